Source: an optimization exercise on an open RTL-to-GDS flow (aim: small area and a short achievable clock period). Production flows keep margins and buffers that such runs may drop. Where RTL was checked, it was by simulation tests only, not by an equivalence proof against the original. The runs stand in the order in which they began. Some may have run side by side, so a run need not build on the results above it, and the first need not be the original design. Not every run is shown, and edits may drop behaviour that the tests do not exercise. The RTL of runs 2 and 3 was laid out without a check of its function. The clock cells of runs 10 to 14 come from the design's own scripts or RTL, not from TritonCTS. The clock port is modelled as an ideal driver, which makes a skipped or thinned clock tree look cheaper than it is; a real chip needs a root buffer or a tree. Power is estimated from default activity; no workload was simulated.

==> design.v <==
`timescale 1ns/1ps
module exec_top (clk, rs1_d, rs2i_d, imm_d, op_a, op_l, op_s, sel_r, bra_c, pc_v, off_v, b_rs1_pc,
                 res_d_op, res_bra, res_brt_dma);
    input clk;
    input [31:0] rs1_d, rs2i_d, imm_d, pc_v, off_v;
    input [3:0] op_a, op_s;
    input [2:0] op_l;
    input [1:0] sel_r;
    input [2:0] bra_c;
    input b_rs1_pc;
    output reg [31:0] res_d_op, res_brt_dma;
    output reg res_bra;
    reg [31:0] q_rs1_d, q_rs2i_d, q_imm_d, q_pc_v, q_off_v;
    reg [3:0] q_op_a, q_op_s;
    reg [2:0] q_op_l, q_bra_c;
    reg [1:0] q_sel_r;
    reg q_b_rs1_pc;
    wire [31:0] w_res_d_op, w_res_brt_dma;
    wire w_res_bra;
    always @(posedge clk) begin
        q_rs1_d <= rs1_d; q_rs2i_d <= rs2i_d; q_imm_d <= imm_d; q_pc_v <= pc_v; q_off_v <= off_v;
        q_op_a <= op_a; q_op_s <= op_s; q_op_l <= op_l; q_bra_c <= bra_c; q_sel_r <= sel_r;
        q_b_rs1_pc <= b_rs1_pc;
        res_d_op <= w_res_d_op;
        res_brt_dma <= w_res_brt_dma;
        res_bra <= w_res_bra;
    end
    exec u_exec (.rs1_d(q_rs1_d), .rs2i_d(q_rs2i_d), .imm_d(q_imm_d), .op_a(q_op_a), .op_l(q_op_l),
                 .op_s(q_op_s), .sel_r(q_sel_r), .bra_c(q_bra_c), .res_d_op(w_res_d_op),
                 .res_bra(w_res_bra), .pc_v(q_pc_v), .off_v(q_off_v), .b_rs1_pc(q_b_rs1_pc),
                 .res_brt_dma(w_res_brt_dma));
endmodule

`timescale 1ns/1ps
module exec (rs1_d, rs2i_d, imm_d, op_a, op_l, op_s, sel_r, bra_c, res_d_op, res_bra, pc_v, off_v,  b_rs1_pc, res_brt_dma);
    input [31:0] rs1_d, rs2i_d, imm_d, pc_v, off_v;      
    input [3:0] op_a, op_s;      
    input [2:0] op_l;      
    input [1:0] sel_r;      
    input [2:0] bra_c;      
    input b_rs1_pc;      
    output [31:0] res_d_op, res_brt_dma;      
    output res_bra;      
    reg [31:0] res_d_op, res_brt_dma;
    reg res_bra;
    reg [32:0] res_d_op_a_33;      
    reg [31:0] res_d_op_a_32;      
    reg [31:0] res_d_op_l_32;      
    reg [31:0] res_d_op_s_32;      
    always @(*)
    begin
        casex (op_a)      
        4 'b0000 : 
            begin
            res_d_op_a_33 =  rs1_d +  rs2i_d;      
            res_d_op_a_32 =  res_d_op_a_33 [31:0];      
            end
        4 'b1000 : 
            begin
            res_d_op_a_33 =  rs1_d -  rs2i_d;      
            res_d_op_a_32 =  res_d_op_a_33 [31:0];      
            end
        4 'bx010 :
            begin 
            res_d_op_a_33 = rs1_d - rs2i_d;      
            res_d_op_a_32 = {{31{1'b0}}, res_d_op_a_33[32]};      
            end
        4 'bx011:
            begin 
            res_d_op_a_33 =  rs1_d - rs2i_d;      
            res_d_op_a_32 = {{31{1'b0}}, !res_d_op_a_33[32]};      
            end
        default: 
            begin
            res_d_op_a_33 =  rs1_d +  rs2i_d;      
            res_d_op_a_32 = res_d_op_a_33 [31:0];      
            end
        endcase
        casex (op_l)      
        3 'b 100: res_d_op_l_32 = rs1_d ^ rs2i_d;      
        3 'b 110: res_d_op_l_32 = rs1_d | rs2i_d;      
        3 'b 111: res_d_op_l_32 = rs1_d & rs2i_d;      
        default: res_d_op_l_32 = rs1_d ^ rs2i_d;      
        endcase
        casex (op_s)      
        4 'b0001: res_d_op_s_32 = rs1_d << rs2i_d [4:0];      
        4 'b0101: res_d_op_s_32 = rs1_d >> rs2i_d [4:0];      
        4 'b1101: res_d_op_s_32 = rs1_d >>> rs2i_d [4:0];      
        default: res_d_op_s_32 = rs1_d << rs2i_d [4:0];      
        endcase
        casex (bra_c)      
        3 'b000 : res_bra = !(|res_d_op_a_33);
        3 'b001 : res_bra = |res_d_op_a_33;
        3 'b100 : res_bra = res_d_op_a_33[32];
        3 'b101 : res_bra = !res_d_op_a_33[32];
        3 'b110 : res_bra = !res_d_op_a_33[32];
        3 'b111 : res_bra = res_d_op_a_33[32];
        default: res_bra = 1 'b0;
        endcase
        casex (sel_r)
        2 'b00 : res_d_op = res_d_op_a_32;
        2 'b01 : res_d_op = res_d_op_l_32;
        2 'b10 : res_d_op = res_d_op_s_32;
        default: res_d_op = rs2i_d;
        endcase
        casex (b_rs1_pc)
        1 'b0 : res_brt_dma =  rs1_d + off_v;
        1 'b1 : res_brt_dma = pc_v + off_v;
        endcase
    end 
endmodule
==> run.sh <==
#!/bin/bash
# synth_recipe.tcl (not shown) runs the flow's synth.tcl, then flattens the netlist and writes it again
# the make line also repeats each setting of config.mk as NAME=value (left out here)
make -C /OpenROAD-flow-scripts/flow DESIGN_CONFIG=/design/flow/config.mk WORK_HOME=/design/flow/orfs CLKGATE_MAP_FILE= SYNTH_SCRIPT=/design/flow/synth_recipe.tcl finish
==> config.mk <==
export PLATFORM = sky130hd
export DESIGN_NAME = exec_top
export DESIGN_NICKNAME = exec_top
export VERILOG_FILES = /design/flow/design.v
export SDC_FILE = /design/flow/constraint.sdc
export NUM_CORES = 4
export LEC_CHECK = 0
export CAP_MARGIN = 20
export CORE_MARGIN = 2
export CORE_UTILIZATION = 40
export SLEW_MARGIN = 20
==> constraint.sdc <==
create_clock -name core_clock -period 5.5 [get_ports {clk}]
set_input_delay 1.1000 -clock core_clock [delete_from_list [all_inputs] [get_ports {clk}]]
set_output_delay 1.1000 -clock core_clock [all_outputs]
set_load 0.01 [all_outputs]
==> results of run 1 <==
==> how the worst max path moves through the flow <==
stage                           start  cells past startpoint  slack, ns  endpoint
after floorplan           q_rs2i_d[2]                     19       1.21   res_bra
after global placement     q_rs1_d[1]                     15       0.92   res_bra
after detailed placement   q_rs1_d[1]                     15       0.92   res_bra
after CTS                  q_rs1_d[1]                     15       0.89   res_bra
after global routing       q_rs1_d[7]                     15       0.41   res_bra
final                     q_rs1_d[13]                     15       0.77   res_bra
==> sequential cells by signal (all words and copies together) (netlist names) <==
register     count
q_off_v         32
q_pc_v          32
q_rs1_d         32
q_rs2i_d        32
res_brt_dma     32
res_d_op        32
q_op_a           4
q_bra_c          3
q_op_l           3
q_op_s           3
q_sel_r          2
q_b_rs1_pc       1
res_bra          1
==> per-layer routing <==
layer | track usage [%] | part of all wire, % | vias to the layer above
li1 | - | - | 7367
met1 | 36.7 | 43 | 7251
met2 | 45.4 | 45 | 581
met3 | 3.27 | 5.8 | 123
met4 | 13.4 | 5.5 | 0
met5 | 0 | 0 | -
==> synthesized netlist by cell type (13+ instances only) <==
library cell,n
mux4_2,24
dfxtp_1,209
o21a_1,14
xor2_1,22
inv_1,99
ha_1,133
nor4_1,18
a31oi_1,18
a21o_1,31
mux2i_1,79
o21ai_0,189
nor3_1,36
nand2b_1,20
a221oi_1,13
and3_1,16
clkbuf_1,98
a21oi_1,175
nand2_1,177
a211oi_1,25
nor2_1,202
nor2b_1,15
nand3_1,22
xnor2_1,53
or3_1,18
o211ai_1,26
o22ai_1,34
==> cell type report <==
type	instances	area, sq um
Tap cell	518	648
Sequential cell	209	4190
Multi-Input combinational cell	1537	10500
Inverter	106	398
Clock inverter	7	95.1
Clock buffer	34	699
Fill cell	3943	19800
Timing Repair Buffer	232	2270
==> per-stage QoR <==
step                      cells  total power, mW  hold slack, ns  setup slack, ns  instance area, sq um
after floorplan            1980             2.85           0.432             1.21                 15600
after global placement     2601             3.52           0.446            0.920                 18000
after detailed placement   2601             3.52           0.465            0.921                 18000
after CTS                  2642             5.14           0.482            0.886                 18800
after global routing       2643             5.37           0.494            0.407                 18800
final                      2643             5.11           0.475            0.773                 18800
==> power by group <==
| part | leakage (nW) | switching (mW) | internal, mW |
|---|---|---|---|
| clock | 0.387 | 0.617 | 0.972 |
| combinational | 5.78 | 0.984 | 0.768 |
| sequential | 1.76 | 0.0928 | 1.68 |
==> kinds of logic after synthesis <==
group,after synthesis
AO/OA/AOI/OAI,649
multiplexers,105
buffers and inverters,234
AND/OR/NAND/NOR,572
flip-flops,209
adder cells (fa/ha/maj),136
XOR/XNOR,75
==> worst max-delay path, delay by kind of cell (launching register included) <==
family | cells | cell delay [ns]
DFF | 1 | 0.49
buffers and inverters | 2 | 0.56
AOI/OAI and AO/OA | 6 | 1.53
and+or+nand+nor | 5 | 1.24
adders and majority gates | 1 | 0.60
muxes | 1 | 0.21
==> run summary, run 1 <==
Worst-Skew Late Latency 0.54 ns; setup TNS 0 ns; vias in the first global route 14.6k; Hold EP res_brt_dma[0]; mux contribution to synthesized area 8.67%; Final Core Density 48.7%; final HPWL from detailed placement 45,300 microns; clock sink total 209; Mapped Cells 1,980; Clock Pin Slew Worst Setup and Hold Paths 0.06 ns; nets@finish 2,424; Hold Path Class reg2reg; Pwr Density 272 mW/mm^2; RR Endpoint res_bra; top cells by area, synth dfxtp_1 27%, ha_1 11%, o21ai_0 6.1%, a21oi_1 5.6%, mux2i_1 5.1%; Synth Area in Adders 11.0%; root buf cell clkbuf_16; share of post-route cells with drive strength above 1 6.07%; Initial Util 40.5%; first-pass GRT wire length 88,000 microns; Final min period 4.73 ns; Synth async-reset ratio 0%; # DRC 0; crit share post-route 85.9%; sequential area share after synthesis 26.8%; CTS tree done; TritonCTS Buffers 24; initial antenna violation count 0; most frequent cells in the layout 209 x clkdlybuf4s50_1, 204 x dfxtp_1, 202 x nor2_1; number of synthesized flops with an enable pin 0; Post CTS Setup Buffer Count 0; hold buffer count at CTS 0; crit-path max cell delay 0.60 ns; Yosys top cell area share 26.8%; critical path type reg2reg; cell area after synthesis 0.0156 sq mm; input/output buffers 209; Via Count 15.3k; remaining antenna violation count 0; Iter 0 DRT Violations 1,315; Avg Inst Size Synth 7.89 sq um; Die ar. 0.0406 sq mm; Synth Area in XOR/XNOR 4.21%; WP data arrival 5.16 ns; syn nets 2,294; routed length per instance 22.0 microns; Layout area overhead 20.3%; Netlist cell types 94; reg2reg path depth 15; worst vdd ir 225 uV; Worst EP required 5.93 ns; Crit-path slowest cell ha_1; H-tree Lvls 1; CTS resizes 0; Via-to-Cell Ratio 5.80; area leader, netlist dfxtp_1; Ant. Diodes 0; Hold Crit Depth 1; Max-Cap Viols 0; Relative slew margins 32.5%; count of final hold-check violations 0; FP Rows 72; GRT overflow 0; routability cong. 0.959; Die X 202 microns; Clock Path Buffers 3; largest family of logic cells by synthesized area compound AO/OA/AOI/OAI gates; Synth Area in Compound Gates 26.4%; RSZ-0062 raised after global routing false; r2r setup slk 0.77 ns; drt pass-1 iters 6; Top cell by count, worst path o31ai_1; # setup viols final 0; Post-Route WL 58,100 microns; FF-to-FF Start q_rs1_d[13]; Critical Path Start Type flop; leakage 7.93 nW; Synth warnings 2; pin count of the biggest net entering global routing 101; IO Pins 243; skew final 0.00976 ns; CP Max Fanout 14; final slew viol count 0; simple-gate area share of the yosys netlist 16.8%; outcome timing/DRC/antenna clean; Main synth FF type dfxtp_1; highest clock rate 212 MHz; total track usage 27.9%; CP cell instances inv_1, ha_1, clkinv_1, a21oi_1, o31ai_1, a21o_1, or3_1, a2111oi_1, o31ai_1, nor4_1, nand4_1, nor4_2, o2111ai_1, mux2i_1, nand2_1; Yosys reg bits 209; Critical Path End Type flop; commonest non-fill, non-tap cell in the layout clkdlybuf4s50_1; worst-margin pin slew 1.01 ns; core footprint 0.0386 sq mm; Die Y 202 microns; worst hold start q_off_v[0]
==> inputs of run 2 (changes only) <==
==> design.v (replaced) <==
`timescale 1ns/1ps
module exec_top (clk, rs1_d, rs2i_d, imm_d, op_a, op_l, op_s, sel_r, bra_c, pc_v, off_v, b_rs1_pc,
                 res_d_op, res_bra, res_brt_dma);
    input clk;
    input [31:0] rs1_d, rs2i_d, imm_d, pc_v, off_v;
    input [3:0] op_a, op_s;
    input [2:0] op_l;
    input [1:0] sel_r;
    input [2:0] bra_c;
    input b_rs1_pc;
    output reg [31:0] res_d_op, res_brt_dma;
    output reg res_bra;
    reg [31:0] q_rs1_d, q_rs2i_d, q_imm_d, q_pc_v, q_off_v;
    reg [3:0] q_op_a, q_op_s;
    reg [2:0] q_op_l, q_bra_c;
    reg [1:0] q_sel_r;
    reg q_b_rs1_pc;
    wire [31:0] w_res_d_op, w_res_brt_dma;
    wire w_res_bra;
    always @(posedge clk) begin
        q_rs1_d <= rs1_d; q_rs2i_d <= rs2i_d; q_imm_d <= imm_d; q_pc_v <= pc_v; q_off_v <= off_v;
        q_op_a <= op_a; q_op_s <= op_s; q_op_l <= op_l; q_bra_c <= bra_c; q_sel_r <= sel_r;
        q_b_rs1_pc <= b_rs1_pc;
        res_d_op <= w_res_d_op;
        res_brt_dma <= w_res_brt_dma;
        res_bra <= w_res_bra;
    end
    exec u_exec (.rs1_d(q_rs1_d), .rs2i_d(q_rs2i_d), .imm_d(q_imm_d), .op_a(q_op_a), .op_l(q_op_l),
                 .op_s(q_op_s), .sel_r(q_sel_r), .bra_c(q_bra_c), .res_d_op(w_res_d_op),
                 .res_bra(w_res_bra), .pc_v(q_pc_v), .off_v(q_off_v), .b_rs1_pc(q_b_rs1_pc),
                 .res_brt_dma(w_res_brt_dma));
endmodule

`timescale 1ns/1ps
module exec (rs1_d, rs2i_d, imm_d, op_a, op_l, op_s, sel_r, bra_c, res_d_op, res_bra, pc_v, off_v,  b_rs1_pc, res_brt_dma);
    input [31:0] rs1_d, rs2i_d, imm_d, pc_v, off_v;
    input [3:0] op_a, op_s;
    input [2:0] op_l;
    input [1:0] sel_r;
    input [2:0] bra_c;
    input b_rs1_pc;
    output [31:0] res_d_op, res_brt_dma;
    output res_bra;
    wire [31:0] a = rs1_d;
    wire [31:0] b = rs2i_d;
    wire sub = (op_a == 4'b1000) | (op_a[2:1] == 2'b01);
    wire slt = (op_a[2:1] == 2'b01);
    wire [31:0] sum;
    wire cout;
    exec_add32a u_add (.a(a), .b(b ^ {32{sub}}), .cin(sub), .s(sum), .cout(cout));
    wire r32 = cout ^ sub;
    wire [31:0] res_l = (op_l == 3'b110) ? (a | b) :
                        (op_l == 3'b111) ? (a & b) : (a ^ b);
    wire shr = (op_s[2:0] == 3'b101);
    wire [31:0] a_rev;
    genvar i;
    generate for (i = 0; i < 32; i = i + 1) begin : g_rev
        assign a_rev[i] = a[31 - i];
    end endgenerate
    wire [31:0] sh_out = (shr ? a : a_rev) >> b[4:0];
    wire [31:0] sh_out_rev;
    generate for (i = 0; i < 32; i = i + 1) begin : g_rev2
        assign sh_out_rev[i] = sh_out[31 - i];
    end endgenerate
    wire en_a = (sel_r == 2'b00) & ~slt;
    wire en_t = (sel_r == 2'b00) & slt;
    wire en_l = (sel_r == 2'b01);
    wire en_r = (sel_r == 2'b10) & shr;
    wire en_f = (sel_r == 2'b10) & ~shr;
    wire en_b = (sel_r == 2'b11);
    assign res_d_op = ({32{en_a}} & sum) | ({32{en_l}} & res_l) | ({32{en_r}} & sh_out) |
                      ({32{en_f}} & sh_out_rev) | ({32{en_b}} & b) |
                      {31'b0, en_t & (r32 ^ op_a[0])};
    wire zero = sub ? (a == b) : ((a | b) == 32'b0);
    assign res_bra = (bra_c[2:1] == 2'b00) ? (zero ^ bra_c[0]) :
                     bra_c[2] ? (r32 ^ bra_c[1] ^ bra_c[0]) : 1'b0;
    wire bco;
    exec_add32b u_badd (.a(b_rs1_pc ? pc_v : rs1_d), .b(off_v), .cin(1'b0), .s(res_brt_dma), .cout(bco));
endmodule
module exec_add32a (a, b, cin, s, cout);
    input [31:0] a, b;
    input cin;
    output [31:0] s;
    output cout;
    wire [31:0] p = a ^ b;
    wire [31:0] g = a & b;
    wire g0c = g[0] | (p[0] & cin);
    wire G0_1 = g[1] | (p[1] & g0c);
    wire P0_1 = p[1] & p[0];
    wire G0_3 = g[3] | (p[3] & g[2]);
    wire P0_3 = p[3] & p[2];
    wire G0_5 = g[5] | (p[5] & g[4]);
    wire P0_5 = p[5] & p[4];
    wire G0_7 = g[7] | (p[7] & g[6]);
    wire P0_7 = p[7] & p[6];
    wire G0_9 = g[9] | (p[9] & g[8]);
    wire P0_9 = p[9] & p[8];
    wire G0_11 = g[11] | (p[11] & g[10]);
    wire P0_11 = p[11] & p[10];
    wire G0_13 = g[13] | (p[13] & g[12]);
    wire P0_13 = p[13] & p[12];
    wire G0_15 = g[15] | (p[15] & g[14]);
    wire P0_15 = p[15] & p[14];
    wire G0_17 = g[17] | (p[17] & g[16]);
    wire P0_17 = p[17] & p[16];
    wire G0_19 = g[19] | (p[19] & g[18]);
    wire P0_19 = p[19] & p[18];
    wire G0_21 = g[21] | (p[21] & g[20]);
    wire P0_21 = p[21] & p[20];
    wire G0_23 = g[23] | (p[23] & g[22]);
    wire P0_23 = p[23] & p[22];
    wire G0_25 = g[25] | (p[25] & g[24]);
    wire P0_25 = p[25] & p[24];
    wire G0_27 = g[27] | (p[27] & g[26]);
    wire P0_27 = p[27] & p[26];
    wire G0_29 = g[29] | (p[29] & g[28]);
    wire P0_29 = p[29] & p[28];
    wire G0_31 = g[31] | (p[31] & g[30]);
    wire P0_31 = p[31] & p[30];
    wire G1_2 = g[2] | (p[2] & G0_1);
    wire P1_2 = p[2] & P0_1;
    wire G1_3 = G0_3 | (P0_3 & G0_1);
    wire P1_3 = P0_3 & P0_1;
    wire G1_6 = g[6] | (p[6] & G0_5);
    wire P1_6 = p[6] & P0_5;
    wire G1_7 = G0_7 | (P0_7 & G0_5);
    wire P1_7 = P0_7 & P0_5;
    wire G1_10 = g[10] | (p[10] & G0_9);
    wire P1_10 = p[10] & P0_9;
    wire G1_11 = G0_11 | (P0_11 & G0_9);
    wire P1_11 = P0_11 & P0_9;
    wire G1_14 = g[14] | (p[14] & G0_13);
    wire P1_14 = p[14] & P0_13;
    wire G1_15 = G0_15 | (P0_15 & G0_13);
    wire P1_15 = P0_15 & P0_13;
    wire G1_18 = g[18] | (p[18] & G0_17);
    wire P1_18 = p[18] & P0_17;
    wire G1_19 = G0_19 | (P0_19 & G0_17);
    wire P1_19 = P0_19 & P0_17;
    wire G1_22 = g[22] | (p[22] & G0_21);
    wire P1_22 = p[22] & P0_21;
    wire G1_23 = G0_23 | (P0_23 & G0_21);
    wire P1_23 = P0_23 & P0_21;
    wire G1_26 = g[26] | (p[26] & G0_25);
    wire P1_26 = p[26] & P0_25;
    wire G1_27 = G0_27 | (P0_27 & G0_25);
    wire P1_27 = P0_27 & P0_25;
    wire G1_30 = g[30] | (p[30] & G0_29);
    wire P1_30 = p[30] & P0_29;
    wire G1_31 = G0_31 | (P0_31 & G0_29);
    wire P1_31 = P0_31 & P0_29;
    wire G2_4 = g[4] | (p[4] & G1_3);
    wire P2_4 = p[4] & P1_3;
    wire G2_5 = G0_5 | (P0_5 & G1_3);
    wire P2_5 = P0_5 & P1_3;
    wire G2_6 = G1_6 | (P1_6 & G1_3);
    wire P2_6 = P1_6 & P1_3;
    wire G2_7 = G1_7 | (P1_7 & G1_3);
    wire P2_7 = P1_7 & P1_3;
    wire G2_12 = g[12] | (p[12] & G1_11);
    wire P2_12 = p[12] & P1_11;
    wire G2_13 = G0_13 | (P0_13 & G1_11);
    wire P2_13 = P0_13 & P1_11;
    wire G2_14 = G1_14 | (P1_14 & G1_11);
    wire P2_14 = P1_14 & P1_11;
    wire G2_15 = G1_15 | (P1_15 & G1_11);
    wire P2_15 = P1_15 & P1_11;
    wire G2_20 = g[20] | (p[20] & G1_19);
    wire P2_20 = p[20] & P1_19;
    wire G2_21 = G0_21 | (P0_21 & G1_19);
    wire P2_21 = P0_21 & P1_19;
    wire G2_22 = G1_22 | (P1_22 & G1_19);
    wire P2_22 = P1_22 & P1_19;
    wire G2_23 = G1_23 | (P1_23 & G1_19);
    wire P2_23 = P1_23 & P1_19;
    wire G2_28 = g[28] | (p[28] & G1_27);
    wire P2_28 = p[28] & P1_27;
    wire G2_29 = G0_29 | (P0_29 & G1_27);
    wire P2_29 = P0_29 & P1_27;
    wire G2_30 = G1_30 | (P1_30 & G1_27);
    wire P2_30 = P1_30 & P1_27;
    wire G2_31 = G1_31 | (P1_31 & G1_27);
    wire P2_31 = P1_31 & P1_27;
    wire G3_8 = g[8] | (p[8] & G2_7);
    wire P3_8 = p[8] & P2_7;
    wire G3_9 = G0_9 | (P0_9 & G2_7);
    wire P3_9 = P0_9 & P2_7;
    wire G3_10 = G1_10 | (P1_10 & G2_7);
    wire P3_10 = P1_10 & P2_7;
    wire G3_11 = G1_11 | (P1_11 & G2_7);
    wire P3_11 = P1_11 & P2_7;
    wire G3_12 = G2_12 | (P2_12 & G2_7);
    wire P3_12 = P2_12 & P2_7;
    wire G3_13 = G2_13 | (P2_13 & G2_7);
    wire P3_13 = P2_13 & P2_7;
    wire G3_14 = G2_14 | (P2_14 & G2_7);
    wire P3_14 = P2_14 & P2_7;
    wire G3_15 = G2_15 | (P2_15 & G2_7);
    wire P3_15 = P2_15 & P2_7;
    wire G3_24 = g[24] | (p[24] & G2_23);
    wire P3_24 = p[24] & P2_23;
    wire G3_25 = G0_25 | (P0_25 & G2_23);
    wire P3_25 = P0_25 & P2_23;
    wire G3_26 = G1_26 | (P1_26 & G2_23);
    wire P3_26 = P1_26 & P2_23;
    wire G3_27 = G1_27 | (P1_27 & G2_23);
    wire P3_27 = P1_27 & P2_23;
    wire G3_28 = G2_28 | (P2_28 & G2_23);
    wire P3_28 = P2_28 & P2_23;
    wire G3_29 = G2_29 | (P2_29 & G2_23);
    wire P3_29 = P2_29 & P2_23;
    wire G3_30 = G2_30 | (P2_30 & G2_23);
    wire P3_30 = P2_30 & P2_23;
    wire G3_31 = G2_31 | (P2_31 & G2_23);
    wire P3_31 = P2_31 & P2_23;
    wire G4_16 = g[16] | (p[16] & G3_15);
    wire P4_16 = p[16] & P3_15;
    wire G4_17 = G0_17 | (P0_17 & G3_15);
    wire P4_17 = P0_17 & P3_15;
    wire G4_18 = G1_18 | (P1_18 & G3_15);
    wire P4_18 = P1_18 & P3_15;
    wire G4_19 = G1_19 | (P1_19 & G3_15);
    wire P4_19 = P1_19 & P3_15;
    wire G4_20 = G2_20 | (P2_20 & G3_15);
    wire P4_20 = P2_20 & P3_15;
    wire G4_21 = G2_21 | (P2_21 & G3_15);
    wire P4_21 = P2_21 & P3_15;
    wire G4_22 = G2_22 | (P2_22 & G3_15);
    wire P4_22 = P2_22 & P3_15;
    wire G4_23 = G2_23 | (P2_23 & G3_15);
    wire P4_23 = P2_23 & P3_15;
    wire G4_24 = G3_24 | (P3_24 & G3_15);
    wire P4_24 = P3_24 & P3_15;
    wire G4_25 = G3_25 | (P3_25 & G3_15);
    wire P4_25 = P3_25 & P3_15;
    wire G4_26 = G3_26 | (P3_26 & G3_15);
    wire P4_26 = P3_26 & P3_15;
    wire G4_27 = G3_27 | (P3_27 & G3_15);
    wire P4_27 = P3_27 & P3_15;
    wire G4_28 = G3_28 | (P3_28 & G3_15);
    wire P4_28 = P3_28 & P3_15;
    wire G4_29 = G3_29 | (P3_29 & G3_15);
    wire P4_29 = P3_29 & P3_15;
    wire G4_30 = G3_30 | (P3_30 & G3_15);
    wire P4_30 = P3_30 & P3_15;
    wire G4_31 = G3_31 | (P3_31 & G3_15);
    wire P4_31 = P3_31 & P3_15;
    assign s[0] = p[0] ^ cin;
    assign s[1] = p[1] ^ g0c;
    assign s[2] = p[2] ^ G0_1;
    assign s[3] = p[3] ^ G1_2;
    assign s[4] = p[4] ^ G1_3;
    assign s[5] = p[5] ^ G2_4;
    assign s[6] = p[6] ^ G2_5;
    assign s[7] = p[7] ^ G2_6;
    assign s[8] = p[8] ^ G2_7;
    assign s[9] = p[9] ^ G3_8;
    assign s[10] = p[10] ^ G3_9;
    assign s[11] = p[11] ^ G3_10;
    assign s[12] = p[12] ^ G3_11;
    assign s[13] = p[13] ^ G3_12;
    assign s[14] = p[14] ^ G3_13;
    assign s[15] = p[15] ^ G3_14;
    assign s[16] = p[16] ^ G3_15;
    assign s[17] = p[17] ^ G4_16;
    assign s[18] = p[18] ^ G4_17;
    assign s[19] = p[19] ^ G4_18;
    assign s[20] = p[20] ^ G4_19;
    assign s[21] = p[21] ^ G4_20;
    assign s[22] = p[22] ^ G4_21;
    assign s[23] = p[23] ^ G4_22;
    assign s[24] = p[24] ^ G4_23;
    assign s[25] = p[25] ^ G4_24;
    assign s[26] = p[26] ^ G4_25;
    assign s[27] = p[27] ^ G4_26;
    assign s[28] = p[28] ^ G4_27;
    assign s[29] = p[29] ^ G4_28;
    assign s[30] = p[30] ^ G4_29;
    assign s[31] = p[31] ^ G4_30;
    assign cout = G4_31;
endmodule
module exec_add32b (a, b, cin, s, cout);
    input [31:0] a, b;
    input cin;
    output [31:0] s;
    output cout;
    wire [31:0] p = a ^ b;
    wire [31:0] g = a & b;
    wire g0c = g[0] | (p[0] & cin);
    wire G0_1 = g[1] | (p[1] & g0c);
    wire P0_1 = p[1] & p[0];
    wire G0_3 = g[3] | (p[3] & g[2]);
    wire P0_3 = p[3] & p[2];
    wire G0_5 = g[5] | (p[5] & g[4]);
    wire P0_5 = p[5] & p[4];
    wire G0_7 = g[7] | (p[7] & g[6]);
    wire P0_7 = p[7] & p[6];
    wire G0_9 = g[9] | (p[9] & g[8]);
    wire P0_9 = p[9] & p[8];
    wire G0_11 = g[11] | (p[11] & g[10]);
    wire P0_11 = p[11] & p[10];
    wire G0_13 = g[13] | (p[13] & g[12]);
    wire P0_13 = p[13] & p[12];
    wire G0_15 = g[15] | (p[15] & g[14]);
    wire P0_15 = p[15] & p[14];
    wire G0_17 = g[17] | (p[17] & g[16]);
    wire P0_17 = p[17] & p[16];
    wire G0_19 = g[19] | (p[19] & g[18]);
    wire P0_19 = p[19] & p[18];
    wire G0_21 = g[21] | (p[21] & g[20]);
    wire P0_21 = p[21] & p[20];
    wire G0_23 = g[23] | (p[23] & g[22]);
    wire P0_23 = p[23] & p[22];
    wire G0_25 = g[25] | (p[25] & g[24]);
    wire P0_25 = p[25] & p[24];
    wire G0_27 = g[27] | (p[27] & g[26]);
    wire P0_27 = p[27] & p[26];
    wire G0_29 = g[29] | (p[29] & g[28]);
    wire P0_29 = p[29] & p[28];
    wire G0_31 = g[31] | (p[31] & g[30]);
    wire P0_31 = p[31] & p[30];
    wire G1_2 = g[2] | (p[2] & G0_1);
    wire P1_2 = p[2] & P0_1;
    wire G1_3 = G0_3 | (P0_3 & G0_1);
    wire P1_3 = P0_3 & P0_1;
    wire G1_6 = g[6] | (p[6] & G0_5);
    wire P1_6 = p[6] & P0_5;
    wire G1_7 = G0_7 | (P0_7 & G0_5);
    wire P1_7 = P0_7 & P0_5;
    wire G1_10 = g[10] | (p[10] & G0_9);
    wire P1_10 = p[10] & P0_9;
    wire G1_11 = G0_11 | (P0_11 & G0_9);
    wire P1_11 = P0_11 & P0_9;
    wire G1_14 = g[14] | (p[14] & G0_13);
    wire P1_14 = p[14] & P0_13;
    wire G1_15 = G0_15 | (P0_15 & G0_13);
    wire P1_15 = P0_15 & P0_13;
    wire G1_18 = g[18] | (p[18] & G0_17);
    wire P1_18 = p[18] & P0_17;
    wire G1_19 = G0_19 | (P0_19 & G0_17);
    wire P1_19 = P0_19 & P0_17;
    wire G1_22 = g[22] | (p[22] & G0_21);
    wire P1_22 = p[22] & P0_21;
    wire G1_23 = G0_23 | (P0_23 & G0_21);
    wire P1_23 = P0_23 & P0_21;
    wire G1_26 = g[26] | (p[26] & G0_25);
    wire P1_26 = p[26] & P0_25;
    wire G1_27 = G0_27 | (P0_27 & G0_25);
    wire P1_27 = P0_27 & P0_25;
    wire G1_30 = g[30] | (p[30] & G0_29);
    wire P1_30 = p[30] & P0_29;
    wire G1_31 = G0_31 | (P0_31 & G0_29);
    wire P1_31 = P0_31 & P0_29;
    wire G2_4 = g[4] | (p[4] & G1_3);
    wire P2_4 = p[4] & P1_3;
    wire G2_5 = G0_5 | (P0_5 & G1_3);
    wire P2_5 = P0_5 & P1_3;
    wire G2_6 = G1_6 | (P1_6 & G1_3);
    wire P2_6 = P1_6 & P1_3;
    wire G2_7 = G1_7 | (P1_7 & G1_3);
    wire P2_7 = P1_7 & P1_3;
    wire G2_12 = g[12] | (p[12] & G1_11);
    wire P2_12 = p[12] & P1_11;
    wire G2_13 = G0_13 | (P0_13 & G1_11);
    wire P2_13 = P0_13 & P1_11;
    wire G2_14 = G1_14 | (P1_14 & G1_11);
    wire P2_14 = P1_14 & P1_11;
    wire G2_15 = G1_15 | (P1_15 & G1_11);
    wire P2_15 = P1_15 & P1_11;
    wire G2_20 = g[20] | (p[20] & G1_19);
    wire P2_20 = p[20] & P1_19;
    wire G2_21 = G0_21 | (P0_21 & G1_19);
    wire P2_21 = P0_21 & P1_19;
    wire G2_22 = G1_22 | (P1_22 & G1_19);
    wire P2_22 = P1_22 & P1_19;
    wire G2_23 = G1_23 | (P1_23 & G1_19);
    wire P2_23 = P1_23 & P1_19;
    wire G2_28 = g[28] | (p[28] & G1_27);
    wire P2_28 = p[28] & P1_27;
    wire G2_29 = G0_29 | (P0_29 & G1_27);
    wire P2_29 = P0_29 & P1_27;
    wire G2_30 = G1_30 | (P1_30 & G1_27);
    wire P2_30 = P1_30 & P1_27;
    wire G2_31 = G1_31 | (P1_31 & G1_27);
    wire P2_31 = P1_31 & P1_27;
    wire G3_8 = g[8] | (p[8] & G2_7);
    wire P3_8 = p[8] & P2_7;
    wire G3_9 = G0_9 | (P0_9 & G2_7);
    wire P3_9 = P0_9 & P2_7;
    wire G3_10 = G1_10 | (P1_10 & G2_7);
    wire P3_10 = P1_10 & P2_7;
    wire G3_11 = G1_11 | (P1_11 & G2_7);
    wire P3_11 = P1_11 & P2_7;
    wire G3_12 = G2_12 | (P2_12 & G2_7);
    wire P3_12 = P2_12 & P2_7;
    wire G3_13 = G2_13 | (P2_13 & G2_7);
    wire P3_13 = P2_13 & P2_7;
    wire G3_14 = G2_14 | (P2_14 & G2_7);
    wire P3_14 = P2_14 & P2_7;
    wire G3_15 = G2_15 | (P2_15 & G2_7);
    wire P3_15 = P2_15 & P2_7;
    wire G3_24 = g[24] | (p[24] & G2_23);
    wire P3_24 = p[24] & P2_23;
    wire G3_25 = G0_25 | (P0_25 & G2_23);
    wire P3_25 = P0_25 & P2_23;
    wire G3_26 = G1_26 | (P1_26 & G2_23);
    wire P3_26 = P1_26 & P2_23;
    wire G3_27 = G1_27 | (P1_27 & G2_23);
    wire P3_27 = P1_27 & P2_23;
    wire G3_28 = G2_28 | (P2_28 & G2_23);
    wire P3_28 = P2_28 & P2_23;
    wire G3_29 = G2_29 | (P2_29 & G2_23);
    wire P3_29 = P2_29 & P2_23;
    wire G3_30 = G2_30 | (P2_30 & G2_23);
    wire P3_30 = P2_30 & P2_23;
    wire G3_31 = G2_31 | (P2_31 & G2_23);
    wire P3_31 = P2_31 & P2_23;
    wire G4_16 = g[16] | (p[16] & G3_15);
    wire P4_16 = p[16] & P3_15;
    wire G4_17 = G0_17 | (P0_17 & G3_15);
    wire P4_17 = P0_17 & P3_15;
    wire G4_18 = G1_18 | (P1_18 & G3_15);
    wire P4_18 = P1_18 & P3_15;
    wire G4_19 = G1_19 | (P1_19 & G3_15);
    wire P4_19 = P1_19 & P3_15;
    wire G4_20 = G2_20 | (P2_20 & G3_15);
    wire P4_20 = P2_20 & P3_15;
    wire G4_21 = G2_21 | (P2_21 & G3_15);
    wire P4_21 = P2_21 & P3_15;
    wire G4_22 = G2_22 | (P2_22 & G3_15);
    wire P4_22 = P2_22 & P3_15;
    wire G4_23 = G2_23 | (P2_23 & G3_15);
    wire P4_23 = P2_23 & P3_15;
    wire G4_24 = G3_24 | (P3_24 & G3_15);
    wire P4_24 = P3_24 & P3_15;
    wire G4_25 = G3_25 | (P3_25 & G3_15);
    wire P4_25 = P3_25 & P3_15;
    wire G4_26 = G3_26 | (P3_26 & G3_15);
    wire P4_26 = P3_26 & P3_15;
    wire G4_27 = G3_27 | (P3_27 & G3_15);
    wire P4_27 = P3_27 & P3_15;
    wire G4_28 = G3_28 | (P3_28 & G3_15);
    wire P4_28 = P3_28 & P3_15;
    wire G4_29 = G3_29 | (P3_29 & G3_15);
    wire P4_29 = P3_29 & P3_15;
    wire G4_30 = G3_30 | (P3_30 & G3_15);
    wire P4_30 = P3_30 & P3_15;
    wire G4_31 = G3_31 | (P3_31 & G3_15);
    wire P4_31 = P3_31 & P3_15;
    assign s[0] = p[0] ^ cin;
    assign s[1] = p[1] ^ g0c;
    assign s[2] = p[2] ^ G0_1;
    assign s[3] = p[3] ^ G1_2;
    assign s[4] = p[4] ^ G1_3;
    assign s[5] = p[5] ^ G2_4;
    assign s[6] = p[6] ^ G2_5;
    assign s[7] = p[7] ^ G2_6;
    assign s[8] = p[8] ^ G2_7;
    assign s[9] = p[9] ^ G3_8;
    assign s[10] = p[10] ^ G3_9;
    assign s[11] = p[11] ^ G3_10;
    assign s[12] = p[12] ^ G3_11;
    assign s[13] = p[13] ^ G3_12;
    assign s[14] = p[14] ^ G3_13;
    assign s[15] = p[15] ^ G3_14;
    assign s[16] = p[16] ^ G3_15;
    assign s[17] = p[17] ^ G4_16;
    assign s[18] = p[18] ^ G4_17;
    assign s[19] = p[19] ^ G4_18;
    assign s[20] = p[20] ^ G4_19;
    assign s[21] = p[21] ^ G4_20;
    assign s[22] = p[22] ^ G4_21;
    assign s[23] = p[23] ^ G4_22;
    assign s[24] = p[24] ^ G4_23;
    assign s[25] = p[25] ^ G4_24;
    assign s[26] = p[26] ^ G4_25;
    assign s[27] = p[27] ^ G4_26;
    assign s[28] = p[28] ^ G4_27;
    assign s[29] = p[29] ^ G4_28;
    assign s[30] = p[30] ^ G4_29;
    assign s[31] = p[31] ^ G4_30;
    assign cout = G4_31;
endmodule
--- a/config.mk
+++ b/config.mk
@@ -9,3 +9,3 @@
 export CORE_MARGIN = 2
-export CORE_UTILIZATION = 40
+export CORE_UTILIZATION = 45
 export SLEW_MARGIN = 20
==> run summary, run 2 <==
outcome timing/DRC/antenna clean; Hold Path Class reg2reg; Fill cells 2,447 (-38%); CTS tree done; most frequent cells in the layout 209 x clkdlybuf4s50_1, 206 x dfxtp_1, 136 x nand2_1; share of post-route cells with drive strength above 1 6.25% (+0.18 points); Die X 169 microns (-16%); RSZ-0062 raised after global routing false; Die Y 169 microns (-16%); syn nets 1,684 (-27%); Yosys top cell area share 34.1% (+7.4 points); highest clock rate 230 MHz (+8.8%); number of synthesized flops with an enable pin 0 (unchanged); area of the multi-input gates 0.00745 sq mm (-29%); Worst-Skew Late Latency 0.53 ns (about the same); worst vdd ir 375 uV (+67%); Final min period 4.34 ns (-0.383 ns); FP Rows 60 (-17%); hold buffer count at CTS 0 (unchanged); Avg Inst Size Synth 8.93 sq um (+13%); Layout area overhead 25.1%; clock sink total 209 (unchanged); # setup viols final 0 (unchanged); worst-margin pin slew 1.11 ns (+0.101 ns); top cells by area, synth dfxtp_1 34%, ha_1 13%, a21oi_1 4.9%, mux4_2 4.6%, mux2i_1 4.2%; CP cell instances nor2b_1, o21bai_4, xnor2_1, ha_1, a21oi_1, o21ai_0, a211oi_1, o22ai_1, a21oi_2, nor2_1, a211oi_1, mux2_2, nand3_1; routed length per instance 22.1 microns (+0.71%); area leader, netlist dfxtp_1; Netlist cell types 73 (-22%); CP top delay family compound AO/OA/AOI/OAI gates; Critical Path End Type flop; WP data arrival 4.81 ns (-0.35 ns); commonest non-fill, non-tap cell in the layout clkdlybuf4s50_1; # DRC 0 (unchanged); crit share post-route 79.0% (-7.0 points); Reg area 0.00419 sq mm (about the same); remaining antenna violation count 0 (unchanged); CTS resizes 0 (unchanged); setup TNS 0 ns (unchanged); post-placement setup slack 1.34 ns (+0.416 ns); GRT overflow 0 (unchanged); Post CTS Setup Buffer Count 0 (unchanged); Crit-path slowest cell a211oi_1; Pwr Density 299 mW/mm^2 (+10%); drt pass-1 iters 6 (unchanged); count leader, synth dfxtp_1; Yosys reg bits 209 (unchanged); crit-path max cell delay 0.67 ns (+0.07 ns); Main synth FF type dfxtp_1; Worst EP required 5.97 ns (+0.04 ns); H-tree Lvls 1 (unchanged); worst hold margin 0.463 ns (-0.0118 ns); core footprint 0.0269 sq mm (-30%); Top cell by count, worst path a211oi_1; Initial Util 45.6% (+5.1 points); Synth async-reset ratio 0% (unchanged); total track usage 29.1% (+1.2 points); skew final 0.0248 ns (+0.0151 ns); input/output buffers 209 (unchanged); pin count of the biggest net entering global routing 65 (-36%); initial antenna violation count 1 (+1); Clock Path Buffers 3 (unchanged); count of final hold-check violations 0 (unchanged); Worst Path Buf+Inv 0 (-2); Ant. Diodes 0 (unchanged); TritonCTS Buffers 23 (-4.2%); root buf cell clkbuf_16; nets@finish 1,865 (-23%); vias in the first global route 10.6k (-27%); CP Max Fanout 19 (+5); Total Power 4.59 mW (-10%); critical path type reg2reg; Max-Cap Viols 0 (unchanged); IO Pins 243 (unchanged); final HPWL from detailed placement 32,800 microns (-27%); top cells by instance count after synthesis 209 x dfxtp_1, 137 x nand2_1, 124 x ha_1; Critical Path Start Type flop; final worst slack 1.16 ns (+0.383 ns); Via Count 11.0k (-28%); Via-to-Cell Ratio 5.75 (-0.86%); final std cells w/o fill 1,908 (-28%); Clock Pin Slew Worst Setup and Hold Paths 0.06 ns (about the same); Mapped Cells 1,372 (-31%); Synth warnings 1 (-1); Post-Route WL 42,200 microns (-27%); Relative slew margins 25.8% (-6.7 points); cell area after synthesis 0.0123 sq mm (-22%); total placed cells including tap cells 1,868 (-28%); final slew viol count 0 (unchanged); Iter 0 DRT Violations 916 (-30%); leakage 6.62 nW (-16%); sequential area share after synthesis 34.1% (+7.4 points); first-pass GRT wire length 62,700 microns (-29%); routability cong. 0.960 (+0.10%); Die ar. 0.0286 sq mm (-30%)
run 2: report_power, final:
group	total [mW]	internal, mW	switching (mW)
Combinational	1.35	0.650	0.699
Sequential	1.78	1.67	0.110
Clock	1.46	0.843	0.613
run 2: cell type report:
class / instances / share of cell area, %
clock buffer: 30 / 4.06
clock inverter: 9 / 0.539
inverter: 88 / 2.15
multi-input combinational: 1006 / 48.6
sequential: 209 / 27.3
tap: 341 / 2.78
timing repair buffer: 225 / 14.6
run 2: metal layers:
layer / up-vias / routed length [microns] / global-route usage [%]
li1: 5253 / - / -
met1: 5188 / 18200 / 38.6
met2: 453 / 19100 / 47.8
met3: 72 / 3340 / 5.26
met4: 0 / 1570 / 10.1
met5: - / 0 / 0
run 2: cells by family after synthesis:
family	synth area share, %
compound gates	17.9
xor+xnor	5.15
fa+ha+maj	14.3
buf+inv	5.20
flops	34.1
mux	9.99
simple gates	13.4
run 2: path summary, 6_finish.rpt:
kind / to / slack, ns / cells past startpoint / start
worst max-delay path: res_bra / 1.16 / 13 / q_op_a[3]
worst min-delay path: res_brt_dma[0] / 0.46 / 1 / q_off_v[0]
worst max register to register: res_bra / 1.16 / 13 / q_op_a[3]
worst min register to register: res_brt_dma[0] / 0.46 / 1 / q_off_v[0]
run 2: metrics by stage:
step / utilization, % / instance area (sq um)
2_1_floorplan: - / 12300
5_1_grt: 57.0 / 15300
3_3_place_gp: 54.3 / 14600
4_1_cts: 56.9 / 15300
3_5_place_dp: 54.3 / 14600
6_report: 57.0 / 15300
==> inputs of run 3 (changes only) <==
--- a/design.v
+++ b/design.v
@@ -47,8 +47,10 @@
     wire slt = (op_a[2:1] == 2'b01);
-    wire [31:0] sum;
-    wire cout;
-    exec_add32a u_add (.a(a), .b(b ^ {32{sub}}), .cin(sub), .s(sum), .cout(cout));
-    wire r32 = cout ^ sub;
+    wire [31:0] x = a ^ b;
+    wire [32:0] ca, cs;
+    exec_pfx_a u_ca (.g(a & b), .t(a | b), .cin(1'b0), .c(ca));
+    exec_pfx_a u_cs (.g(a & ~b), .t(a | ~b), .cin(1'b1), .c(cs));
+    wire [31:0] sum = sub ? ~(x ^ cs[31:0]) : (x ^ ca[31:0]);
+    wire r32 = sub ? ~cs[32] : ca[32];
     wire [31:0] res_l = (op_l == 3'b110) ? (a | b) :
-                        (op_l == 3'b111) ? (a & b) : (a ^ b);
+                        (op_l == 3'b111) ? (a & b) : x;
     wire shr = (op_s[2:0] == 3'b101);
@@ -73,3 +75,3 @@
                       {31'b0, en_t & (r32 ^ op_a[0])};
-    wire zero = sub ? (a == b) : ((a | b) == 32'b0);
+    wire zero = sub ? ~|x : ~|(a | b);
     assign res_bra = (bra_c[2:1] == 2'b00) ? (zero ^ bra_c[0]) :
@@ -79,76 +81,73 @@
 endmodule
-module exec_add32a (a, b, cin, s, cout);
-    input [31:0] a, b;
+module exec_pfx_a (g, t, cin, c);
+    input [31:0] g, t;
     input cin;
-    output [31:0] s;
-    output cout;
-    wire [31:0] p = a ^ b;
-    wire [31:0] g = a & b;
-    wire g0c = g[0] | (p[0] & cin);
-    wire G0_1 = g[1] | (p[1] & g0c);
-    wire P0_1 = p[1] & p[0];
-    wire G0_3 = g[3] | (p[3] & g[2]);
-    wire P0_3 = p[3] & p[2];
-    wire G0_5 = g[5] | (p[5] & g[4]);
-    wire P0_5 = p[5] & p[4];
-    wire G0_7 = g[7] | (p[7] & g[6]);
-    wire P0_7 = p[7] & p[6];
-    wire G0_9 = g[9] | (p[9] & g[8]);
-    wire P0_9 = p[9] & p[8];
-    wire G0_11 = g[11] | (p[11] & g[10]);
-    wire P0_11 = p[11] & p[10];
-    wire G0_13 = g[13] | (p[13] & g[12]);
-    wire P0_13 = p[13] & p[12];
-    wire G0_15 = g[15] | (p[15] & g[14]);
-    wire P0_15 = p[15] & p[14];
-    wire G0_17 = g[17] | (p[17] & g[16]);
-    wire P0_17 = p[17] & p[16];
-    wire G0_19 = g[19] | (p[19] & g[18]);
-    wire P0_19 = p[19] & p[18];
-    wire G0_21 = g[21] | (p[21] & g[20]);
-    wire P0_21 = p[21] & p[20];
-    wire G0_23 = g[23] | (p[23] & g[22]);
-    wire P0_23 = p[23] & p[22];
-    wire G0_25 = g[25] | (p[25] & g[24]);
-    wire P0_25 = p[25] & p[24];
-    wire G0_27 = g[27] | (p[27] & g[26]);
-    wire P0_27 = p[27] & p[26];
-    wire G0_29 = g[29] | (p[29] & g[28]);
-    wire P0_29 = p[29] & p[28];
-    wire G0_31 = g[31] | (p[31] & g[30]);
-    wire P0_31 = p[31] & p[30];
-    wire G1_2 = g[2] | (p[2] & G0_1);
-    wire P1_2 = p[2] & P0_1;
+    output [32:0] c;
+    wire g0c = g[0] | (t[0] & cin);
+    wire G0_1 = g[1] | (t[1] & g0c);
+    wire P0_1 = t[1] & t[0];
+    wire G0_3 = g[3] | (t[3] & g[2]);
+    wire P0_3 = t[3] & t[2];
+    wire G0_5 = g[5] | (t[5] & g[4]);
+    wire P0_5 = t[5] & t[4];
+    wire G0_7 = g[7] | (t[7] & g[6]);
+    wire P0_7 = t[7] & t[6];
+    wire G0_9 = g[9] | (t[9] & g[8]);
+    wire P0_9 = t[9] & t[8];
+    wire G0_11 = g[11] | (t[11] & g[10]);
+    wire P0_11 = t[11] & t[10];
+    wire G0_13 = g[13] | (t[13] & g[12]);
+    wire P0_13 = t[13] & t[12];
+    wire G0_15 = g[15] | (t[15] & g[14]);
+    wire P0_15 = t[15] & t[14];
+    wire G0_17 = g[17] | (t[17] & g[16]);
+    wire P0_17 = t[17] & t[16];
+    wire G0_19 = g[19] | (t[19] & g[18]);
+    wire P0_19 = t[19] & t[18];
+    wire G0_21 = g[21] | (t[21] & g[20]);
+    wire P0_21 = t[21] & t[20];
+    wire G0_23 = g[23] | (t[23] & g[22]);
+    wire P0_23 = t[23] & t[22];
+    wire G0_25 = g[25] | (t[25] & g[24]);
+    wire P0_25 = t[25] & t[24];
+    wire G0_27 = g[27] | (t[27] & g[26]);
+    wire P0_27 = t[27] & t[26];
+    wire G0_29 = g[29] | (t[29] & g[28]);
+    wire P0_29 = t[29] & t[28];
+    wire G0_31 = g[31] | (t[31] & g[30]);
+    wire P0_31 = t[31] & t[30];
+    wire G1_2 = g[2] | (t[2] & G0_1);
+    wire P1_2 = t[2] & P0_1;
     wire G1_3 = G0_3 | (P0_3 & G0_1);
     wire P1_3 = P0_3 & P0_1;
-    wire G1_6 = g[6] | (p[6] & G0_5);
-    wire P1_6 = p[6] & P0_5;
+    wire G1_6 = g[6] | (t[6] & G0_5);
+    wire P1_6 = t[6] & P0_5;
     wire G1_7 = G0_7 | (P0_7 & G0_5);
     wire P1_7 = P0_7 & P0_5;
-    wire G1_10 = g[10] | (p[10] & G0_9);
-    wire P1_10 = p[10] & P0_9;
+    wire G1_10 = g[10] | (t[10] & G0_9);
+    wire P1_10 = t[10] & P0_9;
     wire G1_11 = G0_11 | (P0_11 & G0_9);
     wire P1_11 = P0_11 & P0_9;
-    wire G1_14 = g[14] | (p[14] & G0_13);
-    wire P1_14 = p[14] & P0_13;
+    wire G1_14 = g[14] | (t[14] & G0_13);
+    wire P1_14 = t[14] & P0_13;
     wire G1_15 = G0_15 | (P0_15 & G0_13);
     wire P1_15 = P0_15 & P0_13;
-    wire G1_18 = g[18] | (p[18] & G0_17);
-    wire P1_18 = p[18] & P0_17;
+    wire G1_18 = g[18] | (t[18] & G0_17);
+    wire P1_18 = t[18] & P0_17;
     wire G1_19 = G0_19 | (P0_19 & G0_17);
     wire P1_19 = P0_19 & P0_17;
-    wire G1_22 = g[22] | (p[22] & G0_21);
-    wire P1_22 = p[22] & P0_21;
+    wire G1_22 = g[22] | (t[22] & G0_21);
+    wire P1_22 = t[22] & P0_21;
     wire G1_23 = G0_23 | (P0_23 & G0_21);
     wire P1_23 = P0_23 & P0_21;
-    wire G1_26 = g[26] | (p[26] & G0_25);
-    wire P1_26 = p[26] & P0_25;
+    wire G1_26 = g[26] | (t[26] & G0_25);
+    wire P1_26 = t[26] & P0_25;
     wire G1_27 = G0_27 | (P0_27 & G0_25);
     wire P1_27 = P0_27 & P0_25;
-    wire G1_30 = g[30] | (p[30] & G0_29);
-    wire P1_30 = p[30] & P0_29;
+    wire G1_30 = g[30] | (t[30] & G0_29);
+    wire P1_30 = t[30] & P0_29;
     wire G1_31 = G0_31 | (P0_31 & G0_29);
     wire P1_31 = P0_31 & P0_29;
-    wire G2_4 = g[4] | (p[4] & G1_3);
-    wire P2_4 = p[4] & P1_3;
+    wire G2_4 = g[4] | (t[4] & G1_3);
+    wire P2_4 = t[4] & P1_3;
     wire G2_5 = G0_5 | (P0_5 & G1_3);
@@ -159,4 +158,4 @@
     wire P2_7 = P1_7 & P1_3;
-    wire G2_12 = g[12] | (p[12] & G1_11);
-    wire P2_12 = p[12] & P1_11;
+    wire G2_12 = g[12] | (t[12] & G1_11);
+    wire P2_12 = t[12] & P1_11;
     wire G2_13 = G0_13 | (P0_13 & G1_11);
@@ -167,4 +166,4 @@
     wire P2_15 = P1_15 & P1_11;
-    wire G2_20 = g[20] | (p[20] & G1_19);
-    wire P2_20 = p[20] & P1_19;
+    wire G2_20 = g[20] | (t[20] & G1_19);
+    wire P2_20 = t[20] & P1_19;
     wire G2_21 = G0_21 | (P0_21 & G1_19);
@@ -175,4 +174,4 @@
     wire P2_23 = P1_23 & P1_19;
-    wire G2_28 = g[28] | (p[28] & G1_27);
-    wire P2_28 = p[28] & P1_27;
+    wire G2_28 = g[28] | (t[28] & G1_27);
+    wire P2_28 = t[28] & P1_27;
     wire G2_29 = G0_29 | (P0_29 & G1_27);
@@ -183,4 +182,4 @@
     wire P2_31 = P1_31 & P1_27;
-    wire G3_8 = g[8] | (p[8] & G2_7);
-    wire P3_8 = p[8] & P2_7;
+    wire G3_8 = g[8] | (t[8] & G2_7);
+    wire P3_8 = t[8] & P2_7;
     wire G3_9 = G0_9 | (P0_9 & G2_7);
@@ -199,4 +198,4 @@
     wire P3_15 = P2_15 & P2_7;
-    wire G3_24 = g[24] | (p[24] & G2_23);
-    wire P3_24 = p[24] & P2_23;
+    wire G3_24 = g[24] | (t[24] & G2_23);
+    wire P3_24 = t[24] & P2_23;
     wire G3_25 = G0_25 | (P0_25 & G2_23);
@@ -215,4 +214,4 @@
     wire P3_31 = P2_31 & P2_23;
-    wire G4_16 = g[16] | (p[16] & G3_15);
-    wire P4_16 = p[16] & P3_15;
+    wire G4_16 = g[16] | (t[16] & G3_15);
+    wire P4_16 = t[16] & P3_15;
     wire G4_17 = G0_17 | (P0_17 & G3_15);
@@ -247,35 +246,35 @@
     wire P4_31 = P3_31 & P3_15;
-    assign s[0] = p[0] ^ cin;
-    assign s[1] = p[1] ^ g0c;
-    assign s[2] = p[2] ^ G0_1;
-    assign s[3] = p[3] ^ G1_2;
-    assign s[4] = p[4] ^ G1_3;
-    assign s[5] = p[5] ^ G2_4;
-    assign s[6] = p[6] ^ G2_5;
-    assign s[7] = p[7] ^ G2_6;
-    assign s[8] = p[8] ^ G2_7;
-    assign s[9] = p[9] ^ G3_8;
-    assign s[10] = p[10] ^ G3_9;
-    assign s[11] = p[11] ^ G3_10;
-    assign s[12] = p[12] ^ G3_11;
-    assign s[13] = p[13] ^ G3_12;
-    assign s[14] = p[14] ^ G3_13;
-    assign s[15] = p[15] ^ G3_14;
-    assign s[16] = p[16] ^ G3_15;
-    assign s[17] = p[17] ^ G4_16;
-    assign s[18] = p[18] ^ G4_17;
-    assign s[19] = p[19] ^ G4_18;
-    assign s[20] = p[20] ^ G4_19;
-    assign s[21] = p[21] ^ G4_20;
-    assign s[22] = p[22] ^ G4_21;
-    assign s[23] = p[23] ^ G4_22;
-    assign s[24] = p[24] ^ G4_23;
-    assign s[25] = p[25] ^ G4_24;
-    assign s[26] = p[26] ^ G4_25;
-    assign s[27] = p[27] ^ G4_26;
-    assign s[28] = p[28] ^ G4_27;
-    assign s[29] = p[29] ^ G4_28;
-    assign s[30] = p[30] ^ G4_29;
-    assign s[31] = p[31] ^ G4_30;
-    assign cout = G4_31;
+    assign c[0] = cin;
+    assign c[1] = g0c;
+    assign c[2] = G0_1;
+    assign c[3] = G1_2;
+    assign c[4] = G1_3;
+    assign c[5] = G2_4;
+    assign c[6] = G2_5;
+    assign c[7] = G2_6;
+    assign c[8] = G2_7;
+    assign c[9] = G3_8;
+    assign c[10] = G3_9;
+    assign c[11] = G3_10;
+    assign c[12] = G3_11;
+    assign c[13] = G3_12;
+    assign c[14] = G3_13;
+    assign c[15] = G3_14;
+    assign c[16] = G3_15;
+    assign c[17] = G4_16;
+    assign c[18] = G4_17;
+    assign c[19] = G4_18;
+    assign c[20] = G4_19;
+    assign c[21] = G4_20;
+    assign c[22] = G4_21;
+    assign c[23] = G4_22;
+    assign c[24] = G4_23;
+    assign c[25] = G4_24;
+    assign c[26] = G4_25;
+    assign c[27] = G4_26;
+    assign c[28] = G4_27;
+    assign c[29] = G4_28;
+    assign c[30] = G4_29;
+    assign c[31] = G4_30;
+    assign c[32] = G4_31;
 endmodule
==> flow/run.sh (new file) <==
#!/bin/bash
# Standard ORFS layout, with two changes to how it is made:
#  - synthesis leaves adders to ABC (no full/half-adder cell extraction),
#  - ports are buffered with the plain sky130 buffer instead of a delay cell.
set -euo pipefail
bash standard.sh ADDER_MAP_FILE= "BUFFER_PORTS_ARGS=-buffer_cell sky130_fd_sc_hd__buf_1" finish > flow_make.log 2>&1
==> standard.sh (new file) <==
#!/bin/bash
# synth_recipe.tcl (not shown) runs the flow's synth.tcl, then flattens the netlist and writes it again
# the make line also repeats each setting of config.mk as NAME=value (left out here)
make -C /OpenROAD-flow-scripts/flow DESIGN_CONFIG=/design/flow/config.mk WORK_HOME=/design/flow/orfs CLKGATE_MAP_FILE= SYNTH_SCRIPT=/design/flow/synth_recipe.tcl "${@:-finish}"
removed: run.sh
==> run summary, run 3 <==
top cells by instance count after synthesis 209 x dfxtp_1, 141 x nor2_1, 128 x a21oi_1; final HPWL from detailed placement 28,600 microns (-13%); GRT overflow 0 (unchanged); # setup viols final 0 (unchanged); nets@finish 1,757 (-5.8%); outcome timing/DRC/antenna clean; Final Core Density 52.2% (-4.9 points); total track usage 26.0% (-3.1 points); FP Rows 59 (-1.7%); Post CTS Setup Buffer Count 0 (unchanged); vias in the first global route 10.5k (-0.97%); Total Power 4.27 mW (-7.0%); Post-Route WL 38,000 microns (-10%); count leader, synth dfxtp_1; Yosys reg bits 209 (unchanged); highest clock rate 248 MHz (+7.9%); most frequent cells in the layout 209 x buf_1, 206 x dfxtp_1, 139 x nor2_1; CTS tree done; Highest Signal Layer met4; FF-to-FF Start q_rs2i_d[4]; Hold EP res_brt_dma[0]; cell area after synthesis 0.0121 sq mm (-1.4%); routability cong. 1.02 (+5.9%); RR Endpoint res_bra; drt pass-1 iters 5 (-1); Hold Crit Depth 1 (unchanged); Yosys top cell area share 34.6% (+0.50 points); Via-to-Cell Ratio 5.88 (+2.3%); worst hold start q_off_v[0]; hold buffer count at CTS 0 (unchanged); Die Y 168 microns (-0.70%); first-pass GRT wire length 58,200 microns (-7.2%); Die ar. 0.0282 sq mm (-1.4%); initial antenna violation count 0 (-1); Mapped Cells 1,442 (+5.1%); Critical Path Start Type flop; Ant. Diodes 0 (unchanged); worst vdd ir 261 uV (-30%); H-tree Lvls 1 (unchanged); top cells by area, synth dfxtp_1 35%, mux2i_1 8.4%, a21oi_1 5.3%, xor2_1 4.6%, nor2_1 4.4%; remaining antenna violation count 0 (unchanged); WL met2 17,400 microns (-8.8%); critical path type reg2reg; WP data arrival 4.47 ns (-0.34 ns); setup TNS 0 ns (unchanged); sequential area share after synthesis 34.6% (+0.50 points); syn nets 1,620 (-3.8%); Clock Path Buffers 3 (unchanged); Final min period 4.03 ns (-0.318 ns); crit share post-route 73.2% (-5.8 points); Initial Util 46.1% (+0.50 points); clock sink total 209 (unchanged); Clock Pin Slew Worst Setup and Hold Paths 0.06 ns (about the same); Via Count 11.3k (+3.4%); skew final 0.00624 ns (-0.0186 ns); RSZ-0062 raised after global routing false; Max-Cap Viols 0 (unchanged); count of final hold-check violations 0 (unchanged); Layout area overhead 13.2%; Critical Path End Type flop; Netlist cell types 84 (+15%); Pwr Density 312 mW/mm^2 (+4.3%); r2r setup slk 1.47 ns (+0.32 ns); M1 WL 17,200 microns (-5.8%); commonest non-fill, non-tap cell in the layout buf_1; worst-margin pin slew 1.02 ns (-0.0985 ns); Synth async-reset ratio 0% (unchanged); post-placement setup slack 1.57 ns (+0.233 ns); share of post-route cells with drive strength above 1 7.28% (+1.0 points); final slew viol count 0 (unchanged); Avg Inst Size Synth 8.38 sq um (-6.2%); Worst-Skew Late Latency 0.51 ns (-0.02 ns); pin count of the biggest net entering global routing 47 (-28%); total placed cells including tap cells 1,889 (+1.1%); root buf cell clkbuf_16; reg2reg path depth 13 (unchanged); final std cells w/o fill 1,929 (+1.1%); routed length per instance 19.7 microns (-11%); CP Max Fanout 23 (+4); CTS resizes 0 (unchanged); # DRC 0 (unchanged); number of synthesized flops with an enable pin 0 (unchanged); TritonCTS Buffers 22 (-4.3%); Iter 0 DRT Violations 890 (-2.8%); leakage 5.36 nW (-19%); Die X 168 microns (-0.70%); Synth warnings 1 (unchanged); area leader, netlist dfxtp_1; Worst EP required 5.95 ns (-0.02 ns); final worst slack 1.47 ns (+0.318 ns); Relative slew margins 32.3% (+6.6 points); IO Pins 243 (unchanged); input/output buffers 209 (unchanged); Hold Path Class reg2reg; Main synth FF type dfxtp_1; metal3 WL 2410 microns (-28%); core footprint 0.0262 sq mm (-2.5%)
==> run 3: cell count changes in the layout (fill, tap and decap cells not counted), sizes merged, moves of 16 or more <==
| cell | change |
|---|---|
| xor2 | +47 |
| mux2i | +47 |
| o221ai | +27 |
| nand2 | -44 |
| maj3 | +43 |
| nor2 | +25 |
| clkdlybuf4s50 | -209 |
| ha | -124 |
| inv | -37 |
| a31oi | +16 |
| buf | +210 |
| mux4 | -25 |
==> run 3: logic make-up after synthesis <==
logic type / synth area share, %
compound gates: 22.8
simple gates: 14.5
flops: 34.6
buf+inv: 5.51
mux: 10.5
xor+xnor: 8.34
fa+ha+maj: 3.68
==> run 3: worst max-delay path: stages (launching register included) <==
cell and delay [ns]:
dfxtp_1 0.84, buf_4 0.35, nand3_1 0.12, a311oi_1 0.36
a211oi_2 0.13, o31a_2 0.43, o21ai_2 0.21, a2111oi_2 0.10
o221ai_2 0.23, a31oi_1 0.18, a211oi_2 0.26, o21ai_2 0.13
or4b_1 0.48, nand4_1 0.12
==> run 3: through the flow <==
stage | hold slack [ns] | cell area, sq um
2_1_floorplan | 0.473 | 12100
3_3_place_gp | 0.497 | 12900
3_5_place_dp | 0.497 | 12900
4_1_cts | 0.503 | 13700
5_1_grt | 0.547 | 13700
6_report | 0.511 | 13700
==> run 3: routing by layer <==
metal	global-route usage, %	up-vias
li1	-	5470
met1	35.9	5338
met2	42.7	467
met3	3.34	62
met4	7.56	0
met5	0	-
==> run 3: cell type report <==
type                            instances  area (sq um)
Tap cell                              335           419
Clock buffer                           31           626
Inverter                               53           199
Multi-Input combinational cell       1067          7240
Timing Repair Buffer                  226           910
Fill cell                            2563         12500
Clock inverter                          8          92.6
Sequential cell                       209          4190
==> run 3: worst max-delay path by stage <==
| stage | start | end | slack [ns] |
|---|---|---|---|
| 6_report | q_rs2i_d[4] | res_bra | 1.47 |
| 5_1_grt | q_rs2i_d[4] | res_d_op[19] | 1.23 |
| 4_1_cts | q_rs2i_d[4] | res_bra | 1.54 |
| 3_5_place_dp | q_rs2i_d[4] | res_bra | 1.57 |
| 3_3_place_gp | q_rs2i_d[4] | res_d_op[19] | 1.62 |
| 2_1_floorplan | q_b_rs1_pc | res_brt_dma[23] | 2.32 |
==> run 3: where the power goes <==
group          total, mW  internal, mW  switching [mW]
sequential          1.79          1.67           0.125
combinational       1.00         0.399           0.605
clock               1.47         0.884           0.584
total               4.27          2.95            1.31
==> inputs of run 4 (changes only) <==
==> design.v (replaced) <==
`timescale 1ns/1ps
module exec_top (clk, rs1_d, rs2i_d, imm_d, op_a, op_l, op_s, sel_r, bra_c, pc_v, off_v, b_rs1_pc,
                 res_d_op, res_bra, res_brt_dma);
    input clk;
    input [31:0] rs1_d, rs2i_d, imm_d, pc_v, off_v;
    input [3:0] op_a, op_s;
    input [2:0] op_l;
    input [1:0] sel_r;
    input [2:0] bra_c;
    input b_rs1_pc;
    output reg [31:0] res_d_op, res_brt_dma;
    output reg res_bra;
    reg [31:0] q_rs1_d, q_rs2i_d, q_imm_d, q_pc_v, q_off_v;
    reg [3:0] q_op_a, q_op_s;
    reg [2:0] q_op_l, q_bra_c;
    reg [1:0] q_sel_r;
    reg q_b_rs1_pc;
    wire [31:0] w_res_d_op, w_res_brt_dma;
    wire w_res_bra;
    always @(posedge clk) begin
        q_rs1_d <= rs1_d; q_rs2i_d <= rs2i_d; q_imm_d <= imm_d; q_pc_v <= pc_v; q_off_v <= off_v;
        q_op_a <= op_a; q_op_s <= op_s; q_op_l <= op_l; q_bra_c <= bra_c; q_sel_r <= sel_r;
        q_b_rs1_pc <= b_rs1_pc;
        res_d_op <= w_res_d_op;
        res_brt_dma <= w_res_brt_dma;
        res_bra <= w_res_bra;
    end
    exec u_exec (.rs1_d(q_rs1_d), .rs2i_d(q_rs2i_d), .imm_d(q_imm_d), .op_a(q_op_a), .op_l(q_op_l),
                 .op_s(q_op_s), .sel_r(q_sel_r), .bra_c(q_bra_c), .res_d_op(w_res_d_op),
                 .res_bra(w_res_bra), .pc_v(q_pc_v), .off_v(q_off_v), .b_rs1_pc(q_b_rs1_pc),
                 .res_brt_dma(w_res_brt_dma));
endmodule

`timescale 1ns/1ps
module exec (rs1_d, rs2i_d, imm_d, op_a, op_l, op_s, sel_r, bra_c, res_d_op, res_bra, pc_v, off_v,  b_rs1_pc, res_brt_dma);
    input [31:0] rs1_d, rs2i_d, imm_d, pc_v, off_v;
    input [3:0] op_a, op_s;
    input [2:0] op_l;
    input [1:0] sel_r;
    input [2:0] bra_c;
    input b_rs1_pc;
    output [31:0] res_d_op, res_brt_dma;
    output res_bra;
    wire [31:0] a = rs1_d;
    wire [31:0] b = rs2i_d;
    wire sub = (op_a == 4'b1000) | (op_a[2:1] == 2'b01);
    wire slt = (op_a[2:1] == 2'b01);
    wire [31:0] x = a ^ b;
    wire [32:0] ca, cs;
    exec_pfx_a u_ca (.g(a & b), .t(a | b), .cin(1'b0), .c(ca));
    exec_pfx_a u_cs (.g(a & ~b), .t(a | ~b), .cin(1'b1), .c(cs));
    wire [31:0] sum = sub ? ~(x ^ cs[31:0]) : (x ^ ca[31:0]);
    wire r32 = sub ? ~cs[32] : ca[32];
    wire [31:0] res_l = (op_l == 3'b110) ? (a | b) :
                        (op_l == 3'b111) ? (a & b) : x;
    wire shr = (op_s[2:0] == 3'b101);
    wire [31:0] a_rev;
    genvar i;
    generate for (i = 0; i < 32; i = i + 1) begin : g_rev
        assign a_rev[i] = a[31 - i];
    end endgenerate
    wire [31:0] sh_out = (shr ? a : a_rev) >> b[4:0];
    wire [31:0] sh_out_rev;
    generate for (i = 0; i < 32; i = i + 1) begin : g_rev2
        assign sh_out_rev[i] = sh_out[31 - i];
    end endgenerate
    wire en_a = (sel_r == 2'b00) & ~slt;
    wire en_t = (sel_r == 2'b00) & slt;
    wire en_l = (sel_r == 2'b01);
    wire en_r = (sel_r == 2'b10) & shr;
    wire en_f = (sel_r == 2'b10) & ~shr;
    wire en_b = (sel_r == 2'b11);
    assign res_d_op = ({32{en_a}} & sum) | ({32{en_l}} & res_l) | ({32{en_r}} & sh_out) |
                      ({32{en_f}} & sh_out_rev) | ({32{en_b}} & b) |
                      {31'b0, en_t & (r32 ^ op_a[0])};
    wire zero = sub ? ~|x : ~|(a | b);
    assign res_bra = (bra_c[2:1] == 2'b00) ? (zero ^ bra_c[0]) :
                     bra_c[2] ? (r32 ^ bra_c[1] ^ bra_c[0]) : 1'b0;
    wire bco;
    exec_add32b u_badd (.a(b_rs1_pc ? pc_v : rs1_d), .b(off_v), .cin(1'b0), .s(res_brt_dma), .cout(bco));
endmodule
module exec_pfx_a (g, t, cin, c);
    input [31:0] g, t;
    input cin;
    output [32:0] c;
    wire g0c = g[0] | (t[0] & cin);
    wire G0_1 = g[1] | (t[1] & g0c);
    wire P0_1 = t[1] & t[0];
    wire G0_3 = g[3] | (t[3] & g[2]);
    wire P0_3 = t[3] & t[2];
    wire G0_5 = g[5] | (t[5] & g[4]);
    wire P0_5 = t[5] & t[4];
    wire G0_7 = g[7] | (t[7] & g[6]);
    wire P0_7 = t[7] & t[6];
    wire G0_9 = g[9] | (t[9] & g[8]);
    wire P0_9 = t[9] & t[8];
    wire G0_11 = g[11] | (t[11] & g[10]);
    wire P0_11 = t[11] & t[10];
    wire G0_13 = g[13] | (t[13] & g[12]);
    wire P0_13 = t[13] & t[12];
    wire G0_15 = g[15] | (t[15] & g[14]);
    wire P0_15 = t[15] & t[14];
    wire G0_17 = g[17] | (t[17] & g[16]);
    wire P0_17 = t[17] & t[16];
    wire G0_19 = g[19] | (t[19] & g[18]);
    wire P0_19 = t[19] & t[18];
    wire G0_21 = g[21] | (t[21] & g[20]);
    wire P0_21 = t[21] & t[20];
    wire G0_23 = g[23] | (t[23] & g[22]);
    wire P0_23 = t[23] & t[22];
    wire G0_25 = g[25] | (t[25] & g[24]);
    wire P0_25 = t[25] & t[24];
    wire G0_27 = g[27] | (t[27] & g[26]);
    wire P0_27 = t[27] & t[26];
    wire G0_29 = g[29] | (t[29] & g[28]);
    wire P0_29 = t[29] & t[28];
    wire G0_31 = g[31] | (t[31] & g[30]);
    wire P0_31 = t[31] & t[30];
    wire G1_3 = G0_3 | (P0_3 & G0_1);
    wire P1_3 = P0_3 & P0_1;
    wire G1_7 = G0_7 | (P0_7 & G0_5);
    wire P1_7 = P0_7 & P0_5;
    wire G1_11 = G0_11 | (P0_11 & G0_9);
    wire P1_11 = P0_11 & P0_9;
    wire G1_15 = G0_15 | (P0_15 & G0_13);
    wire P1_15 = P0_15 & P0_13;
    wire G1_19 = G0_19 | (P0_19 & G0_17);
    wire P1_19 = P0_19 & P0_17;
    wire G1_23 = G0_23 | (P0_23 & G0_21);
    wire P1_23 = P0_23 & P0_21;
    wire G1_27 = G0_27 | (P0_27 & G0_25);
    wire P1_27 = P0_27 & P0_25;
    wire G1_31 = G0_31 | (P0_31 & G0_29);
    wire P1_31 = P0_31 & P0_29;
    wire G2_5 = G0_5 | (P0_5 & G1_3);
    wire P2_5 = P0_5 & P1_3;
    wire G2_7 = G1_7 | (P1_7 & G1_3);
    wire P2_7 = P1_7 & P1_3;
    wire G2_13 = G0_13 | (P0_13 & G1_11);
    wire P2_13 = P0_13 & P1_11;
    wire G2_15 = G1_15 | (P1_15 & G1_11);
    wire P2_15 = P1_15 & P1_11;
    wire G2_21 = G0_21 | (P0_21 & G1_19);
    wire P2_21 = P0_21 & P1_19;
    wire G2_23 = G1_23 | (P1_23 & G1_19);
    wire P2_23 = P1_23 & P1_19;
    wire G2_29 = G0_29 | (P0_29 & G1_27);
    wire P2_29 = P0_29 & P1_27;
    wire G2_31 = G1_31 | (P1_31 & G1_27);
    wire P2_31 = P1_31 & P1_27;
    wire G3_9 = G0_9 | (P0_9 & G2_7);
    wire P3_9 = P0_9 & P2_7;
    wire G3_11 = G1_11 | (P1_11 & G2_7);
    wire P3_11 = P1_11 & P2_7;
    wire G3_13 = G2_13 | (P2_13 & G2_7);
    wire P3_13 = P2_13 & P2_7;
    wire G3_15 = G2_15 | (P2_15 & G2_7);
    wire P3_15 = P2_15 & P2_7;
    wire G3_25 = G0_25 | (P0_25 & G2_23);
    wire P3_25 = P0_25 & P2_23;
    wire G3_27 = G1_27 | (P1_27 & G2_23);
    wire P3_27 = P1_27 & P2_23;
    wire G3_29 = G2_29 | (P2_29 & G2_23);
    wire P3_29 = P2_29 & P2_23;
    wire G3_31 = G2_31 | (P2_31 & G2_23);
    wire P3_31 = P2_31 & P2_23;
    wire G4_17 = G0_17 | (P0_17 & G3_15);
    wire P4_17 = P0_17 & P3_15;
    wire G4_19 = G1_19 | (P1_19 & G3_15);
    wire P4_19 = P1_19 & P3_15;
    wire G4_21 = G2_21 | (P2_21 & G3_15);
    wire P4_21 = P2_21 & P3_15;
    wire G4_23 = G2_23 | (P2_23 & G3_15);
    wire P4_23 = P2_23 & P3_15;
    wire G4_25 = G3_25 | (P3_25 & G3_15);
    wire P4_25 = P3_25 & P3_15;
    wire G4_27 = G3_27 | (P3_27 & G3_15);
    wire P4_27 = P3_27 & P3_15;
    wire G4_29 = G3_29 | (P3_29 & G3_15);
    wire P4_29 = P3_29 & P3_15;
    wire G4_31 = G3_31 | (P3_31 & G3_15);
    wire P4_31 = P3_31 & P3_15;
    wire G5_2 = g[2] | (t[2] & G0_1);
    wire P5_2 = t[2] & P0_1;
    wire G5_4 = g[4] | (t[4] & G1_3);
    wire P5_4 = t[4] & P1_3;
    wire G5_6 = g[6] | (t[6] & G2_5);
    wire P5_6 = t[6] & P2_5;
    wire G5_8 = g[8] | (t[8] & G2_7);
    wire P5_8 = t[8] & P2_7;
    wire G5_10 = g[10] | (t[10] & G3_9);
    wire P5_10 = t[10] & P3_9;
    wire G5_12 = g[12] | (t[12] & G3_11);
    wire P5_12 = t[12] & P3_11;
    wire G5_14 = g[14] | (t[14] & G3_13);
    wire P5_14 = t[14] & P3_13;
    wire G5_16 = g[16] | (t[16] & G3_15);
    wire P5_16 = t[16] & P3_15;
    wire G5_18 = g[18] | (t[18] & G4_17);
    wire P5_18 = t[18] & P4_17;
    wire G5_20 = g[20] | (t[20] & G4_19);
    wire P5_20 = t[20] & P4_19;
    wire G5_22 = g[22] | (t[22] & G4_21);
    wire P5_22 = t[22] & P4_21;
    wire G5_24 = g[24] | (t[24] & G4_23);
    wire P5_24 = t[24] & P4_23;
    wire G5_26 = g[26] | (t[26] & G4_25);
    wire P5_26 = t[26] & P4_25;
    wire G5_28 = g[28] | (t[28] & G4_27);
    wire P5_28 = t[28] & P4_27;
    wire G5_30 = g[30] | (t[30] & G4_29);
    wire P5_30 = t[30] & P4_29;
    assign c[0] = cin;
    assign c[1] = g0c;
    assign c[2] = G0_1;
    assign c[3] = G5_2;
    assign c[4] = G1_3;
    assign c[5] = G5_4;
    assign c[6] = G2_5;
    assign c[7] = G5_6;
    assign c[8] = G2_7;
    assign c[9] = G5_8;
    assign c[10] = G3_9;
    assign c[11] = G5_10;
    assign c[12] = G3_11;
    assign c[13] = G5_12;
    assign c[14] = G3_13;
    assign c[15] = G5_14;
    assign c[16] = G3_15;
    assign c[17] = G5_16;
    assign c[18] = G4_17;
    assign c[19] = G5_18;
    assign c[20] = G4_19;
    assign c[21] = G5_20;
    assign c[22] = G4_21;
    assign c[23] = G5_22;
    assign c[24] = G4_23;
    assign c[25] = G5_24;
    assign c[26] = G4_25;
    assign c[27] = G5_26;
    assign c[28] = G4_27;
    assign c[29] = G5_28;
    assign c[30] = G4_29;
    assign c[31] = G5_30;
    assign c[32] = G4_31;
endmodule
module exec_add32b (a, b, cin, s, cout);
    input [31:0] a, b;
    input cin;
    output [31:0] s;
    output cout;
    wire [31:0] p = a ^ b;
    wire [31:0] g = a & b;
    wire g0c = g[0] | (p[0] & cin);
    wire G0_1 = g[1] | (p[1] & g0c);
    wire P0_1 = p[1] & p[0];
    wire G0_3 = g[3] | (p[3] & g[2]);
    wire P0_3 = p[3] & p[2];
    wire G0_5 = g[5] | (p[5] & g[4]);
    wire P0_5 = p[5] & p[4];
    wire G0_7 = g[7] | (p[7] & g[6]);
    wire P0_7 = p[7] & p[6];
    wire G0_9 = g[9] | (p[9] & g[8]);
    wire P0_9 = p[9] & p[8];
    wire G0_11 = g[11] | (p[11] & g[10]);
    wire P0_11 = p[11] & p[10];
    wire G0_13 = g[13] | (p[13] & g[12]);
    wire P0_13 = p[13] & p[12];
    wire G0_15 = g[15] | (p[15] & g[14]);
    wire P0_15 = p[15] & p[14];
    wire G0_17 = g[17] | (p[17] & g[16]);
    wire P0_17 = p[17] & p[16];
    wire G0_19 = g[19] | (p[19] & g[18]);
    wire P0_19 = p[19] & p[18];
    wire G0_21 = g[21] | (p[21] & g[20]);
    wire P0_21 = p[21] & p[20];
    wire G0_23 = g[23] | (p[23] & g[22]);
    wire P0_23 = p[23] & p[22];
    wire G0_25 = g[25] | (p[25] & g[24]);
    wire P0_25 = p[25] & p[24];
    wire G0_27 = g[27] | (p[27] & g[26]);
    wire P0_27 = p[27] & p[26];
    wire G0_29 = g[29] | (p[29] & g[28]);
    wire P0_29 = p[29] & p[28];
    wire G0_31 = g[31] | (p[31] & g[30]);
    wire P0_31 = p[31] & p[30];
    wire G1_3 = G0_3 | (P0_3 & G0_1);
    wire P1_3 = P0_3 & P0_1;
    wire G1_7 = G0_7 | (P0_7 & G0_5);
    wire P1_7 = P0_7 & P0_5;
    wire G1_11 = G0_11 | (P0_11 & G0_9);
    wire P1_11 = P0_11 & P0_9;
    wire G1_15 = G0_15 | (P0_15 & G0_13);
    wire P1_15 = P0_15 & P0_13;
    wire G1_19 = G0_19 | (P0_19 & G0_17);
    wire P1_19 = P0_19 & P0_17;
    wire G1_23 = G0_23 | (P0_23 & G0_21);
    wire P1_23 = P0_23 & P0_21;
    wire G1_27 = G0_27 | (P0_27 & G0_25);
    wire P1_27 = P0_27 & P0_25;
    wire G1_31 = G0_31 | (P0_31 & G0_29);
    wire P1_31 = P0_31 & P0_29;
    wire G2_5 = G0_5 | (P0_5 & G1_3);
    wire P2_5 = P0_5 & P1_3;
    wire G2_7 = G1_7 | (P1_7 & G1_3);
    wire P2_7 = P1_7 & P1_3;
    wire G2_13 = G0_13 | (P0_13 & G1_11);
    wire P2_13 = P0_13 & P1_11;
    wire G2_15 = G1_15 | (P1_15 & G1_11);
    wire P2_15 = P1_15 & P1_11;
    wire G2_21 = G0_21 | (P0_21 & G1_19);
    wire P2_21 = P0_21 & P1_19;
    wire G2_23 = G1_23 | (P1_23 & G1_19);
    wire P2_23 = P1_23 & P1_19;
    wire G2_29 = G0_29 | (P0_29 & G1_27);
    wire P2_29 = P0_29 & P1_27;
    wire G2_31 = G1_31 | (P1_31 & G1_27);
    wire P2_31 = P1_31 & P1_27;
    wire G3_9 = G0_9 | (P0_9 & G2_7);
    wire P3_9 = P0_9 & P2_7;
    wire G3_11 = G1_11 | (P1_11 & G2_7);
    wire P3_11 = P1_11 & P2_7;
    wire G3_13 = G2_13 | (P2_13 & G2_7);
    wire P3_13 = P2_13 & P2_7;
    wire G3_15 = G2_15 | (P2_15 & G2_7);
    wire P3_15 = P2_15 & P2_7;
    wire G3_25 = G0_25 | (P0_25 & G2_23);
    wire P3_25 = P0_25 & P2_23;
    wire G3_27 = G1_27 | (P1_27 & G2_23);
    wire P3_27 = P1_27 & P2_23;
    wire G3_29 = G2_29 | (P2_29 & G2_23);
    wire P3_29 = P2_29 & P2_23;
    wire G3_31 = G2_31 | (P2_31 & G2_23);
    wire P3_31 = P2_31 & P2_23;
    wire G4_17 = G0_17 | (P0_17 & G3_15);
    wire P4_17 = P0_17 & P3_15;
    wire G4_19 = G1_19 | (P1_19 & G3_15);
    wire P4_19 = P1_19 & P3_15;
    wire G4_21 = G2_21 | (P2_21 & G3_15);
    wire P4_21 = P2_21 & P3_15;
    wire G4_23 = G2_23 | (P2_23 & G3_15);
    wire P4_23 = P2_23 & P3_15;
    wire G4_25 = G3_25 | (P3_25 & G3_15);
    wire P4_25 = P3_25 & P3_15;
    wire G4_27 = G3_27 | (P3_27 & G3_15);
    wire P4_27 = P3_27 & P3_15;
    wire G4_29 = G3_29 | (P3_29 & G3_15);
    wire P4_29 = P3_29 & P3_15;
    wire G4_31 = G3_31 | (P3_31 & G3_15);
    wire P4_31 = P3_31 & P3_15;
    wire G5_2 = g[2] | (p[2] & G0_1);
    wire P5_2 = p[2] & P0_1;
    wire G5_4 = g[4] | (p[4] & G1_3);
    wire P5_4 = p[4] & P1_3;
    wire G5_6 = g[6] | (p[6] & G2_5);
    wire P5_6 = p[6] & P2_5;
    wire G5_8 = g[8] | (p[8] & G2_7);
    wire P5_8 = p[8] & P2_7;
    wire G5_10 = g[10] | (p[10] & G3_9);
    wire P5_10 = p[10] & P3_9;
    wire G5_12 = g[12] | (p[12] & G3_11);
    wire P5_12 = p[12] & P3_11;
    wire G5_14 = g[14] | (p[14] & G3_13);
    wire P5_14 = p[14] & P3_13;
    wire G5_16 = g[16] | (p[16] & G3_15);
    wire P5_16 = p[16] & P3_15;
    wire G5_18 = g[18] | (p[18] & G4_17);
    wire P5_18 = p[18] & P4_17;
    wire G5_20 = g[20] | (p[20] & G4_19);
    wire P5_20 = p[20] & P4_19;
    wire G5_22 = g[22] | (p[22] & G4_21);
    wire P5_22 = p[22] & P4_21;
    wire G5_24 = g[24] | (p[24] & G4_23);
    wire P5_24 = p[24] & P4_23;
    wire G5_26 = g[26] | (p[26] & G4_25);
    wire P5_26 = p[26] & P4_25;
    wire G5_28 = g[28] | (p[28] & G4_27);
    wire P5_28 = p[28] & P4_27;
    wire G5_30 = g[30] | (p[30] & G4_29);
    wire P5_30 = p[30] & P4_29;
    assign s[0] = p[0] ^ cin;
    assign s[1] = p[1] ^ g0c;
    assign s[2] = p[2] ^ G0_1;
    assign s[3] = p[3] ^ G5_2;
    assign s[4] = p[4] ^ G1_3;
    assign s[5] = p[5] ^ G5_4;
    assign s[6] = p[6] ^ G2_5;
    assign s[7] = p[7] ^ G5_6;
    assign s[8] = p[8] ^ G2_7;
    assign s[9] = p[9] ^ G5_8;
    assign s[10] = p[10] ^ G3_9;
    assign s[11] = p[11] ^ G5_10;
    assign s[12] = p[12] ^ G3_11;
    assign s[13] = p[13] ^ G5_12;
    assign s[14] = p[14] ^ G3_13;
    assign s[15] = p[15] ^ G5_14;
    assign s[16] = p[16] ^ G3_15;
    assign s[17] = p[17] ^ G5_16;
    assign s[18] = p[18] ^ G4_17;
    assign s[19] = p[19] ^ G5_18;
    assign s[20] = p[20] ^ G4_19;
    assign s[21] = p[21] ^ G5_20;
    assign s[22] = p[22] ^ G4_21;
    assign s[23] = p[23] ^ G5_22;
    assign s[24] = p[24] ^ G4_23;
    assign s[25] = p[25] ^ G5_24;
    assign s[26] = p[26] ^ G4_25;
    assign s[27] = p[27] ^ G5_26;
    assign s[28] = p[28] ^ G4_27;
    assign s[29] = p[29] ^ G5_28;
    assign s[30] = p[30] ^ G4_29;
    assign s[31] = p[31] ^ G5_30;
    assign cout = G4_31;
endmodule
--- a/config.mk
+++ b/config.mk
@@ -7,2 +7,3 @@
 export LEC_CHECK = 0
+export ABC_AREA = 1
 export CAP_MARGIN = 20
==> run summary, run 4 <==
outcome timing/DRC/antenna clean; remaining antenna violation count 0 (unchanged); highest clock rate 296 MHz (+19%); clock share of power 35.8% (+1.4 points); Synth async-reset ratio 0% (unchanged); Layout area overhead 14.2%; worst vdd ir 289 uV (+11%); power share of the sequential group 40.0% (-2.1 points); worst hold margin 0.488 ns (-0.0229 ns); commonest non-fill, non-tap cell in the layout nand2_1; routability cong. 0.961 (-5.5%); Final min period 3.38 ns (-0.651 ns); setup TNS 0 ns (unchanged); Post-DP Area 0.0140 sq mm (+7.8%); first-pass GRT wire length 71,000 microns (+22%); GRT overflow 0 (unchanged); worst hold start q_off_v[0]; count of final hold-check violations 0 (unchanged); Total Power 4.38 mW (+2.7%); Synth warnings 1 (unchanged); # setup viols final 0 (unchanged); RSZ-0062 raised after global routing false; pin count of the biggest net entering global routing 46 (-2.1%); top cells by area, synth dfxtp_1 32%, nand2_1 20%, nand3_1 13%, inv_1 6.7%, nor2_1 4.4%; Yosys top cell area share 32.4% (-2.2 points); Critical Path End Type flop; IO Pins 243 (unchanged); Final Core Density 51.8% (-0.38 points); Post CTS Setup Buffer Count 0 (unchanged); Iter 0 DRT Violations 1,433 (+61%); Worst-Skew Late Latency 0.53 ns (+0.02 ns); NetSw 1.43 mW (+8.6%); FF-to-FF Start q_rs2i_d[1]; area leader, netlist dfxtp_1; Die Y 173 microns (+3.3%); final HPWL from detailed placement 36,300 microns (+27%); Max-Cap Viols 0 (unchanged); drt pass-1 iters 6 (+1); root buf cell clkbuf_16; initial antenna violation count 1 (+1); TritonCTS Buffers 23 (+4.5%); sequential area share after synthesis 32.4% (-2.2 points); top cells by instance count after synthesis 688 x nand2_1, 327 x nand3_1, 232 x inv_1; Main synth FF type dfxtp_1; hold buffer count at CTS 0 (unchanged); H-tree Lvls 1 (unchanged); nets@finish 2,471 (+41%); Yosys reg bits 209 (unchanged); Combinational Power Share 24.3% (+0.8 points); # DRC 0 (unchanged); Die X 173 microns (+3.3%); syn nets 2,296 (+42%); FP Rows 62 (+5.1%); skew final 0.0172 ns (+0.0110 ns); Worst EP required 5.93 ns (-0.02 ns); Post-Route WL 46,400 microns (+22%); routed length per instance 17.2 microns (-13%); Initial Util 45.4% (-0.73 points); Via Count 14.3k (+26%); CTS tree done; Fill cells 3,065 (+20%); cell area after synthesis 0.0129 sq mm (+6.9%); Clock Path Buffers 3 (unchanged); vias in the first global route 13.1k (+25%); Mapped Cells 2,118 (+47%); switch share 32.6% (+1.8 points); clock sink total 209 (unchanged); leakage 7.40 nW (+38%); CP Max Fanout 38 (+65%); count leader, synth nand2_1; input/output buffers 209 (unchanged); most frequent cells in the layout 688 x nand2_1, 327 x nand3_1, 232 x inv_1; number of synthesized flops with an enable pin 0 (unchanged); Via-to-Cell Ratio 5.32 (-9.5%); Finished Cell Area 0.0147 sq mm (+7.9%); Relative slew margins 35.3% (+2.9 points); total track usage 30.1% (+4.1 points); Netlist cell types 50 (-40%); Clock Pin Slew Worst Setup and Hold Paths 0.06 ns (about the same); Pwr Density 297 mW/mm^2 (-4.8%); Avg Inst Size Synth 6.10 sq um (-27%); Critical Path Start Type flop; Power Internal 2.95 mW (about the same); core footprint 0.0285 sq mm (+8.6%); Crit. Startpoint q_rs2i_d[1]; crit share post-route 61.4% (-12 points); worst-margin pin slew 0.965 ns (-0.0502 ns); WP data arrival 3.81 ns (-0.66 ns); final slew viol count 0 (unchanged); share of post-route cells with drive strength above 1 5.72% (-1.6 points); critical path type reg2reg; Hold Path Class reg2reg; CTS resizes 0 (unchanged); Die ar. 0.0301 sq mm (+6.7%)
-- run 4: final timing paths --
path | to | slack, ns | depth (start not counted)
max | res_bra | 2.12 | 17
min reg2reg | res_brt_dma[0] | 0.49 | 2
min | res_brt_dma[0] | 0.49 | 2
max reg2reg | res_bra | 2.12 | 17
-- run 4: cell type report --
class,count,area [sq um],area share [%]
diodes,2,5.00,0.0339
clock buffers,30,632,4.29
clock inverters,11,145,0.984
inverters,248,933,6.33
multi-input cells,1583,7440,50.4
flip-flops and latches,209,4190,28.4
well taps,384,480,3.26
repair buffers,228,927,6.29
-- run 4: cell families after synthesis --
logic type | synth area share (%)
AOI/OAI and AO/OA | 11.9
xor gates and xnor gates | 2.17
buffers and inverters | 10.1
DFF | 32.4
and+or+nand+nor | 43.4
-- run 4: per-layer routing --
metal  GRT usage, %  vias up  share of wire (%)
met5              0        -                  0
met4           12.4        0                4.6
met3           7.02      120                9.0
met2           48.4      629                 44
met1           39.0     6374                 43
li1               -     7215                  -
-- run 4: stage by stage --
step / worst slack [ns] / cells
after floorplan: 3.70 / 2118
after global placement: 2.24 / 2652
after detailed placement: 2.21 / 2652
after CTS: 2.21 / 2693
after global routing: 1.78 / 2694
final: 2.12 / 2695
-- run 4: worst max-delay path, stage by stage, from the launching register on --
cell,delay [ns]
dfxtp_1,0.29
buf_4,0.25
inv_2,0.56
nand2_1,0.14
nand2_1,0.16
nand2_1,0.07
nand2_1,0.24
nand2_1,0.08
nand2_1,0.24
nand2_1,0.09
nand2_1,0.38
nand3_1,0.12
nand2_1,0.21
nand2_1,0.14
nand2_1,0.11
nand2_1,0.06
nand3_1,0.07
nand2_1,0.05
-- run 4: power by group through the flow --
stage                     logic (mW)  clock network [mW]  registers (mW)
after CTS                       1.05                1.60            1.75
after floorplan                0.693                   0            1.80
after detailed placement        1.05                   0            1.78
after global placement          1.04                   0            1.78
final                           1.06                1.57            1.75
after global routing            1.19                1.66            1.76
==> inputs of run 5 (changes only) <==
--- a/config.mk
+++ b/config.mk
@@ -11,2 +11,3 @@
 export CORE_UTILIZATION = 45
+export SETUP_SLACK_MARGIN = 3.2
 export SLEW_MARGIN = 20
==> run summary, run 5 <==
number of synthesized flops with an enable pin 0 (unchanged); # setup viols final 0 (unchanged); power share of the sequential group 39.1% (-0.9 points); count leader, synth nand2_1; GR Util met2 49.6% (+1.3 points); TritonCTS Buffers 23 (unchanged); Hold Crit Depth 2 (unchanged); CTS tree done; sequential area share after synthesis 32.4% (unchanged); switch share 33.2% (+0.60 points); total track usage 31.0% (+0.84 points); final std cells w/o fill 2,722 (+1.0%); GRT overflow 0 (unchanged); Via-to-Cell Ratio 5.42 (+1.8%); setup TNS 0 ns (unchanged); Via Count 14.7k (+2.9%); Max-Cap Viols 0 (unchanged); Yosys top cell area share 32.4% (unchanged); Main synth FF type dfxtp_1; Fill cells 2,983 (-2.7%); Hold Path Class reg2reg; Synth warnings 1 (unchanged); root buf cell clkbuf_16; Final min period 2.24 ns (-1.13 ns); Die X 173 microns (unchanged); Iter 0 DRT Violations 1,579 (+10%); Yosys reg bits 209 (unchanged); WP data arrival 2.65 ns (-1.16 ns); Relative slew margins 56.5% (+21 points); drt pass-1 iters 8 (+2); CP Max Fanout 26 (-32%); syn nets 2,296 (unchanged); FP Rows 62 (unchanged); gr busiest metal met2; Power Internal 3.00 mW (+1.6%); routability cong. 0.961 (unchanged); met1 GRT Util 41.3% (+2.2 points); Ant. Diodes 0 (-2); commonest non-fill, non-tap cell in the layout nand2_1; Initial Util 45.4% (unchanged); Total Power 4.49 mW (+2.5%); Combinational Power Share 25.9% (+1.6 points); worst vdd ir 289 uV (about the same); Post-Route WL 49,400 microns (+6.7%); outcome timing/DRC/antenna clean; crit share post-route 40.8% (-21 points); Critical Path End Type flop; worst-margin pin slew 0.649 ns (-0.315 ns); count of final hold-check violations 0 (unchanged); highest clock rate 446 MHz (+51%); share of post-route cells with drive strength above 1 11.0% (+5.3 points); Critical Path Start Type flop; Layout area overhead 20.9%; nets@finish 2,500 (+1.2%); worst hold start q_bra_c[2]; cell area after synthesis 0.0129 sq mm (unchanged); top cells by instance count after synthesis 688 x nand2_1, 327 x nand3_1, 232 x inv_1; reg2reg path depth 15 (-2); NetSw 1.49 mW (+4.4%); hold buffer count at CTS 0 (unchanged); core footprint 0.0285 sq mm (unchanged); Synth async-reset ratio 0% (unchanged); H-tree Lvls 1 (unchanged); critical path type reg2reg; Post-DP Area 0.0140 sq mm (unchanged); area leader, netlist dfxtp_1; Clock Path Buffers 3 (unchanged); Worst-Skew Late Latency 0.54 ns (about the same); top cells by area, synth dfxtp_1 32%, nand2_1 20%, nand3_1 13%, inv_1 6.7%, nor2_1 4.4%; first-pass GRT wire length 73,100 microns (+3.0%); FF-to-FF Start q_op_s[1]; leakage 7.69 nW (+4.0%); remaining antenna violation count 0 (unchanged); Mapped Cells 2,118 (unchanged); RSZ-0062 raised after global routing true; Die Y 173 microns (unchanged); Crit. Startpoint q_op_s[1]; Finished Cell Area 0.0156 sq mm (+5.9%); most frequent cells in the layout 668 x nand2_1, 315 x nand3_1, 226 x inv_1; Netlist cell types 50 (unchanged); M3 GR Usage 5.86% (-1.2 points); # DRC 0 (unchanged); Avg Inst Size Synth 6.10 sq um (unchanged); vias in the first global route 13.3k (+1.4%); IO Pins 243 (unchanged); initial antenna violation count 0 (-1); Worst EP required 5.91 ns (-0.02 ns); Pwr Density 287 mW/mm^2 (-3.2%); total placed cells including tap cells 2,652 (unchanged); routed length per instance 18.2 microns (+5.6%); skew final 0.0164 ns (-0.000838 ns); clock share of power 35.0% (-0.8 points); input/output buffers 209 (unchanged); Die ar. 0.0301 sq mm (unchanged); final slew viol count 0 (unchanged); final HPWL from detailed placement 36,300 microns (unchanged); pin count of the biggest net entering global routing 46 (unchanged); Clock Pin Slew Worst Setup and Hold Paths 0.06 ns (about the same); clock sink total 209 (unchanged)
[run 5: cell counts after synthesis]
No cell type changed its count.
[run 5: worst paths after layout]
| kind | to | slack [ns] |
|---|---|---|
| max | res_d_op[26] | 3.26 |
| min | res_bra | 0.49 |
| max reg2reg | res_d_op[26] | 3.26 |
| min reg2reg | res_bra | 0.49 |
[run 5: layout make-up]
class / count / area (sq um) / share of cell area [%]
Multi-Input combinational cell: 1587 / 7820 / 50.1
Sequential cell: 209 / 4240 / 27.1
Timing Repair Buffer: 251 / 1300 / 8.31
Inverter: 248 / 982 / 6.29
Clock buffer: 30 / 632 / 4.05
Tap cell: 384 / 480 / 3.08
Clock inverter: 11 / 145 / 0.930
Timing Repair inverter: 2 / 16.3 / 0.104
[run 5: worst max-delay path, stage by stage (launching register included)]
cell and delay (ns):
dfxtp_1 0.33, inv_4 0.12, nand3_4 0.19, buf_12 0.23, nand2_1 0.07, o21ai_0 0.11, nand2_1 0.09, nand2_1 0.06
nand2_1 0.07, nand3_1 0.12, nand2_1 0.09, nand2_1 0.10, nand3_1 0.11, nand2_1 0.15, a21oi_2 0.20, nand2_1 0.08
[run 5: what timing repair did]
action,in CTS,in global routing
cloned,4,7
endpoints found under the setup margin,43,51
setup buffers,5,13
gates resized for setup,70,115
pin swaps,3,8
endpoints found under the hold margin,0,0
[run 5: kinds of logic after synthesis]
kind of cell	count (synthesis)	synth area share, %
DFF	209	32.4
buffers and inverters	326	10.1
and+or+nand+nor	1290	43.4
AOI/OAI and AO/OA	261	11.9
xor gates and xnor gates	32	2.17
[run 5: power groups by stage]
stage	Sequential, mW	Combinational, mW	Clock (mW)
2_1_floorplan	1.80	0.693	0
3_3_place_gp	1.78	1.04	0
3_5_place_dp	1.78	1.05	0
4_1_cts	1.75	1.08	1.60
5_1_grt	1.77	1.29	1.66
6_report	1.76	1.16	1.57
[run 5: per-stage QoR]
step	setup slack [ns]	hold slack (ns)	util (%)
after floorplan	3.70	0.437	-
after global placement	2.24	0.463	49.0
after detailed placement	2.21	0.468	49.0
after CTS	3.20	0.491	52.8
after global routing	3.14	0.519	54.8
final	3.26	0.488	54.8
[run 5: layer usage]
| layer | vias up | share of wire, % |
|---|---|---|
| li1 | 7286 | - |
| met1 | 6628 | 42 |
| met4 | 0 | 4.4 |
| met3 | 112 | 10 |
| met5 | - | 0 |
| met2 | 723 | 44 |
==> inputs of run 6 (changes only) <==
--- a/config.mk
+++ b/config.mk
@@ -11,3 +11,3 @@
 export CORE_UTILIZATION = 45
-export SETUP_SLACK_MARGIN = 3.2
+export SETUP_SLACK_MARGIN = 2.6
 export SLEW_MARGIN = 20
==> run summary, run 6 <==
Yosys reg bits 209 (unchanged); Clock Pin Slew Worst Setup and Hold Paths 0.06 ns (about the same); Reg area 0.00419 sq mm (-1.1%); Layout area overhead 14.7%; Clock Path Buffers 3 (unchanged); total track usage 30.2% (-0.83 points); first-pass GRT wire length 71,000 microns (-2.9%); Via-to-Cell Ratio 5.29 (-2.3%); Post CTS Setup Buffer Count 0 (-5); Die X 173 microns (unchanged); Initial Util 45.4% (unchanged); Relative slew margins 34.5% (-22 points); remaining antenna violation count 0 (unchanged); most frequent cells in the layout 686 x nand2_1, 326 x nand3_1, 232 x inv_1; # setup viols final 0 (unchanged); Critical Path Start Type flop; top cells by area, synth dfxtp_1 32%, nand2_1 20%, nand3_1 13%, inv_1 6.7%, nor2_1 4.4%; mux contribution to synthesized area 0% (unchanged); final slew viol count 0 (unchanged); RSZ-0062 raised after global routing false; Synth Area in Compound Gates 11.9% (unchanged); Fill cells 3,057 (+2.5%); CTS tree done; Netlist cell types 50 (unchanged); Synth async-reset ratio 0% (unchanged); Iter 0 DRT Violations 1,486 (-5.9%); input/output buffers 209 (unchanged); worst-margin pin slew 0.981 ns (+0.332 ns); Worst-Skew Late Latency 0.54 ns (about the same); Synth Area in Adders 0% (unchanged); count leader, synth nand2_1; Synth Area in XOR/XNOR 2.17% (unchanged); Avg Inst Size Synth 6.10 sq um (unchanged); area of the multi-input gates 0.00747 sq mm (-4.5%); routability cong. 0.961 (unchanged); initial antenna violation count 1 (+1); number of synthesized flops with an enable pin 0 (unchanged); H-tree Lvls 1 (unchanged); vias in the first global route 13.1k (-1.4%); share of post-route cells with drive strength above 1 6.11% (-4.9 points); # DRC 0 (unchanged); leakage 7.41 nW (-3.7%); simple-gate area share of the yosys netlist 43.4% (unchanged); GRT overflow 0 (unchanged); Main synth FF type dfxtp_1; CP Max Fanout 26 (unchanged); IO Pins 243 (unchanged); worst hold start q_bra_c[2]; syn nets 2,296 (unchanged); RR Endpoint res_d_op[27]; skew final 0.0171 ns (+0.000720 ns); pin count of the biggest net entering global routing 46 (unchanged); Hold Path Class reg2reg; Worst EP required 5.90 ns (about the same); Die Y 173 microns (unchanged); TritonCTS Buffers 23 (unchanged); Via Count 14.3k (-3.3%); root buf cell clkbuf_16; routed length per instance 17.2 microns (-5.3%); largest family of logic cells by synthesized area simple AND/OR/NAND/NOR gates; Hold Crit Depth 2 (unchanged); Critical Path End Type flop; drt pass-1 iters 7 (-1); Synth warnings 1 (unchanged); critical path type reg2reg; core footprint 0.0285 sq mm (unchanged); r2r setup slk 2.77 ns (-0.49 ns); Hold EP res_bra; hold buffer count at CTS 0 (unchanged); worst vdd ir 289 uV (about the same); reg2reg path depth 9 (-6); WP data arrival 3.14 ns (+0.49 ns); Final min period 2.73 ns (+0.491 ns); clock sink total 209 (unchanged); Total Power 4.39 mW (-2.3%); highest clock rate 366 MHz (-18%); Die ar. 0.0301 sq mm (unchanged); Post-Route WL 46,400 microns (-6.2%); area leader, netlist dfxtp_1; nets@finish 2,471 (-1.2%); Max-Cap Viols 0 (unchanged); top cells by instance count after synthesis 688 x nand2_1, 327 x nand3_1, 232 x inv_1; crit share post-route 49.7% (+8.9 points); setup TNS 0 ns (unchanged); Mapped Cells 2,118 (unchanged); count of final hold-check violations 0 (unchanged); Pwr Density 296 mW/mm^2 (+3.0%); final HPWL from detailed placement 36,300 microns (unchanged); FF-to-FF Start q_sel_r[1]; commonest non-fill, non-tap cell in the layout nand2_1; FP Rows 62 (unchanged); sequential area share after synthesis 32.4% (unchanged); Yosys top cell area share 32.4% (unchanged); cell area after synthesis 0.0129 sq mm (unchanged); outcome timing/DRC/antenna clean
-- run 6: layout make-up --
type | count | area share (%)
multi-input combinational | 1583 | 50.4
sequential | 209 | 28.3
inverter | 248 | 6.41
timing repair buffer | 228 | 6.34
clock buffer | 30 | 4.27
tap | 384 | 3.24
clock inverter | 11 | 0.980
antenna | 2 | 0.0338
-- run 6: routing by layer --
metal | wire length, microns | track usage, %
met5 | 0 | 0
met4 | 1990 | 12.4
met1 | 19900 | 39.1
met2 | 20500 | 48.4
met3 | 4000 | 7.02
-- run 6: worst max-delay path, cell delays in order, from the launching register on --
cell and delay [ns]:
dfxtp_1 0.45, inv_1 0.13, nand2_1 0.44, clkinvlp_4 0.68
o211ai_1 0.26, a21oi_1 0.06, a21oi_1 0.17, nand2_1 0.07
a21oi_1 0.23, nand2_1 0.10
-- run 6: report_power, final --
group	leakage (nW)	internal (mW)	switching [mW]	total (mW)
Clock	0.389	0.952	0.614	1.57
Sequential	1.76	1.66	0.0888	1.75
Combinational	5.26	0.342	0.727	1.07
-- run 6: kinds of logic (layout without fill, tap and decap cells) --
logic type      count (synthesis)  count (layout)
simple gates                 1290            1290
flops                         209             209
other cells                     0               2
compound gates                261             261
buf+inv                       326             517
xor+xnor                       32              32
-- run 6: how the worst max path moves through the flow --
| stage | from | to | depth (start not counted) |
|---|---|---|---|
| detailed placement | q_rs2i_d[1] | res_d_op[0] | 17 |
| CTS | q_rs2i_d[0] | res_bra | 12 |
| finish | q_sel_r[1] | res_d_op[27] | 9 |
| global route | q_op_s[1] | res_d_op[0] | 13 |
| floorplan | q_b_rs1_pc | res_brt_dma[29] | 18 |
| global placement | q_rs2i_d[1] | res_bra | 17 |
-- run 6: through the flow --
step | cells | hold WS (ns) | utilization [%] | setup WS (ns) | instance area (sq um)
final | 2695 | 0.489 | 52.0 | 2.77 | 14800
after global routing | 2694 | 0.519 | 52.0 | 2.60 | 14800
after CTS | 2693 | 0.491 | 51.8 | 2.59 | 14800
after detailed placement | 2652 | 0.468 | 49.0 | 2.21 | 14000
after global placement | 2652 | 0.463 | 49.0 | 2.24 | 14000
after floorplan | 2118 | 0.437 | - | 3.70 | 12900
-- run 6: timing repair --
item | 4_1_cts | 5_1_grt
resized for setup | 4 | 16
setup endpoints to repair | 18 | 22
cloned | 0 | 0
==> inputs of run 7 (changes only) <==
--- a/config.mk
+++ b/config.mk
@@ -11,3 +11,3 @@
 export CORE_UTILIZATION = 45
-export SETUP_SLACK_MARGIN = 2.6
+export SETUP_SLACK_MARGIN = 3.4
 export SLEW_MARGIN = 20
==> run summary, run 7 <==
worst-margin pin slew 0.700 ns (-0.281 ns); routed length per instance 19.3 microns (+12%); Via Count 15.5k (+8.8%); Critical Path End Type flop; Ant. Diodes 0 (-2); remaining antenna violation count 0 (unchanged); Synth warnings 1 (unchanged); nets@finish 2,558 (+3.5%); drt pass-1 iters 7 (unchanged); gr busiest metal met2; Pwr Density 263 mW/mm^2 (-11%); setup TNS 0 ns (unchanged); crit share post-route 40.3% (-9.4 points); area leader, netlist dfxtp_1; post-placement setup slack 2.21 ns (unchanged); Yosys reg bits 209 (unchanged); Max-Cap Viols 0 (unchanged); GRT overflow 0 (unchanged); reg2reg path depth 14 (+5); Yosys top cell area share 32.4% (unchanged); Initial Util 45.4% (unchanged); initial antenna violation count 0 (-1); critical path type reg2reg; final worst slack 3.28 ns (+0.515 ns); top cells by area, synth dfxtp_1 32%, nand2_1 20%, nand3_1 13%, inv_1 6.7%, nor2_1 4.4%; count leader, synth nand2_1; outcome timing/DRC/antenna clean; H-tree Lvls 1 (unchanged); # DRC 0 (unchanged); Clock Path Buffers 3 (unchanged); highest clock rate 451 MHz (+23%); Fill cells 2,688 (-12%); Main synth FF type dfxtp_1; most frequent cells in the layout 562 x nand2_1, 206 x inv_1, 196 x nand3_1; skew final 0.0153 ns (-0.00185 ns); TritonCTS Buffers 23 (unchanged); Worst EP required 5.87 ns (-0.03 ns); Hold EP res_bra; Clock Pin Slew Worst Setup and Hold Paths 0.06 ns (about the same); syn nets 2,296 (unchanged); WP data arrival 2.59 ns (-0.55 ns); Post-DP Area 0.0140 sq mm (unchanged); count of final hold-check violations 0 (unchanged); Die Y 173 microns (unchanged); Die ar. 0.0301 sq mm (unchanged); M3 GR Usage 5.81% (-1.2 points); final HPWL from detailed placement 36,300 microns (unchanged); clock sink total 209 (unchanged); share of post-route cells with drive strength above 1 29.9% (+24 points); pin count of the biggest net entering global routing 46 (unchanged); input/output buffers 209 (unchanged); routability cong. 0.961 (unchanged); Layout area overhead 41.5%; Final min period 2.22 ns (-0.515 ns); total track usage 32.4% (+2.3 points); Relative slew margins 53.3% (+19 points); top cells by instance count after synthesis 688 x nand2_1, 327 x nand3_1, 232 x inv_1; sequential area share after synthesis 32.4% (unchanged); Finished Cell Area 0.0183 sq mm (+23%); vias in the first global route 13.8k (+4.7%); FP Rows 62 (unchanged); Hold Crit Depth 2 (unchanged); Avg Inst Size Synth 6.10 sq um (unchanged); r2r setup slk 3.28 ns (+0.51 ns); Hold Path Class reg2reg; Via-to-Cell Ratio 5.58 (+5.5%); Die X 173 microns (unchanged); number of synthesized flops with an enable pin 0 (unchanged); Worst-Skew Late Latency 0.54 ns (about the same); root buf cell clkbuf_16; Mapped Cells 2,118 (unchanged); core footprint 0.0285 sq mm (unchanged); Final Core Density 64.2% (+12 points); CTS tree done; Synth async-reset ratio 0% (unchanged); met1 GRT Util 43.2% (+4.2 points); worst vdd ir 286 uV (-1.1%); # setup viols final 0 (unchanged); first-pass GRT wire length 76,100 microns (+7.1%); cell area after synthesis 0.0129 sq mm (unchanged); RSZ-0062 raised after global routing true; Netlist cell types 50 (unchanged); CP Max Fanout 6 (-77%); FF-to-FF Start q_op_s[1]; Iter 0 DRT Violations 1,766 (+19%); Critical Path Start Type flop; leakage 8.75 nW (+18%); worst hold start q_bra_c[2]; RR Endpoint res_d_op[4]; final slew viol count 0 (unchanged); commonest non-fill, non-tap cell in the layout nand2_1; GR Util met2 50.8% (+2.4 points); final std cells w/o fill 2,780 (+3.2%); hold buffer count at CTS 0 (unchanged); Post-Route WL 53,600 microns (+16%); total placed cells including tap cells 2,652 (unchanged); IO Pins 243 (unchanged)
run 7: changes by cell type in the layout (fill, tap and decap cells not counted), moves of 28 or more:
| cell | delta |
|---|---|
| nor2_2 | +28 |
| nand2_1 | -124 |
| nand3_2 | +103 |
| nand2_4 | +29 |
| dfxtp_1 | -55 |
| nor2_1 | -37 |
| nand2_2 | +89 |
| buf_2 | +36 |
| nand3_1 | -130 |
| buf_1 | -63 |
| nand3_4 | +29 |
| buf_4 | +46 |
| dfxtp_2 | +35 |
| o21ai_0 | -41 |
run 7: metrics by stage:
stage               hold slack, ns  power, mW
finish                       0.483       4.81
global placement             0.463       2.82
detailed placement           0.468       2.83
global route                 0.511       5.02
CTS                          0.491       4.52
floorplan                    0.437       2.49
run 7: cell type report:
type	count	area (sq um)	area share (%)
Inverter	248	1020	5.56
Timing Repair inverter	2	16.3	0.0890
Clock inverter	11	145	0.794
Tap cell	384	480	2.63
Clock buffer	30	632	3.46
Multi-Input combinational cell	1588	9510	52.1
Timing Repair Buffer	308	2160	11.8
Sequential cell	209	4310	23.6
run 7: routing by layer:
| layer | routed length (microns) | part of all wire (%) |
|---|---|---|
| met2 | 23500 | 44 |
| met5 | 0 | 0 |
| met3 | 5390 | 10 |
| met4 | 2960 | 5.5 |
| met1 | 21700 | 41 |
run 7: worst max path at each step:
| stage | from | endpoint | cells past startpoint |
|---|---|---|---|
| 4_1_cts | q_rs2i_d[0] | res_bra | 12 |
| 3_5_place_dp | q_rs2i_d[1] | res_d_op[0] | 17 |
| 5_1_grt | q_b_rs1_pc | res_brt_dma[21] | 15 |
| 2_1_floorplan | q_b_rs1_pc | res_brt_dma[29] | 18 |
| 3_3_place_gp | q_rs2i_d[1] | res_bra | 17 |
| 6_report | q_op_s[1] | res_d_op[4] | 14 |
run 7: logic make-up after synthesis:
family | Yosys count | synth area share [%]
AOI/OAI and AO/OA | 261 | 11.9
xor gates and xnor gates | 32 | 2.17
buffers and inverters | 326 | 10.1
DFF | 209 | 32.4
and+or+nand+nor | 1290 | 43.4
run 7: repair_timing:
item | 4_1_cts | 5_1_grt
setup endpoints to repair | 95 | 85
cloned | 12 | 11
resized for setup | 238 | 506
buffers inserted | 19 | 45
pin swaps | 20 | 110
run 7: critical path, cell delays in order, from the launching register on:
cell	delay [ns]
dfxtp_2	0.33
clkinv_4	0.10
nand3_4	0.12
buf_12	0.18
clkbuf_16	0.17
o21ai_4	0.22
nand2_2	0.12
nand3_2	0.11
nand2_1	0.06
nand2_1	0.06
nand3_1	0.11
nand3_2	0.17
nand2_4	0.09
nand2_2	0.06
nand4_1	0.16
run 7: report_power, final:
| part | internal, mW | switching, mW |
|---|---|---|
| registers | 1.66 | 0.100 |
| logic | 0.542 | 0.924 |
| clock network | 0.952 | 0.625 |
| total | 3.16 | 1.65 |
==> inputs of run 8 (changes only) <==
--- a/design.v
+++ b/design.v
@@ -53,4 +53,2 @@
     wire r32 = sub ? ~cs[32] : ca[32];
-    wire [31:0] res_l = (op_l == 3'b110) ? (a | b) :
-                        (op_l == 3'b111) ? (a & b) : x;
     wire shr = (op_s[2:0] == 3'b101);
@@ -66,5 +64,8 @@
     end endgenerate
+    wire is_and = (op_l == 3'b111);
+    wire is_or  = (op_l == 3'b110);
     wire en_a = (sel_r == 2'b00) & ~slt;
     wire en_t = (sel_r == 2'b00) & slt;
-    wire en_l = (sel_r == 2'b01);
+    wire en_g = (sel_r == 2'b01) & (is_and | is_or);
+    wire en_x = (sel_r == 2'b01) & ~is_and;
     wire en_r = (sel_r == 2'b10) & shr;
@@ -72,4 +73,4 @@
     wire en_b = (sel_r == 2'b11);
-    assign res_d_op = ({32{en_a}} & sum) | ({32{en_l}} & res_l) | ({32{en_r}} & sh_out) |
-                      ({32{en_f}} & sh_out_rev) | ({32{en_b}} & b) |
+    assign res_d_op = ({32{en_a}} & sum) | ({32{en_g}} & (a & b)) | ({32{en_x}} & x) |
+                      ({32{en_r}} & sh_out) | ({32{en_f}} & sh_out_rev) | ({32{en_b}} & b) |
                       {31'b0, en_t & (r32 ^ op_a[0])};
--- a/config.mk
+++ b/config.mk
@@ -11,3 +11,4 @@
 export CORE_UTILIZATION = 45
-export SETUP_SLACK_MARGIN = 3.4
+export SETUP_SLACK_MARGIN = 3.3
 export SLEW_MARGIN = 20
+export TNS_END_PERCENT = 10
==> run summary, run 8 <==
initial antenna violation count 0 (unchanged); M3 GR Usage 3.82% (-2.0 points); remaining antenna violation count 0 (unchanged); pin count of the biggest net entering global routing 42 (-8.7%); worst hold start q_off_v[0]; worst vdd ir 255 uV (-11%); critical path type reg2reg; vias in the first global route 12.8k (-6.9%); Max-Cap Viols 0 (unchanged); Main synth FF type dfxtp_1; top cells by area, synth dfxtp_1 33%, nand2_1 21%, nand3_1 13%, inv_1 7.1%, nor2_1 4.1%; Relative slew margins 47.8% (-5.5 points); final std cells w/o fill 2,710 (-2.5%); core footprint 0.0276 sq mm (-3.0%); RSZ-0062 raised after global routing true; # DRC 0 (unchanged); final HPWL from detailed placement 35,200 microns (-3.0%); TritonCTS Buffers 22 (-4.3%); share of post-route cells with drive strength above 1 13.7% (-16 points); input/output buffers 209 (unchanged); cell area after synthesis 0.0125 sq mm (-2.8%); Yosys reg bits 209 (unchanged); Via Count 14.7k (-5.5%); sequential area share after synthesis 33.3% (+0.95 points); GRT overflow 0 (unchanged); H-tree Lvls 1 (unchanged); syn nets 2,253 (-1.9%); first-pass GRT wire length 71,800 microns (-5.7%); Yosys top cell area share 33.3% (+0.95 points); routability cong. 1.01 (+4.9%); skew final 0.0125 ns (-0.00274 ns); final slew viol count 0 (unchanged); drt pass-1 iters 6 (-1); root buf cell clkbuf_16; Post-Route WL 50,600 microns (-5.6%); Clock Pin Slew Worst Setup and Hold Paths 0.06 ns (about the same); count of final hold-check violations 0 (unchanged); nets@finish 2,494 (-2.5%); Die Y 171 microns (-1.4%); # setup viols final 0 (unchanged); count leader, synth nand2_1; Critical Path Start Type flop; Initial Util 45.4% (+0.053 points); Final Core Density 57.9% (-6.3 points); highest clock rate 460 MHz (+2.0%); worst-margin pin slew 0.783 ns (+0.0825 ns); Via-to-Cell Ratio 5.41 (-3.1%); Synth warnings 1 (unchanged); Die X 171 microns (-1.4%); hold buffer count at CTS 0 (unchanged); Clock Path Buffers 3 (unchanged); GR Util met2 53.1% (+2.3 points); most frequent cells in the layout 668 x nand2_1, 302 x nand3_1, 221 x inv_1; met1 GRT Util 43.2% (about the same); Mapped Cells 2,075 (-2.0%); outcome timing/DRC/antenna clean; Pwr Density 284 mW/mm^2 (+7.8%); Iter 0 DRT Violations 1,532 (-13%); number of synthesized flops with an enable pin 0 (unchanged); CP Max Fanout 5 (-1); setup TNS 0 ns (unchanged); Final min period 2.17 ns (-0.0441 ns); Netlist cell types 49 (-2.0%); worst hold margin 0.469 ns (-0.0142 ns); total track usage 32.3% (-0.15 points); Worst EP required 5.97 ns (+0.10 ns); Critical Path End Type flop; crit share post-route 39.5% (-0.80 points); FF-to-FF Start q_rs1_d[25]; CTS tree done; IO Pins 243 (unchanged); area leader, netlist dfxtp_1; leakage 7.91 nW (-9.5%); routed length per instance 18.7 microns (-3.2%); top cells by instance count after synthesis 711 x nand2_1, 328 x nand3_1, 237 x inv_1; Worst-Skew Late Latency 0.53 ns (about the same); Hold Path Class reg2reg; Crit. Startpoint q_rs1_d[25]; Avg Inst Size Synth 6.05 sq um (-0.83%); FP Rows 61 (-1.6%); commonest non-fill, non-tap cell in the layout nand2_1; gr busiest metal met2; Synth async-reset ratio 0% (unchanged); WP data arrival 2.64 ns (+0.05 ns); total placed cells including tap cells 2,605 (-1.8%); Layout area overhead 27.4%; clock sink total 209 (unchanged); Die ar. 0.0292 sq mm (-2.8%)
## run 8: changes by cell type after synthesis, sizes merged, moves of 5 or more
| cell | change |
|---|---|
| a21oi | -20 |
| a2111oi | -5 |
| nand4 | -7 |
| nor2 | -14 |
| inv | +7 |
| clkbuf | -6 |
| o211ai | -16 |
| o2111ai | -5 |
| o22ai | +18 |
| o21ai | -5 |
## run 8: path summary, 6_finish.rpt
check | to | slack, ns | cells past startpoint
max | res_d_op[27] | 3.33 | 13
min reg2reg | res_brt_dma[0] | 0.47 | 2
min | res_brt_dma[0] | 0.47 | 2
max reg2reg | res_d_op[27] | 3.33 | 13
## run 8: through the flow
stage | instance area, sq um | power, mW | setup WS [ns]
after global placement | 13600 | 2.78 | 2.37
after global routing | 16000 | 4.76 | 3.25
final | 16000 | 4.53 | 3.33
after detailed placement | 13600 | 2.78 | 2.34
after floorplan | 12500 | 2.46 | 3.72
after CTS | 14900 | 4.43 | 3.21
## run 8: power breakdown
| part | total, mW | switching, mW | internal [mW] |
|---|---|---|---|
| clock network | 1.58 | 0.617 | 0.965 |
| logic | 1.20 | 0.784 | 0.417 |
| registers | 1.75 | 0.0889 | 1.66 |
| total | 4.53 | 1.49 | 3.04 |
## run 8: logic make-up (layout without fill, tap and decap cells)
group | Yosys count | in the layout | synth area share (%)
xor+xnor | 28 | 28 | 1.95
other cells | 0 | 1 | 0
flops | 209 | 209 | 33.3
simple gates | 1274 | 1280 | 43.5
buf+inv | 325 | 575 | 10.2
compound gates | 239 | 239 | 11.0
## run 8: repair_timing
item                                    4_1_cts  5_1_grt
endpoints found under the setup margin       61       49
pin swaps                                     2       21
resized for setup                            70      184
hold endpoints to repair                      0        0
setup buffers                                14       28
gates cloned                                 10       13
## run 8: area by class of cell
cell class	count	area, sq um
fillers	2769	11600
multi-input cells	1547	7710
flip-flops and latches	209	4240
repair buffers	280	1750
inverters	252	1020
clock buffers	29	607
well taps	378	473
clock inverters	10	168
repair inverters	4	28.8
diodes	1	2.50
## run 8: critical path, stage by stage (launching register included)
cell        delay [ns]
dfxtp_4           0.42
clkinvlp_4        0.24
buf_4             0.23
nand2_1           0.11
o21ai_0           0.10
nand2_1           0.09
nand3_1           0.11
nand3_1           0.12
nand3_1           0.12
nand3_1           0.18
nand3_1           0.14
nand2_1           0.15
inv_1             0.05
nand2_1           0.06
## run 8: per-layer routing
| metal | vias up | wire length (microns) |
|---|---|---|
| met1 | 6639 | 21500 |
| li1 | 7200 | - |
| met5 | - | 0 |
| met2 | 699 | 22700 |
| met4 | 0 | 2240 |
| met3 | 123 | 4210 |
==> inputs of run 9 (changes only) <==
--- a/config.mk
+++ b/config.mk
@@ -11,3 +11,3 @@
 export CORE_UTILIZATION = 45
-export SETUP_SLACK_MARGIN = 3.3
+export SETUP_SLACK_MARGIN = 3.2
 export SLEW_MARGIN = 20
==> run summary, run 9 <==
highest clock rate 440 MHz (-4.4%); Worst Path Buf+Inv 3 (unchanged); top cells by area, synth dfxtp_1 33%, nand2_1 21%, nand3_1 13%, inv_1 7.1%, nor2_1 4.1%; IO Pins 243 (unchanged); Crit-path slowest cell clkinvlp_2; first-pass GRT wire length 71,100 microns (-0.87%); setup TNS 0 ns (unchanged); syn nets 2,253 (unchanged); Post-Route WL 48,900 microns (-3.4%); CP Max Fanout 13 (+8); GRT overflow 0 (unchanged); hold buffer count at CTS 0 (unchanged); Synth warnings 1 (unchanged); Layout area overhead 21.1%; leakage 7.62 nW (-3.7%); WP data arrival 2.66 ns (+0.02 ns); count leader, synth nand2_1; Clock Path Buffers 3 (unchanged); critical path type reg2reg; area leader, netlist dfxtp_1; worst hold margin 0.471 ns (+0.00167 ns); sequential area share after synthesis 33.3% (unchanged); Pwr Density 293 mW/mm^2 (+3.3%); CP top delay family buffers and inverters; cell area after synthesis 0.0125 sq mm (unchanged); Via-to-Cell Ratio 5.40 (-0.24%); total track usage 31.9% (-0.32 points); worst-margin pin slew 0.797 ns (+0.0146 ns); nets@finish 2,467 (-1.1%); H-tree Lvls 1 (unchanged); Avg Inst Size Synth 6.05 sq um (unchanged); top cells by instance count after synthesis 711 x nand2_1, 328 x nand3_1, 237 x inv_1; Synth async-reset ratio 0% (unchanged); Iter 0 DRT Violations 1,489 (-2.8%); routability cong. 1.01 (unchanged); # DRC 0 (unchanged); final HPWL from detailed placement 35,200 microns (unchanged); drt pass-1 iters 8 (+2); Critical Path Start Type flop; final slew viol count 0 (unchanged); Final min period 2.27 ns (+0.100 ns); crit share post-route 41.3% (+1.8 points); Main synth FF type dfxtp_1; Ant. Diodes 0 (-1); Die X 171 microns (unchanged); worst vdd ir 258 uV (+0.89%); pin count of the biggest net entering global routing 42 (unchanged); remaining antenna violation count 0 (unchanged); Netlist cell types 49 (unchanged); Yosys top cell area share 33.3% (unchanged); # setup viols final 0 (unchanged); Initial Util 45.4% (unchanged); Max-Cap Viols 0 (unchanged); vias in the first global route 12.7k (-0.71%); count of final hold-check violations 0 (unchanged); Die Y 171 microns (unchanged); Via Count 14.5k (-1.3%); number of synthesized flops with an enable pin 0 (unchanged); Mapped Cells 2,075 (unchanged); CP cell instances inv_1, nor2_1, o21ai_0, buf_4, clkinvlp_2, a21oi_1, nand2_1, nand3b_1; initial antenna violation count 0 (unchanged); share of post-route cells with drive strength above 1 8.77% (-4.9 points); Worst-Skew Late Latency 0.53 ns (about the same); Clock Pin Slew Worst Setup and Hold Paths 0.06 ns (about the same); Critical Path End Type flop; commonest non-fill, non-tap cell in the layout nand2_1; Hold Path Class reg2reg; Relative slew margins 46.9% (-0.97 points); CTS tree done; core footprint 0.0276 sq mm (unchanged); clock sink total 209 (unchanged); Worst EP required 5.88 ns (-0.09 ns); crit-path max cell delay 0.57 ns (+0.15 ns); routed length per instance 18.2 microns (-2.4%); RSZ-0062 raised after global routing true; outcome timing/DRC/antenna clean; root buf cell clkbuf_16; most frequent cells in the layout 699 x nand2_1, 321 x nand3_1, 225 x inv_1; TritonCTS Buffers 22 (unchanged); Yosys reg bits 209 (unchanged); skew final 0.0111 ns (-0.00139 ns); input/output buffers 209 (unchanged); Die ar. 0.0292 sq mm (unchanged); FP Rows 61 (unchanged)
==> run 9: cell counts after synthesis <==
Identical to the previous run, type by type.
==> run 9: cell type report <==
cell class	count	area (sq um)
Tap cell	378	473
Multi-Input combinational cell	1546	7350
Inverter	252	1000
Clock inverter	10	168
Timing Repair Buffer	256	1360
Sequential cell	209	4220
Fill cell	2849	12400
Clock buffer	29	607
Timing Repair inverter	2	12.5
==> run 9: cell families (layout without fill, tap and decap cells) <==
kind of cell           after synthesis  in the layout  synth area share, %
XOR/XNOR                            28             28                 1.95
flip-flops                         209            209                 33.3
buffers and inverters              325            549                 10.2
AO/OA/AOI/OAI                      239            239                 11.0
AND/OR/NAND/NOR                   1274           1279                 43.5
==> run 9: metrics by stage <==
| stage | instance area (sq um) | power, mW | utilization [%] | setup WS, ns | instances |
|---|---|---|---|---|---|
| global placement | 13600 | 2.78 | 49.3 | 2.37 | 2605 |
| detailed placement | 13600 | 2.78 | 49.3 | 2.34 | 2605 |
| finish | 15200 | 4.45 | 55.0 | 3.23 | 2682 |
| floorplan | 12500 | 2.46 | - | 3.72 | 2075 |
| global route | 15200 | 4.67 | 55.0 | 3.15 | 2682 |
| CTS | 14700 | 4.41 | 53.4 | 3.16 | 2659 |
==> run 9: where the power goes <==
part	internal (mW)	switching, mW
clock network	0.965	0.615
registers	1.66	0.0869
logic	0.375	0.744
==> run 9: routing by layer <==
metal	global-route usage (%)	vias up	share of wire [%]
li1	-	7149	-
met1	42.9	6550	42
met2	52.7	663	45
met3	3.65	112	8.2
met4	11.8	0	4.2
met5	0	-	0
==> run 9: repair_timing <==
item                       4_1_cts  5_1_grt
pin swaps                        2        3
gates cloned                     7        5
setup buffers                    8       18
resized for setup               49       88
setup endpoints to repair       61       51
==> run 9: tightest hold or removal path: cells and delay by family, from the launching register on <==
family	cells	cell delay [ns]
DFF	1	0.32
and+or+nand+nor	1	0.07
AOI/OAI and AO/OA	1	0.04
==> run 9: worst paths after layout <==
| path | slack (ns) | startpoint | cells after the start | end |
|---|---|---|---|---|
| worst max-delay path | 3.23 | q_sel_r[0] | 8 | res_d_op[17] |
| worst min-delay path | 0.47 | q_off_v[0] | 2 | res_brt_dma[0] |
| worst max register to register | 3.23 | q_sel_r[0] | 8 | res_d_op[17] |
| worst min register to register | 0.47 | q_off_v[0] | 2 | res_brt_dma[0] |
==> inputs of run 10 (changes only) <==
==> flow/run.sh (replaced) <==
#!/bin/bash
# Standard ORFS layout, with these changes to how it is made:
#  - synthesis leaves adders to ABC (no full/half-adder cell extraction),
#  - ports are buffered with the plain sky130 buffer instead of a delay cell,
#  - after CTS, flow/tree.tcl rebuilds the clock tree two buffers deep
#    (separate roots for the input and the output registers, with one more
#    stage before the output registers' roots), then timing is repaired.
set -euo pipefail
FLOW_DIR=$(cd "$(dirname "$0")" && pwd)
bash standard.sh ADDER_MAP_FILE= "BUFFER_PORTS_ARGS=-buffer_cell sky130_fd_sc_hd__buf_1" \
  SKIP_CTS_REPAIR_TIMING=1 POST_CTS_TCL=$FLOW_DIR/tree.tcl \
  TREE_LEAF_BUF=sky130_fd_sc_hd__clkbuf_16 TREE_ROOT_BUF=sky130_fd_sc_hd__clkbuf_16 \
  TREE_OUT_PRE_BUF=sky130_fd_sc_hd__clkbuf_16 \
  TREE_IN_GROUP=16 TREE_IN_ROOTS=2 TREE_OUT_GROUP=16 TREE_OUT_ROOTS=1 \
  finish > flow_make.log 2>&1
==> flow/tree.tcl (new file) <==
# Replace the clock tree with a shallow one: the clock port drives a few root
# buffers, each root drives leaf buffers, each leaf drives a cluster of nearby
# registers. The input registers and the output registers get separate roots.
set block [ord::get_db_block]
set db [ord::get_db]
set clk_net [[$block findBTerm clk] getNet]

proc kmeans {pts k} {
  set n [llength $pts]
  set sorted [lsort -real -index 0 $pts]
  set cents {}
  for {set i 0} {$i < $k} {incr i} { lappend cents [lindex $sorted [expr {int(($i + 0.5) * $n / $k)}]] }
  for {set iter 0} {$iter < 30} {incr iter} {
    set asg {}
    foreach p $pts {
      set best 0; set bd 1e30
      for {set i 0} {$i < $k} {incr i} {
        lassign [lindex $cents $i] cx cy
        set d [expr {abs([lindex $p 0] - $cx) + abs([lindex $p 1] - $cy)}]
        if {$d < $bd} { set bd $d; set best $i }
      }
      lappend asg $best
    }
    set nc {}
    for {set i 0} {$i < $k} {incr i} {
      set sx 0; set sy 0; set c 0
      foreach p $pts a $asg { if {$a == $i} { set sx [expr {$sx + [lindex $p 0]}]; set sy [expr {$sy + [lindex $p 1]}]; incr c } }
      if {$c} { lappend nc [list [expr {$sx / $c}] [expr {$sy / $c}]] } else { lappend nc [lindex $cents $i] }
    }
    set cents $nc
  }
  return [list $cents $asg]
}

proc make_buf {name master x y in_net} {
  set block [ord::get_db_block]
  set buf [odb::dbInst_create $block $master $name]
  $buf setLocation [expr {int($x)}] [expr {int($y)}]
  $buf setPlacementStatus PLACED
  set net [odb::dbNet_create $block "net_$name"]
  $net setSigType CLOCK
  [$buf findITerm A] connect $in_net
  [$buf findITerm X] connect $net
  return $net
}

# all registers
set ins {}; set outs {}
foreach inst [$block getInsts] {
  if {![string match "*dfxtp*" [[$inst getMaster] getName]]} continue
  if {[string match "q_*" [$inst getName]]} { lappend ins $inst } else { lappend outs $inst }
}

# remove the old tree: every cell on the clock nets but the registers
# (buffers, inverters and the dummy loads CTS adds for balance)
set clock_nets [list $clk_net]
foreach net [$block getNets] {
  if {[$net getSigType] eq "CLOCK" && $net ne $clk_net} { lappend clock_nets $net }
}
foreach f [concat $ins $outs] { [$f findITerm CLK] disconnect }
set old {}
foreach net $clock_nets {
  foreach it [$net getITerms] {
    set inst [$it getInst]
    if {[lsearch -exact $old $inst] < 0} { lappend old $inst }
  }
}
foreach inst $old { odb::dbInst_destroy $inst }
foreach net [lrange $clock_nets 1 end] { odb::dbNet_destroy $net }
puts "tree: removed [llength $old] clock cells and [expr {[llength $clock_nets] - 1}] clock nets"

set leaf_master [$db findMaster $::env(TREE_LEAF_BUF)]
set root_master [$db findMaster $::env(TREE_ROOT_BUF)]
set li 0
foreach {group regs per nroots} [list in $ins $::env(TREE_IN_GROUP) $::env(TREE_IN_ROOTS) out $outs $::env(TREE_OUT_GROUP) $::env(TREE_OUT_ROOTS)] {
  set pts {}
  foreach f $regs { lassign [$f getLocation] x y; lappend pts [list [expr {double($x)}] [expr {double($y)}]] }
  set k [expr {int(ceil([llength $regs] / double($per)))}]
  lassign [kmeans $pts $k] cents asg
  # roots over the leaf centroids (none: the leaves hang off the clock port)
  if {$nroots == 0} {
    set rcents {}; set rasg {}
    foreach c $cents { lappend rasg 0 }
  } else {
    lassign [kmeans $cents $nroots] rcents rasg
  }
  set root_nets {}
  set src $clk_net
  if {$group eq "out" && [info exists ::env(TREE_OUT_PRE_BUF)] && $::env(TREE_OUT_PRE_BUF) ne ""} {
    # one more stage before the output registers' roots: useful skew for the
    # paths from the input registers to the output registers
    lassign [lindex [expr {[llength $rcents] ? $rcents : $cents}] 0] rx ry
    set src [make_buf "clkpre_out" [$db findMaster $::env(TREE_OUT_PRE_BUF)] $rx $ry $clk_net]
  }
  for {set r 0} {$r < $nroots} {incr r} {
    lassign [lindex $rcents $r] rx ry
    lappend root_nets [make_buf "clkroot_${group}_$r" $root_master $rx $ry $src]
  }
  if {$nroots == 0} { set root_nets [list $src] }
  for {set i 0} {$i < $k} {incr i} {
    set members {}
    foreach f $regs a $asg { if {$a == $i} { lappend members $f } }
    if {![llength $members]} continue
    lassign [lindex $cents $i] cx cy
    set net [make_buf "clkleaf_${group}_$i" $leaf_master $cx $cy [lindex $root_nets [lindex $rasg $i]]]
    foreach f $members { [$f findITerm CLK] connect $net }
    puts "tree: clkleaf_${group}_$i (root [lindex $rasg $i]) drives [llength $members] registers"
  }
}

global_connect
detailed_placement
estimate_parasitics -placement
report_clock_skew
repair_timing_helper
detailed_placement
check_placement -verbose
--- a/config.mk
+++ b/config.mk
@@ -11,3 +11,3 @@
 export CORE_UTILIZATION = 45
-export SETUP_SLACK_MARGIN = 3.2
+export SETUP_SLACK_MARGIN = 3.5
 export SLEW_MARGIN = 20
==> run summary, run 10 <==
final slew viol count 0 (unchanged); CP top delay family flip-flops; top cells by area, synth dfxtp_1 33%, nand2_1 21%, nand3_1 13%, inv_1 7.1%, nor2_1 4.1%; commonest non-fill, non-tap cell in the layout nand2_1; syn nets 2,253 (unchanged); final HPWL from detailed placement 35,200 microns (unchanged); area leader, netlist dfxtp_1; Relative slew margins 47.4% (+0.51 points); Max-Cap Viols 0 (unchanged); Synth async-reset ratio 0% (unchanged); RR Endpoint res_d_op[27]; Die ar. 0.0292 sq mm (unchanged); Die X 171 microns (unchanged); remaining antenna violation count 0 (unchanged); area of the multi-input gates 0.00822 sq mm (+12%); FF-to-FF Start q_op_s[1]; most frequent cells in the layout 620 x nand2_1, 276 x nand3_1, 216 x inv_1; reg2reg path depth 14 (+6); skew final 0.183 ns (+0.171 ns); crit-path max cell delay 0.32 ns (-0.25 ns); Mapped Cells 2,075 (unchanged); Fill cells 2,733 (-4.1%); worst hold start q_bra_c[2]; Pwr Density 255 mW/mm^2 (-13%); Hold Crit Depth 2 (unchanged); Via Count 14.9k (+2.7%); cell area after synthesis 0.0125 sq mm (unchanged); Hold Path Class reg2reg; count of final hold-check violations 0 (unchanged); Via-to-Cell Ratio 5.50 (+1.9%); sequential area share after synthesis 33.3% (unchanged); GRT overflow 0 (unchanged); Crit-path slowest cell dfxtp_2; Critical Path Start Type flop; pin count of the biggest net entering global routing 42 (unchanged); final std cells w/o fill 2,702 (+0.75%); Main synth FF type dfxtp_1; Clock Pin Slew Worst Setup and Hold Paths 0.08 ns (+0.02 ns); input/output buffers 209 (unchanged); leakage 8.12 nW (+6.6%); first-pass GRT wire length 73,100 microns (+2.7%); clock sink total 209 (unchanged); total placed cells including tap cells 2,605 (unchanged); Ant. Diodes 0 (unchanged); Layout area overhead 30.8%; initial antenna violation count 0 (unchanged); Die Y 171 microns (unchanged); FP Rows 61 (unchanged); worst-margin pin slew 0.790 ns (-0.00770 ns); Worst Path Buf+Inv 1 (-2); Worst EP required 4.40 ns (-1.48 ns); number of synthesized flops with an enable pin 0 (unchanged); Yosys reg bits 209 (unchanged); critical path type reg2out; Final min period 2.03 ns (-0.245 ns); worst vdd ir 279 uV (+8.3%); Worst-Skew Late Latency 0.48 ns (-0.05 ns); Total Power 4.19 mW (-5.8%); CP Max Fanout 1 (-12); core footprint 0.0276 sq mm (unchanged); RSZ-0062 raised after global routing true; drt pass-1 iters 6 (-2); Reg area 0.00427 sq mm (+1.2%); Iter 0 DRT Violations 1,445 (-3.0%); Critical Path End Type output pin; IO Pins 243 (unchanged); Hold EP res_bra; r2r setup slk 3.49 ns (+0.26 ns); Synth warnings 1 (unchanged); routed length per instance 19.2 microns (+5.5%); top cells by instance count after synthesis 711 x nand2_1, 328 x nand3_1, 237 x inv_1; highest clock rate 493 MHz (+12%); Yosys top cell area share 33.3% (unchanged); Netlist cell types 49 (unchanged); outcome timing/DRC/antenna clean; Post-Route WL 51,900 microns (+6.3%); count leader, synth nand2_1; crit share post-route 36.9% (-4.5 points); Initial Util 45.4% (unchanged); CP cell instances buf_2; total track usage 32.9% (+0.97 points); Avg Inst Size Synth 6.05 sq um (unchanged); routability cong. 1.01 (unchanged); # DRC 0 (unchanged); WP data arrival 0.93 ns (-1.73 ns); vias in the first global route 12.9k (+1.8%); # setup viols final 0 (unchanged); share of post-route cells with drive strength above 1 20.9% (+12 points); nets@finish 2,504 (+1.5%); setup TNS 0 ns (unchanged)
## run 10: cells by family (layout without fill, tap and decap cells)
| family | Yosys count | after routing | share of synthesized area, % |
|---|---|---|---|
| simple gates | 1274 | 1280 | 43.5 |
| buf+inv | 325 | 568 | 10.2 |
| compound gates | 239 | 239 | 11.0 |
| flops | 209 | 209 | 33.3 |
| xor+xnor | 28 | 28 | 1.95 |
## run 10: how the worst max path moves through the flow
stage | slack (ns) | endpoint | from | cells past startpoint
finish | 3.47 | res_d_op[16] | res_d_op[16] | 1
floorplan | 3.72 | res_brt_dma[31] | q_b_rs1_pc | 17
detailed placement | 2.34 | res_d_op[21] | q_rs2i_d[4] | 16
global placement | 2.37 | res_d_op[22] | q_rs2i_d[4] | 16
global route | 3.38 | res_brt_dma[23] | q_b_rs1_pc | 17
## run 10: per-layer routing
layer  up-vias  track usage, %  part of all wire (%)
li1       7208               -                     -
met1      6814            43.8                    41
met2       706            54.2                    45
met3       138            4.21                   8.9
met4         0            12.7                   4.5
met5         -               0                     0
## run 10: final cells by class
cell class | instances | area share, %
Tap cell | 378 | 2.88
Multi-Input combinational cell | 1547 | 50.1
Timing Repair Buffer | 294 | 11.8
Buffer | 18 | 2.74
Sequential cell | 209 | 26.0
Inverter | 252 | 6.20
Timing Repair inverter | 4 | 0.229
## run 10: power breakdown
group,switching (mW),internal [mW]
Combinational,0.826,0.470
Clock,0.560,0.581
Sequential,0.0910,1.66
## run 10: per-stage QoR
| step | setup slack, ns | utilization [%] | area, sq um | hold slack (ns) |
|---|---|---|---|---|
| 3_3_place_gp | 2.37 | 49.3 | 13600 | 0.464 |
| 2_1_floorplan | 3.72 | - | 12500 | 0.437 |
| 6_report | 3.47 | 59.4 | 16400 | 0.297 |
| 3_5_place_dp | 2.34 | 49.3 | 13600 | 0.460 |
| 5_1_grt | 3.38 | 59.4 | 16400 | 0.338 |
## run 10: worst min-delay path, stage by stage, from the launching register on
cell and delay (ns):
dfxtp_1 0.32, nand3_2 0.06, nand2_1 0.04
==> inputs of run 11 (changes only) <==
--- a/config.mk
+++ b/config.mk
@@ -11,3 +11,3 @@
 export CORE_UTILIZATION = 45
-export SETUP_SLACK_MARGIN = 3.5
+export SETUP_SLACK_MARGIN = 3.4
 export SLEW_MARGIN = 20
==> run summary, run 11 <==
Worst-Skew Late Latency 0.48 ns (about the same); Post-DP Area 0.0136 sq mm (unchanged); Final Core Density 54.3% (-5.1 points); Power Internal 2.62 mW (-3.3%); Via Count 14.4k (-3.5%); simple-gate area share of the yosys netlist 43.5% (unchanged); Initial Util 45.4% (unchanged); Post-Route WL 49,400 microns (-4.8%); CP cell instances buf_1; Synth async-reset ratio 0% (unchanged); post-placement setup slack 2.34 ns (unchanged); Main synth FF type dfxtp_1; cell area after synthesis 0.0125 sq mm (unchanged); FP Rows 61 (unchanged); cell depth of the worst setup path 1 (unchanged); NetSw 1.39 mW (-5.6%); leakage 7.51 nW (-7.6%); Worst EP required 4.40 ns (about the same); WP data arrival 0.97 ns (+0.04 ns); routability cong. 1.01 (unchanged); Synth Area in XOR/XNOR 1.95% (unchanged); count leader, synth nand2_1; Worst Path Buf+Inv 1 (unchanged); worst vdd ir 292 uV (+4.7%); outcome timing/DRC/antenna clean; sequential area share after synthesis 33.3% (unchanged); largest family of logic cells by synthesized area simple AND/OR/NAND/NOR gates; Combinational Power Share 28.2% (-2.7 points); top cells by instance count after synthesis 711 x nand2_1, 328 x nand3_1, 237 x inv_1; power share of the sequential group 43.5% (+1.7 points); Synth warnings 1 (unchanged); vias in the first global route 12.8k (-0.88%); Synth Area in Compound Gates 11.0% (unchanged); Avg Inst Size Synth 6.05 sq um (unchanged); Die Y 171 microns (unchanged); crit share post-route 37.6% (+0.69 points); input/output buffers 209 (unchanged); initial antenna violation count 0 (unchanged); clock share of power 28.3% (+1.1 points); final slew viol count 0 (unchanged); total track usage 32.4% (-0.53 points); Hold Crit Depth 2 (unchanged); core footprint 0.0276 sq mm (unchanged); syn nets 2,253 (unchanged); GRT overflow 0 (unchanged); setup TNS 0 ns (unchanged); Hold Path Class reg2reg; Netlist cell types 49 (unchanged); RSZ-0062 raised after global routing true; Yosys reg bits 209 (unchanged); commonest non-fill, non-tap cell in the layout nand2_1; switch share 34.7% (-0.56 points); Max-Cap Viols 0 (unchanged); Crit-path slowest cell dfxtp_1; CP top delay family flip-flops; # DRC 0 (unchanged); area leader, netlist dfxtp_1; final HPWL from detailed placement 35,200 microns (unchanged); Mapped Cells 2,075 (unchanged); Pwr Density 268 mW/mm^2 (+4.9%); Yosys top cell area share 33.3% (unchanged); routed length per instance 18.5 microns (-3.5%); most frequent cells in the layout 696 x nand2_1, 321 x nand3_1, 224 x inv_1; clock sink total 209 (unchanged); # setup viols final 0 (unchanged); mux contribution to synthesized area 0% (unchanged); crit-path max cell delay 0.31 ns (about the same); highest clock rate 484 MHz (-1.8%); reg2reg path depth 13 (-1); pin count of the biggest net entering global routing 42 (unchanged); final worst slack 3.43 ns (-0.0377 ns); Ant. Diodes 0 (unchanged); Relative slew margins 47.4% (about the same); Clock Pin Slew Worst Setup and Hold Paths 0.08 ns (about the same); Finished Cell Area 0.0150 sq mm (-8.6%); Critical Path End Type output pin; Die X 171 microns (unchanged); Die ar. 0.0292 sq mm (unchanged); nets@finish 2,466 (-1.5%); first-pass GRT wire length 71,900 microns (-1.6%); remaining antenna violation count 0 (unchanged); drt pass-1 iters 6 (unchanged); number of synthesized flops with an enable pin 0 (unchanged); IO Pins 243 (unchanged); Total Power 4.02 mW (-4.1%); Iter 0 DRT Violations 1,468 (+1.6%); Layout area overhead 19.6%; Via-to-Cell Ratio 5.39 (-2.1%); skew final 0.177 ns (-0.00507 ns); Synth Area in Adders 0% (unchanged); top cells by area, synth dfxtp_1 33%, nand2_1 21%, nand3_1 13%, inv_1 7.1%, nor2_1 4.1%; Final min period 2.07 ns (+0.0377 ns); CP Max Fanout 1 (unchanged); count of final hold-check violations 0 (unchanged); share of post-route cells with drive strength above 1 8.92% (-12 points); critical path type reg2out; Critical Path Start Type flop; worst-margin pin slew 0.789 ns (-0.0000661 ns)
## run 11: cell counts after synthesis
No cell type changed its count.
## run 11: cell type report
class / instances / area [sq um]
fill: 2875 / 12600
multi-input combinational: 1545 / 7400
sequential: 209 / 4230
timing repair buffer: 260 / 1430
inverter: 252 / 1000
tap: 378 / 473
buffer: 18 / 450
timing repair inverter: 2 / 15.0
## run 11: power groups by stage
stage          Clock [mW]  Sequential (mW)  Combinational [mW]
3_3_place_gp            0             1.78               0.997
3_5_place_dp            0             1.78                1.00
2_1_floorplan           0             1.79               0.663
5_1_grt              1.22             1.76                1.26
6_report             1.14             1.75                1.13
## run 11: path summary, 6_finish.rpt
kind                 from      endpoint  slack (ns)
min            q_bra_c[2]       res_bra        0.30
max          res_d_op[24]  res_d_op[24]        3.43
max reg2reg   q_rs1_d[25]  res_d_op[27]        3.45
min reg2reg    q_bra_c[2]       res_bra        0.30
## run 11: stage by stage
| stage | cells | hold WS (ns) |
|---|---|---|
| after global placement | 2605 | 0.464 |
| after global routing | 2664 | 0.373 |
| final | 2664 | 0.304 |
| after floorplan | 2075 | 0.437 |
| after detailed placement | 2605 | 0.460 |
## run 11: worst min-delay path, stage by stage, from the launching register on
cell     delay (ns)
dfxtp_1        0.31
nand3_1        0.07
nand2_1        0.05
## run 11: routing by layer
metal  vias up  wire length, microns  global-route usage (%)
met5         -                     0                       0
met4         0                  2210                    12.3
met3       137                  3920                    4.09
met2       650                 22100                    53.8
met1      6446                 21200                    42.8
li1       7119                     -                       -
## run 11: cell families after synthesis
group | count (synthesis)
flops | 209
buf+inv | 325
xor+xnor | 28
simple gates | 1274
compound gates | 239
==> inputs of run 12 (changes only) <==
--- a/config.mk
+++ b/config.mk
@@ -11,3 +11,3 @@
 export CORE_UTILIZATION = 45
-export SETUP_SLACK_MARGIN = 3.4
+export SETUP_SLACK_MARGIN = 3.3
 export SLEW_MARGIN = 20
==> run summary, run 12 <==
final slew viol count 0 (unchanged); Via-to-Cell Ratio 5.39 (about the same); Layout area overhead 17.9%; FF-to-FF Start q_rs2i_d[0]; crit share post-route 39.7% (+2.1 points); Clock Pin Slew Worst Setup and Hold Paths 0.07 ns (about the same); worst vdd ir 274 uV (-6.2%); nets@finish 2,463 (-0.12%); GRT overflow 0 (unchanged); Die ar. 0.0292 sq mm (unchanged); critical path type reg2reg; Via Count 14.3k (-0.14%); WP data arrival 2.58 ns (+1.61 ns); top cells by area, synth dfxtp_1 33%, nand2_1 21%, nand3_1 13%, inv_1 7.1%, nor2_1 4.1%; Hold Path Class reg2reg; Avg Inst Size Synth 6.05 sq um (unchanged); leakage 7.44 nW (-0.85%); Worst EP required 5.90 ns (+1.50 ns); pin count of the biggest net entering global routing 42 (unchanged); drt pass-1 iters 6 (unchanged); Hold Crit Depth 2 (unchanged); most frequent cells in the layout 701 x nand2_1, 322 x nand3_1, 228 x inv_1; Die Y 171 microns (unchanged); routed length per instance 18.4 microns (-0.62%); skew final 0.176 ns (-0.00110 ns); final HPWL from detailed placement 35,200 microns (unchanged); Final Core Density 53.5% (-0.76 points); Critical Path Start Type flop; # DRC 0 (unchanged); Pwr Density 270 mW/mm^2 (+0.69%); M3 GR Usage 4.12% (+0.023 points); worst-margin pin slew 0.797 ns (+0.00799 ns); Mapped Cells 2,075 (unchanged); Main synth FF type dfxtp_1; first-pass GRT wire length 71,200 microns (-1.1%); sequential area share after synthesis 33.3% (unchanged); Critical Path End Type flop; Netlist cell types 49 (unchanged); met1 GRT Util 42.3% (-0.51 points); Die X 171 microns (unchanged); cell area after synthesis 0.0125 sq mm (unchanged); clock sink total 209 (unchanged); Hold EP res_bra; Iter 0 DRT Violations 1,565 (+6.6%); initial antenna violation count 0 (unchanged); number of synthesized flops with an enable pin 0 (unchanged); Synth async-reset ratio 0% (unchanged); input/output buffers 209 (unchanged); Ant. Diodes 0 (unchanged); commonest non-fill, non-tap cell in the layout nand2_1; IO Pins 243 (unchanged); RSZ-0062 raised after global routing true; GR Util met2 53.1% (-0.67 points); Final min period 2.18 ns (+0.115 ns); FP Rows 61 (unchanged); RR Endpoint res_d_op[21]; remaining antenna violation count 0 (unchanged); routability cong. 1.01 (unchanged); gr busiest metal met2; Post-Route WL 49,000 microns (-0.73%); core footprint 0.0276 sq mm (unchanged); count of final hold-check violations 0 (unchanged); Initial Util 45.4% (unchanged); total track usage 32.0% (-0.40 points); count leader, synth nand2_1; syn nets 2,253 (unchanged); CP Max Fanout 18 (+17); Yosys top cell area share 33.3% (unchanged); Max-Cap Viols 0 (unchanged); outcome timing/DRC/antenna clean; highest clock rate 459 MHz (-5.3%); top cells by instance count after synthesis 711 x nand2_1, 328 x nand3_1, 237 x inv_1; worst hold start q_bra_c[2]; # setup viols final 0 (unchanged); share of post-route cells with drive strength above 1 7.67% (-1.3 points); Worst-Skew Late Latency 0.48 ns (about the same); Yosys reg bits 209 (unchanged); setup TNS 0 ns (unchanged); r2r setup slk 3.32 ns (-0.13 ns); Relative slew margins 46.8% (-0.53 points); area leader, netlist dfxtp_1; reg2reg path depth 12 (-1); Synth warnings 1 (unchanged); vias in the first global route 12.7k (-0.72%)
[run 12: cells by family (layout without fill, tap and decap cells)]
family / after synthesis / in the layout / synth area share (%)
buffers and inverters: 325 / 528 / 10.2
XOR/XNOR: 28 / 28 / 1.95
AO/OA/AOI/OAI: 239 / 239 / 11.0
flip-flops: 209 / 209 / 33.3
AND/OR/NAND/NOR: 1274 / 1279 / 43.5
[run 12: cell type report]
type,count,area [sq um]
Buffer,18,450
Fill cell,2911,12800
Inverter,252,987
Multi-Input combinational cell,1546,7310
Sequential cell,209,4210
Tap cell,378,473
Timing Repair Buffer,256,1340
Timing Repair inverter,2,12.5
[run 12: how the worst max path moves through the flow]
stage,start,end,cells past startpoint,slack (ns)
floorplan,q_b_rs1_pc,res_brt_dma[31],17,3.72
global placement,q_rs2i_d[4],res_d_op[22],16,2.37
detailed placement,q_rs2i_d[4],res_d_op[21],16,2.34
global route,q_b_rs1_pc,res_brt_dma[27],16,3.26
finish,q_rs2i_d[0],res_d_op[21],12,3.32
[run 12: metrics by stage]
stage | hold WS, ns | area (sq um) | cells | power (mW) | worst slack (ns)
global route | 0.373 | 14800 | 2661 | 4.21 | 3.26
detailed placement | 0.460 | 13600 | 2605 | 2.78 | 2.34
finish | 0.304 | 14800 | 2661 | 3.99 | 3.32
global placement | 0.464 | 13600 | 2605 | 2.78 | 2.37
floorplan | 0.437 | 12500 | 2075 | 2.46 | 3.72
[run 12: critical path, stage by stage (launching register included)]
cell and delay [ns]:
dfxtp_2 0.40, buf_12 0.19, clkinvlp_4 0.30, buf_4 0.26, nand2_1 0.08, nand3_1 0.15, nand3_1 0.17, nand3_1 0.11
nand3_1 0.19, nand2_2 0.11, nor2_1 0.14, nor2_1 0.06, nand2_1 0.11
[run 12: per-layer routing]
metal	vias up	share of wire, %
met5	-	0
met4	0	4.0
met3	112	8.8
met2	651	45
met1	6462	42
li1	7107	-
[run 12: power by group]
group	switching, mW	internal (mW)
Combinational	0.739	0.367
Clock	0.555	0.581
Sequential	0.0866	1.66
==> inputs of run 13 (changes only) <==
--- a/config.mk
+++ b/config.mk
@@ -11,3 +11,3 @@
 export CORE_UTILIZATION = 45
-export SETUP_SLACK_MARGIN = 3.3
+export SETUP_SLACK_MARGIN = 3.45
 export SLEW_MARGIN = 20
==> run summary, run 13 <==
total placed cells including tap cells 2,605 (unchanged); Die X 171 microns (unchanged); sequential area share after synthesis 33.3% (unchanged); nets@finish 2,503 (+1.6%); WP data arrival 2.48 ns (-0.10 ns); Avg Inst Size Synth 6.05 sq um (unchanged); Crit-path slowest cell dfxtp_1; crit share post-route 37.5% (-2.1 points); Post-Route WL 51,600 microns (+5.2%); RR Endpoint res_d_op[27]; Netlist cell types 49 (unchanged); total track usage 32.6% (+0.65 points); remaining antenna violation count 0 (unchanged); Layout area overhead 27.8%; cell area after synthesis 0.0125 sq mm (unchanged); routability cong. 1.01 (unchanged); syn nets 2,253 (unchanged); Relative slew margins 46.6% (-0.27 points); share of post-route cells with drive strength above 1 16.8% (+9.1 points); Initial Util 45.4% (unchanged); crit-path max cell delay 0.32 ns (-0.08 ns); number of synthesized flops with an enable pin 0 (unchanged); FF-to-FF Start q_op_s[1]; worst hold start q_bra_c[2]; highest clock rate 484 MHz (+5.6%); outcome timing/DRC/antenna clean; Die Y 171 microns (unchanged); CP cell instances inv_4, nand3_4, clkbuf_16, nand2_1, nand2_1, nand2_1, nand3_1, nand3_1, nand3_1, nand3_1, nand3_1, nand2_1, inv_1, nand2_1; final slew viol count 0 (unchanged); Clock Pin Slew Worst Setup and Hold Paths 0.07 ns (about the same); Via-to-Cell Ratio 5.49 (+1.9%); top cells by area, synth dfxtp_1 33%, nand2_1 21%, nand3_1 13%, inv_1 7.1%, nor2_1 4.1%; Die ar. 0.0292 sq mm (unchanged); core footprint 0.0276 sq mm (unchanged); WL met2 23,400 microns (+6.2%); most frequent cells in the layout 641 x nand2_1, 300 x nand3_1, 218 x inv_1; metal3 WL 4370 microns (+0.81%); vias in the first global route 12.9k (+1.3%); leakage 7.93 nW (+6.5%); pin count of the biggest net entering global routing 42 (unchanged); Max-Cap Viols 0 (unchanged); CP Max Fanout 7 (-11); Ant. Diodes 0 (unchanged); Synth async-reset ratio 0% (unchanged); Yosys top cell area share 33.3% (unchanged); # DRC 0 (unchanged); Mapped Cells 2,075 (unchanged); final std cells w/o fill 2,701 (+1.5%); area of the multi-input gates 0.00793 sq mm (+8.4%); Yosys reg bits 209 (unchanged); Fill cells 2,786 (-4.3%); Hold Crit Depth 2 (unchanged); Critical Path End Type flop; final worst slack 3.44 ns (+0.117 ns); Worst EP required 5.91 ns (about the same); count of final hold-check violations 0 (unchanged); critical path type reg2reg; Hold EP res_bra; Synth warnings 1 (unchanged); CP top delay family simple AND/OR/NAND/NOR gates; input/output buffers 209 (unchanged); Pwr Density 258 mW/mm^2 (-4.4%); routed length per instance 19.1 microns (+3.6%); reg2reg path depth 14 (+2); Iter 0 DRT Violations 1,597 (+2.0%); Main synth FF type dfxtp_1; Worst Path Buf+Inv 3 (unchanged); r2r setup slk 3.44 ns (+0.12 ns); M1 WL 21,600 microns (+4.4%); FP Rows 61 (unchanged); Final min period 2.06 ns (-0.117 ns); worst-margin pin slew 0.801 ns (+0.00398 ns); GRT overflow 0 (unchanged); Via Count 14.8k (+3.4%); IO Pins 243 (unchanged); first-pass GRT wire length 72,500 microns (+1.8%); area leader, netlist dfxtp_1; final HPWL from detailed placement 35,200 microns (unchanged); skew final 0.178 ns (+0.00166 ns); post-placement setup slack 2.34 ns (unchanged); Reg area 0.00425 sq mm (+0.95%); Final Core Density 58.0% (+4.5 points); setup TNS 0 ns (unchanged); clock sink total 209 (unchanged); Critical Path Start Type flop; Highest Signal Layer met4; count leader, synth nand2_1; Hold Path Class reg2reg; # setup viols final 0 (unchanged); worst vdd ir 274 uV (about the same); drt pass-1 iters 6 (unchanged); initial antenna violation count 0 (unchanged); commonest non-fill, non-tap cell in the layout nand2_1; top cells by instance count after synthesis 711 x nand2_1, 328 x nand3_1, 237 x inv_1; Worst-Skew Late Latency 0.48 ns (about the same); worst hold margin 0.306 ns (+0.00155 ns); RSZ-0062 raised after global routing true
==> run 13: area by class of cell <==
type,instances,area share [%]
timing repair buffer,294,11.7
multi-input combinational,1547,49.5
tap,378,2.95
buffer,18,2.81
sequential,209,26.5
timing repair inverter,3,0.164
inverter,252,6.34
==> run 13: worst max-delay path by stage <==
| stage | from | to | slack, ns | cells after the start |
|---|---|---|---|---|
| after floorplan | q_b_rs1_pc | res_brt_dma[31] | 3.72 | 17 |
| after global placement | q_rs2i_d[4] | res_d_op[22] | 2.37 | 16 |
| after detailed placement | q_rs2i_d[4] | res_d_op[21] | 2.34 | 16 |
| after global routing | q_b_rs1_pc | res_brt_dma[31] | 3.36 | 16 |
| final | q_op_s[1] | res_d_op[27] | 3.44 | 14 |
==> run 13: kinds of logic after synthesis <==
kind of cell / synth area share [%]
flip-flops: 33.3
AO/OA/AOI/OAI: 11.0
buffers and inverters: 10.2
AND/OR/NAND/NOR: 43.5
XOR/XNOR: 1.95
==> run 13: through the flow <==
step / total power, mW / area [sq um]
after floorplan: 2.46 / 12500
after global placement: 2.78 / 13600
after detailed placement: 2.78 / 13600
after global routing: 4.35 / 16000
final: 4.13 / 16000
==> run 13: routing by layer <==
layer	vias to the layer above	track usage, %
li1	7206	-
met1	6762	43.3
met2	718	54.1
met3	134	4.02
met4	0	12.3
met5	-	0
==> run 13: worst register-to-register path, cell delays in order, from the launching register on <==
cell       delay (ns)
dfxtp_1          0.32
inv_4            0.13
nand3_4          0.22
clkbuf_16        0.25
nand2_1          0.14
nand2_1          0.08
nand2_1          0.10
nand3_1          0.11
nand3_1          0.10
nand3_1          0.13
nand3_1          0.19
nand3_1          0.15
nand2_1          0.14
inv_1            0.05
nand2_1          0.05
==> run 13: report_power, final <==
| part | switching (mW) | internal (mW) | leakage (nW) | total, mW |
|---|---|---|---|---|
| Clock | 0.554 | 0.581 | 0.222 | 1.13 |
| Combinational | 0.806 | 0.439 | 5.94 | 1.25 |
| Sequential | 0.0915 | 1.66 | 1.77 | 1.75 |
| Total | 1.45 | 2.68 | 7.93 | 4.13 |
==> inputs of run 14 (changes only) <==
--- a/flow/run.sh
+++ b/flow/run.sh
@@ -13,3 +13,3 @@
   TREE_OUT_PRE_BUF=sky130_fd_sc_hd__clkbuf_16 \
-  TREE_IN_GROUP=16 TREE_IN_ROOTS=2 TREE_OUT_GROUP=16 TREE_OUT_ROOTS=1 \
+  TREE_IN_GROUP=24 TREE_IN_ROOTS=2 TREE_OUT_GROUP=22 TREE_OUT_ROOTS=1 \
   finish > flow_make.log 2>&1
--- a/config.mk
+++ b/config.mk
@@ -11,3 +11,3 @@
 export CORE_UTILIZATION = 45
-export SETUP_SLACK_MARGIN = 3.45
+export SETUP_SLACK_MARGIN = 3.4
 export SLEW_MARGIN = 20
==> run summary, run 14 <==
outcome timing/DRC/antenna clean; Yosys top cell area share 33.3% (unchanged); worst vdd ir 292 uV (+6.6%); syn nets 2,253 (unchanged); CP cell instances buf_1; area leader, netlist dfxtp_1; clock sink total 209 (unchanged); nets@finish 2,467 (-1.4%); Clock Pin Slew Worst Setup and Hold Paths 0.12 ns (+0.05 ns); skew final 0.155 ns (-0.0229 ns); FP Rows 61 (unchanged); final std cells w/o fill 2,665 (-1.3%); remaining antenna violation count 0 (unchanged); Pwr Density 256 mW/mm^2 (-0.50%); Crit. Startpoint res_d_op[11]; Layout area overhead 19.2%; Yosys reg bits 209 (unchanged); total track usage 32.5% (-0.17 points); IO Pins 243 (unchanged); Via Count 14.4k (-2.6%); # setup viols final 0 (unchanged); CP top delay family flip-flops; # DRC 0 (unchanged); Die ar. 0.0292 sq mm (unchanged); WP data arrival 0.97 ns (-1.51 ns); total placed cells including tap cells 2,605 (unchanged); Die Y 171 microns (unchanged); crit-path max cell delay 0.35 ns (+0.03 ns); highest clock rate 484 MHz (-0.11%); input/output buffers 209 (unchanged); Ant. Diodes 0 (unchanged); count of final hold-check violations 0 (unchanged); routed length per instance 18.5 microns (-2.9%); power share of the sequential group 45.5% (+3.1 points); drt pass-1 iters 5 (-1); Hold Path Class reg2reg; Crit-path slowest cell dfxtp_1; top cells by instance count after synthesis 711 x nand2_1, 328 x nand3_1, 237 x inv_1; worst hold margin 0.319 ns (+0.0137 ns); Total Power 3.84 mW (-7.1%); RSZ-0062 raised after global routing true; FF-to-FF Start q_sel_r[0]; Main synth FF type dfxtp_1; Max-Cap Viols 0 (unchanged); worst hold start q_bra_c[2]; cell area after synthesis 0.0125 sq mm (unchanged); Relative slew margins 47.3% (+0.69 points); Iter 0 DRT Violations 1,364 (-15%); NetSw 1.36 mW (-6.1%); GRT overflow 0 (unchanged); sequential area share after synthesis 33.3% (unchanged); crit share post-route 37.6% (+0.040 points); Worst-Skew Late Latency 0.47 ns (about the same); count leader, synth nand2_1; Synth warnings 1 (unchanged); most frequent cells in the layout 689 x nand2_1, 318 x nand3_1, 226 x inv_1; critical path type reg2out; Worst EP required 4.40 ns (-1.51 ns); Avg Inst Size Synth 6.05 sq um (unchanged); top cells by area, synth dfxtp_1 33%, nand2_1 21%, nand3_1 13%, inv_1 7.1%, nor2_1 4.1%; vias in the first global route 12.8k (-0.64%); Worst Path Buf+Inv 1 (-2); setup TNS 0 ns (unchanged); Combinational Power Share 29.7% (-0.4 points); Critical Path End Type output pin; leakage 7.48 nW (-5.7%); Final min period 2.07 ns (+0.00221 ns); share of post-route cells with drive strength above 1 9.75% (-7.0 points); clock share of power 24.7% (-2.8 points); Synth async-reset ratio 0% (unchanged); Power Internal 2.47 mW (-7.7%); final HPWL from detailed placement 35,200 microns (unchanged); pin count of the biggest net entering global routing 42 (unchanged); routability cong. 1.01 (unchanged); worst-margin pin slew 0.791 ns (-0.0104 ns); Die X 171 microns (unchanged); Mapped Cells 2,075 (unchanged); Netlist cell types 49 (unchanged); number of synthesized flops with an enable pin 0 (unchanged); CP Max Fanout 1 (-6); Initial Util 45.4% (unchanged); commonest non-fill, non-tap cell in the layout nand2_1; final slew viol count 0 (unchanged); switch share 35.5% (+0.40 points); first-pass GRT wire length 71,800 microns (-0.93%); core footprint 0.0276 sq mm (unchanged); initial antenna violation count 0 (unchanged); Via-to-Cell Ratio 5.42 (-1.2%); Post-Route WL 49,400 microns (-4.2%); Critical Path Start Type flop
-- run 14: cell counts after synthesis --
No cell type changed its count.
-- run 14: power groups by stage --
stage,combinational [mW],clock (mW),sequential (mW)
2_1_floorplan,0.663,0,1.79
3_3_place_gp,0.997,0,1.78
3_5_place_dp,1.00,0,1.78
5_1_grt,1.26,1.03,1.76
6_report,1.14,0.949,1.75
-- run 14: cells by family after synthesis --
group / synth area share, %
buffers and inverters: 10.2
AOI/OAI and AO/OA: 11.0
DFF: 33.3
xor gates and xnor gates: 1.95
and+or+nand+nor: 43.5
-- run 14: layer usage --
layer / track usage, % / vias to the layer above / wire [microns]
li1: - / 7127 / -
met1: 42.6 / 6539 / 20800
met2: 53.4 / 651 / 22200
met3: 4.53 / 125 / 4060
met4: 13.6 / 0 / 2340
met5: 0 / - / 0
-- run 14: cell type report --
| cell class | instances | area, sq um |
|---|---|---|
| sequential | 209 | 4240 |
| inverter | 252 | 1000 |
| fill | 2869 | 12700 |
| tap | 378 | 473 |
| timing repair buffer | 265 | 1470 |
| buffer | 13 | 325 |
| timing repair inverter | 2 | 15.0 |
| multi-input combinational | 1546 | 7440 |
-- run 14: worst paths after layout --
kind	to	slack, ns	cells after the start
max	res_d_op[11]	3.43	1
min	res_bra	0.32	2
max reg2reg	res_d_op[25]	3.46	10
min reg2reg	res_bra	0.32	2
-- run 14: per-stage QoR --
step | cell area [sq um] | setup WS, ns | util, %
floorplan | 12500 | 3.72 | -
global placement | 13600 | 2.37 | 49.3
detailed placement | 13600 | 2.34 | 49.3
global route | 15000 | 3.34 | 54.1
finish | 15000 | 3.43 | 54.1

-- re-timing with driven ports --
How much do the figures lean on ideal ports? The routed layouts below were timed once more, with nothing changed but the port constraints.
Step 1, drivers: a clkbuf_16 drives clk and a buf_2 each remaining input, both assumed.
Step 2 times the ports against the registers' clock, not the clock port: input delays grow and output delays shrink by t, the midpoint of the rising clock arrivals with the driver on.
Three values: ideal, step 1, step 2; two values: the first two.
| run | shift t [ns] | setup WS [ns] | worst setup path after step 2 | latest minus earliest clock arrival (ns) | worst register clock-pin slew, ns |
|---|---|---|---|---|---|
| run 1 | 0.589 | 0.773 / 0.773 / 0.773 | register to register | 0.010 / 0.010 | 0.06 / 0.06 |
| run 2 | 0.565 | 1.156 / 1.156 / 1.156 | register to register | 0.025 / 0.025 | 0.07 / 0.07 |
| run 3 | 0.558 | 1.474 / 1.474 / 1.474 | register to register | 0.007 / 0.007 | 0.06 / 0.06 |
| run 4 | 0.577 | 2.125 / 2.125 / 2.125 | register to register | 0.017 / 0.017 | 0.06 / 0.06 |
| run 5 | 0.583 | 3.258 / 3.258 / 3.258 | register to register | 0.016 / 0.017 | 0.06 / 0.06 |
| run 6 | 0.577 | 2.768 / 2.768 / 2.768 | register to register | 0.017 / 0.017 | 0.06 / 0.06 |
| run 7 | 0.585 | 3.283 / 3.283 / 3.283 | register to register | 0.017 / 0.017 | 0.06 / 0.06 |
| run 8 | 0.575 | 3.327 / 3.327 / 3.327 | register to register | 0.013 / 0.013 | 0.07 / 0.07 |
| run 9 | 0.573 | 3.227 / 3.227 / 3.227 | register to register | 0.011 / 0.011 | 0.07 / 0.07 |
| run 10 | 0.472 | 3.472 / 3.391 / 3.490 | register to register | 0.183 / 0.183 | 0.10 / 0.10 |
| run 11 | 0.473 | 3.434 / 3.352 / 3.445 | register to register | 0.177 / 0.177 | 0.10 / 0.10 |
| run 12 | 0.471 | 3.319 / 3.319 / 3.319 | register to register | 0.177 / 0.176 | 0.10 / 0.10 |
| run 13 | 0.469 | 3.436 / 3.369 / 3.436 | register to register | 0.178 / 0.178 | 0.10 / 0.10 |
| run 14 | 0.474 | 3.433 / 3.351 / 3.458 | register to register | 0.155 / 0.155 | 0.12 / 0.12 |
After both steps setup and hold are still met in every run listed.
